Background: an optimization exercise with open tools, aiming at small area. Do not read the settings as production practice.
Where RTL was checked, it was by simulation tests only, not by an equivalence proof against the original.
The runs stand in the order in which they began. Some may have run side by side, so a run need not build on the results above it, and the first need not be the original design.
Some runs may be left out. An edit can pass the tests and still lose a function that they never use.
The RTL of runs 7, 8 and 14 to 16 was laid out without a check of its function.

File: run.sh
#!/bin/bash
# synth_recipe.tcl (not shown) runs the flow's synth.tcl, then flattens the netlist and writes it again
# the make line also repeats each setting of config.mk as NAME=value (left out here)
make -C /OpenROAD-flow-scripts/flow DESIGN_CONFIG=/design/flow/config.mk WORK_HOME=/design/flow/orfs CLKGATE_MAP_FILE= SYNTH_SCRIPT=/design/flow/synth_recipe.tcl finish
File: config.mk
export PLATFORM = sky130hd
export DESIGN_NAME = top_fan
export DESIGN_NICKNAME = top_fan
export VERILOG_FILES = /design/flow/design.v
export SDC_FILE = /design/flow/constraint.sdc
export NUM_CORES = 4
export LEC_CHECK = 0
export CAP_MARGIN = 20
export CORE_MARGIN = 2
export CORE_UTILIZATION = 40
export SLEW_MARGIN = 20
File: constraint.sdc
create_clock -name core_clock -period 10.0 [get_ports {clk}]
set_input_delay 2.0000 -clock core_clock [delete_from_list [all_inputs] [get_ports {clk}]]
set_output_delay 2.0000 -clock core_clock [all_outputs]
set_load 0.01 [all_outputs]
File: design.v
`timescale 1ns / 1ps
module edge_detector_p(
    input clk, reset_p, cp,
    output pedge
    );
    reg ff_slave, ff_master;
    always @(posedge clk, posedge reset_p)
    begin
        if(reset_p) begin
            ff_master <= 0;
            ff_slave <= 0;
        end
        else begin
            ff_master <= cp;
            ff_slave <= ff_master;
        end
    end
    assign pedge = ({ff_master, ff_slave} == 2'b10)? 1:0;
endmodule
module edge_detector_n(
    input clk, reset_p, cp,
    output nedge
    );
    reg ff_slave, ff_master;
    always @(negedge clk, posedge reset_p)
    begin
        if(reset_p) begin
            ff_master <= 0;
            ff_slave <= 0;
        end
        else begin
            ff_master <= cp;
            ff_slave <= ff_master;
        end
    end
    assign nedge = ({ff_master, ff_slave} == 2'b01)? 1:0;
endmodule
`timescale 1ns / 1ps
module clock_div #(parameter N = 100)(
    input clk, reset_p,
    output reg div_edge
    );
    integer count;
    always @(posedge clk, posedge reset_p) begin
        if(reset_p) begin
            count <= 0; div_edge <= 0;
        end
        else if(count < (N-1)) begin
            count <= count + 1;
            div_edge <= 0;
        end
        else begin
            count <= 0; div_edge <= 1;
        end
    end
endmodule
module frequency_divider #(parameter N = 15)(
    input clk, reset_p,
    output clk_div
);
    reg [N-1:0] count;
    always @(posedge clk, posedge reset_p) begin
        if(reset_p)
            count <= 0;
        else begin
            count <= count + 1;
        end
    end
    edge_detector_p ed(
        .clk(clk), .reset_p(reset_p), .cp(count[N-1]),
        .pedge(clk_div)
    );
endmodule
`timescale 1ns / 1ps
module flipflop_t_p(
    input t, clk, reset_p,
    output reg q
    );
    always @(posedge clk, posedge reset_p) begin
        if(reset_p) q <= 0;
        else if(t) q <= ~q;
    end
endmodule
`timescale 1ns / 1ps
module pwm_Nbit #(
    parameter N = 10,
    parameter target_freq = 100,
    parameter clk_freq = 100_000_000,
    parameter resolution = 1024,
    parameter divide = clk_freq / target_freq / resolution)
    (
    input clk, reset_p, input [N-1:0] duty,
    output reg pwm
    );
    wire div_edge;
    clock_div #(divide) cd(
        clk, reset_p, div_edge
    );
    reg [N-1:0] count;
    wire [N-1:0] count_next = count + 1'b1;
    always @(posedge clk, posedge reset_p) begin
        if(reset_p) begin
            count <= 0;
            pwm <= 0;
        end
        else if(div_edge) begin
            count <= count_next;
            if(count_next < duty)
                pwm <= 1;
            else
                pwm <= 0;
        end
    end
endmodule
`timescale 1ns / 1ps
module adc(
    input clk, reset_p,
    input adc_eoc,               
    input [6:0] adc_do,          
    output reg [6:0] adc_value
);
    wire read;
    edge_detector_p eoc_edge(
        .clk(clk), .reset_p(reset_p),
        .cp(adc_eoc), .pedge(read)
    );
    always @(posedge clk or posedge reset_p) begin
        if (reset_p) begin
            adc_value <= 0;
        end
        else if(read) begin
            adc_value <= adc_do;
        end
    end
endmodule
`timescale 1ns / 1ps
module btn_cntr_long(
    input clk, reset_p, btn,
    output btn_pedge,        
    output reg held_pedge    
    );
    wire clk_ms;
    clock_div #(100) debouncing(
        .clk(clk), .reset_p(reset_p),
        .div_edge(clk_ms)
    );
    reg btn_sampled;
    integer wait_count;
    integer count;
    always @(posedge clk or posedge reset_p) begin
        if(reset_p) begin
            btn_sampled <= 0;
            wait_count <= 0;
            count <= 0;
            held_pedge <= 0;
        end
        else if(clk_ms) begin
            btn_sampled <= btn;
            if(btn) begin
                if(wait_count < 69)
                    wait_count <= wait_count + 1;
                else begin
                    if(count < 9)
                        count <= count + 1;
                    else begin
                        count <= 0;
                        held_pedge <= 1;
                    end
                end
            end
            else begin
                wait_count <= 0;
                count <= 0;
            end
        end
        else held_pedge <= 0;
    end
    edge_detector_p ed0(
        .clk(clk), .reset_p(reset_p), .cp(btn_sampled),
        .pedge(btn_pedge)
    );
endmodule
module btn_cntr_n(
    input clk, reset_p, btn,
    output btn_nedge
    );
    wire clk_ms;
    clock_div #(100) debouncing(
        .clk(clk), .reset_p(reset_p),
        .div_edge(clk_ms)
    );
    reg btn_sampled;
    always @(posedge clk or posedge reset_p) begin
        if(reset_p) begin
            btn_sampled <= 0;
        end
        else if(clk_ms) begin
            btn_sampled <= btn;
        end
    end
    edge_detector_n ed0(
        .clk(clk), .reset_p(reset_p), .cp(btn_sampled),
        .nedge(btn_nedge)
    );
endmodule
module btn_cntr_long_short (
    input  clk,
    input  reset_p,
    input  button,
    output reg short_press,
    output reg long_press
);
    parameter LONG_PRESS_COUNT = 27'd5_000;
    reg button_prev;
    reg [27:0] counter;
    wire btn_pedge;
    button_cntr_long long( .btn(button), .clk(clk), .reset_p(reset_p), .btn_long(btn_pedge));
    always @(posedge clk or posedge reset_p) begin
        if (reset_p) begin
            counter <= 0;
            short_press <= 0;
            long_press <= 0;
            button_prev <= 0;
        end
        else begin
            button_prev <= btn_pedge;
            if (btn_pedge == 1 && button_prev == 0) begin
                counter <= 0;
            end
            else if (btn_pedge && button_prev) begin
                counter <= counter + 1;
            end
            else if (btn_pedge == 0 && button_prev == 1) begin
                if (counter > LONG_PRESS_COUNT) begin
                    counter <= 0;
                    short_press <= 0;
                    long_press <= 1;
                end
                else begin
                    counter <=0;
                    short_press <= 1;
                    long_press <= 0;
                end
            end
            else begin
                short_press <= 0;
                long_press <= 0;
            end
        end
    end
endmodule
module button_cntr_long(
    input btn, clk, reset_p,
    output btn_long
);
    wire  btn_clk;
    reg [6:0] clk_div;
    reg debounced_btn;
    always @(posedge clk or posedge reset_p) begin
        if(reset_p) clk_div <= 0;
        else clk_div <= clk_div + 1;
    end
    edge_detector_p  ed1 (.clk(clk), .reset_p(reset_p), .cp(clk_div[6]), .pedge(btn_clk));
    always @(posedge clk, posedge reset_p) begin
        if(reset_p) debounced_btn <= 0;
        else if (btn_clk) debounced_btn <= btn;
    end
    assign btn_long = debounced_btn;
endmodule
`timescale 1ns / 1ps
module counter_ring_fnd(
    input clk, reset_p,
    output reg [1:0] shift
);
    wire clk_div;
    frequency_divider #(7) fd(
        .clk(clk), .reset_p(reset_p), .clk_div(clk_div)
    );
    always @(posedge clk, posedge reset_p) begin
        if(reset_p) shift <= 0;
        else if(clk_div) begin
            if(shift == 2'b01)
                shift <= 2'b10;
            else shift <= 2'b01;
        end
    end
endmodule
module seven_segment(
    input [3:0] value,
    output reg [6:0] seg
    );
    always @(*) begin
        case(value)
            4'b0000 : seg = 7'b100_0000;  
            4'b0001 : seg = 7'b111_1001;  
            4'b0010 : seg = 7'b010_0100;  
            4'b0011 : seg = 7'b011_0000;  
            4'b0100 : seg = 7'b001_1001;  
            4'b0101 : seg = 7'b001_0010;  
            4'b0110 : seg = 7'b000_0010;  
            4'b0111 : seg = 7'b111_1000;  
            4'b1000 : seg = 7'b000_0000;  
            4'b1001 : seg = 7'b001_0000;  
            default : seg = 7'b111_1111;  
        endcase
    end
endmodule
module fnd_4digit_cntr(
    input clk, reset_p,
    input [7:0] value,
    output [3:0] an, output [6:0] seg
);
    assign an[3:2] = 2'b11;
    counter_ring_fnd rc(
        .clk(clk), .reset_p(reset_p),
        .shift(an[1:0])
    );
    reg [3:0] temp;
    always @(posedge clk, posedge reset_p) begin
        if(reset_p) begin
            temp <= 0;
        end
        else begin
            case(an)
                4'b1110 : temp <= value[3:0];
                4'b1101 : temp <= value[7:4];
            endcase
        end
    end
    seven_segment fnd(.value(temp), .seg(seg));
endmodule
module bin_to_dec(
    input [7:0] bin,
    output reg [7:0] bcd
);
    integer i;
    always @(*) begin
        bcd = 0;
        for (i = 0; i < 8; i = i + 1) begin
            bcd = {bcd[6:0], bin[7 - i]};
            if (i < 7 && bcd[3:0] > 4) bcd[3:0] = bcd[3:0] + 3;
            if (i < 7 && bcd[7:4] > 4) bcd[7:4] = bcd[7:4] + 3;
        end
    end
endmodule
`timescale 1ns / 1ps
module local_default(
    input clk, reset_p,
    input [1:0] btn,
    input enable,
    output pwm,
    output reg [7:0] duty
    );
    parameter MAX = 255;
    parameter MIN = 80;
    always @(posedge clk, posedge reset_p) begin
        if(reset_p) begin
            duty <= 0;
        end
        else if(btn[0]) begin
            if(!duty)
                duty <= MIN;
            else
                duty <= 0;
        end
        else if(enable) begin
            if(btn[1]) begin
                if(duty) begin
                    if(duty != MAX)
                        duty <= duty + 25;
                    else
                        duty <= MIN;
                end
            end
        end
        else if(duty)
            duty <= MIN;
    end
    pwm_Nbit #(.N(8), .resolution(256), .target_freq(100), .divide(4)) DC_motor(
        clk, reset_p, duty, pwm
    );
endmodule
`timescale 1ns / 1ps
module local_natural(
    input clk, reset_p,
    input btn,
    input enable,
    output pwm,
    output reg [7:0] duty
    );
    reg state, next_state;
    parameter INC = 1'b0;
    parameter DEC = 1'b1;
    wire clk_1s;
    clock_div #(2_000) fd(
        .clk(clk), .reset_p(reset_p),
        .div_edge(clk_1s)
    );
    parameter MAX = 255;
    parameter MIN = 80;
    always @(negedge clk, posedge reset_p) begin
        if(reset_p)
            state <= INC;
        else
            state <= next_state;
    end
    always @(posedge clk, posedge reset_p) begin
        if(reset_p) begin
            duty <= 0;
            next_state <= INC;
        end
        else if(btn) begin
            if(!duty)
                duty <= MIN;
            else
                duty <= 0;
        end
        else if(enable) begin
            if(clk_1s && (duty != 0)) begin
                case(state)
                    INC: begin
                        if(duty != MAX)
                            duty <= duty + 25;
                        else begin
                            duty <= duty - 25;
                            next_state <= DEC;
                        end
                    end
                    DEC: begin
                        if(duty != MIN)
                            duty <= duty - 25;
                        else begin
                            duty <= duty + 25;
                            next_state <= INC;
                        end
                    end
                endcase
            end
        end
        else if(duty)
            duty <= MIN;
    end
    pwm_Nbit #(.N(8), .resolution(256), .target_freq(100), .divide(4)) DC_motor(
        clk, reset_p, duty, pwm
    );
endmodule
`timescale 1ns / 1ps
module local_auto(
	input clk, reset_p, enable,
	input btn,
	input dht11_in,                  
	output dht11_drive,              
	output motor_pwm,
	output [3:0] an, output [6:0] seg,
	output reg [7:0] duty_value
);
	wire [7:0] temp;
	dht11_cntr dht11(
	   .clk(clk), .reset_p(reset_p), .dht11_in(dht11_in), .dht11_drive(dht11_drive),
	   .temperature(temp)
	);
	wire [7:0] bcd_temp;
	bin_to_dec	b2d_temp(.bin(temp), .bcd(bcd_temp));
	fnd_4digit_cntr fnd(
	   .clk(clk), .reset_p(reset_p),
	   .value(bcd_temp),
	   .seg(seg), .an(an)
	);
	wire power;
	flipflop_t_p power_ff(
	   .clk(clk), .reset_p(reset_p),
	   .t(btn), .q(power)
	);
    always @(*) begin
        if (enable && power) begin
            if (temp <= 20) begin
                duty_value = 1;
            end else if (temp <= 22) begin
                duty_value = 80;
            end else if (temp <= 24) begin
                duty_value = 105;
            end else if (temp <= 26) begin
                duty_value = 130;
            end else if (temp <= 27) begin
                duty_value = 155;
            end else if (temp <= 28) begin
                duty_value = 180;
            end else if (temp <= 29) begin
                duty_value = 205;
            end else if (temp <= 30) begin
                duty_value = 230;
            end else begin
                duty_value = 255;
            end
        end
        else begin
            duty_value = 0;
        end
    end
	pwm_Nbit #(.N(8), .resolution(256), .target_freq(100), .divide(4)) DC_motor(
        .clk(clk), .reset_p(reset_p), .duty(duty_value), .pwm(motor_pwm)
    );
endmodule
module dht11_cntr(
    input clk, reset_p,
    input dht11_in,
    output dht11_drive,
    output reg [7:0] temperature
);
    parameter S_IDLE        = 6'b00_0001;
    parameter S_LOW_18MS    = 6'b00_0010;
    parameter S_HIGH_20US   = 6'b00_0100;
    parameter S_LOW_80US    = 6'b00_1000;
    parameter S_HIGH_80US   = 6'b01_0000;
    parameter S_READ_DATA   = 6'b10_0000;
    parameter S_WAIT_PEDGE  = 2'b01;
    parameter S_WAIT_NEDGE  = 2'b10;
    reg [21:0] count_usec;
    wire clk_usec;
    reg count_enable;
    clock_div #(4) us_clk(
        .clk(clk), .reset_p(reset_p), .div_edge(clk_usec)
    );
    always @(negedge clk or posedge reset_p) begin
        if (reset_p)
            count_usec <= 0;
        else if (clk_usec && count_enable)
            count_usec <= count_usec + 1;
        else if (count_enable == 0)
            count_usec <= 0;
    end
    wire dht_nedge, dht_pedge;
    edge_detector_p ed0(
        .clk(clk), .reset_p(reset_p), .cp(dht11_in),
        .pedge(dht_pedge)
    );
    edge_detector_n ed1(
        .clk(clk), .reset_p(reset_p), .cp(dht11_in),
        .nedge(dht_nedge)
    );
    reg [5:0] state, next_state;
    reg [1:0] read_state;
    always @(negedge clk or posedge reset_p) begin
        if (reset_p)
            state <= S_IDLE;
        else
            state <= next_state;
    end
    reg [39:0] temp_data;
    reg [5:0] data_count;
    reg drive_low;
    assign dht11_drive = drive_low;
    always @(posedge clk or posedge reset_p) begin
        if (reset_p) begin
            count_enable <= 0;
            next_state <= S_IDLE;
            read_state <= S_WAIT_PEDGE;
            data_count <= 0;
            drive_low <= 0;
            temp_data <= 0;
            temperature <= 0;
        end else begin
            case (state)
                S_IDLE: begin
                    if (count_usec < 22'd3_000) begin
                        count_enable <= 1;
                        drive_low <= 0;
                    end else begin
                        next_state <= S_LOW_18MS;
                        count_enable <= 0;
                    end
                end
                S_LOW_18MS: begin
                    if (count_usec < 22'd180) begin
                        drive_low <= 1;
                        count_enable <= 1;
                    end else begin
                        next_state <= S_HIGH_20US;
                        count_enable <= 0;
                        drive_low <= 0;
                    end
                end
                S_HIGH_20US: begin
                    count_enable <= 1;
                    if (count_usec > 22'd100) begin
                        next_state <= S_IDLE;
                        count_enable <= 0;
                    end
                    if (dht_nedge) begin
                        next_state <= S_LOW_80US;
                        count_enable <= 0;
                    end
                end
                S_LOW_80US: begin
                    count_enable <= 1;
                    if (count_usec > 22'd100) begin
                        next_state <= S_IDLE;
                        count_enable <= 0;
                    end
                    if (dht_pedge) begin
                        next_state <= S_HIGH_80US;
                    end
                end
                S_HIGH_80US: begin
                    if (dht_nedge) begin
                        next_state <= S_READ_DATA;
                    end
                end
                S_READ_DATA: begin
                    case (read_state)
                        S_WAIT_PEDGE: begin
                            if (dht_pedge)
                                read_state <= S_WAIT_NEDGE;
                            count_enable <= 0;
                        end
                        S_WAIT_NEDGE: begin
                            if (dht_nedge) begin
                                if (count_usec < 45) begin
                                    temp_data <= {temp_data[38:0], 1'b0};
                                end else begin
                                    temp_data <= {temp_data[38:0], 1'b1};
                                end
                                data_count <= data_count + 1;
                                read_state <= S_WAIT_PEDGE;
                            end else
                                count_enable <= 1;
                            if (count_usec > 22'd700) begin
                                next_state <= S_IDLE;
                                count_enable <= 0;
                                data_count <= 0;
                                read_state <= S_WAIT_PEDGE;
                            end
                        end
                    endcase
                    if (data_count >= 40) begin
                        data_count <= 0;
                        next_state <= S_IDLE;
                        if ((temp_data[39:32] + temp_data[31:24] + temp_data[23:16] + temp_data[15:8]) == temp_data[7:0]) begin
                            temperature <= temp_data[23:16];
                        end
                    end
                end
                default: next_state <= S_IDLE;
            endcase
        end
    end
endmodule
`timescale 1ns / 1ps
module auto_pause(
    input clk, reset_p, sw,
    input [7:0] duty,
    input pwm,
    output pwm_onoff,
    input echo, output trig
    );
    wire [11:0] distance;
    ultrasonic_sensing uls(
        .clk(clk), .reset_p(reset_p),
        .distance(distance),
        .echo(echo), .trig(trig)
    );
    wire fan_off;
    assign fan_off = (sw && duty && (distance > 500))? 1 : 0;
    assign pwm_onoff = fan_off? 0: pwm;
endmodule
module ultrasonic_sensing(
    input clk, reset_p,
    input echo,
    output reg trig,
    output reg [11:0] distance
);
    parameter IDLE = 3'b001,
              TRIGGER = 3'b010,
              CALC_DISTANCE = 3'b100;
    reg [2:0] state, next_state;
    always @(negedge clk, posedge reset_p) begin
        if(reset_p)
            state <= IDLE;
        else
            state <= next_state;
    end
    wire div_580;
    clock_div #(8) clock_divider(
        .clk(clk), .reset_p(reset_p),
        .div_edge(div_580)
    );
    wire echo_nedge;
    edge_detector_n echo_edge_detection(
        .clk(clk), .reset_p(reset_p),
        .cp(echo),
        .nedge(echo_nedge)
    );
    integer counter, distance_counter;
    always @(posedge clk, posedge reset_p) begin
        if(reset_p) begin
            trig <= 0;
            distance <= 0;
            next_state <= IDLE;
            counter <= 0;
            distance_counter <= 0;
        end
        else begin
            case(state)
                IDLE: begin
                    if(counter < 30_000) begin
                        counter <= counter + 1;
                    end
                    else begin
                        counter <= 0;
                        distance_counter <= 0;
                        next_state <= TRIGGER;
                    end
                end
                TRIGGER: begin
                    if(counter < 100) begin
                        trig <= 1;
                        counter <= counter + 1;
                    end
                    else begin
                        counter <= 0;
                        trig <= 0;
                        next_state <= CALC_DISTANCE;
                    end
                end
                CALC_DISTANCE: begin
                    if(echo) begin
                        if(div_580)
                            distance_counter <= distance_counter + 1;
                    end
                    else if(echo_nedge) begin
                        distance <= distance_counter;
                        next_state <= IDLE;
                    end
                end
                default: next_state <= IDLE;
            endcase
        end
    end
endmodule
`timescale 1ns / 1ps
module beep(
    input clk, reset_p,
    input [6:0] btn, input [1:0] sw,
    input [7:0] duty,
    input [6:0] adc_value,
    output buzz_passive
    );
    wire [3:0] sw_edge;
    edge_detector_p sw_sound_1(
        .clk(clk), .reset_p(reset_p), .cp(sw[0]), .pedge(sw_edge[0])
    );
    edge_detector_n sw_sound_2(
        .clk(clk), .reset_p(reset_p), .cp(sw[0]), .nedge(sw_edge[1])
    );
    edge_detector_p sw_sound_3(
        .clk(clk), .reset_p(reset_p), .cp(sw[1]), .pedge(sw_edge[2])
    );
    edge_detector_n sw_sound_4(
        .clk(clk), .reset_p(reset_p), .cp(sw[1]), .nedge(sw_edge[3])
    );
    reg buzz; integer count;
    always @(posedge clk or posedge reset_p) begin
        if(reset_p) begin
            buzz <= 0; count <= 0;
        end
        else if(adc_value < 40) begin
            buzz <= 0; count <= 0;
        end
        else if(btn[0])
            buzz <= 1;
        else if(btn[4] && !sw[1])
            buzz <= 1;
        else if((btn[1] || btn[2] || btn[3] || btn[5] || btn[6] || sw_edge) && duty)
            buzz <= 1;
        else if(buzz) begin
            if(count < 1_999)
                count <= count + 1;
            else begin
                buzz <= 0; count <= 0;
            end
        end
    end
    wire clk_div;
    frequency_divider #(5) freq_sound(
        clk, reset_p, clk_div
    );
    assign buzz_passive = buzz? clk_div : 0;
endmodule
`timescale 1ns / 1ps
module led_lighting(
    input clk, reset_p,
    input btn, sw,
    output led_pwm
);
    parameter IDLE = 4'b0001;
    parameter LED_1 = 4'b0010;
    parameter LED_2 = 4'b0100;
    parameter LED_3 = 4'b1000;
    reg [3:0] state, next_state;
    reg [6:0] duty_cycle;
    pwm_Nbit #(.N(7), .resolution(128), .target_freq(10_000), .divide(1)) LED(
        .clk(clk), .reset_p(reset_p), .duty(duty_cycle), .pwm(led_pwm)
    );
    reg sw_sampled;
    wire clk_div;
    frequency_divider #(6) switch_sampling(
        .clk(clk), .reset_p(reset_p),
        .clk_div(clk_div)
    );
    always @(posedge clk, posedge reset_p) begin
        if(reset_p)
            sw_sampled <= 0;
        else if(clk_div)
            sw_sampled <= sw;
    end
    always @(negedge clk or posedge reset_p) begin
        if (reset_p)
            state <= IDLE;
        else
            state <= next_state;
    end
    always @(posedge clk or posedge reset_p) begin
        if (reset_p) begin
            next_state <= IDLE;
            duty_cycle <= 0;
        end
        else if(sw_sampled) begin
            next_state <= IDLE;
            duty_cycle <= 0;
        end
        else begin
            case(state)
                IDLE : begin
                    if (btn) begin
                        next_state <= LED_1;
                    end else begin
                        duty_cycle <= 0;
                    end
                end
                LED_1 : begin
                    if (btn) begin
                        next_state <= LED_2;
                    end else begin
                        duty_cycle <= 42;
                    end
                end
                LED_2 : begin
                    if (btn) begin
                        next_state <= LED_3;
                    end else begin
                        duty_cycle <= 84;
                    end
                end
                LED_3 : begin
                    if (btn) begin
                        next_state <= IDLE;
                    end else begin
                        duty_cycle <= 127;
                    end
                end
            endcase
        end
    end
endmodule
module led_lighting_auto(
    input clk, reset_p,
    input sw,
    input [6:0] adc_value,
    output led_pwm
);
    reg sw_sampled;
    wire clk_div;
    frequency_divider #(6) switch_sampling(
        .clk(clk), .reset_p(reset_p),
        .clk_div(clk_div)
    );
    always @(posedge clk, posedge reset_p) begin
        if(reset_p)
            sw_sampled <= 0;
        else if(clk_div)
            sw_sampled <= sw;
    end
    reg [6:0] intensity;
    always @(posedge clk, posedge reset_p) begin
        if(reset_p)
            intensity <= 0;
        else if(sw_sampled) begin
            if(adc_value[6:0] < 15)
                intensity <= 127;
            else if(adc_value[6:0] < 40)
                intensity <= 84;
            else if(adc_value[6:0] < 60)
                intensity <= 42;
            else
                intensity <= 0;
        end
    end
    pwm_Nbit #(.N(7), .resolution(128), .target_freq(10_000), .divide(1)) LED(
        .clk(clk), .reset_p(reset_p), .duty(intensity), .pwm(led_pwm)
    );
endmodule
`timescale 1ns / 1ps
module Spin(
    input clk, reset_p,
    input btn,
    input [7:0] duty,
    output servo_pwm
    );
    reg mode;
    always @(posedge clk, posedge reset_p) begin
        if(reset_p)
            mode <= 0;
        else if(!duty)
            mode <= 0;
        else if(btn)
            mode <= ~mode;
    end
    reg [11:0] duty_servo;
    pwm_Nbit #(.target_freq(50), .N(12), .resolution(4096), .divide(1)) servo_control(
        .clk(clk), .reset_p(reset_p),
        .duty(duty_servo), .pwm(servo_pwm)
    );
    reg [1:0] state;
    parameter LEFT = 1'b0;
    parameter RIGHT = 1'b1;
    wire clk_div;
    clock_div #(100) cd_duty_level(
        .clk(clk), .reset_p(reset_p),
        .div_edge(clk_div)
    );
    integer count;
    always @(posedge clk, posedge reset_p) begin
        if(reset_p) begin
            duty_servo <= 288;
            state <= RIGHT;
            count <= 0;
        end
        else if(mode && duty && clk_div) begin
            case(state)
                RIGHT: begin
                    if(duty_servo < 400)
                        duty_servo <= duty_servo + 1;
                    else begin
                        if(count < 29)
                            count <= count + 1;
                        else begin
                            count <= 0;
                            state <= LEFT;
                        end
                    end
                end
                LEFT: begin
                    if(duty_servo > 176)
                        duty_servo <= duty_servo - 1;
                    else begin
                        if(count < 29)
                            count <= count + 1;
                        else begin
                            count <= 0;
                            state <= RIGHT;
                        end
                    end
                end
            endcase
        end
    end
endmodule
`timescale 1ns / 1ps
module fan_timer(
    input clk, reset_p,
    input btn,
    input [7:0] duty,
    output [2:0] led,
    output reg timeout
    );
    wire clk_div;
    clock_div #(100) second(
        .clk(clk), .reset_p(reset_p),
        .div_edge(clk_div)
    );
    integer count, timer;
    always @(posedge clk, posedge reset_p) begin
        if(reset_p) begin
            count <= 0;
            timer <= 0;
            timeout <= 0;
        end
        else if(!duty) begin
            count <= 0;
            timer <= 0;
        end
        else if(btn && duty) begin
            case(timer)
                0: timer <= 100;
                100: begin
                    timer <= 300;
                    count <= 0;
                end
                300: begin
                    timer <= 500;
                    count <= 0;
                end
                500: begin
                    timer <= 0;
                    count <= 0;
                end
            endcase
        end
        else if(timer) begin
            if(clk_div) begin
                if(count < timer - 1)
                    count <= count + 1;
                else begin
                    count <= 0;
                    timeout <= 1;
                end
            end
        end
        else timeout <= 0;
    end
    assign led = (timer == 500)? 3'b111 :
                 (timer == 300)? 3'b011 :
                 (timer == 100)? 3'b001 : 3'b000;
endmodule
`timescale 1ns / 1ps
module top_fan(
    input clk, reset_p,
    input [5:0] btn, input [1:0] sw,
    input adc_eoc, input [6:0] adc_do,
    input dht11_in, output dht11_drive,
    input echo, output trig,
    output motor_pwm, output led_pwm, output servo_pwm,
    output [13:0] led,
    output buzz,
    output [3:0] an, output [6:0] seg
    );
    wire [8:0] btn_edge;
    btn_cntr_n btn_power(
        .clk(clk), .reset_p(reset_p), .btn(btn[0]), .btn_nedge(btn_edge[0])
    );
    btn_cntr_long_short local_mode_change(
        .clk(clk), .reset_p(reset_p), .button(btn[1]),
        .short_press(btn_edge[1]), .long_press(btn_edge[2])
    );
    btn_cntr_n btn_timer(
        .clk(clk), .reset_p(reset_p), .btn(btn[2]), .btn_nedge(btn_edge[3])
    );
    btn_cntr_n btn_led_manual(
        .clk(clk), .reset_p(reset_p), .btn(btn[3]), .btn_nedge(btn_edge[4])
    );
    btn_cntr_n btn_servo_spin(
        .clk(clk), .reset_p(reset_p), .btn(btn[4]), .btn_nedge(btn_edge[5])
    );
    btn_cntr_long btn_fan_speed(
        .clk(clk), .reset_p(reset_p), .btn(btn[5]), .btn_pedge(btn_edge[6]), .held_pedge(btn_edge[7])
    );
    assign btn_edge[8] = btn_edge[6] || btn_edge[7];
    reg [2:0] mode;
    wire [7:0] duty;
    parameter DEFAULT   = 3'b001;
    parameter AUTO      = 3'b010;
    parameter NATURAL   = 3'b100;
    always @(posedge clk, posedge reset_p) begin
        if(reset_p) begin
            mode <= DEFAULT;
        end
        else if(!duty) begin
            mode <= DEFAULT;
        end
        else if(mode == DEFAULT) begin
            if(btn_edge[1])
                mode <= AUTO;
            else if(btn_edge[2])
                mode <= NATURAL;
        end
        else if(btn_edge[1])
            mode <= DEFAULT;
    end
    wire pwm, pwm_d, pwm_a, pwm_n;
    wire [7:0] duty_d, duty_a, duty_n;
    assign pwm = (mode == DEFAULT)? pwm_d : (mode == AUTO)? pwm_a : pwm_n;
    assign duty = (mode == DEFAULT)? duty_d : (mode == AUTO)? duty_a : duty_n;
    wire timeout, turn_off;
    assign turn_off = btn_edge[0] || timeout;
    local_default normal_mode(
        .clk(clk), .reset_p(reset_p), .btn({btn_edge[8], turn_off}),
        .enable(mode[0]),
        .pwm(pwm_d), .duty(duty_d)
    );
    local_natural natural_wind_mode(
        .clk(clk), .reset_p(reset_p), .btn(turn_off),
        .enable(mode[2]),
        .pwm(pwm_n), .duty(duty_n)
    );
    local_auto auto_mode(
        .clk(clk), .reset_p(reset_p), .btn(turn_off),
        .enable(mode[1]),
        .dht11_in(dht11_in), .dht11_drive(dht11_drive),
        .motor_pwm(pwm_a), .duty_value(duty_a),
        .seg(seg), .an(an)
    );
    auto_pause UltraSonic(
        .clk(clk), .reset_p(reset_p), .sw(sw[0]),
        .trig(trig), .echo(echo),
        .duty(duty), .pwm(pwm), .pwm_onoff(motor_pwm)
    );
    fan_timer shut_off(
        .clk(clk), .reset_p(reset_p),
        .btn(btn_edge[3]), .timeout(timeout),
        .duty(duty),
        .led(led[10:8])
    );
    wire led_pwm_a, led_pwm_p;
    assign led_pwm = sw[1]? led_pwm_p : led_pwm_a;
    led_lighting lamp(
        .clk(clk), .reset_p(reset_p), .sw(sw[1]),
        .btn(btn_edge[4]), .led_pwm(led_pwm_a)
    );
    wire [6:0] adc_value;
    adc XADC(
        .clk(clk), .reset_p(reset_p),
        .adc_eoc(adc_eoc), .adc_do(adc_do),
        .adc_value(adc_value)
    );
    led_lighting_auto automatic_lamp(
        .clk(clk), .reset_p(reset_p), .sw(sw[1]),
        .adc_value(adc_value),
        .led_pwm(led_pwm_p)
    );
    Spin servo_motor(
        .clk(clk), .reset_p(reset_p), .btn(btn_edge[5]),
        .duty(duty), .servo_pwm(servo_pwm)
    );
    beep buzzer_output(
        .clk(clk), .reset_p(reset_p), .btn(btn_edge[6:0]), .sw(sw),
        .adc_value(adc_value), .duty(duty), .buzz_passive(buzz)
    );
    assign led[0] = (duty >= 80)? 1 : 0; assign led[1] = (duty >= 105)? 1 : 0;
    assign led[2] = (duty >= 130)? 1 : 0; assign led[3] = (duty >= 155)? 1 : 0;
    assign led[4] = (duty >= 180)? 1 : 0; assign led[5] = (duty >= 205)? 1 : 0;
    assign led[6] = (duty >= 230)? 1 : 0; assign led[7] = (duty == 255)? 1 : 0;
    assign led[13:11] = ((mode == DEFAULT) && duty)? 3'b001 :
                        (mode == AUTO)? 3'b010 :
                        (mode == NATURAL)? 3'b100 : 3'b000;
endmodule
==> flow_summary.ini, run 1 <==
[timing]
worstMarginPinSlew_ns = 1.080
finalHoldViolCount = 0
report.final.slew_viol_count = 0
rsz0062_at_grt = no
slew_headroom = 0.2801
setup_viol_count_final = 0
finalSetupTns_ns = 0
setup_ws_ns = 2.083
finClkSkew_ns = 0.06922

[critical_path]
critPathMaxFanout = 38
r2r_start = btn_timer.ed0.ff_slave$_DFF_NP0_
worstSetupPathType = flop to flop
start_kind = flop
end_kind = flop
r2r_slack_ns = 2.08
reg2reg_to = shut_off.count[13]$_DFFE_PP0P_
crit_slowest_cell = a31oi_4
critPathBufInv = 1
cpPeakStageDelay_ns = 0.91
crit_family = compound AO/OA/AOI/OAI gates
arrival_ns = 8.51
critPathRequiredTime_ns = 10.60
rr_worst_depth = 6
critical_path.cell_chain = nor2b_1, a21oi_1, a31oi_4, buf_4, o21ai_0, a22o_1

[clock_tree]
clk_latency_ns = 0.72
cts_tree = yes
post_cts_resized = 0
root_buffer = clkbuf_16
ctsHtreeMaxLevel = 3
cts_buffers = 117
postCtsSetupRepairBufs = 0
cts.reportedPaths.clkPinSlew_ns = 0.06
cts_num_sinks = 1076
hold_buffers = 0
clock_path_buffers = 3

[global_route]
overflow = 0
antenna_found_initial = 1
grt_pass1_wl_mm = 191.7
groute.usage.overall = 0.1592
grt_start_max_net_pins = 151
grt_pass1_vias = 39090

[detailed_routing]
dr.first_iter.drc_count = 2455
met3_wirelength_mm = 3.655
drtPass1Iterations = 5
wl_mm = 110.6
m1WireLength_mm = 54.83
dr_wl_met2_mm = 49.71
vias = 40320
wl_per_cell_um = 14.40
antenna_left = 0
top_layer = met4
drcViolationCount = 0
vias_per_cell = 5.247

[logic_synthesis]
yosys_warnings = 34
syn_inst = 5741
synth-seq-area-share = 0.4931
synthArstFlopShare = 1.000
synth_commonest_cells = dfrtp_1, nor2_1, nand2_1, xor2_1, nand3_1
ys.flop_type = dfrtp_1
syn-cell-area_um2 = 54630
synthTopCellsByArea = dfrtp_1, xor2_1, nor2_1
synth.distinct_cells = 91
synth-seq-cells = 1076
synth_area_per_cell_um2 = 9.516
yosysMostFrequentCell = dfrtp_1
synth_edf_count = 0
synth_top_area_frac = 0.4654
synth_top_area_cell = dfrtp_1

[cells_and_area]
fin_cells = 7685
fin_util = 0.4533
syn2layout_area_growth_pct = 12.40
fillers = 12860
largest_reg_flops = 40
drive_above_1_share = 0.06047
fin_nets = 6003
largest_register = auto_mode.dht11.temp_data
antennaDiodeCount = 0

[place]
dpl.cell_count = 7465
io_buffers = 48
place_ws_ns = 1.619
dp.final_hpwl_mm = 74.90
gp_congestion = 0.8210

[die]
initial_core_util = 0.4033
io_pins = 51
die_h_um = 373.6
rows = 135
die_w_um = 373.6
fp.coreArea_um2 = 135500
die_area_um2 = 139600

[run]
maxCapViolCount = 0

[status]
status = finished clean

[worst_hold_path]
hold_path_class = flop to flop
hold_path_depth = 0
hold_end = btn_servo_spin.ed0.ff_slave$_DFF_NP0_
holdCritStartpoint = btn_servo_spin.ed0.ff_master$_DFF_NP0_
## cells in the final DEF, fill, tap and decap left out, types with 15 or more instances in the layout
| cell | Yosys | layout |
|---|---|---|
| a21o_1 | 36 | 36 |
| nor3b_1 | 16 | 16 |
| ha_1 | 162 | 162 |
| clkdlybuf4s50_1 | 0 | 48 |
| a21boi_0 | 18 | 18 |
| a22o_1 | 18 | 18 |
| clkbuf_1 | 145 | 21 |
| o22ai_1 | 31 | 31 |
| nand3_1 | 326 | 326 |
| or3_1 | 101 | 101 |
| nand4_1 | 166 | 166 |
| clkbuf_8 | 0 | 22 |
| and4_1 | 45 | 45 |
| nor4_1 | 128 | 127 |
| inv_1 | 175 | 180 |
| buf_4 | 3 | 55 |
| clkbuf_16 | 0 | 128 |
| o21a_1 | 17 | 17 |
| nor3_1 | 90 | 90 |
| xnor2_1 | 262 | 262 |
| fa_1 | 15 | 15 |
| and3_1 | 175 | 175 |
| or4_1 | 18 | 18 |
| nor2b_1 | 59 | 59 |
| dfrtn_1 | 49 | 49 |
| nand2_1 | 592 | 592 |
| nand2b_1 | 42 | 42 |
| o21ai_0 | 296 | 296 |
| a21oi_1 | 205 | 200 |
| dfrtp_1 | 1016 | 1016 |
| o31ai_1 | 23 | 23 |
| a31oi_1 | 41 | 41 |
| and2_1 | 45 | 45 |
| nor2_1 | 765 | 760 |
| xor2_1 | 414 | 414 |
| mux2_2 | 43 | 43 |
## worst register-to-register path: stages (launching register included)
cell and delay [ns]:
dfrtn_1 0.39, nor2b_1 0.72, a21oi_1 0.27, a31oi_4 0.91, buf_4 0.28, o21ai_0 0.08, a22o_1 0.19
## routing by layer
| metal | vias to the layer above | track usage |
|---|---|---|
| met2 | 476 | 0.2530 |
| li1 | 20070 | - |
| met3 | 148 | 0.02196 |
| met1 | 19620 | 0.2255 |
| met5 | - | 0 |
| met4 | 0 | 0.04843 |
## through the flow
stage | area [um^2] | hold WS (ns)
floorplan | 54640 | 0.3058
global placement | 57260 | 0.3111
CTS | 61380 | 0.3179
detailed placement | 57260 | 0.3177
finish | 61410 | 0.3163
global route | 61410 | 0.3277
## worst max path at each step
stage / start / end / cells past startpoint
floorplan: reset_p / UltraSonic.uls.echo_edge_detection.ff_master$_DFF_NP0_ / 1
global placement: reset_p / lamp.state[0]$_DFF_NP1_ / 3
detailed placement: reset_p / auto_mode.dht11.count_usec[5]$_DFFE_NP0P_ / 4
CTS: btn_timer.ed0.ff_slave$_DFF_NP0_ / shut_off.count[13]$_DFFE_PP0P_ / 6
global route: btn_timer.ed0.ff_slave$_DFF_NP0_ / shut_off.count[30]$_DFFE_PP0P_ / 6
finish: btn_timer.ed0.ff_slave$_DFF_NP0_ / shut_off.count[13]$_DFFE_PP0P_ / 6
## cells by family (layout without fill, tap and decap cells)
family | count (synthesis) | count (layout) | synth area share
AO/OA/AOI/OAI | 811 | 811 | 0.08950
flip-flops | 1076 | 1076 | 0.4931
XOR/XNOR | 676 | 676 | 0.1084
buffers and inverters | 342 | 504 | 0.02444
multiplexers | 57 | 57 | 0.01143
adder cells (fa/ha/maj) | 177 | 177 | 0.04260
other | 1 | 2 | 0.00006864
AND/OR/NAND/NOR | 2601 | 2601 | 0.2305
## area by class of cell
cell class | instances | area, um^2 | area share
tap | 1781 | 2228 | 0.03629
timing repair buffer | 108 | 979.7 | 0.01595
clock buffer | 171 | 3585 | 0.05838
sequential | 1076 | 26940 | 0.4387
multi-input combinational | 4324 | 26470 | 0.4310
clock inverter | 49 | 543.0 | 0.008843
inverter | 176 | 664.4 | 0.01082
Power of run 1 is not shown: the default activity estimate is doubtful for this run.
==> inputs of run 2 (changes only) <==
==> design.v (replaced) <==
`timescale 1ns / 1ps
module top_fan(
    input clk, reset_p,
    input [5:0] btn, input [1:0] sw,
    input adc_eoc, input [6:0] adc_do,
    input dht11_in, output dht11_drive,
    input echo, output trig,
    output motor_pwm, output led_pwm, output servo_pwm,
    output [13:0] led,
    output buzz,
    output [3:0] an, output [6:0] seg
    );
    reg [11:0] t;        
    reg [6:0]  v;        
    reg        s66;      
    always @(posedge clk, posedge reset_p) begin
        if(reset_p) begin
            t <= 0; v <= 0; s66 <= 0;
        end
        else begin
            t <= t + 1'b1;
            v <= (v == 7'd124) ? 7'd0 : v + 1'b1;
            if(t[6:0] == 7'd65) s66 <= 1'b1;
        end
    end
    wire started = s66 | (|t[6:0]);                       
    wire v25 = (v == 7'd0) | (v == 7'd25) | (v == 7'd50) | (v == 7'd75) | (v == 7'd100);
    wire tick100  = started & (t[1:0] == 2'd0) & v25;      
    wire tick2000 = (t[3:0] == 4'd0) & (v == 7'd0);        
    wire tick4    = (t[1:0] == 2'd0);
    wire tick8    = (t[2:0] == 3'd0);
    wire mode_clk = (t[6:0] == 7'd65);                     
    wire mode_ph  = (t[6:0] == 7'd66);                     
    wire sw_clk   = (t[5:0] == 6'd33);                     
    reg [3:0] bs;        
    reg [3:0] bn;        
    always @(posedge clk, posedge reset_p) begin
        if(reset_p) begin
            bs <= 0; bn <= 0;
        end
        else if(tick100) begin
            bs <= {btn[4], btn[3], btn[2], btn[0]};
            bn <= bs & ~{btn[4], btn[3], btn[2], btn[0]};
        end
        else bn <= 0;
    end
    wire pwr_n   = bn[0];
    wire timer_n = bn[1];
    wire lamp_n  = bn[2];
    wire servo_n = bn[3];
    reg sp_s, sp_m, sp_d, sp_held;
    reg [6:0] sp_cnt;    
    always @(posedge clk, posedge reset_p) begin
        if(reset_p) begin
            sp_s <= 0; sp_m <= 0; sp_d <= 0; sp_held <= 0; sp_cnt <= 0;
        end
        else begin
            sp_m <= sp_s;
            sp_d <= sp_m;
            if(tick100) begin
                sp_s <= btn[5];
                if(btn[5]) begin
                    if(sp_cnt == 7'd78) begin
                        sp_cnt <= 7'd69;
                        sp_held <= 1'b1;
                    end
                    else sp_cnt <= sp_cnt + 1'b1;
                end
                else sp_cnt <= 0;
            end
            else sp_held <= 0;
        end
    end
    wire sp_pedge = sp_m & ~sp_d;
    wire speed = sp_pedge | sp_held;
    reg md_deb, md_prev, short_p, long_p;
    reg [20:0] md_h;     
    always @(posedge clk, posedge reset_p) begin
        if(reset_p) begin
            md_deb <= 0; md_prev <= 0; short_p <= 0; long_p <= 0; md_h <= 0;
        end
        else begin
            if(mode_clk) md_deb <= btn[1];
            md_prev <= md_deb;
            if(md_deb & md_prev) begin
                if(mode_ph) md_h <= md_h + 1'b1;
            end
            else md_h <= 0;
            if(~md_deb & md_prev) begin
                if(md_h >= 21'd39) begin
                    short_p <= 0; long_p <= 1;
                end
                else begin
                    short_p <= 1; long_p <= 0;
                end
            end
            else if(~md_deb & ~md_prev) begin
                short_p <= 0; long_p <= 0;
            end
        end
    end
    reg p;               
    reg [1:0] mode;      
    reg timeout;
    wire turn_off = pwr_n | timeout;
    wire is_d = (mode == 2'd0);
    wire is_a = (mode == 2'd1);
    wire is_n = (mode == 2'd2);
    always @(posedge clk, posedge reset_p) begin
        if(reset_p) begin
            mode <= 0;
        end
        else if(!p) mode <= 0;
        else if(is_d) begin
            if(short_p) mode <= 2'd1;
            else if(long_p) mode <= 2'd2;
        end
        else if(short_p) mode <= 0;
    end
    reg [2:0] lv_d, lv_n;
    reg dir_n;           
    always @(posedge clk, posedge reset_p) begin
        if(reset_p) begin
            p <= 0; lv_d <= 0; lv_n <= 0; dir_n <= 0;
        end
        else begin
            if(turn_off) p <= ~p;
            if(turn_off | ~is_d) lv_d <= 0;
            else if(speed) lv_d <= lv_d + 1'b1;
            if(turn_off | ~is_n) lv_n <= 0;
            else if(tick2000) begin
                if(~dir_n) begin
                    if(lv_n != 3'd7) lv_n <= lv_n + 1'b1;
                    else begin
                        lv_n <= lv_n - 1'b1;
                        if(p) dir_n <= 1'b1;
                    end
                end
                else begin
                    if(lv_n != 3'd0) lv_n <= lv_n - 1'b1;
                    else begin
                        lv_n <= lv_n + 1'b1;
                        if(p) dir_n <= 1'b0;
                    end
                end
            end
        end
    end
    localparam S_IDLE = 3'd0, S_LOW = 3'd1, S_H20 = 3'd2, S_L80 = 3'd3, S_H80 = 3'd4, S_READ = 3'd5;
    reg [21:0] cu;       
    reg ce;
    reg [2:0] ds;
    reg rs;              
    reg dp_m, dp_s, dn_m, dn_s;
    reg [5:0] dcnt;
    reg [7:0] acc;       
    reg [7:0] tcap;      
    reg ok;              
    reg [7:0] temperature;
    always @(negedge clk, posedge reset_p) begin
        if(reset_p) begin
            cu <= 0; dn_m <= 0; dn_s <= 0;
        end
        else begin
            dn_m <= dht11_in;
            dn_s <= dn_m;
            if(!ce) cu <= 0;
            else if(tick4) cu <= cu + 1'b1;
        end
    end
    wire d_pedge = dp_m & ~dp_s;
    wire d_nedge = ~dn_m & dn_s;
    assign dht11_drive = (ds == S_LOW) & ce;
    wire dbit = (cu >= 22'd45);
    wire [2:0] bpos = ~dcnt[2:0];
    wire [7:0] onehot = {7'd0, dbit} << bpos;
    always @(posedge clk, posedge reset_p) begin
        if(reset_p) begin
            ce <= 0; ds <= S_IDLE; rs <= 0; dp_m <= 0; dp_s <= 0;
            dcnt <= 0; acc <= 0; tcap <= 0; ok <= 0; temperature <= 0;
        end
        else begin
            dp_m <= dht11_in;
            dp_s <= dp_m;
            case(ds)
                S_IDLE: begin
                    if(cu < 22'd3000) ce <= 1;
                    else begin
                        ds <= S_LOW; ce <= 0;
                    end
                end
                S_LOW: begin
                    if(cu < 22'd180) ce <= 1;
                    else begin
                        ds <= S_H20; ce <= 0;
                    end
                end
                S_H20: begin
                    ce <= 1;
                    if(cu > 22'd100) begin
                        ds <= S_IDLE; ce <= 0;
                    end
                    if(d_nedge) begin
                        ds <= S_L80; ce <= 0;
                    end
                end
                S_L80: begin
                    ce <= 1;
                    if(cu > 22'd100) begin
                        ds <= S_IDLE; ce <= 0;
                    end
                    if(d_pedge) ds <= S_H80;
                end
                S_H80: begin
                    if(d_nedge) ds <= S_READ;
                end
                S_READ: begin
                    if(!rs) begin
                        if(d_pedge) rs <= 1;
                        ce <= 0;
                    end
                    else begin
                        if(d_nedge) begin
                            if(dcnt[5] == 1'b0) begin
                                if(dcnt == 6'd0) acc <= onehot;
                                else acc <= acc + onehot;
                            end
                            else begin
                                if(dcnt[2:0] == 3'd0) ok <= (dbit == acc[7]);
                                else ok <= ok & (dbit == acc[bpos]);
                            end
                            if(dcnt[5:3] == 3'd2) tcap <= {tcap[6:0], dbit};
                            dcnt <= dcnt + 1'b1;
                            rs <= 0;
                        end
                        else ce <= 1;
                        if(cu > 22'd700) begin
                            ds <= S_IDLE; ce <= 0; dcnt <= 0; rs <= 0;
                        end
                    end
                    if(dcnt[5] & dcnt[3]) begin
                        dcnt <= 0;
                        ds <= S_IDLE;
                        if(ok) temperature <= tcap;
                    end
                end
                default: ds <= S_IDLE;
            endcase
        end
    end
    wire a_low = (temperature <= 8'd20);      
    reg [2:0] lv_a;
    always @(*) begin
        if(temperature <= 8'd22) lv_a = 3'd0;
        else if(temperature <= 8'd24) lv_a = 3'd1;
        else if(temperature <= 8'd26) lv_a = 3'd2;
        else if(temperature <= 8'd27) lv_a = 3'd3;
        else if(temperature <= 8'd28) lv_a = 3'd4;
        else if(temperature <= 8'd29) lv_a = 3'd5;
        else if(temperature <= 8'd30) lv_a = 3'd6;
        else lv_a = 3'd7;
    end
    reg [7:0] bcd;
    integer i;
    always @(*) begin
        bcd = 0;
        for (i = 0; i < 8; i = i + 1) begin
            bcd = {bcd[6:0], temperature[7 - i]};
            if (i < 7 && bcd[3:0] > 4) bcd[3:0] = bcd[3:0] + 3;
            if (i < 7 && bcd[7:4] > 4) bcd[7:4] = bcd[7:4] + 3;
        end
    end
    wire sh01 = s66 & (t[7:0] >= 8'd66) & (t[7:0] <= 8'd193);
    wire sh10 = s66 & ~sh01;
    assign an = {2'b11, sh10, sh01};
    reg [3:0] digit;
    always @(posedge clk, posedge reset_p) begin
        if(reset_p) digit <= 0;
        else if(sh10) digit <= bcd[3:0];
        else if(sh01) digit <= bcd[7:4];
    end
    reg [6:0] seg_r;
    always @(*) begin
        case(digit)
            4'd0 : seg_r = 7'b100_0000;
            4'd1 : seg_r = 7'b111_1001;
            4'd2 : seg_r = 7'b010_0100;
            4'd3 : seg_r = 7'b011_0000;
            4'd4 : seg_r = 7'b001_1001;
            4'd5 : seg_r = 7'b001_0010;
            4'd6 : seg_r = 7'b000_0010;
            4'd7 : seg_r = 7'b111_1000;
            4'd8 : seg_r = 7'b000_0000;
            4'd9 : seg_r = 7'b001_0000;
            default : seg_r = 7'b111_1111;
        endcase
    end
    assign seg = seg_r;
    wire [2:0] lv = is_d ? lv_d : is_a ? lv_a : lv_n;
    wire on80 = p & ~(is_a & a_low);         
    function [7:0] lvl_duty(input [2:0] l);
        lvl_duty = 8'd80 + {l, 4'd0} + {l, 3'd0} + {5'd0, l};
    endfunction
    wire [7:0] pc = t[9:2];
    reg pwm_d, pwm_a, pwm_n;
    always @(posedge clk, posedge reset_p) begin
        if(reset_p) begin
            pwm_d <= 0; pwm_a <= 0; pwm_n <= 0;
        end
        else if(tick4) begin
            pwm_d <= p & (pc < lvl_duty(lv_d));
            pwm_n <= p & (pc < lvl_duty(lv_n));
            pwm_a <= p & is_a & (a_low ? (pc == 8'd0) : (pc < lvl_duty(lv_a)));
        end
    end
    wire pwm = is_d ? pwm_d : is_a ? pwm_a : pwm_n;
    reg [14:0] us_c;
    reg us_calc, far;
    reg en_m, en_s;
    always @(negedge clk, posedge reset_p) begin
        if(reset_p) begin
            en_m <= 0; en_s <= 0;
        end
        else begin
            en_m <= echo;
            en_s <= en_m;
        end
    end
    wire echo_nedge = ~en_m & en_s;
    always @(posedge clk, posedge reset_p) begin
        if(reset_p) begin
            us_c <= 0; us_calc <= 0; far <= 0;
        end
        else if(!us_calc) begin
            if(us_c == 15'd30101) begin
                us_c <= 0; us_calc <= 1;
            end
            else us_c <= us_c + 1'b1;
        end
        else begin
            if(echo) begin
                if(tick8) us_c[11:0] <= us_c[11:0] + 1'b1;
            end
            else if(echo_nedge) begin
                far <= (us_c[11:0] > 12'd500);
                us_c <= 0; us_calc <= 0;
            end
        end
    end
    assign trig = ~us_calc & (us_c >= 15'd30002) & (us_c <= 15'd30101);
    assign motor_pwm = (sw[0] & p & far) ? 1'b0 : pwm;
    reg [1:0] tmr;       
    reg [8:0] tcnt;
    wire [8:0] tlim = (tmr == 2'd1) ? 9'd99 : (tmr == 2'd2) ? 9'd299 : 9'd499;
    always @(posedge clk, posedge reset_p) begin
        if(reset_p) begin
            tmr <= 0; tcnt <= 0; timeout <= 0;
        end
        else if(!p) begin
            tmr <= 0; tcnt <= 0;
        end
        else if(timer_n) begin
            tmr <= tmr + 1'b1;
            tcnt <= 0;
        end
        else if(tmr != 2'd0) begin
            if(tick100) begin
                if(tcnt < tlim) tcnt <= tcnt + 1'b1;
                else begin
                    tcnt <= 0; timeout <= 1;
                end
            end
        end
        else timeout <= 0;
    end
    reg sw_s;
    reg [1:0] lst, ldc, lint;
    reg adc_m, adc_s;
    reg [1:0] acls;      
    reg pwm_la, pwm_lp;
    always @(posedge clk, posedge reset_p) begin
        if(reset_p) begin
            sw_s <= 0; lst <= 0; ldc <= 0; lint <= 0;
            adc_m <= 0; adc_s <= 0; acls <= 2'd3;
            pwm_la <= 0; pwm_lp <= 0;
        end
        else begin
            if(sw_clk) sw_s <= sw[1];
            if(sw_s) begin
                lst <= 0; ldc <= 0;
                lint <= acls;
            end
            else if(lamp_n) lst <= lst + 1'b1;
            else ldc <= lst;
            adc_m <= adc_eoc;
            adc_s <= adc_m;
            if(adc_m & ~adc_s)
                acls <= (adc_do < 7'd15) ? 2'd3 : (adc_do < 7'd40) ? 2'd2 : (adc_do < 7'd60) ? 2'd1 : 2'd0;
            pwm_la <= (t[6:0] < lamp_duty(ldc));
            pwm_lp <= (t[6:0] < lamp_duty(lint));
        end
    end
    function [6:0] lamp_duty(input [1:0] c);
        case(c)
            2'd0: lamp_duty = 7'd0;
            2'd1: lamp_duty = 7'd42;
            2'd2: lamp_duty = 7'd84;
            default: lamp_duty = 7'd127;
        endcase
    endfunction
    assign led_pwm = sw[1] ? pwm_lp : pwm_la;
    reg sv_on, sv_dir;   
    reg [8:0] sv_duty;
    reg [4:0] sv_cnt;
    reg sv_pwm;
    always @(posedge clk, posedge reset_p) begin
        if(reset_p) begin
            sv_on <= 0; sv_dir <= 1; sv_duty <= 9'd288; sv_cnt <= 0; sv_pwm <= 0;
        end
        else begin
            if(!p) sv_on <= 0;
            else if(servo_n) sv_on <= ~sv_on;
            if(sv_on & p & tick100) begin
                if(sv_dir) begin
                    if(sv_duty < 9'd400) sv_duty <= sv_duty + 1'b1;
                    else if(sv_cnt < 5'd29) sv_cnt <= sv_cnt + 1'b1;
                    else begin
                        sv_cnt <= 0; sv_dir <= 0;
                    end
                end
                else begin
                    if(sv_duty > 9'd176) sv_duty <= sv_duty - 1'b1;
                    else if(sv_cnt < 5'd29) sv_cnt <= sv_cnt + 1'b1;
                    else begin
                        sv_cnt <= 0; sv_dir <= 1;
                    end
                end
            end
            sv_pwm <= started & (t < {3'd0, sv_duty});
        end
    end
    assign servo_pwm = sv_pwm;
    reg s0p_m, s0p_s, s1p_m, s1p_s;
    reg s0n_m, s0n_s, s1n_m, s1n_s;
    always @(negedge clk, posedge reset_p) begin
        if(reset_p) begin
            s0n_m <= 0; s0n_s <= 0; s1n_m <= 0; s1n_s <= 0;
        end
        else begin
            s0n_m <= sw[0]; s0n_s <= s0n_m;
            s1n_m <= sw[1]; s1n_s <= s1n_m;
        end
    end
    wire sw_edge = (s0p_m & ~s0p_s) | (~s0n_m & s0n_s) | (s1p_m & ~s1p_s) | (~s1n_m & s1n_s);
    reg bz;
    reg [10:0] bz_cnt;
    always @(posedge clk, posedge reset_p) begin
        if(reset_p) begin
            s0p_m <= 0; s0p_s <= 0; s1p_m <= 0; s1p_s <= 0;
            bz <= 0; bz_cnt <= 0;
        end
        else begin
            s0p_m <= sw[0]; s0p_s <= s0p_m;
            s1p_m <= sw[1]; s1p_s <= s1p_m;
            if(acls[1]) begin
                bz <= 0; bz_cnt <= 0;
            end
            else if(pwr_n) bz <= 1;
            else if(lamp_n & ~sw[1]) bz <= 1;
            else if((short_p | long_p | timer_n | servo_n | sp_pedge | sw_edge) & p) bz <= 1;
            else if(bz) begin
                if(bz_cnt < 11'd1999) bz_cnt <= bz_cnt + 1'b1;
                else begin
                    bz <= 0; bz_cnt <= 0;
                end
            end
        end
    end
    assign buzz = bz & (t[4:0] == 5'd17);
    assign led[0] = on80;
    assign led[1] = on80 & (lv >= 3'd1);
    assign led[2] = on80 & (lv >= 3'd2);
    assign led[3] = on80 & (lv >= 3'd3);
    assign led[4] = on80 & (lv >= 3'd4);
    assign led[5] = on80 & (lv >= 3'd5);
    assign led[6] = on80 & (lv >= 3'd6);
    assign led[7] = on80 & (lv == 3'd7);
    assign led[10:8] = (tmr == 2'd3) ? 3'b111 : (tmr == 2'd2) ? 3'b011 : (tmr == 2'd1) ? 3'b001 : 3'b000;
    assign led[13:11] = {is_n, is_a, is_d & p};
endmodule
==> run 2 against run 1 <==
Flip-flop and latch count shrank 852. Cell count is 73% lower. First-iteration DRC count down 79%. Core utilization up 0.30 points. Register-to-register slack got worse by 1.1 ns.
==> flow_summary.ini, run 2 <==
[clock_tree]
cts_buffers = 27
hold_buffers = 0
ctsHtreeMaxLevel = 1
cts_num_sinks = 224
root_buffer = clkbuf_16
cts_tree = yes
clock_path_buffers = 3
cts.reportedPaths.clkPinSlew_ns = 0.06
postCtsSetupRepairBufs = 0
clk_latency_ns = 0.54
post_cts_resized = 0

[timing]
worstMarginPinSlew_ns = 0.9932
finalHoldViolCount = 0
slew_headroom = 0.3318
report.final.slew_viol_count = 0
finalSetupTns_ns = 0
setup_viol_count_final = 0
rsz0062_at_grt = no
finClkSkew_ns = 0.02275

[logic_synthesis]
syn-cell-area_um2 = 13860
ys.flop_type = dfrtp_1
synth-seq-cells = 224
synth_top_area_frac = 0.3411
synth_commonest_cells = dfrtp_1, nand2_1, nor2_1, ha_1, o21ai_0
synth.distinct_cells = 77
yosys_warnings = 1
syn_inst = 1561
synth-seq-area-share = 0.4047
yosysMostFrequentCell = dfrtp_1
synthArstFlopShare = 1.000
synth_edf_count = 0
synth_top_area_cell = dfrtp_1
synth_area_per_cell_um2 = 8.882
synthTopCellsByArea = dfrtp_1, ha_1, dfrtn_1

[detailed_routing]
vias_per_cell = 5.240
dr.first_iter.drc_count = 508
top_layer = met4
antenna_left = 0
drcViolationCount = 0
m1WireLength_mm = 14.39
vias = 10820
met3_wirelength_mm = 1.030
drtPass1Iterations = 5
dr_wl_met2_mm = 13.30
wl_per_cell_um = 14.12
wl_mm = 29.15

[cells_and_area]
fillers = 3277
reg_top3 = cu (22), md_h (21), us_c (15)
syn2layout_area_growth_pct = 13.12
largest_register = cu
largest_reg_flops = 22
antennaDiodeCount = 0
mostFrequentLayoutCell = dfrtp_1
fin_cells = 2065
drive_above_1_share = 0.05528
final_cell_mix = dfrtp_1, nand2_1, nor2_1
fin_nets = 1732
multi_input_area_um2 = 7645
regArea_um2 = 5612

[global_route]
overflow = 0
antenna_found_initial = 0
grt_start_max_net_pins = 62
grt_pass1_vias = 10400
groute.usage.overall = 0.1649
grt_pass1_wl_mm = 50.46

[critical_path]
arrival_ns = 9.47
critPathMaxFanout = 7
critPathRequiredTime_ns = 10.46
reg2reg_to = acc[7]$_DFFE_PP0P_
start_kind = flop
rr_worst_depth = 16
r2r_start = cu[12]$_DFFE_NP0P_
r2r_slack_ns = 0.99
worstSetupPathType = flop to flop
crit_path_start = cu[12]$_DFFE_NP0P_
crit_end = acc[7]$_DFFE_PP0P_
end_kind = flop

[run]
maxCapViolCount = 0

[die]
rows = 68
die_h_um = 190.2
io_pins = 51
fp.coreArea_um2 = 34370
die_w_um = 190.2
initial_core_util = 0.4034
die_area_um2 = 36170

[place]
dpl.cell_count = 2015
dp.final_hpwl_mm = 21.08
io_buffers = 48
gp_congestion = 0.8243

[worst_hold_path]
hold_path_class = flop to flop

[status]
status = finished clean
-- run 2: cell types whose count changed after synthesis, moves of 145 or more --
cell     change
o21ai_0    -176
nor2_1     -598
xnor2_1    -213
nand3_1    -280
nand4_1    -145
dfrtp_1    -827
and3_1     -160
nand2_1    -424
xor2_1     -368
-- run 2: kinds of logic after synthesis --
kind of cell	after synthesis	share of synthesized area
flip-flops	224	0.4047
AO/OA/AOI/OAI	339	0.1492
multiplexers	28	0.02364
AND/OR/NAND/NOR	594	0.2043
XOR/XNOR	96	0.06119
other	1	0.0002705
adder cells (fa/ha/maj)	123	0.1121
buffers and inverters	156	0.04458
-- run 2: cell type report --
cell class	count	share of cell area
Tap cell	455	0.03630
Sequential cell	224	0.3578
Clock inverter	15	0.01189
Inverter	97	0.02345
Multi-Input combinational cell	1182	0.4874
Timing Repair Buffer	57	0.03494
Clock buffer	35	0.04819
-- run 2: metrics by stage --
stage / hold WS, ns / area [um^2] / setup WS, ns / utilization
6_report: 0.3184 / 15680 / 0.9933 / 0.4563
5_1_grt: 0.3301 / 15680 / 0.6534 / 0.4563
4_1_cts: 0.3191 / 15680 / 0.9850 / 0.4563
3_5_place_dp: 0.3165 / 14740 / 0.9866 / 0.4289
3_3_place_gp: 0.3165 / 14740 / 1.131 / 0.4289
2_1_floorplan: 0.3058 / 13870 / 0.2139 / -
-- run 2: worst max-delay path: stages, from the launching register on --
cell	delay, ns
dfrtn_1	0.39
nor4_1	0.37
nand4_1	0.24
nor4_1	0.43
and2_1	0.39
nor2_1	0.09
nand3_1	0.15
inv_1	0.06
ha_1	0.26
a21o_1	0.18
a21oi_1	0.22
o21bai_1	0.09
a21oi_1	0.26
o21ai_0	0.22
mux2_2	0.30
a21oi_1	0.14
o22a_1	0.14
-- run 2: worst min-delay path by stage --
stage                    start               to  slack, ns  cells past startpoint
2_1_floorplan   en_m$_DFF_NP0_   en_s$_DFF_NP0_       0.31                      0
3_3_place_gp   s0n_m$_DFF_NP0_  s0n_s$_DFF_NP0_       0.32                      0
3_5_place_dp    en_m$_DFF_NP0_   en_s$_DFF_NP0_       0.32                      0
4_1_cts         en_m$_DFF_NP0_   en_s$_DFF_NP0_       0.32                      0
5_1_grt         en_m$_DFF_NP0_   en_s$_DFF_NP0_       0.33                      0
6_report       s1n_m$_DFF_NP0_  s1n_s$_DFF_NP0_       0.32                      0
-- run 2: metal layers --
layer | vias up | GRT usage
met5 | - | 0
met4 | 0 | 0.03518
met3 | 38 | 0.02103
met2 | 139 | 0.2744
met1 | 5160 | 0.2302
li1 | 5483 | -
Power of run 2 is not shown: the default activity estimate is doubtful for this run.
==> inputs of run 3 (changes only) <==
--- a/design.v
+++ b/design.v
@@ -77,15 +77,11 @@
     reg [20:0] md_h;     
     always @(posedge clk, posedge reset_p) begin
         if(reset_p) begin
-            md_deb <= 0; md_prev <= 0; short_p <= 0; long_p <= 0; md_h <= 0;
+            md_deb <= 0; md_prev <= 0; short_p <= 0; long_p <= 0;
         end
         else begin
             if(mode_clk) md_deb <= btn[1];
             md_prev <= md_deb;
-            if(md_deb & md_prev) begin
-                if(mode_ph) md_h <= md_h + 1'b1;
-            end
-            else md_h <= 0;
             if(~md_deb & md_prev) begin
                 if(md_h >= 21'd39) begin
                     short_p <= 0; long_p <= 1;
@@ -99,6 +95,12 @@
             end
         end
     end
+    always @(posedge clk) begin
+        if(md_deb & md_prev) begin
+            if(mode_ph) md_h <= md_h + 1'b1;
+        end
+        else md_h <= 0;
+    end
     reg p;               
     reg [1:0] mode;      
     reg timeout;
@@ -121,28 +123,28 @@
     reg dir_n;           
     always @(posedge clk, posedge reset_p) begin
         if(reset_p) begin
-            p <= 0; lv_d <= 0; lv_n <= 0; dir_n <= 0;
+            p <= 0; dir_n <= 0;
         end
         else begin
             if(turn_off) p <= ~p;
-            if(turn_off | ~is_d) lv_d <= 0;
-            else if(speed) lv_d <= lv_d + 1'b1;
-            if(turn_off | ~is_n) lv_n <= 0;
-            else if(tick2000) begin
-                if(~dir_n) begin
-                    if(lv_n != 3'd7) lv_n <= lv_n + 1'b1;
-                    else begin
-                        lv_n <= lv_n - 1'b1;
-                        if(p) dir_n <= 1'b1;
-                    end
-                end
-                else begin
-                    if(lv_n != 3'd0) lv_n <= lv_n - 1'b1;
-                    else begin
-                        lv_n <= lv_n + 1'b1;
-                        if(p) dir_n <= 1'b0;
-                    end
-                end
+            if(~turn_off & is_n & tick2000 & p) begin
+                if(~dir_n & (lv_n == 3'd7)) dir_n <= 1'b1;
+                if(dir_n & (lv_n == 3'd0)) dir_n <= 1'b0;
+            end
+        end
+    end
+    always @(posedge clk) begin
+        if(turn_off | ~is_d) lv_d <= 0;
+        else if(speed) lv_d <= lv_d + 1'b1;
+        if(turn_off | ~is_n) lv_n <= 0;
+        else if(tick2000) begin
+            if(~dir_n) begin
+                if(lv_n != 3'd7) lv_n <= lv_n + 1'b1;
+                else lv_n <= lv_n - 1'b1;
+            end
+            else begin
+                if(lv_n != 3'd0) lv_n <= lv_n - 1'b1;
+                else lv_n <= lv_n + 1'b1;
             end
         end
     end
@@ -155,8 +157,10 @@
     reg [5:0] dcnt;
     reg [7:0] acc;       
     reg [7:0] tcap;      
+    reg tcap_h;          
     reg ok;              
-    reg [7:0] temperature;
+    reg [7:0] temperature;   
+    reg temp_h;              
     always @(negedge clk, posedge reset_p) begin
         if(reset_p) begin
             cu <= 0; dn_m <= 0; dn_s <= 0;
@@ -172,12 +176,10 @@
     wire d_nedge = ~dn_m & dn_s;
     assign dht11_drive = (ds == S_LOW) & ce;
     wire dbit = (cu >= 22'd45);
-    wire [2:0] bpos = ~dcnt[2:0];
-    wire [7:0] onehot = {7'd0, dbit} << bpos;
     always @(posedge clk, posedge reset_p) begin
         if(reset_p) begin
             ce <= 0; ds <= S_IDLE; rs <= 0; dp_m <= 0; dp_s <= 0;
-            dcnt <= 0; acc <= 0; tcap <= 0; ok <= 0; temperature <= 0;
+            dcnt <= 0; temperature <= 0; temp_h <= 0;
         end
         else begin
             dp_m <= dht11_in;
@@ -221,15 +223,6 @@
                     end
                     else begin
                         if(d_nedge) begin
-                            if(dcnt[5] == 1'b0) begin
-                                if(dcnt == 6'd0) acc <= onehot;
-                                else acc <= acc + onehot;
-                            end
-                            else begin
-                                if(dcnt[2:0] == 3'd0) ok <= (dbit == acc[7]);
-                                else ok <= ok & (dbit == acc[bpos]);
-                            end
-                            if(dcnt[5:3] == 3'd2) tcap <= {tcap[6:0], dbit};
                             dcnt <= dcnt + 1'b1;
                             rs <= 0;
                         end
@@ -241,35 +234,62 @@
                     if(dcnt[5] & dcnt[3]) begin
                         dcnt <= 0;
                         ds <= S_IDLE;
-                        if(ok) temperature <= tcap;
+                        if(ok) begin
+                            temperature <= tcap;
+                            temp_h <= tcap_h;
+                        end
                     end
                 end
                 default: ds <= S_IDLE;
             endcase
         end
     end
-    wire a_low = (temperature <= 8'd20);      
-    reg [2:0] lv_a;
-    always @(*) begin
-        if(temperature <= 8'd22) lv_a = 3'd0;
-        else if(temperature <= 8'd24) lv_a = 3'd1;
-        else if(temperature <= 8'd26) lv_a = 3'd2;
-        else if(temperature <= 8'd27) lv_a = 3'd3;
-        else if(temperature <= 8'd28) lv_a = 3'd4;
-        else if(temperature <= 8'd29) lv_a = 3'd5;
-        else if(temperature <= 8'd30) lv_a = 3'd6;
-        else lv_a = 3'd7;
+    wire [3:0] tlo = tcap[3:0], thi = tcap[7:4];
+    wire [7:0] tadj = {(thi > 4'd4) ? thi + 4'd3 : thi, (tlo > 4'd4) ? tlo + 4'd3 : tlo};
+    wire [7:0] acc0 = (dcnt == 6'd0) ? 8'd0 : acc;
+    wire [2:0] q = dcnt[2:0];
+    wire [6:0] g;
+    assign g[0] = acc0[7] & dbit & (q > 3'd0);
+    genvar gi;
+    generate for (gi = 1; gi < 7; gi = gi + 1) begin : cchain
+        assign g[gi] = g[gi-1] & acc0[gi-1] & (q > gi);
+    end endgenerate
+    wire [7:0] acc_add = {acc0[7] ^ dbit, acc0[6:0] ^ g};
+    wire bit_in = (ds == S_READ) & rs & d_nedge;
+    always @(posedge clk) begin
+        if(bit_in) begin
+            if(dcnt[5] == 1'b0) acc <= {acc_add[6:0], acc_add[7]};
+            else begin
+                acc <= {acc[6:0], acc[7]};
+                if(dcnt[2:0] == 3'd0) ok <= (dbit == acc[7]);
+                else ok <= ok & (dbit == acc[7]);
+            end
+            if(dcnt[5:3] == 3'd2) begin
+                if(dcnt[2:0] == 3'd0) begin
+                    tcap <= {7'd0, dbit};
+                    tcap_h <= 0;
+                end
+                else begin
+                    tcap <= {tadj[6:0], dbit};
+                    tcap_h <= tcap_h | tadj[7];
+                end
+            end
+        end
     end
-    reg [7:0] bcd;
-    integer i;
+    wire [3:0] tens = temperature[7:4], ones = temperature[3:0];
+    wire t_le20 = ~temp_h & ((tens < 4'd2) | ((tens == 4'd2) & (ones == 4'd0)));
+    wire a_low = t_le20;      
+    reg [2:0] lv_a;
     always @(*) begin
-        bcd = 0;
-        for (i = 0; i < 8; i = i + 1) begin
-            bcd = {bcd[6:0], temperature[7 - i]};
-            if (i < 7 && bcd[3:0] > 4) bcd[3:0] = bcd[3:0] + 3;
-            if (i < 7 && bcd[7:4] > 4) bcd[7:4] = bcd[7:4] + 3;
-        end
+        if(temp_h | (tens > 4'd3)) lv_a = 3'd7;
+        else if(tens == 4'd3) lv_a = (ones == 4'd0) ? 3'd6 : 3'd7;
+        else if(tens < 4'd2) lv_a = 3'd0;
+        else if(ones <= 4'd2) lv_a = 3'd0;
+        else if(ones <= 4'd4) lv_a = 3'd1;
+        else if(ones <= 4'd6) lv_a = 3'd2;
+        else lv_a = ones[2:0] - 3'd4;    
     end
+    wire [7:0] bcd = temperature;
     wire sh01 = s66 & (t[7:0] >= 8'd66) & (t[7:0] <= 8'd193);
     wire sh10 = s66 & ~sh01;
     assign an = {2'b11, sh10, sh01};
@@ -329,13 +349,11 @@
     wire echo_nedge = ~en_m & en_s;
     always @(posedge clk, posedge reset_p) begin
         if(reset_p) begin
-            us_c <= 0; us_calc <= 0; far <= 0;
+            us_c <= 15'd2666; us_calc <= 0; far <= 0;
         end
         else if(!us_calc) begin
-            if(us_c == 15'd30101) begin
-                us_c <= 0; us_calc <= 1;
-            end
-            else us_c <= us_c + 1'b1;
+            us_c <= us_c + 1'b1;
+            if(&us_c) us_calc <= 1;
         end
         else begin
             if(echo) begin
@@ -343,36 +361,33 @@
             end
             else if(echo_nedge) begin
                 far <= (us_c[11:0] > 12'd500);
-                us_c <= 0; us_calc <= 0;
+                us_c <= 15'd2666; us_calc <= 0;
             end
         end
     end
-    assign trig = ~us_calc & (us_c >= 15'd30002) & (us_c <= 15'd30101);
+    assign trig = ~us_calc & (us_c >= 15'd32668);
     assign motor_pwm = (sw[0] & p & far) ? 1'b0 : pwm;
     reg [1:0] tmr;       
     reg [8:0] tcnt;
     wire [8:0] tlim = (tmr == 2'd1) ? 9'd99 : (tmr == 2'd2) ? 9'd299 : 9'd499;
     always @(posedge clk, posedge reset_p) begin
         if(reset_p) begin
-            tmr <= 0; tcnt <= 0; timeout <= 0;
-        end
-        else if(!p) begin
-            tmr <= 0; tcnt <= 0;
-        end
-        else if(timer_n) begin
-            tmr <= tmr + 1'b1;
-            tcnt <= 0;
+            tmr <= 0; timeout <= 0;
         end
+        else if(!p) tmr <= 0;
+        else if(timer_n) tmr <= tmr + 1'b1;
         else if(tmr != 2'd0) begin
-            if(tick100) begin
-                if(tcnt < tlim) tcnt <= tcnt + 1'b1;
-                else begin
-                    tcnt <= 0; timeout <= 1;
-                end
-            end
+            if(tick100 & (tcnt >= tlim)) timeout <= 1;
         end
         else timeout <= 0;
     end
+    always @(posedge clk) begin
+        if(!p | timer_n) tcnt <= 0;
+        else if(tick100) begin
+            if(tcnt < tlim) tcnt <= tcnt + 1'b1;
+            else tcnt <= 0;
+        end
+    end
     reg sw_s;
     reg [1:0] lst, ldc, lint;
     reg adc_m, adc_s;
@@ -410,33 +425,30 @@
     endfunction
     assign led_pwm = sw[1] ? pwm_lp : pwm_la;
     reg sv_on, sv_dir;   
-    reg [8:0] sv_duty;
-    reg [4:0] sv_cnt;
+    reg [8:0] sv_x;
     reg sv_pwm;
     always @(posedge clk, posedge reset_p) begin
         if(reset_p) begin
-            sv_on <= 0; sv_dir <= 1; sv_duty <= 9'd288; sv_cnt <= 0; sv_pwm <= 0;
+            sv_on <= 0; sv_dir <= 1; sv_x <= 9'd288; sv_pwm <= 0;
         end
         else begin
             if(!p) sv_on <= 0;
             else if(servo_n) sv_on <= ~sv_on;
             if(sv_on & p & tick100) begin
                 if(sv_dir) begin
-                    if(sv_duty < 9'd400) sv_duty <= sv_duty + 1'b1;
-                    else if(sv_cnt < 5'd29) sv_cnt <= sv_cnt + 1'b1;
-                    else begin
-                        sv_cnt <= 0; sv_dir <= 0;
+                    if(sv_x == 9'd429) begin
+                        sv_x <= 9'd400; sv_dir <= 0;
                     end
+                    else sv_x <= sv_x + 1'b1;
                 end
                 else begin
-                    if(sv_duty > 9'd176) sv_duty <= sv_duty - 1'b1;
-                    else if(sv_cnt < 5'd29) sv_cnt <= sv_cnt + 1'b1;
-                    else begin
-                        sv_cnt <= 0; sv_dir <= 1;
+                    if(sv_x == 9'd147) begin
+                        sv_x <= 9'd176; sv_dir <= 1;
                     end
+                    else sv_x <= sv_x - 1'b1;
                 end
             end
-            sv_pwm <= started & (t < {3'd0, sv_duty});
+            sv_pwm <= started & ((t < 12'd176) | ((t < {3'd0, sv_x}) & (t < 12'd400)));
         end
     end
     assign servo_pwm = sv_pwm;
@@ -457,21 +469,21 @@
     always @(posedge clk, posedge reset_p) begin
         if(reset_p) begin
             s0p_m <= 0; s0p_s <= 0; s1p_m <= 0; s1p_s <= 0;
-            bz <= 0; bz_cnt <= 0;
+            bz <= 0; bz_cnt <= 11'd48;
         end
         else begin
             s0p_m <= sw[0]; s0p_s <= s0p_m;
             s1p_m <= sw[1]; s1p_s <= s1p_m;
             if(acls[1]) begin
-                bz <= 0; bz_cnt <= 0;
+                bz <= 0; bz_cnt <= 11'd48;
             end
             else if(pwr_n) bz <= 1;
             else if(lamp_n & ~sw[1]) bz <= 1;
             else if((short_p | long_p | timer_n | servo_n | sp_pedge | sw_edge) & p) bz <= 1;
             else if(bz) begin
-                if(bz_cnt < 11'd1999) bz_cnt <= bz_cnt + 1'b1;
+                if(~&bz_cnt) bz_cnt <= bz_cnt + 1'b1;
                 else begin
-                    bz <= 0; bz_cnt <= 0;
+                    bz <= 0; bz_cnt <= 11'd48;
                 end
             end
         end
==> run 3 against run 2 <==
Global-route usage rose by 0.19 points. Critical path depth increased by 3. Core utilization up 0.50 points. Clock-buffer cell count is 1 lower. Worst setup slack worse by 0.16 ns. Clock skew fell by 0.015 ns. Hold slack improved by 0.011 ns.
==> flow_summary.ini, run 3 <==
[clock_tree]
root_buffer = clkbuf_16
post_cts_resized = 0
hold_buffers = 0
cts.reportedPaths.clkPinSlew_ns = 0.06
ctsHtreeMaxLevel = 1
cts_tree = yes
cts_num_sinks = 221
cts_buffers = 26
postCtsSetupRepairBufs = 0
clk_latency_ns = 0.53
clock_path_buffers = 3

[critical_path]
start_kind = flop
crit_slowest_cell = dfrtn_1
critPathBufInv = 1
critical_path.cell_chain = inv_1, ha_1, nand2b_1, a31o_2, a211o_1, ha_1, nor2b_1, ha_1, o21a_1, ha_1, and2_1, ha_1, nor3b_1, ha_1, nor3b_1, ha_1, nor4b_1, ha_1, mux2_2
arrival_ns = 9.45
critPathMaxFanout = 4
end_kind = flop
r2r_slack_ns = 0.83
crit_top_cell = ha_1
crit_family = adder cells
worstSetupPathType = flop to flop
critPathRequiredTime_ns = 10.28
cpPeakStageDelay_ns = 0.44

[logic_synthesis]
synth.distinct_cells = 80
synth-seq-cells = 221
yosysMostFrequentCell = nor2_1
ys.flop_type = dfrtp_1
synthTopCellsByArea = dfrtp_1, ha_1, dfrtn_1
synth_edf_count = 18
yosys_warnings = 1
syn-cell-area_um2 = 12910
syn_inst = 1384
synth_commonest_cells = nor2_1, dfrtp_1, nand2_1, ha_1, o21ai_0
synth_top_area_frac = 0.2404
synthArstFlopShare = 0.7557
synth_top_area_cell = dfrtp_1
synth-seq-area-share = 0.4228
synth_area_per_cell_um2 = 9.325

[cells_and_area]
reg_top3 = cu (22), md_h (21), us_c (15)
largest_register = cu
drive_above_1_share = 0.07118
mostFrequentLayoutCell = nor2_1
syn2layout_area_growth_pct = 13.08
regArea_um2 = 5456
largest_reg_flops = 22
fillers = 3019
antennaDiodeCount = 0
final_cell_mix = nor2_1, dfrtp_1, nand2_1
fin_nets = 1543
multi_input_area_um2 = 6878

[die]
die_w_um = 183.6
rows = 65
io_pins = 51
fp.coreArea_um2 = 31640
initial_core_util = 0.4079
die_area_um2 = 33720
die_h_um = 183.6

[place]
io_buffers = 48
dp.final_hpwl_mm = 19.08
gp_congestion = 0.8289
place_ws_ns = 0.8448

[detailed_routing]
antenna_left = 0
wl_per_cell_um = 14.95
dr.first_iter.drc_count = 595
wl_mm = 27.44
vias = 9828
drtPass1Iterations = 5
vias_per_cell = 5.356
drcViolationCount = 0

[global_route]
grt_pass1_vias = 9616
grt_start_max_net_pins = 61
grt_pass1_wl_mm = 47.24
groute.usage.overall = 0.1668
antenna_found_initial = 0
overflow = 0

[timing]
worstMarginPinSlew_ns = 1.055
slew_headroom = 0.2951
report.final.slew_viol_count = 0
finalSetupTns_ns = 0
finClkSkew_ns = 0.007502
finalHoldViolCount = 0
rsz0062_at_grt = no
setup_viol_count_final = 0
setup_ws_ns = 0.8315

[status]
status = finished clean

[worst_hold_path]
hold_path_class = flop to flop

[run]
maxCapViolCount = 0
## run 3: cell types whose count changed in the layout (fill, tap and decap cells not counted), moves of 14 or more
cell,change
nand2b_1,-21
edfxtp_1,+18
nand2_1,-54
dfrtp_1,-65
o21ai_0,-27
xnor2_1,-14
nand4_1,+14
a21oi_1,-22
nor2_1,-31
dfxtp_1,+36
## run 3: metal layers
metal / routed length (um) / up-vias / track usage
met4: 683 / 0 / 0.04352
met2: 12610 / 131 / 0.2702
met3: 881 / 49 / 0.02377
met1: 13270 / 4690 / 0.2341
li1: - / 4958 / -
met5: 0 / - / 0
## run 3: final cells by class
| type | count | share of cell area |
|---|---|---|
| multi-input cells | 1025 | 0.4713 |
| clock inverters | 14 | 0.009859 |
| well taps | 402 | 0.03446 |
| clock buffers | 34 | 0.05153 |
| flip-flops and latches | 221 | 0.3739 |
| inverters | 85 | 0.02212 |
| repair buffers | 54 | 0.03687 |
## run 3: path summary, 6_finish.rpt
path / startpoint / endpoint / depth (start not counted)
max in group asynchronous: reset_p / cu[12]$_DFFE_NP0P_ / 3
setup / recovery: cu[1]$_DFFE_NP0P_ / acc[6]$_DFFE_PP_ / 19
hold / removal: s0n_m$_DFF_NP0_ / s0n_s$_DFF_NP0_ / 0
min in group asynchronous: reset_p / us_c[2]$_DFFE_PP0P_ / 2
hold reg to reg: s0n_m$_DFF_NP0_ / s0n_s$_DFF_NP0_ / 0
setup reg to reg: cu[1]$_DFFE_NP0P_ / acc[6]$_DFFE_PP_ / 19
## run 3: kinds of logic after synthesis
kind of cell | count (synthesis) | synth area share
AOI/OAI and AO/OA | 270 | 0.1311
xor gates and xnor gates | 82 | 0.05565
adders and majority gates | 110 | 0.1066
buffers and inverters | 139 | 0.04556
DFF | 221 | 0.4228
muxes | 28 | 0.02356
other | 1 | 0.0002906
and+or+nand+nor | 533 | 0.2144
## run 3: per-stage QoR
stage               utilization  hold WS, ns  instance area (um^2)  std cells
floorplan                     -       0.3141                 12910       1385
global placement         0.4330       0.3281                 13700       1787
detailed placement       0.4330       0.3311                 13700       1787
CTS                      0.4613       0.3376                 14590       1835
global route             0.4613       0.3506                 14590       1835
finish                   0.4613       0.3295                 14590       1835
Power of run 3 is not shown: the default activity estimate is doubtful for this run.
==> inputs of run 4 (changes only) <==
--- a/design.v
+++ b/design.v
@@ -179,7 +179,7 @@
     always @(posedge clk, posedge reset_p) begin
         if(reset_p) begin
             ce <= 0; ds <= S_IDLE; rs <= 0; dp_m <= 0; dp_s <= 0;
-            dcnt <= 0; temperature <= 0; temp_h <= 0;
+            temperature <= 0; temp_h <= 0;
         end
         else begin
             dp_m <= dht11_in;
@@ -223,16 +223,14 @@
                     end
                     else begin
                         if(d_nedge) begin
-                            dcnt <= dcnt + 1'b1;
                             rs <= 0;
                         end
                         else ce <= 1;
                         if(cu > 22'd700) begin
-                            ds <= S_IDLE; ce <= 0; dcnt <= 0; rs <= 0;
+                            ds <= S_IDLE; ce <= 0; rs <= 0;
                         end
                     end
                     if(dcnt[5] & dcnt[3]) begin
-                        dcnt <= 0;
                         ds <= S_IDLE;
                         if(ok) begin
                             temperature <= tcap;
@@ -246,6 +244,10 @@
     end
     wire [3:0] tlo = tcap[3:0], thi = tcap[7:4];
     wire [7:0] tadj = {(thi > 4'd4) ? thi + 4'd3 : thi, (tlo > 4'd4) ? tlo + 4'd3 : tlo};
+    always @(posedge clk) begin
+        if(ds != S_READ) dcnt <= 0;
+        else if(bit_in) dcnt <= dcnt + 1'b1;
+    end
     wire [7:0] acc0 = (dcnt == 6'd0) ? 8'd0 : acc;
     wire [2:0] q = dcnt[2:0];
     wire [6:0] g;
@@ -318,9 +320,8 @@
     assign seg = seg_r;
     wire [2:0] lv = is_d ? lv_d : is_a ? lv_a : lv_n;
     wire on80 = p & ~(is_a & a_low);         
-    function [7:0] lvl_duty(input [2:0] l);
-        lvl_duty = 8'd80 + {l, 4'd0} + {l, 3'd0} + {5'd0, l};
-    endfunction
+    wire [7:0] below = {pc != 8'd255, pc < 8'd230, pc < 8'd205, pc < 8'd180,
+                        pc < 8'd155, pc < 8'd130, pc < 8'd105, pc < 8'd80};
     wire [7:0] pc = t[9:2];
     reg pwm_d, pwm_a, pwm_n;
     always @(posedge clk, posedge reset_p) begin
@@ -328,9 +329,9 @@
             pwm_d <= 0; pwm_a <= 0; pwm_n <= 0;
         end
         else if(tick4) begin
-            pwm_d <= p & (pc < lvl_duty(lv_d));
-            pwm_n <= p & (pc < lvl_duty(lv_n));
-            pwm_a <= p & is_a & (a_low ? (pc == 8'd0) : (pc < lvl_duty(lv_a)));
+            pwm_d <= p & below[lv_d];
+            pwm_n <= p & below[lv_n];
+            pwm_a <= p & is_a & (a_low ? (pc == 8'd0) : below[lv_a]);
         end
     end
     wire pwm = is_d ? pwm_d : is_a ? pwm_a : pwm_n;
@@ -411,10 +412,11 @@
             adc_s <= adc_m;
             if(adc_m & ~adc_s)
                 acls <= (adc_do < 7'd15) ? 2'd3 : (adc_do < 7'd40) ? 2'd2 : (adc_do < 7'd60) ? 2'd1 : 2'd0;
-            pwm_la <= (t[6:0] < lamp_duty(ldc));
-            pwm_lp <= (t[6:0] < lamp_duty(lint));
+            pwm_la <= lbelow[ldc];
+            pwm_lp <= lbelow[lint];
         end
     end
+    wire [3:0] lbelow = {t[6:0] != 7'd127, t[6:0] < 7'd84, t[6:0] < 7'd42, 1'b0};
     function [6:0] lamp_duty(input [1:0] c);
         case(c)
             2'd0: lamp_duty = 7'd0;
@@ -469,23 +471,22 @@
     always @(posedge clk, posedge reset_p) begin
         if(reset_p) begin
             s0p_m <= 0; s0p_s <= 0; s1p_m <= 0; s1p_s <= 0;
-            bz <= 0; bz_cnt <= 11'd48;
+            bz <= 0;
         end
         else begin
             s0p_m <= sw[0]; s0p_s <= s0p_m;
             s1p_m <= sw[1]; s1p_s <= s1p_m;
-            if(acls[1]) begin
-                bz <= 0; bz_cnt <= 11'd48;
-            end
-            else if(pwr_n) bz <= 1;
-            else if(lamp_n & ~sw[1]) bz <= 1;
-            else if((short_p | long_p | timer_n | servo_n | sp_pedge | sw_edge) & p) bz <= 1;
-            else if(bz) begin
-                if(~&bz_cnt) bz_cnt <= bz_cnt + 1'b1;
-                else begin
-                    bz <= 0; bz_cnt <= 11'd48;
-                end
-            end
+            if(acls[1]) bz <= 0;
+            else if(bz_set) bz <= 1;
+            else if(bz & (&bz_cnt)) bz <= 0;
+        end
+    end
+    wire bz_set = pwr_n | (lamp_n & ~sw[1]) | ((short_p | long_p | timer_n | servo_n | sp_pedge | sw_edge) & p);
+    always @(posedge clk) begin
+        if(~bz | acls[1]) bz_cnt <= 11'd48;
+        else if(~bz_set) begin
+            if(~&bz_cnt) bz_cnt <= bz_cnt + 1'b1;
+            else bz_cnt <= 11'd48;
         end
     end
     assign buzz = bz & (t[4:0] == 5'd17);
==> run 4 against run 3 <==
Clock-buffer cell count is 3 higher. Via count is 4.6% lower. Critical path depth is 1 lower. Critical path type unchanged. Highest routed layer unchanged.
==> flow_summary.ini, run 4 <==
[critical_path]
worstSetupPathType = flop to flop
crit_path_start = cu[15]$_DFFE_NP0P_
end_kind = flop
critical_path.cell_chain = nor4_1, nand4_1, or3b_2, ha_1, nor2b_1, ha_1, o21a_1, ha_1, and2_1, ha_1, nor3b_1, ha_1, inv_1, nor2_1, ha_1, nor3b_1, ha_1, mux2_2
cpPeakStageDelay_ns = 0.54
critPathMaxFanout = 5
crit_slowest_cell = or3b_2
critPathRequiredTime_ns = 10.28
arrival_ns = 9.58
r2r_start = cu[15]$_DFFE_NP0P_
rr_worst_depth = 18
crit_top_cell = ha_1
start_kind = flop

[timing]
setup_viol_count_final = 0
rsz0062_at_grt = no
finClkSkew_ns = 0.008821
worstMarginPinSlew_ns = 0.9460
finalSetupTns_ns = 0
report.final.slew_viol_count = 0
timing.hold.ws_ns = 0.3257
slew_headroom = 0.3624
finalHoldViolCount = 0

[place]
placed_area_um2 = 13010
dp.final_hpwl_mm = 18.23
gp_congestion = 0.8368
io_buffers = 48

[clock_tree]
post_cts_resized = 0
root_buffer = clkbuf_16
hold_buffers = 0
cts_num_sinks = 221
postCtsSetupRepairBufs = 0
clock_path_buffers = 3
cts_buffers = 26
cts_tree = yes
clk_latency_ns = 0.53
cts.reportedPaths.clkPinSlew_ns = 0.06
ctsHtreeMaxLevel = 1

[global_route]
antenna_found_initial = 0
groute.usage.overall = 0.1666
grt_pass1_vias = 8974
grt_start_max_net_pins = 47
grt_pass1_wl_mm = 44.26
overflow = 0

[logic_synthesis]
synth_area_per_cell_um2 = 9.270
synth_top_area_frac = 0.2229
yosysMostFrequentCell = nor2_1
synthArstFlopShare = 0.6787
syn-cell-area_um2 = 12240
synthTopCellsByArea = dfrtp_1, dfxtp_1, ha_1
yosys_warnings = 1
synthAdderAreaFrac = 0.06646
synth_commonest_cells = nor2_1, nand2_1, dfrtp_1, o21ai_0
synth-seq-area-share = 0.4388
ys.flop_type = dfrtp_1
synth_top_area_cell = dfrtp_1
synth_compound_area_frac = 0.1276
synth_edf_count = 18
synth-seq-cells = 221
synth.distinct_cells = 79
synthMuxAreaShare = 0.03425
synth_top_family_by_area = simple AND/OR/NAND/NOR gates
yosys.area_share.simple = 0.2301
synth_xor_area_frac = 0.06513
syn_inst = 1320

[die]
die_area_um2 = 32010
die_w_um = 178.9
initial_core_util = 0.4032
rows = 64
io_pins = 51
die_h_um = 178.9
fp.coreArea_um2 = 30350

[cells_and_area]
largest_reg_flops = 22
antennaDiodeCount = 0
final_cell_mix = nor2_1, nand2_1, dfrtp_1
mostFrequentLayoutCell = nor2_1
fillers = 2916
reg_top3 = cu (22), md_h (21), us_c (15)
largest_register = cu
final_area_um2 = 13940
syn2layout_area_growth_pct = 13.93
fin_nets = 1429
drive_above_1_share = 0.07551
fin_util = 0.4594

[worst_hold_path]
holdCritStartpoint = s0n_m$_DFF_NP0_
hold_path_depth = 0
hold_path_class = flop to flop

[run]
maxCapViolCount = 0

[detailed_routing]
vias_per_cell = 5.324
dr.first_iter.drc_count = 532
antenna_left = 0
drtPass1Iterations = 5
drcViolationCount = 0
vias = 9371
wl_per_cell_um = 14.68
wl_mm = 25.84

[status]
status = finished clean
-- run 4: changes by cell type in the layout (fill, tap and decap cells not counted), sizes merged, moves of 10 or more --
cell / previous run / this run
dfrtp: 124 / 109
inv: 84 / 54
ha: 110 / 65
dfxtp: 36 / 53
xor2: 47 / 57
o21ai: 93 / 80
and2: 15 / 35
-- run 4: cell type report --
cell class / instances / area (um^2) / share of cell area
clock buffers: 37 / 794.5 / 0.05699
clock inverters: 11 / 128.9 / 0.009244
inverters: 54 / 206.4 / 0.01481
multi-input cells: 988 / 6429 / 0.4611
flip-flops and latches: 221 / 5369 / 0.3851
well taps: 396 / 495.5 / 0.03554
repair buffers: 53 / 518.0 / 0.03716
-- run 4: critical path, delay by kind of cell, from the launching register on --
kind	cells	cell delay, ns
flip-flops	1	0.39
buffers and inverters	1	0.05
AND/OR/NAND/NOR	8	1.81
multiplexers	1	0.25
AO/OA/AOI/OAI	1	0.10
adder cells (fa/ha/maj)	7	1.45
-- run 4: stage by stage --
step	worst slack, ns	std cells
finish	0.6939	1760
global placement	0.7644	1712
detailed placement	0.6965	1712
global route	0.4402	1760
CTS	0.6934	1760
floorplan	1.095	1321
-- run 4: layer usage --
metal / global-route usage / vias up / share of wire
met4: 0.04201 / 0 / 0.021
met1: 0.2292 / 4487 / 0.48
met3: 0.02226 / 39 / 0.034
li1: - / 4703 / -
met5: 0 / - / 0
met2: 0.2768 / 142 / 0.47
-- run 4: kinds of logic (layout without fill, tap and decap cells) --
logic type | Yosys count | count (layout)
mux | 39 | 39
compound gates | 251 | 251
fa+ha+maj | 65 | 65
simple gates | 540 | 540
other cells | 1 | 2
flops | 221 | 221
buf+inv | 112 | 155
xor+xnor | 91 | 91
-- run 4: worst paths after layout --
kind / endpoint / slack [ns]
worst max register to register: acc[6]$_DFFE_PP_ / 0.69
worst min register to register: s0n_s$_DFF_NP0_ / 0.33
worst max-delay path: acc[6]$_DFFE_PP_ / 0.69
max in group asynchronous: dn_m$_DFF_NP0_ / 2.43
worst min-delay path: s0n_s$_DFF_NP0_ / 0.33
min in group asynchronous: s0p_s$_DFF_PP0_ / 2.03
Power of run 4 is not shown: the default activity estimate is doubtful for this run.
==> inputs of run 5 (changes only) <==
==> flow/run.sh (new file) <==
#!/bin/bash
# Layout flow: the standard flow (standard.sh), with an area-oriented ABC
# mapping script in synthesis and flow settings passed to make below.
# Synthesis is the standard flow's own script (synth_recipe.tcl) with only the ABC script
# swapped, so the registers are the same as the standard synthesis.
set -euo pipefail
here=$(pwd)
{
  cat <<'EOT'
proc abc {args} {
  set i [lsearch -exact $args -script]
  if {$i >= 0} { lset args [expr {$i+1}] $::env(AREA_ABC_SCRIPT) }
  yosys abc {*}$args
}
EOT
  cat "$here/synth_recipe.tcl"
} > "$here/area_synth.tcl"
export AREA_ABC_SCRIPT="$here/flow/abc_area.script"
bash standard.sh SYNTH_SCRIPT="$here/area_synth.tcl"  finish > "$here/flow_make.log" 2>&1
==> flow/abc_area.script (new file) <==
strash
dc2
dch -f
amap
strash
dc2
dch -f
amap
topo
==> standard.sh (new file) <==
#!/bin/bash
# synth_recipe.tcl (not shown) runs the flow's synth.tcl, then flattens the netlist and writes it again
# the make line also repeats each setting of config.mk as NAME=value (left out here)
make -C /OpenROAD-flow-scripts/flow DESIGN_CONFIG=/design/flow/config.mk WORK_HOME=/design/flow/orfs CLKGATE_MAP_FILE= SYNTH_SCRIPT=/design/flow/synth_recipe.tcl "${@:-finish}"
removed: run.sh
==> run 5 against run 4 <==
Die area down 6.0%. Critical path depth up 6. Hold slack worse by 0.0031 ns. Flip-flop and latch count unchanged. Worst setup slack worse by 0.36 ns. Area after synthesis down 6.2%. Core utilization up 0.96 points. Synthesized cell count up 1.5%. Design area down 4.2%. Clock-buffer cell count up 4. Sequential share of layout area up 1.7 points. Clock skew up 0.0014 ns. Largest cell class is now sequential cells.
==> flow_summary.ini, run 5 <==
[status]
status = finished clean

[detailed_routing]
drcViolationCount = 0
wl_mm = 25.37
vias_per_cell = 5.240
antenna_left = 0
wl_per_cell_um = 13.93
vias = 9542
drtPass1Iterations = 5
dr.first_iter.drc_count = 578

[place]
io_buffers = 48
gp_congestion = 0.8333
placed_area_um2 = 12440
place_ws_ns = 0.1228
dpl.cell_count = 1771
dp.final_hpwl_mm = 18.48

[clock_tree]
cts_num_sinks = 221
hold_buffers = 0
ctsHtreeMaxLevel = 1
root_buffer = clkbuf_16
cts.reportedPaths.clkPinSlew_ns = 0.06
cts_buffers = 26
clk_latency_ns = 0.52
cts_tree = yes
clock_path_buffers = 3

[cells_and_area]
reg_top3 = cu (22), md_h (21), us_c (15)
final_area_um2 = 13350
final_cell_mix = nor2_1, clkinv_1, dfrtp_1
fin_nets = 1502
drive_above_1_share = 0.04454
syn2layout_area_growth_pct = 16.29
fin_cells = 1821
antennaDiodeCount = 0
fillers = 2728
mostFrequentLayoutCell = nor2_1
fin_util = 0.4690
largest_register = cu
largest_reg_flops = 22

[logic_synthesis]
synth_commonest_cells = nor2_1, clkinv_1, dfrtp_1, nand2_1, o21ai_0
synth_top_area_cell = dfrtp_1
synthTopCellsByArea = dfrtp_1, dfxtp_1, nor2_1
synth.distinct_cells = 55
syn_inst = 1340
synth_edf_count = 18
synth_top_area_frac = 0.2376
ys.flop_type = dfrtp_1
syn-cell-area_um2 = 11480
synthArstFlopShare = 0.6787
yosysMostFrequentCell = nor2_1
synth-seq-area-share = 0.4676
yosys_warnings = 1
synth_area_per_cell_um2 = 8.568
synth-seq-cells = 221

[critical_path]
r2r_start = cu[15]$_DFFE_NP0P_
rr_worst_depth = 24
critPathRequiredTime_ns = 10.25
critPathMaxFanout = 4
start_kind = flop
crit_path_start = cu[15]$_DFFE_NP0P_
worstSetupPathType = flop to flop
end_kind = flop
arrival_ns = 9.92

[global_route]
overflow = 0
antenna_found_initial = 0
grt_pass1_vias = 8984
grt_start_max_net_pins = 86
groute.usage.overall = 0.1682
grt_pass1_wl_mm = 43.02

[timing]
slew_headroom = 0.2637
report.final.slew_viol_count = 0
setup_viol_count_final = 0
finClkSkew_ns = 0.01024
worstMarginPinSlew_ns = 1.093
setup_ws_ns = 0.3338
finalHoldViolCount = 0

[die]
die_w_um = 173.4
die_h_um = 173.4
die_area_um2 = 30070
fp.coreArea_um2 = 28470
rows = 62
initial_core_util = 0.4033
io_pins = 51

[worst_hold_path]
holdCritStartpoint = en_m$_DFF_NP0_
hold_path_class = flop to flop
hold_path_depth = 0

[run]
maxCapViolCount = 0
## run 5: cell count changes in the layout (fill, tap and decap cells not counted), sizes merged, moves of 23 or more
cell,change
nor2,+93
and2,-31
xnor2,-34
nor3,+45
o22ai,+24
mux2,-23
nand4,-26
clkinv,+191
xor2,-56
inv,-52
a211oi,+37
## run 5: cell families after synthesis
group,synth area share
compound gates,0.1968
buf+inv,0.06866
xor+xnor,0.0007630
flops,0.4676
fa+ha+maj,0.07084
simple gates,0.1950
other cells,0.0003266
## run 5: per-layer routing
metal  part of all wire  vias up  GRT usage
li1                   -     4928          -
met1               0.49     4408     0.2330
met2               0.45      167     0.2718
met3              0.042       39    0.03092
met4              0.023        0    0.04379
met5                  0        -          0
## run 5: worst max-delay path: stages (launching register included)
cell	delay, ns
dfrtn_1	0.36
clkinv_1	0.09
nand4_1	0.12
nor3_2	0.12
nand4_1	0.12
or3_1	0.41
or4_4	0.44
a311oi_2	0.34
inv_2	0.08
ha_1	0.19
nor2b_1	0.13
ha_1	0.20
o21a_1	0.10
ha_1	0.19
o21a_1	0.10
ha_1	0.18
nor3b_1	0.14
ha_1	0.19
nand2_1	0.06
nor2_1	0.04
ha_1	0.18
and3_1	0.17
ha_1	0.26
nand2_1	0.06
o21ai_0	0.11
## run 5: final timing paths
kind	slack [ns]	to
max in group asynchronous	2.54	cu[3]$_DFFE_NP0P_
min in group asynchronous	1.99	sp_cnt[5]$_DFFE_PP0P_
setup reg to reg	0.33	acc[6]$_DFFE_PP_
setup / recovery	0.33	acc[6]$_DFFE_PP_
hold / removal	0.32	en_s$_DFF_NP0_
hold reg to reg	0.32	en_s$_DFF_NP0_
## run 5: what timing repair did
action / CTS / global route
endpoints found under the setup margin: 0 / 2
resized for setup: 0 / 4
hold endpoints to repair: 0 / 0
setup buffers: 0 / 2
## run 5: area by class of cell
class | count | area (um^2) | share of cell area
multi-input combinational | 917 | 5343 | 0.4001
inverter | 196 | 740.7 | 0.05548
sequential | 221 | 5369 | 0.4021
timing repair buffer | 55 | 533.0 | 0.03992
tap | 384 | 480.5 | 0.03599
clock buffer | 41 | 798.3 | 0.05979
clock inverter | 7 | 87.58 | 0.006560
## run 5: stage by stage
step	TNS, ns	hold WS (ns)
4_1_cts	0	0.3248
6_report	0	0.3226
5_1_grt	-0.03376	0.3304
3_5_place_dp	0	0.3249
3_3_place_gp	0	0.3213
2_1_floorplan	0	0.3141
Power of run 5 is not shown: the default activity estimate is doubtful for this run.
==> inputs of run 6 (changes only) <==
--- a/flow/run.sh
+++ b/flow/run.sh
@@ -16,4 +16,4 @@
   cat "$here/synth_recipe.tcl"
 } > "$here/area_synth.tcl"
 export AREA_ABC_SCRIPT="$here/flow/abc_area.script"
-bash standard.sh SYNTH_SCRIPT="$here/area_synth.tcl"  finish > "$here/flow_make.log" 2>&1
+bash standard.sh SYNTH_SCRIPT="$here/area_synth.tcl" BUFFER_PORTS_ARGS='-buffer_cell sky130_fd_sc_hd__buf_1' CTS_ARGS='-sink_clustering_enable -repair_clock_nets -dont_use_dummy_load' finish > "$here/flow_make.log" 2>&1
==> run 6 against run 5 <==
Still clean on timing, DRC and antenna. Design area fell by 4.2%. Wire length fell by 1.2%. Largest cell class unchanged. First-iteration DRC count fell by 0.35%. Critical endpoint is now acc[7]$_DFFE_PP_.
==> flow_summary.ini, run 6 <==
[status]
status = finished clean

[critical_path]
crit_slowest_cell = or4_4
worstSetupPathType = flop to flop
r2r_start = cu[15]$_DFFE_NP0P_
reg2reg_to = acc[7]$_DFFE_PP_
cpPeakStageDelay_ns = 0.45
rr_worst_depth = 26
start_kind = flop
path_depth = 26
r2r_slack_ns = 0.30
crit_top_cell = ha_1
critPathRequiredTime_ns = 10.29
critPathBufInv = 2
crit_family = simple AND/OR/NAND/NOR gates
arrival_ns = 9.99
critPathMaxFanout = 4
end_kind = flop

[detailed_routing]
wl_mm = 25.06
antenna_left = 0
vias_per_cell = 5.321
vias = 9556
dr.first_iter.drc_count = 576
drtPass1Iterations = 5
wl_per_cell_um = 13.95
drcViolationCount = 0

[die]
io_pins = 51
rows = 62
fp.coreArea_um2 = 28470
die_area_um2 = 30070
die_w_um = 173.4
die_h_um = 173.4
initial_core_util = 0.4033

[global_route]
groute.usage.overall = 0.1690
antenna_found_initial = 0
grt_start_max_net_pins = 101
grt_pass1_wl_mm = 43.51
grt_pass1_vias = 9202
overflow = 0

[clock_tree]
cts.reportedPaths.clkPinSlew_ns = 0.05
cts_tree = yes
clk_latency_ns = 0.54
root_buffer = clkbuf_16
clock_path_buffers = 3
hold_buffers = 0
cts_num_sinks = 221
cts_buffers = 26
ctsHtreeMaxLevel = 1

[timing]
timing.hold.ws_ns = 0.3267
finClkSkew_ns = 0.07433
slew_headroom = 0.2789
finalHoldViolCount = 0
setup_viol_count_final = 0
report.final.slew_viol_count = 0
worstMarginPinSlew_ns = 1.070
finalSetupTns_ns = 0
rsz0062_at_grt = no

[logic_synthesis]
synth_compound_area_frac = 0.1968
yosysMostFrequentCell = nor2_1
syn-cell-area_um2 = 11480
synthTopCellsByArea = dfrtp_1, dfxtp_1, nor2_1
synth_top_family_by_area = compound AO/OA/AOI/OAI gates
synth_area_per_cell_um2 = 8.568
synth_commonest_cells = nor2_1, clkinv_1, dfrtp_1, nand2_1, o21ai_0
synth_xor_area_frac = 0.0007629
synth.distinct_cells = 55
synthAdderAreaFrac = 0.07084
synth-seq-area-share = 0.4676
synth_edf_count = 18
ys.flop_type = dfrtp_1
yosys.area_share.simple = 0.1950
synthMuxAreaShare = 0
synth_top_area_cell = dfrtp_1
synthArstFlopShare = 0.6787
synth_top_area_frac = 0.2376
synth-seq-cells = 221
syn_inst = 1340
yosys_warnings = 1

[cells_and_area]
largest_register = cu
drive_above_1_share = 0.03187
syn2layout_area_growth_pct = 11.39
antennaDiodeCount = 0
multi_input_area_um2 = 5338
fin_nets = 1499
mostFrequentLayoutCell = nor2_1
fin_cells = 1796
largest_reg_flops = 22
final_cell_mix = nor2_1, clkinv_1, dfrtp_1
regArea_um2 = 5369
reg_top3 = cu (22), md_h (21), us_c (15)
fillers = 2793

[place]
dp.final_hpwl_mm = 18.46
gp_congestion = 0.8337
io_buffers = 48
dpl.cell_count = 1770

[worst_hold_path]
hold_end = s0n_s$_DFF_NP0_
hold_path_class = flop to flop
hold_path_depth = 0
holdCritStartpoint = s0n_m$_DFF_NP0_

[run]
maxCapViolCount = 0
-- run 6: cell count changes in the layout (fill, tap and decap cells not counted), moves of 2 or more --
cell and delta:
buf_1 +48, buf_4 -3, bufinv_16 -2, clkbuf_1 -7, clkbuf_8 -7, clkdlybuf4s50_1 -48
clkinv_2 -4
-- run 6: through the flow --
stage	utilization	instance area (um^2)	setup slack, ns
2_1_floorplan	-	11480	0.4841
3_3_place_gp	0.4260	12130	0.1658
3_5_place_dp	0.4260	12130	0.1569
4_1_cts	0.4488	12780	0.1549
5_1_grt	0.4492	12790	0.02304
6_report	0.4492	12790	0.2964
-- run 6: worst max path at each step --
stage | slack [ns] | to | startpoint
floorplan | 0.48 | cu[0]$_DFFE_NP0P_ | reset_p
global placement | 0.17 | acc[7]$_DFFE_PP_ | cu[15]$_DFFE_NP0P_
detailed placement | 0.16 | acc[7]$_DFFE_PP_ | cu[15]$_DFFE_NP0P_
CTS | 0.15 | acc[7]$_DFFE_PP_ | cu[15]$_DFFE_NP0P_
global route | 0.02 | acc[7]$_DFFE_PP_ | cu[15]$_DFFE_NP0P_
finish | 0.30 | acc[7]$_DFFE_PP_ | cu[15]$_DFFE_NP0P_
-- run 6: layout make-up --
cell class	instances	area share
tap	384	0.03757
sequential	221	0.4198
inverter	196	0.05792
timing repair buffer	52	0.01644
clock buffer	26	0.05088
multi-input combinational	917	0.4174
-- run 6: per-layer routing --
layer | part of all wire | GRT usage
met5 | 0 | 0
met4 | 0.022 | 0.04273
met3 | 0.041 | 0.02785
met2 | 0.46 | 0.2760
met1 | 0.48 | 0.2343
-- run 6: repair_timing --
action                     4_1_cts  5_1_grt
setup endpoints to repair        0        2
resized for setup                0        3
setup buffers                    0        0
-- run 6: cells by family (layout without fill, tap and decap cells) --
| family | after synthesis | count (layout) |
|---|---|---|
| compound gates | 343 | 343 |
| simple gates | 506 | 506 |
| other cells | 1 | 2 |
| flops | 221 | 221 |
| xor+xnor | 1 | 1 |
| fa+ha+maj | 65 | 65 |
| buf+inv | 203 | 274 |
Power of run 6 is not shown: the default activity estimate is doubtful for this run.
==> inputs of run 7 (changes only) <==
--- a/design.v
+++ b/design.v
@@ -378,14 +378,14 @@
         else if(!p) tmr <= 0;
         else if(timer_n) tmr <= tmr + 1'b1;
         else if(tmr != 2'd0) begin
-            if(tick100 & (tcnt >= tlim)) timeout <= 1;
+            if(tick100 & (tcnt == tlim)) timeout <= 1;
         end
         else timeout <= 0;
     end
     always @(posedge clk) begin
         if(!p | timer_n) tcnt <= 0;
         else if(tick100) begin
-            if(tcnt < tlim) tcnt <= tcnt + 1'b1;
+            if(tcnt != tlim) tcnt <= tcnt + 1'b1;
             else tcnt <= 0;
         end
     end
--- a/flow/run.sh
+++ b/flow/run.sh
@@ -16,4 +16,4 @@
   cat "$here/synth_recipe.tcl"
 } > "$here/area_synth.tcl"
 export AREA_ABC_SCRIPT="$here/flow/abc_area.script"
-bash standard.sh SYNTH_SCRIPT="$here/area_synth.tcl" BUFFER_PORTS_ARGS='-buffer_cell sky130_fd_sc_hd__buf_1' CTS_ARGS='-sink_clustering_enable -repair_clock_nets -dont_use_dummy_load' finish > "$here/flow_make.log" 2>&1
+bash standard.sh SYNTH_SCRIPT="$here/area_synth.tcl" CORE_UTILIZATION=65 BUFFER_PORTS_ARGS='-buffer_cell sky130_fd_sc_hd__buf_1' CTS_ARGS='-sink_clustering_enable -repair_clock_nets -dont_use_dummy_load -buf_list sky130_fd_sc_hd__clkbuf_8 -sink_clustering_size 14 -sink_clustering_max_diameter 60' finish > "$here/flow_make.log" 2>&1
==> flow/abc_area.script (replaced) <==
strash
ifraig
dc2
dch -f
amap -F 4 -A 8
strash
dc2
dch -f
amap -F 4 -A 8
topo
==> run 7 against run 6 <==
Non-clock buffer count is the same. Clock skew shrank 0.0063 ns. Largest cell class unchanged. Highest routed layer unchanged. Cell count down 13%. Flip-flop and latch count stayed put. Still clean on timing, DRC and antenna. Sequential share of layout area grew 2.8 points. Synthesized cell count down 4.6%. Critical endpoint unchanged.
==> flow_summary.ini, run 7 <==
[critical_path]
crit_slowest_cell = or4_1
r2r_start = cu[12]$_DFFE_NP0P_
crit_end = acc[7]$_DFFE_PP_
path_depth = 23
end_kind = flop
crit_top_cell = ha_1
cpPeakStageDelay_ns = 0.54
worstSetupPathType = flop to flop
reg2reg_to = acc[7]$_DFFE_PP_
critical_path.cell_chain = or4_1, nor4_2, nand3_1, or3_1, nor2_2, o2111ai_2, ha_1, nor2b_1, ha_1, o21a_1, ha_1, o21a_1, ha_1, nor3b_1, ha_1, nand2_1, a21oi_1, ha_1, and3_1, ha_1, nor3b_1, nor2_1, a21oi_1
critPathRequiredTime_ns = 10.29
critPathBufInv = 0
crit_path_start = cu[12]$_DFFE_NP0P_
rr_worst_depth = 23
arrival_ns = 9.94
critPathMaxFanout = 5
crit_family = simple AND/OR/NAND/NOR gates
r2r_slack_ns = 0.35
start_kind = flop

[logic_synthesis]
yosysMostFrequentCell = clkinv_1
synth.distinct_cells = 54
yosys_warnings = 1
synth_edf_count = 18
synthArstFlopShare = 0.6787
synth-seq-cells = 221
synth_top_area_cell = dfrtp_1
syn-cell-area_um2 = 11240
ys.flop_type = dfrtp_1
synth_top_area_frac = 0.2427
synthTopCellsByArea = dfrtp_1, dfxtp_1, dfrtn_1
synth_area_per_cell_um2 = 8.793
synth-seq-area-share = 0.4778
synth_commonest_cells = clkinv_1, nor2_1, dfrtp_1, a21oi_1, o21ai_0
syn_inst = 1278

[global_route]
groute.usage.overall = 0.2515
grt_use_met1 = 0.3440
overflow = 0
grtUsageMet2 = 0.4191
grt_pass1_wl_mm = 38.31
grt_start_max_net_pins = 115
top_usage_layer = met2
grt_pass1_vias = 8322
antenna_found_initial = 0
grt_util_met3 = 0.03629

[timing]
slew_headroom = 0.4947
finalSetupTns_ns = 0
rsz0062_at_grt = no
finalHoldViolCount = 0
report.final.slew_viol_count = 0
timing.hold.ws_ns = 0.3243
worstMarginPinSlew_ns = 0.7552
setup_viol_count_final = 0
finClkSkew_ns = 0.06799

[die]
die_area_um2 = 18350
die_w_um = 135.5
initial_core_util = 0.6565
io_pins = 51
die_h_um = 135.5
rows = 48
fp.coreArea_um2 = 17120

[cells_and_area]
final_area_um2 = 11980
multi_input_area_um2 = 5095
regArea_um2 = 5369
drive_above_1_share = 0.02902
final_cell_mix = clkinv_1, nor2_1, dfrtp_1
fin_util = 0.6998
reg_top3 = cu (22), md_h (21), us_c (15)
syn2layout_area_growth_pct = 6.591
fin_nets = 1426
fillers = 1394
mostFrequentLayoutCell = clkinv_1
largest_reg_flops = 22
largest_register = cu
antennaDiodeCount = 0

[worst_hold_path]
hold_path_class = flop to flop
hold_path_depth = 0

[detailed_routing]
antenna_left = 0
wl_per_cell_um = 14.60
drcViolationCount = 0
wl_mm = 22.90
drtPass1Iterations = 5
vias = 9222
vias_per_cell = 5.878
dr.first_iter.drc_count = 587

[clock_tree]
clock_path_buffers = 3
clk_latency_ns = 0.55
cts_tree = yes
cts_buffers = 20
hold_buffers = 0
root_buffer = clkbuf_8
cts_num_sinks = 221
ctsHtreeMaxLevel = 1
cts.reportedPaths.clkPinSlew_ns = 0.08

[status]
status = finished clean

[place]
placed_area_um2 = 11690
dp.final_hpwl_mm = 16.90
io_buffers = 48
gp_congestion = 0.9204

[run]
maxCapViolCount = 0
[run 7: cell families (layout without fill, tap and decap cells)]
kind of cell,Yosys count,count (layout),synth area share
simple gates,412,412,0.1704
flops,221,221,0.4778
other cells,1,2,0.0003337
fa+ha+maj,60,60,0.06681
xor+xnor,1,1,0.0007796
compound gates,379,379,0.2135
buf+inv,204,269,0.07048
[run 7: worst min path at each step]
stage	startpoint	endpoint	slack, ns
finish	dn_m$_DFF_NP0_	dn_s$_DFF_NP0_	0.32
global route	dn_m$_DFF_NP0_	dn_s$_DFF_NP0_	0.33
CTS	dn_m$_DFF_NP0_	dn_s$_DFF_NP0_	0.33
detailed placement	dn_m$_DFF_NP0_	dn_s$_DFF_NP0_	0.33
global placement	en_m$_DFF_NP0_	en_s$_DFF_NP0_	0.32
floorplan	dn_m$_DFF_NP0_	dn_s$_DFF_NP0_	0.31
[run 7: what timing repair did]
action,in CTS,in global routing
resized for setup,0,3
setup endpoints to repair,0,2
setup buffers,0,0
[run 7: worst reg2reg max path, stage by stage (launching register included)]
cell	delay, ns
dfrtn_1	0.38
or4_1	0.54
nor4_2	0.27
nand3_1	0.15
or3_1	0.41
nor2_2	0.13
o2111ai_2	0.15
ha_1	0.21
nor2b_1	0.12
ha_1	0.21
o21a_1	0.10
ha_1	0.19
o21a_1	0.10
ha_1	0.19
nor3b_1	0.14
ha_1	0.19
nand2_1	0.06
a21oi_1	0.04
ha_1	0.19
and3_1	0.17
ha_1	0.17
nor3b_1	0.14
nor2_1	0.13
a21oi_1	0.04
[run 7: metrics by stage]
stage               instances  setup slack (ns)
global route             1569           0.03190
finish                   1569            0.3491
floorplan                1279            0.4841
CTS                      1569            0.1720
global placement         1549            0.2172
detailed placement       1549            0.1494
[run 7: per-layer routing]
metal  wire (um)  vias to the layer above
met1       10610                     4266
met4         639                        0
met2       10630                      183
met5           0                        -
met3        1021                       51
li1            -                     4722
[run 7: cell type report]
type | instances | share of cell area
clock buffer | 20 | 0.02298
inverter | 197 | 0.06236
multi-input combinational | 854 | 0.4254
sequential | 221 | 0.4482
tap | 225 | 0.02350
timing repair buffer | 52 | 0.01755
Power of run 7 is not shown: the default activity estimate is doubtful for this run.
==> inputs of run 8 (changes only) <==
--- a/flow/run.sh
+++ b/flow/run.sh
@@ -16,4 +16,4 @@
   cat "$here/synth_recipe.tcl"
 } > "$here/area_synth.tcl"
 export AREA_ABC_SCRIPT="$here/flow/abc_area.script"
-bash standard.sh SYNTH_SCRIPT="$here/area_synth.tcl" CORE_UTILIZATION=65 BUFFER_PORTS_ARGS='-buffer_cell sky130_fd_sc_hd__buf_1' CTS_ARGS='-sink_clustering_enable -repair_clock_nets -dont_use_dummy_load -buf_list sky130_fd_sc_hd__clkbuf_8 -sink_clustering_size 14 -sink_clustering_max_diameter 60' finish > "$here/flow_make.log" 2>&1
+bash standard.sh SYNTH_SCRIPT="$here/area_synth.tcl" CORE_UTILIZATION=65 BUFFER_PORTS_ARGS='-buffer_cell sky130_fd_sc_hd__buf_1' CTS_ARGS='-sink_clustering_enable -repair_clock_nets -dont_use_dummy_load -buf_list sky130_fd_sc_hd__clkbuf_16 -sink_clustering_size 25 -sink_clustering_max_diameter 80' finish > "$here/flow_make.log" 2>&1
==> run 8 against run 7 <==
First-iteration DRC count fell by 0.17%. Via count rose by 0.26%. Clock-buffer cell count fell by 7. Design area rose by 0.56%. Non-clock buffer count did not move. Register-to-register slack got worse by 0.04 ns. Sequential share of layout area fell by 0.25 points. Synthesized cell count did not move.
==> flow_summary.ini, run 8 <==
[cells_and_area]
fillers = 1356
fin_nets = 1419
antennaDiodeCount = 0
regArea_um2 = 5369
final_cell_mix = clkinv_1, nor2_1, dfrtp_1
largest_reg_flops = 22
mostFrequentLayoutCell = clkinv_1
syn2layout_area_growth_pct = 7.193
largest_register = cu
drive_above_1_share = 0.02543
multi_input_area_um2 = 5112
reg_top3 = cu (22), md_h (21), us_c (15)

[place]
io_buffers = 48
dp.final_hpwl_mm = 16.90
gp_congestion = 0.9204
place_ws_ns = 0.1494

[run]
maxCapViolCount = 0

[logic_synthesis]
yosysMostFrequentCell = clkinv_1
syn_inst = 1278
synth_edf_count = 18
synth_top_area_cell = dfrtp_1
ys.flop_type = dfrtp_1
synthArstFlopShare = 0.6787
synth-seq-area-share = 0.4778
yosys_warnings = 1
synth_area_per_cell_um2 = 8.793
syn-cell-area_um2 = 11240
synth.distinct_cells = 54
synth-seq-cells = 221
synth_top_area_frac = 0.2427
synthTopCellsByArea = dfrtp_1, dfxtp_1, dfrtn_1
synth_commonest_cells = clkinv_1, nor2_1, dfrtp_1, a21oi_1, o21ai_0

[timing]
report.final.slew_viol_count = 0
timing.hold.ws_ns = 0.3269
finalSetupTns_ns = 0
finClkSkew_ns = 0.03789
setup_ws_ns = 0.3134
finalHoldViolCount = 0
worstMarginPinSlew_ns = 0.7499
rsz0062_at_grt = no
setup_viol_count_final = 0
slew_headroom = 0.4982

[global_route]
grt_start_max_net_pins = 115
grt_pass1_wl_mm = 38.12
antenna_found_initial = 0
overflow = 0
groute.usage.overall = 0.2497
grt_pass1_vias = 8283

[detailed_routing]
antenna_left = 0
drcViolationCount = 0
dr.first_iter.drc_count = 586
wl_per_cell_um = 14.63
vias_per_cell = 5.919
wl_mm = 22.85
vias = 9246
drtPass1Iterations = 5

[die]
initial_core_util = 0.6565
io_pins = 51
rows = 48
die_w_um = 135.5
die_area_um2 = 18350
fp.coreArea_um2 = 17120
die_h_um = 135.5

[critical_path]
path_depth = 23
reg2reg_to = acc[7]$_DFFE_PP_
cpPeakStageDelay_ns = 0.54
critPathMaxFanout = 4
r2r_slack_ns = 0.31
critPathBufInv = 0
crit_end = acc[7]$_DFFE_PP_
crit_top_cell = ha_1
start_kind = flop
worstSetupPathType = flop to flop
critPathRequiredTime_ns = 10.20
crit_slowest_cell = or4_4
crit_family = simple AND/OR/NAND/NOR gates
rr_worst_depth = 23
critical_path.cell_chain = or4_4, nor4_4, nand3_2, or3_1, nor2_2, o2111ai_2, ha_1, nor2b_1, ha_1, o21a_1, ha_1, o21a_1, ha_1, nor3b_1, ha_1, nand2_1, a21oi_1, ha_1, and3_1, ha_1, nor3b_1, nor2_1, a21oi_1
end_kind = flop
r2r_start = cu[20]$_DFFE_NP0P_
crit_path_start = cu[20]$_DFFE_NP0P_
arrival_ns = 9.89

[clock_tree]
hold_buffers = 0
root_buffer = clkbuf_16
cts_num_sinks = 221
cts_buffers = 13
clock_path_buffers = 3
postCtsSetupRepairBufs = 0
post_cts_resized = 0
clk_latency_ns = 0.49
ctsHtreeMaxLevel = 1
cts.reportedPaths.clkPinSlew_ns = 0.07
cts_tree = yes

[worst_hold_path]
hold_path_class = flop to flop

[status]
status = finished clean
[run 8: cell counts after synthesis]
Identical to the previous run, type by type.
[run 8: logic make-up after synthesis]
group / count (synthesis) / synth area share
simple gates: 412 / 0.1704
other cells: 1 / 0.0003337
fa+ha+maj: 60 / 0.06681
compound gates: 379 / 0.2135
buf+inv: 204 / 0.07048
flops: 221 / 0.4778
xor+xnor: 1 / 0.0007796
[run 8: worst register-to-register path: stages, from the launching register on]
cell and delay [ns]:
dfrtn_1 0.38, or4_4 0.54, nor4_4 0.27, nand3_2 0.13
or3_1 0.40, nor2_2 0.13, o2111ai_2 0.15, ha_1 0.21
nor2b_1 0.12, ha_1 0.21, o21a_1 0.10, ha_1 0.19
o21a_1 0.10, ha_1 0.18, nor3b_1 0.14, ha_1 0.19
nand2_1 0.06, a21oi_1 0.04, ha_1 0.19, and3_1 0.17
ha_1 0.17, nor3b_1 0.14, nor2_1 0.13, a21oi_1 0.04
[run 8: layout make-up]
type,count,share of cell area
timing repair buffer,52,0.01745
sequential,221,0.4457
tap,225,0.02337
inverter,197,0.06201
clock buffer,13,0.02701
multi-input combinational,854,0.4244
[run 8: worst min path at each step]
stage                               from        endpoint  slack (ns)  depth (start not counted)
after global placement    en_m$_DFF_NP0_  en_s$_DFF_NP0_        0.32                          0
after global routing      dn_m$_DFF_NP0_  dn_s$_DFF_NP0_        0.33                          0
after detailed placement  dn_m$_DFF_NP0_  dn_s$_DFF_NP0_        0.33                          0
after CTS                 dn_m$_DFF_NP0_  dn_s$_DFF_NP0_        0.33                          0
final                     dn_m$_DFF_NP0_  dn_s$_DFF_NP0_        0.33                          0
after floorplan           dn_m$_DFF_NP0_  dn_s$_DFF_NP0_        0.31                          0
[run 8: per-stage QoR]
stage               utilization  instances  instance area (um^2)
floorplan                     -       1279                 11240
detailed placement       0.6827       1549                 11690
CTS                      0.7017       1562                 12010
global route             0.7037       1562                 12050
finish                   0.7037       1562                 12050
global placement         0.6827       1549                 11690
[run 8: layer usage]
layer | vias to the layer above | track usage | share of wire
li1 | 4710 | - | -
met1 | 4311 | 0.3431 | 0.46
met2 | 185 | 0.4202 | 0.47
met3 | 40 | 0.03330 | 0.038
met4 | 0 | 0.06829 | 0.026
met5 | - | 0 | 0
Power of run 8 is not shown: the default activity estimate is doubtful for this run.
==> inputs of run 9 (changes only) <==
--- a/design.v
+++ b/design.v
@@ -52,36 +52,37 @@
     reg [6:0] sp_cnt;    
     always @(posedge clk, posedge reset_p) begin
         if(reset_p) begin
-            sp_s <= 0; sp_m <= 0; sp_d <= 0; sp_held <= 0; sp_cnt <= 0;
+            sp_s <= 0; sp_cnt <= 0;
         end
-        else begin
-            sp_m <= sp_s;
-            sp_d <= sp_m;
-            if(tick100) begin
-                sp_s <= btn[5];
-                if(btn[5]) begin
-                    if(sp_cnt == 7'd78) begin
-                        sp_cnt <= 7'd69;
-                        sp_held <= 1'b1;
-                    end
-                    else sp_cnt <= sp_cnt + 1'b1;
-                end
-                else sp_cnt <= 0;
+        else if(tick100) begin
+            sp_s <= btn[5];
+            if(btn[5]) begin
+                if(sp_cnt == 7'd78) sp_cnt <= 7'd69;
+                else sp_cnt <= sp_cnt + 1'b1;
             end
-            else sp_held <= 0;
+            else sp_cnt <= 0;
         end
     end
+    always @(posedge clk) begin
+        sp_m <= sp_s;
+        sp_d <= sp_m;
+        sp_held <= tick100 & btn[5] & (sp_cnt == 7'd78);
+    end
     wire sp_pedge = sp_m & ~sp_d;
     wire speed = sp_pedge | sp_held;
     reg md_deb, md_prev, short_p, long_p;
     reg [20:0] md_h;     
     always @(posedge clk, posedge reset_p) begin
         if(reset_p) begin
-            md_deb <= 0; md_prev <= 0; short_p <= 0; long_p <= 0;
+            md_deb <= 0; md_prev <= 0;
         end
         else begin
             if(mode_clk) md_deb <= btn[1];
             md_prev <= md_deb;
+        end
+    end
+    always @(posedge clk) begin
+        begin
             if(~md_deb & md_prev) begin
                 if(md_h >= 21'd39) begin
                     short_p <= 0; long_p <= 1;
@@ -163,27 +164,31 @@
     reg temp_h;              
     always @(negedge clk, posedge reset_p) begin
         if(reset_p) begin
-            cu <= 0; dn_m <= 0; dn_s <= 0;
+            cu <= 0;
         end
         else begin
-            dn_m <= dht11_in;
-            dn_s <= dn_m;
             if(!ce) cu <= 0;
             else if(tick4) cu <= cu + 1'b1;
         end
     end
+    always @(negedge clk) begin
+        dn_m <= dht11_in;
+        dn_s <= dn_m;
+    end
+    always @(posedge clk) begin
+        dp_m <= dht11_in;
+        dp_s <= dp_m;
+    end
     wire d_pedge = dp_m & ~dp_s;
     wire d_nedge = ~dn_m & dn_s;
     assign dht11_drive = (ds == S_LOW) & ce;
     wire dbit = (cu >= 22'd45);
     always @(posedge clk, posedge reset_p) begin
         if(reset_p) begin
-            ce <= 0; ds <= S_IDLE; rs <= 0; dp_m <= 0; dp_s <= 0;
+            ce <= 0; ds <= S_IDLE; rs <= 0;
             temperature <= 0; temp_h <= 0;
         end
         else begin
-            dp_m <= dht11_in;
-            dp_s <= dp_m;
             case(ds)
                 S_IDLE: begin
                     if(cu < 22'd3000) ce <= 1;
@@ -338,14 +343,9 @@
     reg [14:0] us_c;
     reg us_calc, far;
     reg en_m, en_s;
-    always @(negedge clk, posedge reset_p) begin
-        if(reset_p) begin
-            en_m <= 0; en_s <= 0;
-        end
-        else begin
-            en_m <= echo;
-            en_s <= en_m;
-        end
+    always @(negedge clk) begin
+        en_m <= echo;
+        en_s <= en_m;
     end
     wire echo_nedge = ~en_m & en_s;
     always @(posedge clk, posedge reset_p) begin
@@ -456,26 +456,22 @@
     assign servo_pwm = sv_pwm;
     reg s0p_m, s0p_s, s1p_m, s1p_s;
     reg s0n_m, s0n_s, s1n_m, s1n_s;
-    always @(negedge clk, posedge reset_p) begin
-        if(reset_p) begin
-            s0n_m <= 0; s0n_s <= 0; s1n_m <= 0; s1n_s <= 0;
-        end
-        else begin
-            s0n_m <= sw[0]; s0n_s <= s0n_m;
-            s1n_m <= sw[1]; s1n_s <= s1n_m;
-        end
+    always @(negedge clk) begin
+        s0n_m <= sw[0]; s0n_s <= s0n_m;
+        s1n_m <= sw[1]; s1n_s <= s1n_m;
+    end
+    always @(posedge clk) begin
+        s0p_m <= sw[0]; s0p_s <= s0p_m;
+        s1p_m <= sw[1]; s1p_s <= s1p_m;
     end
     wire sw_edge = (s0p_m & ~s0p_s) | (~s0n_m & s0n_s) | (s1p_m & ~s1p_s) | (~s1n_m & s1n_s);
     reg bz;
     reg [10:0] bz_cnt;
     always @(posedge clk, posedge reset_p) begin
         if(reset_p) begin
-            s0p_m <= 0; s0p_s <= 0; s1p_m <= 0; s1p_s <= 0;
             bz <= 0;
         end
         else begin
-            s0p_m <= sw[0]; s0p_s <= s0p_m;
-            s1p_m <= sw[1]; s1p_s <= s1p_m;
             if(acls[1]) bz <= 0;
             else if(bz_set) bz <= 1;
             else if(bz & (&bz_cnt)) bz <= 0;
--- a/flow/run.sh
+++ b/flow/run.sh
@@ -16,4 +16,4 @@
   cat "$here/synth_recipe.tcl"
 } > "$here/area_synth.tcl"
 export AREA_ABC_SCRIPT="$here/flow/abc_area.script"
-bash standard.sh SYNTH_SCRIPT="$here/area_synth.tcl" CORE_UTILIZATION=65 BUFFER_PORTS_ARGS='-buffer_cell sky130_fd_sc_hd__buf_1' CTS_ARGS='-sink_clustering_enable -repair_clock_nets -dont_use_dummy_load -buf_list sky130_fd_sc_hd__clkbuf_16 -sink_clustering_size 25 -sink_clustering_max_diameter 80' finish > "$here/flow_make.log" 2>&1
+bash standard.sh SYNTH_SCRIPT="$here/area_synth.tcl" CORE_UTILIZATION=75 BUFFER_PORTS_ARGS='-buffer_cell sky130_fd_sc_hd__buf_1' CTS_ARGS='-sink_clustering_enable -repair_clock_nets -dont_use_dummy_load -buf_list sky130_fd_sc_hd__clkbuf_8 -sink_clustering_size 18 -sink_clustering_max_diameter 50' finish > "$here/flow_make.log" 2>&1
==> run 9 against run 8 <==
Still clean on timing, DRC and antenna. Via count is 3.6% higher. Flip-flop and latch count stayed put. Global-route usage is 5.0 points higher.
==> flow_summary.ini, run 9 <==
[global_route]
top_usage_layer = met2
overflow = 0
grt_util_met3 = 0.04588
grt_use_met1 = 0.3940
grt_pass1_wl_mm = 40.29
grt_pass1_vias = 9156
groute.usage.overall = 0.2996
antenna_found_initial = 0
grtUsageMet2 = 0.5174
grt_start_max_net_pins = 72

[die]
rows = 44
die_w_um = 126.2
io_pins = 51
initial_core_util = 0.7703
die_h_um = 126.2
die_area_um2 = 15920
fp.coreArea_um2 = 14530

[detailed_routing]
wl_mm = 23.55
dr.first_iter.drc_count = 772
vias = 9578
drcViolationCount = 0
wl_per_cell_um = 15.22
antenna_left = 0
drtPass1Iterations = 5
vias_per_cell = 6.191

[critical_path]
rr_worst_depth = 20
worstSetupPathType = flop to flop
r2r_slack_ns = 0.22
r2r_start = cu[14]$_DFFE_NP0P_
critPathRequiredTime_ns = 10.27
start_kind = flop
end_kind = flop
critPathMaxFanout = 4
arrival_ns = 10.05
reg2reg_to = acc[6]$_DFFE_PP_

[logic_synthesis]
synth_edf_count = 20
synth.distinct_cells = 57
synth_area_per_cell_um2 = 8.719
synth_commonest_cells = clkinv_1, nor2_1, o21ai_0, dfrtp_1, a21oi_1
syn_inst = 1284
synth_top_area_frac = 0.2190
synth-seq-cells = 221
synth-seq-area-share = 0.4728
synthTopCellsByArea = dfrtp_1, dfxtp_1, clkinv_1
synth_top_area_cell = dfrtp_1
yosys_warnings = 1
syn-cell-area_um2 = 11200
yosysMostFrequentCell = clkinv_1
synthArstFlopShare = 0.5928
ys.flop_type = dfrtp_1

[cells_and_area]
mostFrequentLayoutCell = clkinv_1
fin_util = 0.8240
drive_above_1_share = 0.03448
syn2layout_area_growth_pct = 6.974
largest_register = cu
final_area_um2 = 11980
largest_reg_flops = 22
reg_top3 = cu (22), md_h (21), us_c (15)
final_cell_mix = clkinv_1, nor2_1, o21ai_0
fin_nets = 1445
antennaDiodeCount = 0
fin_cells = 1547

[worst_hold_path]
hold_path_depth = 0
holdCritStartpoint = s1p_m$_DFF_P_
hold_path_class = flop to flop
hold_end = s1p_s$_DFF_P_

[timing]
setup_viol_count_final = 0
report.final.slew_viol_count = 0
setup_ws_ns = 0.2184
finClkSkew_ns = 0.07674
worstMarginPinSlew_ns = 0.8812
slew_headroom = 0.4126
finalHoldViolCount = 0

[place]
dp.final_hpwl_mm = 17.33
placed_area_um2 = 11600
dpl.cell_count = 1515
gp_congestion = 0.9543
place_ws_ns = -0.02545
io_buffers = 48

[clock_tree]
hold_buffers = 0
root_buffer = clkbuf_8
cts_tree = yes
ctsHtreeMaxLevel = 1
cts_buffers = 21
clk_latency_ns = 0.55
clock_path_buffers = 3
cts.reportedPaths.clkPinSlew_ns = 0.11
cts_num_sinks = 221

[status]
status = finished clean

[run]
maxCapViolCount = 0
run 9: per-layer routing:
metal | part of all wire | wire [um]
met1 | 0.43 | 10140
met2 | 0.49 | 11600
met3 | 0.051 | 1200
met4 | 0.026 | 616
met5 | 0 | 0
run 9: stage by stage:
step                      hold slack, ns   TNS, ns
after global routing              0.3067  -0.02652
after detailed placement          0.3402  -0.02545
after CTS                         0.3090         0
after global placement            0.3308         0
after floorplan                   0.3235         0
final                             0.3069         0
run 9: cell type report:
class | instances | area [um^2]
fill | 952 | 2557
tap | 184 | 230.2
clock buffer | 21 | 289.0
multi-input combinational | 843 | 5081
sequential | 221 | 5294
inverter | 213 | 804.5
clock inverter | 8 | 30.03
timing repair buffer | 57 | 247.7
run 9: cells by family after synthesis:
| family | Yosys count | synth area share |
|---|---|---|
| and+or+nand+nor | 393 | 0.1625 |
| DFF | 221 | 0.4728 |
| AOI/OAI and AO/OA | 388 | 0.2208 |
| buffers and inverters | 221 | 0.07644 |
| other | 1 | 0.0003349 |
| adders and majority gates | 60 | 0.06705 |
run 9: how the worst max path moves through the flow:
stage                       end  cells after the start                from
3_3_place_gp   acc[6]$_DFFE_PP_                     20  cu[20]$_DFFE_NP0P_
2_1_floorplan  acc[6]$_DFFE_PP_                     20  cu[20]$_DFFE_NP0P_
4_1_cts        acc[6]$_DFFE_PP_                     20  cu[20]$_DFFE_NP0P_
3_5_place_dp   acc[6]$_DFFE_PP_                     20  cu[20]$_DFFE_NP0P_
5_1_grt        acc[7]$_DFFE_PP_                     23  cu[14]$_DFFE_NP0P_
6_report       acc[6]$_DFFE_PP_                     20  cu[14]$_DFFE_NP0P_
run 9: repair_timing:
item	4_1_cts	5_1_grt
pin swaps	0	2
buffers inserted	0	4
gates resized for setup	1	5
endpoints found under the setup margin	2	2
run 9: critical path, cell delays in order, from the launching register on:
cell,delay [ns]
dfrtn_1,0.36
or4_4,0.55
nor4_4,0.27
nand3_2,0.13
or3_1,0.38
or4_4,0.47
ha_1,0.20
nor2b_1,0.13
ha_1,0.20
o21a_1,0.10
ha_1,0.20
o21a_1,0.11
ha_1,0.18
nor3b_1,0.13
ha_1,0.19
nand2_1,0.07
a21oi_1,0.04
ha_1,0.19
and3_1,0.18
ha_1,0.26
o22a_1,0.20
Power of run 9 is not shown: the default activity estimate is doubtful for this run.
==> inputs of run 10 (changes only) <==
--- a/flow/run.sh
+++ b/flow/run.sh
@@ -16,4 +16,4 @@
   cat "$here/synth_recipe.tcl"
 } > "$here/area_synth.tcl"
 export AREA_ABC_SCRIPT="$here/flow/abc_area.script"
-bash standard.sh SYNTH_SCRIPT="$here/area_synth.tcl" CORE_UTILIZATION=75 BUFFER_PORTS_ARGS='-buffer_cell sky130_fd_sc_hd__buf_1' CTS_ARGS='-sink_clustering_enable -repair_clock_nets -dont_use_dummy_load -buf_list sky130_fd_sc_hd__clkbuf_8 -sink_clustering_size 18 -sink_clustering_max_diameter 50' finish > "$here/flow_make.log" 2>&1
+bash standard.sh SYNTH_SCRIPT="$here/area_synth.tcl" CORE_UTILIZATION=75 BUFFER_PORTS_ARGS='-buffer_cell sky130_fd_sc_hd__buf_1' CTS_ARGS='-sink_clustering_enable -repair_clock_nets -dont_use_dummy_load -buf_list sky130_fd_sc_hd__clkbuf_16 -sink_clustering_size 40 -sink_clustering_max_diameter 80' finish > "$here/flow_make.log" 2>&1
==> run 10 against run 9 <==
Synthesized cell count stayed put. Cell count is 0.58% lower. Clock-buffer cell count is 10 lower. Register-to-register slack worse by 0.05 ns. Wire length is 0.53% lower. Area after synthesis stayed put. Sequential share of layout area is 0.060 points lower. Critical path depth stayed put. Flip-flop and latch count stayed put. Non-clock buffer count is 1 higher.
==> flow_summary.ini, run 10 <==
[clock_tree]
cts_buffers = 11
cts.reportedPaths.clkPinSlew_ns = 0.12
clk_latency_ns = 0.54
cts_tree = yes
hold_buffers = 0
ctsHtreeMaxLevel = 1
root_buffer = clkbuf_16
cts_num_sinks = 221
clock_path_buffers = 3

[logic_synthesis]
syn_inst = 1284
synth_commonest_cells = clkinv_1, nor2_1, o21ai_0, dfrtp_1, a21oi_1
ys.flop_type = dfrtp_1
synth-seq-cells = 221
synthTopCellsByArea = dfrtp_1, dfxtp_1, clkinv_1
synth.distinct_cells = 57
syn-cell-area_um2 = 11200
synth-seq-area-share = 0.4728
yosysMostFrequentCell = clkinv_1
synthArstFlopShare = 0.5928
synth_area_per_cell_um2 = 8.719
synth_edf_count = 20
synth_top_area_cell = dfrtp_1
yosys_warnings = 1
synth_top_area_frac = 0.2190

[critical_path]
r2r_start = cu[14]$_DFFE_NP0P_
crit_top_cell = ha_1
r2r_slack_ns = 0.17
critPathRequiredTime_ns = 10.24
end_kind = flop
critical_path.cell_chain = or4_4, nor4_4, nand3_2, or3_4, or4_4, ha_4, nor2b_1, ha_1, o21a_1, ha_2, o21a_1, ha_1, nor3b_1, ha_1, nand2_1, a21oi_1, ha_2, and3_1, ha_1, o22a_1
crit_family = simple AND/OR/NAND/NOR gates
start_kind = flop
rr_worst_depth = 20
crit_slowest_cell = or4_4
critPathBufInv = 0
reg2reg_to = acc[6]$_DFFE_PP_
arrival_ns = 10.08
cpPeakStageDelay_ns = 0.60
critPathMaxFanout = 4
worstSetupPathType = flop to flop

[cells_and_area]
final_cell_mix = clkinv_1, nor2_1, o21ai_0
fin_cells = 1538
antennaDiodeCount = 0
fillers = 938
largest_reg_flops = 22
syn2layout_area_growth_pct = 7.119
reg_top3 = cu (22), md_h (21), us_c (15)
drive_above_1_share = 0.03102
regArea_um2 = 5294
largest_register = cu
fin_nets = 1436
mostFrequentLayoutCell = clkinv_1
fin_util = 0.8252
multi_input_area_um2 = 5104

[place]
io_buffers = 48
dpl.cell_count = 1515
dp.final_hpwl_mm = 17.33
gp_congestion = 0.9543

[run]
maxCapViolCount = 0

[die]
die_h_um = 126.2
initial_core_util = 0.7703
die_w_um = 126.2
fp.coreArea_um2 = 14530
die_area_um2 = 15920
io_pins = 51
rows = 44

[detailed_routing]
drtPass1Iterations = 8
vias_per_cell = 6.191
wl_per_cell_um = 15.23
vias = 9522
wl_mm = 23.43
dr.first_iter.drc_count = 765
antenna_left = 0
drcViolationCount = 0

[worst_hold_path]
hold_end = en_s$_DFF_N_
hold_path_depth = 0
hold_path_class = flop to flop
holdCritStartpoint = en_m$_DFF_N_

[timing]
setup_viol_count_final = 0
worstMarginPinSlew_ns = 0.8963
finalHoldViolCount = 0
finalSetupTns_ns = 0
report.final.slew_viol_count = 0
slew_headroom = 0.4025
finClkSkew_ns = 0.08567

[global_route]
grt_start_max_net_pins = 72
groute.usage.overall = 0.2954
grt_pass1_vias = 9061
grt_pass1_wl_mm = 39.87
antenna_found_initial = 0
overflow = 0

[status]
status = finished clean
## run 10: worst register-to-register path: stages, from the launching register on
cell and delay, ns:
dfrtn_1 0.36, or4_4 0.55, nor4_4 0.27, nand3_2 0.13, or3_4 0.35, or4_4 0.60
ha_4 0.19, nor2b_1 0.12, ha_1 0.20, o21a_1 0.11, ha_2 0.18, o21a_1 0.10
ha_1 0.18, nor3b_1 0.13, ha_1 0.19, nand2_1 0.07, a21oi_1 0.05, ha_2 0.17
and3_1 0.17, ha_1 0.27, o22a_1 0.20
## run 10: cell type report
type / count / share of cell area
inverters: 213 / 0.06708
flip-flops and latches: 221 / 0.4414
clock buffers: 11 / 0.02295
well taps: 184 / 0.01920
repair buffers: 58 / 0.02128
multi-input cells: 843 / 0.4256
clock inverters: 8 / 0.002504
## run 10: cell families after synthesis
logic type / count (synthesis) / share of synthesized area
DFF: 221 / 0.4728
adders and majority gates: 60 / 0.06705
buffers and inverters: 221 / 0.07644
other: 1 / 0.0003349
AOI/OAI and AO/OA: 388 / 0.2208
and+or+nand+nor: 393 / 0.1625
## run 10: per-layer routing
layer	track usage	wire, um	vias to the layer above
met5	0	0	-
met4	0.1028	703	0
met3	0.03144	1104	57
met2	0.5092	11380	265
met1	0.3928	10240	4437
li1	-	-	4763
## run 10: worst max-delay path by stage
stage                            start                to  slack (ns)  cells after the start
global route        cu[14]$_DFFE_NP0P_  acc[7]$_DFFE_PP_       -0.04                     23
detailed placement  cu[20]$_DFFE_NP0P_  acc[6]$_DFFE_PP_       -0.03                     20
CTS                 cu[20]$_DFFE_NP0P_  acc[6]$_DFFE_PP_        0.01                     20
floorplan           cu[20]$_DFFE_NP0P_  acc[6]$_DFFE_PP_        0.43                     20
global placement    cu[20]$_DFFE_NP0P_  acc[6]$_DFFE_PP_        0.15                     20
finish              cu[14]$_DFFE_NP0P_  acc[6]$_DFFE_PP_        0.17                     20
## run 10: per-stage QoR
step                area (um^2)  hold WS (ns)  setup slack, ns
finish                    11990        0.3447           0.1652
global route              11990        0.3582         -0.04480
CTS                       11910        0.3485          0.01320
detailed placement        11600        0.3402         -0.02545
global placement          11600        0.3308           0.1517
floorplan                 11200        0.3235           0.4297
## run 10: what timing repair did
item	in CTS	in global routing
resized for setup	1	10
setup endpoints to repair	2	2
pin swaps	0	5
setup buffers	0	5
Power of run 10 is not shown: the default activity estimate is doubtful for this run.
==> inputs of run 11 (changes only) <==
--- a/flow/run.sh
+++ b/flow/run.sh
@@ -16,4 +16,4 @@
   cat "$here/synth_recipe.tcl"
 } > "$here/area_synth.tcl"
 export AREA_ABC_SCRIPT="$here/flow/abc_area.script"
-bash standard.sh SYNTH_SCRIPT="$here/area_synth.tcl" CORE_UTILIZATION=75 BUFFER_PORTS_ARGS='-buffer_cell sky130_fd_sc_hd__buf_1' CTS_ARGS='-sink_clustering_enable -repair_clock_nets -dont_use_dummy_load -buf_list sky130_fd_sc_hd__clkbuf_16 -sink_clustering_size 40 -sink_clustering_max_diameter 80' finish > "$here/flow_make.log" 2>&1
+bash standard.sh SYNTH_SCRIPT="$here/area_synth.tcl" CORE_UTILIZATION=60 BUFFER_PORTS_ARGS='-buffer_cell sky130_fd_sc_hd__buf_1' CTS_ARGS='-sink_clustering_enable -repair_clock_nets -dont_use_dummy_load -buf_list sky130_fd_sc_hd__clkbuf_8 -sink_clustering_size 16 -sink_clustering_max_diameter 60' finish > "$here/flow_make.log" 2>&1
==> run 11 against run 10 <==
Hold slack got worse by 0.0029 ns. Critical path type unchanged. Global-route usage decreased by 5.9 points. Core utilization decreased by 17 points. Non-clock buffer count decreased by 5. Area after synthesis unchanged. Sequential share of layout area increased by 0.11 points. Critical endpoint unchanged. Clock-buffer cell count increased by 7. Still clean. First-iteration DRC count decreased by 43%. Worst setup slack improved by 0.065 ns. Cell count increased by 3.1%. Largest cell class unchanged. Flip-flop and latch count unchanged. Design area decreased by 0.25%.
==> flow_summary.ini, run 11 <==
[status]
status = finished clean

[detailed_routing]
wl_per_cell_um = 14.58
drtPass1Iterations = 5
vias_per_cell = 5.823
drcViolationCount = 0
vias = 9229
dr.first_iter.drc_count = 435
wl_mm = 23.11
antenna_left = 0

[logic_synthesis]
synth.distinct_cells = 57
synthTopCellsByArea = dfrtp_1, dfxtp_1, clkinv_1
yosysMostFrequentCell = clkinv_1
synthArstFlopShare = 0.5928
synth_commonest_cells = clkinv_1, nor2_1, o21ai_0, dfrtp_1, a21oi_1
synth_top_area_frac = 0.2190
syn-cell-area_um2 = 11200
syn_inst = 1284
ys.flop_type = dfrtp_1
yosys_warnings = 1
synth-seq-area-share = 0.4728
synth_area_per_cell_um2 = 8.719
synth_top_area_cell = dfrtp_1
synth_edf_count = 20
synth-seq-cells = 221

[critical_path]
arrival_ns = 10.04
critical_path.cell_chain = or4_4, nor4_4, nand3_2, or3_4, or4_4, ha_1, nor2b_1, ha_1, o21a_1, ha_1, o21a_1, ha_1, nor3b_1, ha_1, nand2_1, a21oi_1, ha_1, and3_1, ha_1, o22a_1
critPathBufInv = 0
crit_family = simple AND/OR/NAND/NOR gates
end_kind = flop
crit_slowest_cell = or4_4
critPathRequiredTime_ns = 10.27
crit_top_cell = ha_1
cpPeakStageDelay_ns = 0.55
start_kind = flop
critPathMaxFanout = 6
worstSetupPathType = flop to flop

[worst_hold_path]
hold_path_class = flop to flop

[global_route]
antenna_found_initial = 0
grt_start_max_net_pins = 68
groute.usage.overall = 0.2360
overflow = 0
grt_pass1_vias = 8711
grt_pass1_wl_mm = 39.66

[clock_tree]
ctsHtreeMaxLevel = 1
cts_buffers = 18
clk_latency_ns = 0.54
hold_buffers = 0
root_buffer = clkbuf_8
cts_tree = yes
cts_num_sinks = 221
cts.reportedPaths.clkPinSlew_ns = 0.10
clock_path_buffers = 3

[cells_and_area]
largest_reg_flops = 22
regArea_um2 = 5294
antennaDiodeCount = 0
fin_nets = 1438
fin_util = 0.6592
fillers = 1565
final_cell_mix = clkinv_1, nor2_1, o21ai_0
reg_top3 = cu (22), md_h (21), us_c (15)
syn2layout_area_growth_pct = 6.850
multi_input_area_um2 = 5082
largest_register = cu
fin_cells = 1585
mostFrequentLayoutCell = clkinv_1
drive_above_1_share = 0.02950

[die]
die_area_um2 = 19770
die_w_um = 140.6
die_h_um = 140.6
rows = 49
io_pins = 51
initial_core_util = 0.6169
fp.coreArea_um2 = 18150

[place]
io_buffers = 48
dpl.cell_count = 1559
dp.final_hpwl_mm = 17.27
place_ws_ns = 0.05617
gp_congestion = 0.8916

[timing]
setup_viol_count_final = 0
finalHoldViolCount = 0
worstMarginPinSlew_ns = 0.9596
slew_headroom = 0.3579
report.final.slew_viol_count = 0
setup_ws_ns = 0.2297
finalSetupTns_ns = 0
finClkSkew_ns = 0.04162

[run]
maxCapViolCount = 0
[run 11: layout make-up]
cell class | instances | area share
clock buffers | 18 | 0.02071
clock inverters | 8 | 0.002510
inverters | 213 | 0.06725
multi-input cells | 843 | 0.4249
flip-flops and latches | 221 | 0.4425
well taps | 229 | 0.02395
repair buffers | 53 | 0.01820
[run 11: logic make-up after synthesis]
logic type,after synthesis,synth area share
flip-flops,221,0.4728
AO/OA/AOI/OAI,388,0.2208
adder cells (fa/ha/maj),60,0.06705
AND/OR/NAND/NOR,393,0.1625
buffers and inverters,221,0.07644
other,1,0.0003349
[run 11: repair_timing]
item	in CTS	in global routing
setup endpoints to repair	0	2
setup buffers	0	1
resized for setup	0	6
[run 11: per-layer routing]
| layer | up-vias | wire length (um) | global-route usage |
|---|---|---|---|
| met5 | - | 0 | 0 |
| met4 | 0 | 531 | 0.06579 |
| met3 | 37 | 817 | 0.02989 |
| met2 | 160 | 10680 | 0.3923 |
| met1 | 4279 | 11080 | 0.3294 |
| li1 | 4753 | - | - |
[run 11: worst paths after layout]
kind | from | to | slack (ns) | cells past startpoint
min reg2reg | en_m$_DFF_N_ | en_s$_DFF_N_ | 0.34 | 0
min | en_m$_DFF_N_ | en_s$_DFF_N_ | 0.34 | 0
min in group asynchronous | reset_p | digit[1]$_DFFE_PP0P_ | 1.57 | 2
max in group asynchronous | reset_p | cu[18]$_DFFE_NP0P_ | 3.06 | 2
max | cu[12]$_DFFE_NP0P_ | acc[6]$_DFFE_PP_ | 0.23 | 20
max reg2reg | cu[12]$_DFFE_NP0P_ | acc[6]$_DFFE_PP_ | 0.23 | 20
[run 11: per-stage QoR]
step           hold WS [ns]  cell area, um^2
2_1_floorplan        0.3235            11200
3_3_place_gp         0.3303            11650
3_5_place_dp         0.3334            11650
4_1_cts              0.3467            11920
5_1_grt              0.3584            11960
6_report             0.3418            11960
Power of run 11 is not shown: the default activity estimate is doubtful for this run.
==> inputs of run 12 (changes only) <==
--- a/flow/run.sh
+++ b/flow/run.sh
@@ -16,4 +16,4 @@
   cat "$here/synth_recipe.tcl"
 } > "$here/area_synth.tcl"
 export AREA_ABC_SCRIPT="$here/flow/abc_area.script"
-bash standard.sh SYNTH_SCRIPT="$here/area_synth.tcl" CORE_UTILIZATION=60 BUFFER_PORTS_ARGS='-buffer_cell sky130_fd_sc_hd__buf_1' CTS_ARGS='-sink_clustering_enable -repair_clock_nets -dont_use_dummy_load -buf_list sky130_fd_sc_hd__clkbuf_8 -sink_clustering_size 16 -sink_clustering_max_diameter 60' finish > "$here/flow_make.log" 2>&1
+bash standard.sh SYNTH_SCRIPT="$here/area_synth.tcl" CORE_UTILIZATION=65 BUFFER_PORTS_ARGS='-buffer_cell sky130_fd_sc_hd__buf_1' CTS_ARGS='-sink_clustering_enable -repair_clock_nets -dont_use_dummy_load -buf_list sky130_fd_sc_hd__clkbuf_4 -sink_clustering_size 9 -sink_clustering_max_diameter 40' finish > "$here/flow_make.log" 2>&1
==> run 12 against run 11 <==
Still clean on timing, DRC and antenna. Die area fell by 7.5%. Non-clock buffer count down 1. Critical path depth unchanged. Register-to-register slack is essentially flat. Via count grew 2.9%. Global-route usage grew 3.2 points. Critical path type unchanged. Critical endpoint unchanged. Largest cell class unchanged.
==> flow_summary.ini, run 12 <==
[detailed_routing]
vias = 9499
dr.first_iter.drc_count = 410
wl_mm = 23.48
drcViolationCount = 0
wl_per_cell_um = 14.74
drtPass1Iterations = 5
vias_per_cell = 5.963
antenna_left = 0

[critical_path]
critPathMaxFanout = 4
r2r_slack_ns = 0.22
arrival_ns = 10.14
r2r_start = cu[20]$_DFFE_NP0P_
end_kind = flop
critPathRequiredTime_ns = 10.36
worstSetupPathType = flop to flop
start_kind = flop
rr_worst_depth = 20
reg2reg_to = acc[6]$_DFFE_PP_

[clock_tree]
cts_buffers = 35
ctsHtreeMaxLevel = 2
postCtsSetupRepairBufs = 0
root_buffer = clkbuf_4
cts_tree = yes
clock_path_buffers = 3
cts.reportedPaths.clkPinSlew_ns = 0.10
clk_latency_ns = 0.64
cts_num_sinks = 221

[timing]
worstMarginPinSlew_ns = 0.9804
finalHoldViolCount = 0
finalSetupTns_ns = 0
finClkSkew_ns = 0.08076
report.final.slew_viol_count = 0
setup_viol_count_final = 0
timing.hold.ws_ns = 0.3532
slew_headroom = 0.3440

[logic_synthesis]
yosysMostFrequentCell = clkinv_1
synth_commonest_cells = clkinv_1, nor2_1, o21ai_0, dfrtp_1, a21oi_1
yosys_warnings = 1
synth_top_area_frac = 0.2190
synthArstFlopShare = 0.5928
synth_top_area_cell = dfrtp_1
synthTopCellsByArea = dfrtp_1, dfxtp_1, clkinv_1
ys.flop_type = dfrtp_1
syn-cell-area_um2 = 11200
synth-seq-area-share = 0.4728
synth_area_per_cell_um2 = 8.719
synth-seq-cells = 221
synth_edf_count = 20
syn_inst = 1284
synth.distinct_cells = 57

[global_route]
overflow = 0
grt_pass1_wl_mm = 40.70
antenna_found_initial = 1
grt_pass1_vias = 9082
grt_start_max_net_pins = 70
groute.usage.overall = 0.2685

[run]
maxCapViolCount = 0

[cells_and_area]
syn2layout_area_growth_pct = 6.717
drive_above_1_share = 0.03863
reg_top3 = cu (22), md_h (21), us_c (15)
largest_reg_flops = 22
largest_register = cu
fin_nets = 1454
fin_cells = 1593
fillers = 1358
final_cell_mix = clkinv_1, nor2_1, o21ai_0
fin_util = 0.7154
mostFrequentLayoutCell = clkinv_1

[place]
dp.final_hpwl_mm = 17.31
dpl.cell_count = 1550
io_buffers = 48
gp_congestion = 0.9044

[die]
initial_core_util = 0.6704
fp.coreArea_um2 = 16700
die_w_um = 135.2
die_h_um = 135.2
die_area_um2 = 18290
io_pins = 51
rows = 47

[worst_hold_path]
hold_end = s1p_s$_DFF_P_
hold_path_class = flop to flop
hold_path_depth = 0
holdCritStartpoint = s1p_m$_DFF_P_

[status]
status = finished clean
run 12: timing repair:
action	CTS	global route
endpoints found under the setup margin	0	2
hold buffers	0	0
gates resized for setup	0	3
endpoints found under the hold margin	0	0
run 12: worst max-delay path by stage:
stage / startpoint / endpoint / slack, ns / cells after the start
floorplan: cu[20]$_DFFE_NP0P_ / acc[6]$_DFFE_PP_ / 0.43 / 20
global placement: cu[20]$_DFFE_NP0P_ / acc[6]$_DFFE_PP_ / 0.16 / 20
detailed placement: cu[20]$_DFFE_NP0P_ / acc[6]$_DFFE_PP_ / 0.1 / 20
CTS: cu[20]$_DFFE_NP0P_ / acc[6]$_DFFE_PP_ / 0.14 / 20
global route: cu[20]$_DFFE_NP0P_ / acc[7]$_DFFE_PP_ / -0.006 / 23
finish: cu[20]$_DFFE_NP0P_ / acc[6]$_DFFE_PP_ / 0.22 / 20
run 12: kinds of logic after synthesis:
logic type      share of synthesized area
fa+ha+maj                         0.06705
simple gates                       0.1625
other cells                     0.0003349
compound gates                     0.2208
flops                              0.4728
buf+inv                           0.07644
run 12: cell type report:
type | instances | area [um^2] | area share
flip-flops and latches | 221 | 5294 | 0.4431
multi-input cells | 843 | 5069 | 0.4242
inverters | 213 | 804.5 | 0.06734
well taps | 220 | 275.3 | 0.02304
clock buffers | 35 | 262.8 | 0.02199
repair buffers | 52 | 210.2 | 0.01759
clock inverters | 8 | 30.03 | 0.002513
diodes | 1 | 2.502 | 0.0002094
run 12: worst max-delay path, cell delays in order (launching register included):
cell	delay, ns
dfrtn_1	0.38
or4_1	0.58
nor4_4	0.26
nand3_1	0.16
or3_1	0.39
or4_4	0.46
ha_1	0.19
nor2b_1	0.13
ha_1	0.20
o21a_1	0.10
ha_1	0.19
o21a_1	0.10
ha_1	0.19
nor3b_1	0.13
ha_1	0.19
nand2_1	0.06
a21oi_1	0.04
ha_1	0.19
and3_1	0.18
ha_1	0.26
o22a_1	0.20
run 12: routing by layer:
| metal | up-vias | track usage | wire, um |
|---|---|---|---|
| li1 | 4814 | - | - |
| met1 | 4438 | 0.3562 | 10920 |
| met2 | 214 | 0.4529 | 11120 |
| met3 | 33 | 0.04489 | 1010 |
| met4 | 0 | 0.08681 | 426 |
| met5 | - | 0 | 0 |
run 12: through the flow:
step / setup WS (ns) / instance area, um^2
floorplan: 0.4297 / 11200
global placement: 0.1640 / 11640
detailed placement: 0.09621 / 11640
CTS: 0.1398 / 11930
global route: -0.006286 / 11950
finish: 0.2175 / 11950
Power of run 12 is not shown: the default activity estimate is doubtful for this run.
==> inputs of run 13 (changes only) <==
==> flow/run.sh (replaced) <==
#!/bin/bash
# Layout flow: the standard flow (standard.sh) with these changes:
#  - synthesis: the standard flow's own script (synth_recipe.tcl) with the ABC mapping
#    script swapped for an area-oriented one (flow/abc_area.script) and no
#    separate adder mapping, so ABC maps the adders with the rest of the logic;
#    the registers are the standard synthesis's;
#  - port buffers: sky130_fd_sc_hd__buf_1 on every input and output port;
#  - clock tree: smaller clock buffers, no dummy loads;
#  - higher core utilization.
# Each tool's output is in orfs/logs/ (ORFS) and flow_make.log.
set -euo pipefail
here=$(pwd)
{
  cat <<'EOT'
proc abc {args} {
  set i [lsearch -exact $args -script]
  if {$i >= 0} { lset args [expr {$i+1}] $::env(AREA_ABC_SCRIPT) }
  yosys abc {*}$args
}
EOT
  cat "$here/synth_recipe.tcl"
} > "$here/area_synth.tcl"
export AREA_ABC_SCRIPT="$here/flow/abc_area.script"
bash standard.sh \
  SYNTH_SCRIPT="$here/area_synth.tcl" \
  ADDER_MAP_FILE= \
  CORE_UTILIZATION=65 BUFFER_PORTS_ARGS='-buffer_cell sky130_fd_sc_hd__buf_1' CTS_ARGS='-sink_clustering_enable -repair_clock_nets -dont_use_dummy_load -buf_list sky130_fd_sc_hd__clkbuf_4 -sink_clustering_size 9 -sink_clustering_max_diameter 40' \
  finish > "$here/flow_make.log" 2>&1
==> flow/abc_area.script (replaced) <==
strash
ifraig
dc2
dch -f
amap -m -F 10 -A 20
strash
dc2
dch -f
amap -m -F 10 -A 20
strash
dc2
dch -f
amap -m -F 10 -A 20
topo
==> run 13 against run 12 <==
Non-clock buffer count fell by 1. Critical path type unchanged. Flip-flop and latch count is the same. Die area is 8.9% lower. Critical endpoint is now cu[21]$_DFFE_NP0P_. Wire length fell by 10%.
==> flow_summary.ini, run 13 <==
[critical_path]
start_kind = flop
critPathMaxFanout = 7
worstSetupPathType = flop to flop
arrival_ns = 4.59
end_kind = flop
critPathRequiredTime_ns = 5.45

[cells_and_area]
largest_reg_flops = 22
fin_nets = 1293
multi_input_area_um2 = 4126
drive_above_1_share = 0.03698
syn2layout_area_growth_pct = 6.666
mostFrequentLayoutCell = clkinv_1
regArea_um2 = 5294
reg_top3 = cu (22), md_h (21), us_c (15)
fillers = 1220
largest_register = cu
final_cell_mix = clkinv_1, nor2_1, o21ai_0

[detailed_routing]
vias_per_cell = 5.809
wl_per_cell_um = 14.21
drtPass1Iterations = 6
antenna_left = 0
vias = 8615
wl_mm = 21.07
drcViolationCount = 0
dr.first_iter.drc_count = 612

[status]
status = finished clean

[logic_synthesis]
synth_xor_area_frac = 0.0008609
synth_commonest_cells = nor2_1, clkinv_1, o21ai_0, dfrtp_1, nand2_1
synth_edf_count = 20
syn_inst = 1190
yosys_warnings = 1
synthMuxAreaShare = 0.001107
yosysMostFrequentCell = nor2_1
synthTopCellsByArea = dfrtp_1, dfxtp_1, nor2_1
yosys.area_share.simple = 0.1848
synth-seq-cells = 221
ys.flop_type = dfrtp_1
synth_top_family_by_area = compound AO/OA/AOI/OAI gates
synthArstFlopShare = 0.5928
synth_area_per_cell_um2 = 8.549
synthAdderAreaFrac = 0
synth-seq-area-share = 0.5204
synth_compound_area_frac = 0.2176
synth.distinct_cells = 54
syn-cell-area_um2 = 10170
synth_top_area_frac = 0.2411
synth_top_area_cell = dfrtp_1

[clock_tree]
cts_num_sinks = 221
cts.reportedPaths.clkPinSlew_ns = 0.09
ctsHtreeMaxLevel = 1
clk_latency_ns = 0.68
clock_path_buffers = 3
cts_buffers = 30
cts_tree = yes
root_buffer = clkbuf_4

[worst_hold_path]
hold_path_class = flop to flop

[die]
io_pins = 51
die_area_um2 = 16670
die_h_um = 129.1
die_w_um = 129.1
rows = 45
fp.coreArea_um2 = 15260
initial_core_util = 0.6667

[timing]
setup_viol_count_final = 0
finClkSkew_ns = 0.07947
rsz0062_at_grt = no
finalSetupTns_ns = 0
worstMarginPinSlew_ns = 0.8676
finalHoldViolCount = 0
report.final.slew_viol_count = 0
slew_headroom = 0.4163

[global_route]
antenna_found_initial = 1
overflow = 0
groute.usage.overall = 0.2618
grt_pass1_wl_mm = 36.15
grt_pass1_vias = 7925
grt_start_max_net_pins = 68

[place]
io_buffers = 48
dp.final_hpwl_mm = 15.73
gp_congestion = 0.9234

[run]
maxCapViolCount = 0
## run 13: cell count changes in the layout (fill, tap and decap cells not counted), sizes merged, moves of 10 or more
cell    previous run  this run
ha                60         0
nor2             141       192
a21oi             92        66
clkinv           220       194
nand3             30        17
and2               4        14
## run 13: cell families after synthesis
logic type / after synthesis
buf+inv: 196
flops: 221
simple gates: 423
other cells: 1
xor+xnor: 1
mux: 1
compound gates: 347
## run 13: worst max-delay path: stages, from the launching register on
cell and delay, ns:
dfrtp_1 0.46, nor2_2 0.27, and3_1 0.25, nand2_1 0.08
nor2_1 0.18, nand2_1 0.10, nor2_1 0.20, nand2_1 0.11
nor2_1 0.21, nand2_1 0.10, nor2_1 0.19, nand2_1 0.10
nor2_1 0.19, nand2_1 0.11, nor2_1 0.20, nand2_1 0.10
nor2_1 0.20, nand2_1 0.10, nor2_1 0.20, nand2_1 0.10
nor2_1 0.18, and2_0 0.21, a21oi_1 0.09
## run 13: metrics by stage
step	utilization	hold slack [ns]	setup WS, ns	instance area, um^2	instances
final	0.7112	0.3499	0.8585	10850	1483
after global routing	0.7112	0.3554	0.09856	10850	1483
after CTS	0.7107	0.3541	0.8223	10840	1482
after detailed placement	0.6942	0.3314	0.9294	10590	1445
after global placement	0.6942	0.3280	1.186	10590	1445
after floorplan	-	0.3235	0.8410	10180	1191
## run 13: what timing repair did
action,in CTS,in global routing
hold buffers,0,0
buffers inserted,0,0
resized for setup,0,1
endpoints found under the setup margin,0,2
## run 13: path summary, 6_finish.rpt
path	start	slack, ns	cells after the start	to
worst min register to register	sp_m$_DFF_P_	0.35	0	sp_d$_DFF_P_
worst max-delay path	t[0]$_DFF_PP0_	0.86	22	cu[21]$_DFFE_NP0P_
worst min-delay path	sp_m$_DFF_P_	0.35	0	sp_d$_DFF_P_
worst max register to register	t[0]$_DFF_PP0_	0.86	22	cu[21]$_DFFE_NP0P_
max in group asynchronous	reset_p	3.22	2	cu[6]$_DFFE_NP0P_
min in group asynchronous	reset_p	1.40	2	adc_s$_DFF_PP0_
## run 13: area by class of cell
type / instances / area share
Timing Repair Buffer: 51 / 0.01868
Multi-Input combinational cell: 774 / 0.3803
Clock inverter: 8 / 0.002767
Clock buffer: 30 / 0.02075
Inverter: 187 / 0.06514
Tap cell: 211 / 0.02433
Sequential cell: 221 / 0.4878
Antenna cell: 1 / 0.0002306
## run 13: layer usage
metal / wire, um / up-vias / GRT usage / part of all wire
li1: - / 4380 / - / -
met1: 10040 / 3993 / 0.3780 / 0.48
met2: 9373 / 202 / 0.4186 / 0.44
met3: 1222 / 40 / 0.04500 / 0.058
met4: 435 / 0 / 0.06074 / 0.021
met5: 0 / - / 0 / 0
Power of run 13 is not shown: the default activity estimate is doubtful for this run.
==> inputs of run 14 (changes only) <==
--- a/design.v
+++ b/design.v
@@ -325,6 +325,9 @@
     assign seg = seg_r;
     wire [2:0] lv = is_d ? lv_d : is_a ? lv_a : lv_n;
     wire on80 = p & ~(is_a & a_low);         
+    wire [3:0] pm = (pc < 8'd80) ? 4'd0 : (pc < 8'd105) ? 4'd1 : (pc < 8'd130) ? 4'd2 :
+                    (pc < 8'd155) ? 4'd3 : (pc < 8'd180) ? 4'd4 : (pc < 8'd205) ? 4'd5 :
+                    (pc < 8'd230) ? 4'd6 : (pc < 8'd255) ? 4'd7 : 4'd8;
     wire [7:0] below = {pc != 8'd255, pc < 8'd230, pc < 8'd205, pc < 8'd180,
                         pc < 8'd155, pc < 8'd130, pc < 8'd105, pc < 8'd80};
     wire [7:0] pc = t[9:2];
@@ -334,9 +337,9 @@
             pwm_d <= 0; pwm_a <= 0; pwm_n <= 0;
         end
         else if(tick4) begin
-            pwm_d <= p & below[lv_d];
-            pwm_n <= p & below[lv_n];
-            pwm_a <= p & is_a & (a_low ? (pc == 8'd0) : below[lv_a]);
+            pwm_d <= p & ({1'b0, lv_d} >= pm);
+            pwm_n <= p & ({1'b0, lv_n} >= pm);
+            pwm_a <= p & is_a & (a_low ? (pc == 8'd0) : ({1'b0, lv_a} >= pm));
         end
     end
     wire pwm = is_d ? pwm_d : is_a ? pwm_a : pwm_n;
--- a/flow/run.sh
+++ b/flow/run.sh
@@ -24,5 +24,5 @@
 bash standard.sh \
   SYNTH_SCRIPT="$here/area_synth.tcl" \
   ADDER_MAP_FILE= \
-  CORE_UTILIZATION=65 BUFFER_PORTS_ARGS='-buffer_cell sky130_fd_sc_hd__buf_1' CTS_ARGS='-sink_clustering_enable -repair_clock_nets -dont_use_dummy_load -buf_list sky130_fd_sc_hd__clkbuf_4 -sink_clustering_size 9 -sink_clustering_max_diameter 40' \
+  CORE_UTILIZATION=65 BUFFER_PORTS_ARGS='-buffer_cell sky130_fd_sc_hd__buf_1' CTS_ARGS='-sink_clustering_enable -repair_clock_nets -dont_use_dummy_load -buf_list sky130_fd_sc_hd__clkbuf_2 -sink_clustering_size 5 -sink_clustering_max_diameter 30' \
   finish > "$here/flow_make.log" 2>&1
==> run 14 against run 13 <==
Critical path depth decreased by 9. Sequential share of layout area down 0.18 points. Non-clock buffer count is the same. Design area increased by 0.37%. Register-to-register slack better by 0.48 ns. Core utilization grew 0.26 points. Area after synthesis about the same. First-iteration DRC count down 5.7%.
==> flow_summary.ini, run 14 <==
[die]
die_w_um = 129.1
fp.coreArea_um2 = 15260
io_pins = 51
die_area_um2 = 16660
rows = 45
die_h_um = 129.1
initial_core_util = 0.6666

[place]
dp.final_hpwl_mm = 15.48
io_buffers = 48
placed_area_um2 = 10590
dpl.cell_count = 1457
gp_congestion = 0.9222

[logic_synthesis]
synthTopCellsByArea = dfrtp_1, dfxtp_1, clkinv_1
syn_inst = 1202
syn-cell-area_um2 = 10170
synth_edf_count = 20
synth-seq-area-share = 0.5205
synthArstFlopShare = 0.5928
synth_commonest_cells = clkinv_1, nor2_1, o21ai_0, dfrtp_1, nand2_1
synth.distinct_cells = 53
synth_area_per_cell_um2 = 8.462
ys.flop_type = dfrtp_1
synth_top_area_frac = 0.2411
synth-seq-cells = 221
yosysMostFrequentCell = clkinv_1
yosys_warnings = 1
synth_top_area_cell = dfrtp_1

[clock_tree]
clock_path_buffers = 3
clk_latency_ns = 0.81
cts_num_sinks = 221
ctsHtreeMaxLevel = 2
post_cts_resized = 0
cts.reportedPaths.clkPinSlew_ns = 0.09
cts_buffers = 54
postCtsSetupRepairBufs = 0
hold_buffers = 0
root_buffer = clkbuf_2
cts_tree = yes

[critical_path]
start_kind = flop
arrival_ns = 4.24
critPathRequiredTime_ns = 5.57
end_kind = flop
worstSetupPathType = flop to flop
critPathMaxFanout = 8

[cells_and_area]
reg_top3 = cu (22), md_h (21), us_c (15)
final_cell_mix = clkinv_1, nor2_1, o21ai_0
fin_cells = 1519
fillers = 1276
syn2layout_area_growth_pct = 7.086
largest_reg_flops = 22
fin_nets = 1329
final_area_um2 = 10890
largest_register = cu
mostFrequentLayoutCell = clkinv_1
drive_above_1_share = 0.05356

[global_route]
grt_start_max_net_pins = 78
antenna_found_initial = 1
groute.usage.overall = 0.2678
grt_pass1_vias = 8229
overflow = 0
grt_pass1_wl_mm = 36.76

[timing]
report.final.slew_viol_count = 0
finalSetupTns_ns = 0
setup_viol_count_final = 0
timing.hold.ws_ns = 0.3366
slew_headroom = 0.2988
finClkSkew_ns = 0.1857
finalHoldViolCount = 0
rsz0062_at_grt = no
worstMarginPinSlew_ns = 1.044

[detailed_routing]
antenna_left = 0
drcViolationCount = 0
wl_per_cell_um = 14.06
vias_per_cell = 5.761
dr.first_iter.drc_count = 577
drtPass1Iterations = 5
wl_mm = 21.36
vias = 8751

[run]
maxCapViolCount = 0

[worst_hold_path]
hold_path_class = flop to flop

[status]
status = finished clean
==> run 14: cell count changes after synthesis, sizes merged, moves of 3 or more <==
cell | before | now
o32a | 3 | 0
nor3 | 52 | 62
nand3 | 17 | 24
o21a | 18 | 11
o211a | 5 | 2
o21ai | 106 | 111
a31oi | 21 | 13
clkinv | 188 | 195
a221oi | 5 | 8
nand4 | 8 | 14
==> run 14: area by class of cell <==
cell class | instances | area [um^2] | area share
Antenna cell | 1 | 2.502 | 0.0002298
Clock buffer | 54 | 270.3 | 0.02481
Clock inverter | 8 | 30.03 | 0.002757
Inverter | 194 | 733.2 | 0.06732
Multi-Input combinational cell | 779 | 4095 | 0.3760
Sequential cell | 221 | 5294 | 0.4860
Tap cell | 211 | 264.0 | 0.02424
Timing Repair Buffer | 51 | 202.7 | 0.01861
==> run 14: cell families after synthesis <==
logic type,count (synthesis),synth area share
AO/OA/AOI/OAI,326,0.1997
XOR/XNOR,1,0.0008613
buffers and inverters,203,0.07750
flip-flops,221,0.5205
multiplexers,1,0.001107
other,1,0.0003687
AND/OR/NAND/NOR,449,0.2000
==> run 14: path summary, 6_finish.rpt <==
kind | startpoint | to | slack (ns) | depth (start not counted)
max | t[1]$_DFF_PP0_ | cu[19]$_DFFE_NP0P_ | 1.34 | 13
min | dn_m$_DFF_N_ | dn_s$_DFF_N_ | 0.34 | 0
max reg2reg | t[1]$_DFF_PP0_ | cu[19]$_DFFE_NP0P_ | 1.34 | 13
min reg2reg | dn_m$_DFF_N_ | dn_s$_DFF_N_ | 0.34 | 0
max in group asynchronous | reset_p | cu[5]$_DFFE_NP0P_ | 3.12 | 2
min in group asynchronous | reset_p | timeout$_DFFE_PP0P_ | 1.30 | 2
==> run 14: per-layer routing <==
metal | track usage | up-vias | part of all wire
met1 | 0.3735 | 4022 | 0.47
met2 | 0.4261 | 228 | 0.45
li1 | - | 4467 | -
met4 | 0.08887 | 0 | 0.017
met3 | 0.05367 | 34 | 0.058
met5 | 0 | - | 0
==> run 14: worst max-delay path, stage by stage, from the launching register on <==
cell	delay [ns]
dfrtp_1	0.46
nor2_1	0.40
clkinv_1	0.30
nor4_1	0.42
nand2_1	0.17
clkinv_1	0.10
nand3_1	0.10
nor3_1	0.33
nand2_1	0.15
nor3_1	0.30
clkinv_1	0.16
nor3_1	0.23
clkinv_1	0.13
and3_1	0.19
==> run 14: per-stage QoR <==
stage	setup slack [ns]	utilization
6_report	1.336	0.7138
5_1_grt	0.8673	0.7138
4_1_cts	1.352	0.7135
3_5_place_dp	1.481	0.6941
3_3_place_gp	1.667	0.6941
2_1_floorplan	0.8410	-
Power of run 14 is not shown: the default activity estimate is doubtful for this run.
==> inputs of run 15 (changes only) <==
--- a/flow/run.sh
+++ b/flow/run.sh
@@ -24,5 +24,5 @@
 bash standard.sh \
   SYNTH_SCRIPT="$here/area_synth.tcl" \
   ADDER_MAP_FILE= \
-  CORE_UTILIZATION=65 BUFFER_PORTS_ARGS='-buffer_cell sky130_fd_sc_hd__buf_1' CTS_ARGS='-sink_clustering_enable -repair_clock_nets -dont_use_dummy_load -buf_list sky130_fd_sc_hd__clkbuf_2 -sink_clustering_size 5 -sink_clustering_max_diameter 30' \
+  CORE_UTILIZATION=70 BUFFER_PORTS_ARGS='-buffer_cell sky130_fd_sc_hd__buf_1' CTS_ARGS='-sink_clustering_enable -repair_clock_nets -dont_use_dummy_load -buf_list sky130_fd_sc_hd__clkbuf_4 -sink_clustering_size 10 -sink_clustering_max_diameter 40' \
   finish > "$here/flow_make.log" 2>&1
==> run 15 against run 14 <==
Hold slack got worse by 0.035 ns. Worst setup slack improved by 0.025 ns. First-iteration DRC count rose by 1.7%. Critical path depth did not move. Die area fell by 6.9%. Wire length fell by 2.0%. Area after synthesis unchanged. Sequential share of layout area increased by 0.22 points. Clock-buffer cell count shrank 20. Critical path type unchanged. Critical endpoint unchanged. Largest cell class unchanged.
==> flow_summary.ini, run 15 <==
[logic_synthesis]
synthTopCellsByArea = dfrtp_1, dfxtp_1, clkinv_1
syn_inst = 1202
yosysMostFrequentCell = clkinv_1
ys.flop_type = dfrtp_1
synth_edf_count = 20
synth_commonest_cells = clkinv_1, nor2_1, o21ai_0, dfrtp_1, nand2_1
yosys_warnings = 1
synth_top_area_cell = dfrtp_1
synth_top_area_frac = 0.2411
synth.distinct_cells = 53
synth-seq-area-share = 0.5205
syn-cell-area_um2 = 10170
synthArstFlopShare = 0.5928
synth_area_per_cell_um2 = 8.462
synth-seq-cells = 221

[cells_and_area]
drive_above_1_share = 0.03885
final_cell_mix = clkinv_1, nor2_1, o21ai_0
fin_nets = 1309
syn2layout_area_growth_pct = 6.606
reg_top3 = cu (22), md_h (21), us_c (15)
largest_register = cu
final_area_um2 = 10840
fillers = 1074
fin_cells = 1472
mostFrequentLayoutCell = clkinv_1
largest_reg_flops = 22

[worst_hold_path]
hold_path_depth = 0
hold_path_class = flop to flop

[die]
die_area_um2 = 15510
io_pins = 51
fp.coreArea_um2 = 14370
die_w_um = 124.5
die_h_um = 124.5
rows = 44
initial_core_util = 0.7079

[detailed_routing]
drcViolationCount = 0
vias = 8660
antenna_left = 0
drtPass1Iterations = 5
vias_per_cell = 5.883
wl_per_cell_um = 14.21
dr.first_iter.drc_count = 587
wl_mm = 20.92

[critical_path]
end_kind = flop
crit_slowest_cell = dfrtp_1
r2r_slack_ns = 1.36
critPathRequiredTime_ns = 5.41
critPathBufInv = 4
crit_top_cell = clkinv_1
arrival_ns = 4.05
start_kind = flop
path_depth = 13
crit_family = simple AND/OR/NAND/NOR gates
critPathMaxFanout = 8
cpPeakStageDelay_ns = 0.47
rr_worst_depth = 13
critical_path.cell_chain = nor2_1, clkinv_1, nor4_1, nand2_1, clkinv_1, nand3_1, nor3_1, nand2_1, nor3_1, clkinv_1, nor3_1, clkinv_1, and3_1
worstSetupPathType = flop to flop

[place]
dpl.cell_count = 1430
placed_area_um2 = 10560
gp_congestion = 0.9419
io_buffers = 48
dp.final_hpwl_mm = 15.35

[clock_tree]
clock_path_buffers = 3
root_buffer = clkbuf_4
cts.reportedPaths.clkPinSlew_ns = 0.10
clk_latency_ns = 0.62
cts_num_sinks = 221
post_cts_resized = 0
cts_buffers = 34
postCtsSetupRepairBufs = 0
hold_buffers = 0
cts_tree = yes
ctsHtreeMaxLevel = 2

[timing]
rsz0062_at_grt = no
report.final.slew_viol_count = 0
slew_headroom = 0.3032
finalHoldViolCount = 0
finalSetupTns_ns = 0
worstMarginPinSlew_ns = 1.037
setup_viol_count_final = 0
finClkSkew_ns = 0.09595

[global_route]
overflow = 0
groute.usage.overall = 0.2773
grt_pass1_vias = 8096
antenna_found_initial = 1
grt_start_max_net_pins = 92
grt_pass1_wl_mm = 36.45

[status]
status = finished clean

[run]
maxCapViolCount = 0
## run 15: cell counts after synthesis
Identical to the previous run, type by type.
## run 15: logic make-up after synthesis
group                  count (synthesis)  synth area share
other                                  1         0.0003687
AO/OA/AOI/OAI                        326            0.1997
XOR/XNOR                               1         0.0008613
AND/OR/NAND/NOR                      449            0.2000
buffers and inverters                203           0.07750
flip-flops                           221            0.5205
multiplexers                           1          0.001107
## run 15: final timing paths
path / end / startpoint
worst max-delay path: cu[19]$_DFFE_NP0P_ / t[1]$_DFF_PP0_
worst min-delay path: dn_s$_DFF_N_ / dn_m$_DFF_N_
worst max register to register: cu[19]$_DFFE_NP0P_ / t[1]$_DFF_PP0_
worst min register to register: dn_s$_DFF_N_ / dn_m$_DFF_N_
max in group asynchronous: cu[5]$_DFFE_NP0P_ / reset_p
min in group asynchronous: bn[2]$_DFF_PP0_ / reset_p
## run 15: layer usage
metal / share of wire / GRT usage / wire (um)
met1: 0.47 / 0.3964 / 9774
met2: 0.46 / 0.4391 / 9548
met3: 0.057 / 0.04811 / 1196
met4: 0.019 / 0.08460 / 404
met5: 0 / 0 / 0
## run 15: layout make-up
class	instances	area, um^2	share of cell area
diodes	1	2.502	0.0002308
repair buffers	51	202.7	0.01869
well taps	184	230.2	0.02123
clock inverters	8	30.03	0.002769
inverters	194	733.2	0.06762
multi-input cells	779	4095	0.3777
flip-flops and latches	221	5294	0.4882
clock buffers	34	255.2	0.02354
## run 15: stage by stage
stage | worst slack (ns) | util | hold WS [ns]
after detailed placement | 1.479 | 0.7347 | 0.3306
final | 1.362 | 0.7546 | 0.3011
after floorplan | 0.8410 | - | 0.3226
after CTS | 1.379 | 0.7543 | 0.3049
after global placement | 1.668 | 0.7347 | 0.3256
after global routing | 0.8960 | 0.7546 | 0.3263
## run 15: worst reg2reg max path, cell delays in order, from the launching register on
cell      delay (ns)
dfrtp_1         0.47
nor2_1          0.39
clkinv_1        0.30
nor4_1          0.43
nand2_1         0.17
clkinv_1        0.10
nand3_1         0.10
nor3_1          0.32
nand2_1         0.15
nor3_1          0.29
clkinv_1        0.16
nor3_1          0.23
clkinv_1        0.12
and3_1          0.19
Power of run 15 is not shown: the default activity estimate is doubtful for this run.
==> inputs of run 16 (changes only) <==
--- a/flow/run.sh
+++ b/flow/run.sh
@@ -24,5 +24,5 @@
 bash standard.sh \
   SYNTH_SCRIPT="$here/area_synth.tcl" \
   ADDER_MAP_FILE= \
-  CORE_UTILIZATION=70 BUFFER_PORTS_ARGS='-buffer_cell sky130_fd_sc_hd__buf_1' CTS_ARGS='-sink_clustering_enable -repair_clock_nets -dont_use_dummy_load -buf_list sky130_fd_sc_hd__clkbuf_4 -sink_clustering_size 10 -sink_clustering_max_diameter 40' \
+  CORE_UTILIZATION=65 BUFFER_PORTS_ARGS='-buffer_cell sky130_fd_sc_hd__buf_1' CTS_ARGS='-sink_clustering_enable -repair_clock_nets -dont_use_dummy_load -buf_list sky130_fd_sc_hd__clkbuf_4 -sink_clustering_size 10 -sink_clustering_max_diameter 45' \
   finish > "$here/flow_make.log" 2>&1
==> run 16 against run 15 <==
Area after synthesis is the same. Flip-flop and latch count is the same. Critical path depth unchanged. Die area grew 7.4%. Design area up 0.10%. Via count shrank 0.12%. Hold slack improved by 0.038 ns. Non-clock buffer count unchanged. Global-route usage decreased by 1.4 points. Synthesized cell count is the same. Worst setup slack worse by 0.0025 ns.
==> flow_summary.ini, run 16 <==
[die]
fp.coreArea_um2 = 15260
die_w_um = 129.1
die_area_um2 = 16660
rows = 45
initial_core_util = 0.6666
io_pins = 51
die_h_um = 129.1

[logic_synthesis]
synthTopCellsByArea = dfrtp_1, dfxtp_1, clkinv_1
yosysMostFrequentCell = clkinv_1
ys.flop_type = dfrtp_1
yosys_warnings = 1
synth_top_area_cell = dfrtp_1
synth-seq-cells = 221
synth-seq-area-share = 0.5205
synth_commonest_cells = clkinv_1, nor2_1, o21ai_0, dfrtp_1, nand2_1
synth_edf_count = 20
synth_top_area_frac = 0.2411
synth.distinct_cells = 53
synth_area_per_cell_um2 = 8.462
syn_inst = 1202
synthArstFlopShare = 0.5928
syn-cell-area_um2 = 10170

[place]
gp_congestion = 0.9222
io_buffers = 48
dp.final_hpwl_mm = 15.48

[critical_path]
arrival_ns = 4.10
critical_path.cell_chain = nor2_1, clkinv_1, nor4_1, nand2_1, clkinv_1, nand3_1, nor3_1, nand2_1, nor3_1, clkinv_1, nor3_1, clkinv_1, and3_1
r2r_slack_ns = 1.36
critPathMaxFanout = 8
critPathRequiredTime_ns = 5.46
cpPeakStageDelay_ns = 0.45
crit_top_cell = clkinv_1
crit_family = simple AND/OR/NAND/NOR gates
crit_slowest_cell = dfrtp_1
start_kind = flop
worstSetupPathType = flop to flop
end_kind = flop
critPathBufInv = 4

[cells_and_area]
final_cell_mix = clkinv_1, nor2_1, o21ai_0
fillers = 1262
drive_above_1_share = 0.03660
fin_nets = 1306
syn2layout_area_growth_pct = 6.717
regArea_um2 = 5294
largest_reg_flops = 22
largest_register = cu
reg_top3 = cu (22), md_h (21), us_c (15)
fin_util = 0.7114
mostFrequentLayoutCell = clkinv_1
multi_input_area_um2 = 4095

[clock_tree]
post_cts_resized = 0
root_buffer = clkbuf_4
cts_buffers = 31
cts_tree = yes
cts_num_sinks = 221
cts.reportedPaths.clkPinSlew_ns = 0.07
clock_path_buffers = 3
postCtsSetupRepairBufs = 0
hold_buffers = 0
ctsHtreeMaxLevel = 1
clk_latency_ns = 0.66

[global_route]
grt_pass1_wl_mm = 36.47
overflow = 0
grt_pass1_vias = 7986
antenna_found_initial = 1
groute.usage.overall = 0.2632
grt_start_max_net_pins = 78

[timing]
setup_viol_count_final = 0
rsz0062_at_grt = no
slew_headroom = 0.3180
finalSetupTns_ns = 0
worstMarginPinSlew_ns = 1.015
report.final.slew_viol_count = 0
timing.hold.ws_ns = 0.3387
finalHoldViolCount = 0
finClkSkew_ns = 0.09190

[detailed_routing]
wl_mm = 21.12
antenna_left = 0
vias = 8650
drtPass1Iterations = 6
dr.first_iter.drc_count = 666
vias_per_cell = 5.782
drcViolationCount = 0
wl_per_cell_um = 14.12

[worst_hold_path]
hold_path_class = flop to flop

[run]
maxCapViolCount = 0

[status]
status = finished clean
-- run 16: worst reg2reg max path, cell delays in order, from the launching register on --
cell and delay (ns):
dfrtp_1 0.45, nor2_1 0.41, clkinv_1 0.31, nor4_1 0.43, nand2_1 0.17, clkinv_1 0.10
nand3_1 0.10, nor3_1 0.33, nand2_1 0.15, nor3_1 0.29, clkinv_1 0.16, nor3_1 0.22
clkinv_1 0.13, and3_1 0.19
-- run 16: per-layer routing --
layer  GRT usage  part of all wire  wire, um
met1      0.3771              0.48     10070
met2      0.4261              0.45      9439
met3     0.04418             0.059      1256
met4     0.06202             0.017       351
met5           0                 0         0
-- run 16: path summary, 6_finish.rpt --
check | startpoint | to | depth (start not counted)
worst max-delay path | t[1]$_DFF_PP0_ | cu[19]$_DFFE_NP0P_ | 13
worst min-delay path | dn_m$_DFF_N_ | dn_s$_DFF_N_ | 0
worst max register to register | t[1]$_DFF_PP0_ | cu[19]$_DFFE_NP0P_ | 13
worst min register to register | dn_m$_DFF_N_ | dn_s$_DFF_N_ | 0
max in group asynchronous | reset_p | cu[0]$_DFFE_NP0P_ | 2
min in group asynchronous | reset_p | v[1]$_DFF_PP0_ | 2
-- run 16: kinds of logic after synthesis --
| logic type | synth area share |
|---|---|
| AOI/OAI and AO/OA | 0.1997 |
| muxes | 0.001107 |
| buffers and inverters | 0.07750 |
| other | 0.0003687 |
| xor gates and xnor gates | 0.0008613 |
| DFF | 0.5205 |
| and+or+nand+nor | 0.2000 |
-- run 16: layout make-up --
cell class,instances,share of cell area
diodes,1,0.0002305
clock buffers,31,0.02144
clock inverters,8,0.002767
inverters,194,0.06755
multi-input cells,779,0.3773
flip-flops and latches,221,0.4877
well taps,211,0.02432
repair buffers,51,0.01867
-- run 16: stage by stage --
stage / setup WS (ns) / instances / area, um^2
after CTS: 1.408 / 1495 / 10850
after floorplan: 0.8410 / 1203 / 10170
final: 1.359 / 1496 / 10850
after detailed placement: 1.481 / 1457 / 10590
after global placement: 1.667 / 1457 / 10590
after global routing: 0.9200 / 1496 / 10850
Power of run 16 is not shown: the default activity estimate is doubtful for this run.
==> inputs of run 17 (changes only) <==
--- a/design.v
+++ b/design.v
@@ -11,22 +11,24 @@
     output [3:0] an, output [6:0] seg
     );
     reg [11:0] t;        
-    reg [6:0]  v;        
+    reg [4:0]  v;        
+    reg [2:0]  w;        
     reg        s66;      
     always @(posedge clk, posedge reset_p) begin
         if(reset_p) begin
-            t <= 0; v <= 0; s66 <= 0;
+            t <= 0; v <= 0; w <= 0; s66 <= 0;
         end
         else begin
             t <= t + 1'b1;
-            v <= (v == 7'd124) ? 7'd0 : v + 1'b1;
+            v <= (v == 5'd24) ? 5'd0 : v + 1'b1;
+            if(v == 5'd24) w <= (w == 3'd4) ? 3'd0 : w + 1'b1;
             if(t[6:0] == 7'd65) s66 <= 1'b1;
         end
     end
     wire started = s66 | (|t[6:0]);                       
-    wire v25 = (v == 7'd0) | (v == 7'd25) | (v == 7'd50) | (v == 7'd75) | (v == 7'd100);
+    wire v25 = (v == 5'd0);
     wire tick100  = started & (t[1:0] == 2'd0) & v25;      
-    wire tick2000 = (t[3:0] == 4'd0) & (v == 7'd0);        
+    wire tick2000 = (t[3:0] == 4'd0) & (v == 5'd0) & (w == 3'd0);        
     wire tick4    = (t[1:0] == 2'd0);
     wire tick8    = (t[2:0] == 3'd0);
     wire mode_clk = (t[6:0] == 7'd65);                     
--- a/flow/run.sh
+++ b/flow/run.sh
@@ -24,5 +24,5 @@
 bash standard.sh \
   SYNTH_SCRIPT="$here/area_synth.tcl" \
   ADDER_MAP_FILE= \
-  CORE_UTILIZATION=65 BUFFER_PORTS_ARGS='-buffer_cell sky130_fd_sc_hd__buf_1' CTS_ARGS='-sink_clustering_enable -repair_clock_nets -dont_use_dummy_load -buf_list sky130_fd_sc_hd__clkbuf_4 -sink_clustering_size 10 -sink_clustering_max_diameter 45' \
+  CORE_UTILIZATION=65 BUFFER_PORTS_ARGS='-buffer_cell sky130_fd_sc_hd__buf_1' CTS_ARGS='-sink_clustering_enable -repair_clock_nets -dont_use_dummy_load -buf_list sky130_fd_sc_hd__clkbuf_4 -sink_clustering_size 9 -sink_clustering_max_diameter 40' \
   finish > "$here/flow_make.log" 2>&1
==> run 17 against run 16 <==
Via count fell by 1.7%. Synthesized cell count fell by 2.3%. Die area fell by 1.2%. Wire length fell by 0.48%. Critical path type unchanged.
==> flow_summary.ini, run 17 <==
[status]
status = finished clean

[run]
maxCapViolCount = 0

[clock_tree]
ctsHtreeMaxLevel = 2
cts_buffers = 37
post_cts_resized = 0
clk_latency_ns = 0.62
hold_buffers = 0
cts_num_sinks = 222
cts.reportedPaths.clkPinSlew_ns = 0.07
clock_path_buffers = 3
cts_tree = yes
root_buffer = clkbuf_4
postCtsSetupRepairBufs = 0

[die]
initial_core_util = 0.6635
io_pins = 51
die_area_um2 = 16470
fp.coreArea_um2 = 15150
rows = 45
die_h_um = 128.3
die_w_um = 128.3

[timing]
finalHoldViolCount = 0
worstMarginPinSlew_ns = 1.158
report.final.slew_viol_count = 0
slew_headroom = 0.2184
finClkSkew_ns = 0.07878
setup_ws_ns = 0.7667
finalSetupTns_ns = 0
rsz0062_at_grt = no
setup_viol_count_final = 0

[critical_path]
cpPeakStageDelay_ns = 0.46
critPathMaxFanout = 8
crit_slowest_cell = dfrtp_1
crit_family = simple AND/OR/NAND/NOR gates
r2r_slack_ns = 0.77
critical_path.cell_chain = clkinv_1, and3_1, nand2_1, nor2_1, nand2_1, nor2_1, nand2_1, nor2_1, clkinv_1, nor3_1, nand2_1, nor2_1, nand2_1, nor2_1, nand2_1, nor2_1, nand2_1, nor2_1, and2_0, nand2_1, nor2_1, a211oi_1
critPathRequiredTime_ns = 5.36
end_kind = flop
critPathBufInv = 2
worstSetupPathType = flop to flop
start_kind = flop
arrival_ns = 4.60

[logic_synthesis]
synthTopCellsByArea = dfrtp_1, dfxtp_1, nor2_1
synth_edf_count = 20
synth_area_per_cell_um2 = 8.560
yosysMostFrequentCell = nor2_1
syn-cell-area_um2 = 10050
yosys_warnings = 1
synth.distinct_cells = 56
syn_inst = 1174
synth_top_area_frac = 0.2465
synth-seq-area-share = 0.5293
synth_commonest_cells = nor2_1, clkinv_1, o21ai_0, dfrtp_1, nand2_1
synthArstFlopShare = 0.5946
synth-seq-cells = 222
ys.flop_type = dfrtp_1
synth_top_area_cell = dfrtp_1

[cells_and_area]
mostFrequentLayoutCell = nor2_1
largest_reg_flops = 22
reg_top3 = cu (22), md_h (21), us_c (15)
syn2layout_area_growth_pct = 7.060
largest_register = cu
final_cell_mix = nor2_1, clkinv_1, o21ai_0
drive_above_1_share = 0.04200
fin_nets = 1284

[place]
dp.final_hpwl_mm = 15.43
place_ws_ns = 0.8093
io_buffers = 48
gp_congestion = 0.9747

[detailed_routing]
drtPass1Iterations = 5
drcViolationCount = 0
wl_per_cell_um = 14.45
dr.first_iter.drc_count = 623
vias = 8503
vias_per_cell = 5.844
wl_mm = 21.02
antenna_left = 0

[global_route]
grt_pass1_wl_mm = 35.92
grt_pass1_vias = 7788
groute.usage.overall = 0.2666
antenna_found_initial = 1
overflow = 0
grt_start_max_net_pins = 88

[worst_hold_path]
hold_path_class = flop to flop
[run 17: cell types whose count changed after synthesis, sizes merged, moves of 6 or more]
cell | before | now
a211oi | 26 | 19
clkinv | 195 | 161
nand3 | 24 | 18
nor2 | 191 | 220
nor3 | 62 | 47
o221ai | 10 | 4
o22ai | 34 | 27
[run 17: final timing paths]
check | startpoint | endpoint | cells after the start
min in group asynchronous | reset_p | t[10]$_DFF_PP0_ | 2
max in group asynchronous | reset_p | cu[20]$_DFFE_NP0P_ | 2
hold / removal | dn_m$_DFF_N_ | dn_s$_DFF_N_ | 0
hold reg to reg | dn_m$_DFF_N_ | dn_s$_DFF_N_ | 0
setup / recovery | t[1]$_DFF_PP0_ | cu[20]$_DFFE_NP0P_ | 22
setup reg to reg | t[1]$_DFF_PP0_ | cu[20]$_DFFE_NP0P_ | 22
[run 17: area by class of cell]
cell class	instances	area [um^2]
Fill cell	1251	4387
Timing Repair Buffer	51	202.7
Tap cell	188	235.2
Inverter	160	605.6
Sequential cell	222	5319
Clock buffer	37	277.8
Antenna cell	5	12.51
Clock inverter	8	30.03
Multi-Input combinational cell	784	4076
[run 17: per-layer routing]
metal	vias to the layer above	track usage	wire length (um)
met4	0	0.09308	533
met5	-	0	0
met1	3897	0.3737	9669
met2	229	0.4243	9692
met3	51	0.04699	1123
li1	4326	-	-
[run 17: cell families (layout without fill, tap and decap cells)]
kind of cell | after synthesis | count (layout) | share of synthesized area
AND/OR/NAND/NOR | 460 | 460 | 0.2032
AO/OA/AOI/OAI | 321 | 321 | 0.2003
flip-flops | 222 | 222 | 0.5293
buffers and inverters | 169 | 256 | 0.06574
other | 1 | 7 | 0.0003731
multiplexers | 1 | 1 | 0.001120
[run 17: through the flow]
stage | hold slack [ns] | util | cells | cell area [um^2]
final | 0.3335 | 0.7104 | 1455 | 10760
after global routing | 0.3401 | 0.7104 | 1455 | 10760
after CTS | 0.3366 | 0.7094 | 1450 | 10740
after detailed placement | 0.3288 | 0.6893 | 1406 | 10440
after global placement | 0.3263 | 0.6893 | 1406 | 10440
after floorplan | 0.3226 | - | 1175 | 10050
Power of run 17 is not shown: the default activity estimate is doubtful for this run.
==> inputs of run 18 (changes only) <==
--- a/design.v
+++ b/design.v
@@ -255,7 +255,7 @@
         if(ds != S_READ) dcnt <= 0;
         else if(bit_in) dcnt <= dcnt + 1'b1;
     end
-    wire [7:0] acc0 = (dcnt == 6'd0) ? 8'd0 : acc;
+    wire [7:0] acc0 = acc;
     wire [2:0] q = dcnt[2:0];
     wire [6:0] g;
     assign g[0] = acc0[7] & dbit & (q > 3'd0);
@@ -266,10 +266,13 @@
     wire [7:0] acc_add = {acc0[7] ^ dbit, acc0[6:0] ^ g};
     wire bit_in = (ds == S_READ) & rs & d_nedge;
     always @(posedge clk) begin
+        if(ds != S_READ) acc <= 0;
+        else if(bit_in & ~dcnt[5]) acc <= {acc_add[6:0], acc_add[7]};
+        else if(bit_in) acc <= {acc[6:0], acc[7]};
+    end
+    always @(posedge clk) begin
         if(bit_in) begin
-            if(dcnt[5] == 1'b0) acc <= {acc_add[6:0], acc_add[7]};
-            else begin
-                acc <= {acc[6:0], acc[7]};
+            if(dcnt[5] == 1'b1) begin
                 if(dcnt[2:0] == 3'd0) ok <= (dbit == acc[7]);
                 else ok <= ok & (dbit == acc[7]);
             end
==> run 18 against run 17 <==
Still clean. Core utilization up 0.29 points. Wire length is 2.2% lower. Critical path depth is the same. Critical path type unchanged.
==> flow_summary.ini, run 18 <==
[status]
status = finished clean

[detailed_routing]
wl_per_cell_um = 13.79
wl_mm = 20.57
vias = 8662
antenna_left = 0
drcViolationCount = 0
dr.first_iter.drc_count = 537
vias_per_cell = 5.810
drtPass1Iterations = 5

[cells_and_area]
largest_register = cu
syn2layout_area_growth_pct = 6.895
reg_top3 = cu (22), md_h (21), us_c (15)
drive_above_1_share = 0.04147
final_cell_mix = nor2_1, clkinv_1, o21ai_0
fin_nets = 1324
largest_reg_flops = 22
final_area_um2 = 10840
mostFrequentLayoutCell = nor2_1
fin_util = 0.7133

[clock_tree]
cts_tree = yes
cts.reportedPaths.clkPinSlew_ns = 0.10
ctsHtreeMaxLevel = 2
cts_num_sinks = 222
root_buffer = clkbuf_4
clk_latency_ns = 0.61
hold_buffers = 0
clock_path_buffers = 3
cts_buffers = 34

[critical_path]
r2r_slack_ns = 0.70
crit_slowest_cell = dfrtp_1
start_kind = flop
crit_top_cell = nor2_1
critPathRequiredTime_ns = 5.41
worstSetupPathType = flop to flop
crit_end = cu[21]$_DFFE_NP0P_
arrival_ns = 4.71
critPathMaxFanout = 6
end_kind = flop
crit_path_start = t[1]$_DFF_PP0_
cpPeakStageDelay_ns = 0.45
r2r_start = t[1]$_DFF_PP0_
critical_path.cell_chain = clkinv_1, and3_1, nand2_1, nor2_1, nand2_1, nor2_1, nand2_1, nor2_1, clkinv_1, nor3_2, clkinv_1, nor4_2, clkinv_1, nor4_2, nand2_1, nor2_1, and3_1, nand2_1, nor2_1, nor2_1, a21oi_1, nor2_1
rr_worst_depth = 22
reg2reg_to = cu[21]$_DFFE_NP0P_

[global_route]
grt_start_max_net_pins = 70
grt_pass1_wl_mm = 35.09
groute.usage.overall = 0.2560
antenna_found_initial = 1
overflow = 0
grt_pass1_vias = 7864

[logic_synthesis]
synthTopCellsByArea = dfrtp_1, dfxtp_1, nor2_1
syn_inst = 1217
yosysMostFrequentCell = nor2_1
synthArstFlopShare = 0.5946
ys.flop_type = dfrtp_1
synth_top_area_frac = 0.2442
yosys_warnings = 1
synth_edf_count = 12
synth-seq-area-share = 0.5165
synth_top_area_cell = dfrtp_1
syn-cell-area_um2 = 10140
synth_area_per_cell_um2 = 8.335
synth-seq-cells = 222
synth.distinct_cells = 53
synth_commonest_cells = nor2_1, clkinv_1, o21ai_0, dfrtp_1, nand2_1

[die]
die_area_um2 = 16620
initial_core_util = 0.6672
die_w_um = 128.9
fp.coreArea_um2 = 15200
io_pins = 51
die_h_um = 128.9
rows = 45

[worst_hold_path]
hold_path_class = flop to flop

[place]
gp_congestion = 0.9170
placed_area_um2 = 10530
io_buffers = 48
place_ws_ns = 0.4133
dp.final_hpwl_mm = 14.99

[timing]
worstMarginPinSlew_ns = 0.8345
finClkSkew_ns = 0.06639
finalHoldViolCount = 0
timing.hold.ws_ns = 0.3496
report.final.slew_viol_count = 0
setup_viol_count_final = 0
slew_headroom = 0.4386
setup_ws_ns = 0.7002

[run]
maxCapViolCount = 0
[run 18: changes by cell type after synthesis, sizes merged, moves of 4 or more]
cell and delta:
nor3 +5, edfxtp -8, o32ai +4, dfxtp +8, and2 -5, nor4 +5, nand3 +4, a221oi -4
clkinv +21, a21oi +17
[run 18: layout make-up]
class	instances	area, um^2
tap	188	235.2
clock buffer	34	255.2
clock inverter	8	30.03
inverter	181	684.4
timing repair buffer	51	202.7
multi-input combinational	806	4194
fill	1201	4359
antenna	1	2.502
sequential	222	5239
[run 18: critical path, delay by kind of cell (launching register included)]
family | cells | cell delay (ns)
AOI/OAI and AO/OA | 1 | 0.12
DFF | 1 | 0.45
buffers and inverters | 4 | 0.60
and+or+nand+nor | 17 | 2.91
[run 18: repair_timing]
item | CTS | global route
setup buffers | 0 | 0
endpoints found under the setup margin | 0 | 2
gates resized for setup | 0 | 3
[run 18: logic make-up after synthesis]
kind of cell    synth area share
compound gates            0.2008
other cells            0.0003697
buf+inv                  0.07290
mux                     0.001110
flops                     0.5165
simple gates              0.2083
[run 18: metrics by stage]
step | instances | TNS (ns)
3_5_place_dp | 1449 | 0
2_1_floorplan | 1218 | 0
3_3_place_gp | 1449 | 0
5_1_grt | 1491 | -0.01340
4_1_cts | 1490 | 0
6_report | 1491 | 0
[run 18: how the worst min path moves through the flow]
stage / slack (ns) / depth (start not counted) / startpoint / end
2_1_floorplan: 0.32 / 0 / dn_m$_DFF_N_ / dn_s$_DFF_N_
3_3_place_gp: 0.33 / 0 / dp_m$_DFF_P_ / dp_s$_DFF_P_
3_5_place_dp: 0.33 / 0 / sp_m$_DFF_P_ / sp_d$_DFF_P_
4_1_cts: 0.35 / 0 / s0p_m$_DFF_P_ / s0p_s$_DFF_P_
5_1_grt: 0.35 / 0 / sp_m$_DFF_P_ / sp_d$_DFF_P_
6_report: 0.35 / 0 / sp_m$_DFF_P_ / sp_d$_DFF_P_
[run 18: per-layer routing]
layer | part of all wire | track usage
met5 | 0 | 0
met4 | 0.020 | 0.08120
met3 | 0.044 | 0.04324
met2 | 0.44 | 0.4074
met1 | 0.50 | 0.3625
Power of run 18 is not shown: the default activity estimate is doubtful for this run.
==> inputs of run 19 (changes only) <==
--- a/flow/run.sh
+++ b/flow/run.sh
@@ -24,5 +24,5 @@
 bash standard.sh \
   SYNTH_SCRIPT="$here/area_synth.tcl" \
   ADDER_MAP_FILE= \
-  CORE_UTILIZATION=65 BUFFER_PORTS_ARGS='-buffer_cell sky130_fd_sc_hd__buf_1' CTS_ARGS='-sink_clustering_enable -repair_clock_nets -dont_use_dummy_load -buf_list sky130_fd_sc_hd__clkbuf_4 -sink_clustering_size 9 -sink_clustering_max_diameter 40' \
+  CORE_UTILIZATION=65 BUFFER_PORTS_ARGS='-buffer_cell sky130_fd_sc_hd__buf_1' CTS_ARGS='-sink_clustering_enable -repair_clock_nets -dont_use_dummy_load -buf_list sky130_fd_sc_hd__clkbuf_4 -sink_clustering_size 10 -sink_clustering_max_diameter 70' \
   finish > "$here/flow_make.log" 2>&1
==> run 19 against run 18 <==
Clock-buffer cell count decreased by 8. Via count fell by 1.0%. Clock skew about the same. Sequential share of layout area rose by 0.27 points. Die area stayed put. Critical endpoint unchanged.
==> flow_summary.ini, run 19 <==
[die]
rows = 45
fp.coreArea_um2 = 15200
io_pins = 51
die_h_um = 128.9
die_w_um = 128.9
initial_core_util = 0.6672
die_area_um2 = 16620

[cells_and_area]
multi_input_area_um2 = 4194
mostFrequentLayoutCell = nor2_1
regArea_um2 = 5239
drive_above_1_share = 0.03555
syn2layout_area_growth_pct = 6.303
fillers = 1201
largest_register = cu
reg_top3 = cu (22), md_h (21), us_c (15)
largest_reg_flops = 22
fin_util = 0.7093
final_cell_mix = nor2_1, clkinv_1, o21ai_0
fin_nets = 1316

[logic_synthesis]
synthTopCellsByArea = dfrtp_1, dfxtp_1, nor2_1
synthAdderAreaFrac = 0
synth.distinct_cells = 53
synth-seq-area-share = 0.5165
ys.flop_type = dfrtp_1
yosys_warnings = 1
yosysMostFrequentCell = nor2_1
synth_area_per_cell_um2 = 8.335
synthArstFlopShare = 0.5946
synth_compound_area_frac = 0.2008
synthMuxAreaShare = 0.001110
synth_top_area_frac = 0.2442
syn-cell-area_um2 = 10140
yosys.area_share.simple = 0.2083
syn_inst = 1217
synth_top_family_by_area = simple AND/OR/NAND/NOR gates
synth_xor_area_frac = 0
synth_commonest_cells = nor2_1, clkinv_1, o21ai_0, dfrtp_1, nand2_1
synth-seq-cells = 222
synth_edf_count = 12
synth_top_area_cell = dfrtp_1

[critical_path]
crit_slowest_cell = dfrtp_1
critical_path.cell_chain = clkinv_1, and3_1, nand2_1, nor2_1, nand2_1, nor2_1, nand2_1, nor2_1, clkinv_1, nor3_2, clkinv_1, nor4_2, clkinv_1, nor4_2, nand2_1, nor2_1, and3_1, nand2_1, nor2_1, nor2_1, a21oi_1, nor2_1
critPathBufInv = 4
arrival_ns = 4.72
worstSetupPathType = flop to flop
crit_family = simple AND/OR/NAND/NOR gates
cpPeakStageDelay_ns = 0.47
end_kind = flop
critPathMaxFanout = 7
critPathRequiredTime_ns = 5.42
crit_top_cell = nor2_1
start_kind = flop

[clock_tree]
clock_path_buffers = 3
clk_latency_ns = 0.64
hold_buffers = 0
ctsHtreeMaxLevel = 1
cts_tree = yes
root_buffer = clkbuf_4
cts_buffers = 26
cts.reportedPaths.clkPinSlew_ns = 0.11
cts_num_sinks = 222

[detailed_routing]
vias = 8574
dr.first_iter.drc_count = 561
antenna_left = 0
wl_mm = 20.48
wl_per_cell_um = 13.81
drtPass1Iterations = 5
vias_per_cell = 5.782
drcViolationCount = 0

[global_route]
overflow = 0
antenna_found_initial = 1
grt_start_max_net_pins = 70
grt_pass1_vias = 7737
grt_pass1_wl_mm = 34.80
groute.usage.overall = 0.2506

[timing]
setup_viol_count_final = 0
timing.hold.ws_ns = 0.3530
finalHoldViolCount = 0
finClkSkew_ns = 0.06678
setup_ws_ns = 0.6970
slew_headroom = 0.4316
report.final.slew_viol_count = 0
worstMarginPinSlew_ns = 0.8449

[status]
status = finished clean

[place]
io_buffers = 48
dp.final_hpwl_mm = 14.99
gp_congestion = 0.9170
place_ws_ns = 0.4133

[run]
maxCapViolCount = 0

[worst_hold_path]
hold_path_class = flop to flop
run 19: cell counts after synthesis:
No cell type changed its count.
run 19: metal layers:
layer  up-vias  track usage  routed length (um)
met5         -            0                   0
met4         0      0.05115                 303
met3        28      0.03784                 850
li1       4442            -                   -
met1      3930       0.3622               10190
met2       174       0.4077                9132
run 19: path summary, 6_finish.rpt:
check                               startpoint                  end  slack [ns]  depth (start not counted)
worst max register to register  t[0]$_DFF_PP0_   cu[21]$_DFFE_NP0P_        0.70                         22
worst max-delay path            t[0]$_DFF_PP0_   cu[21]$_DFFE_NP0P_        0.70                         22
min in group asynchronous              reset_p  us_c[4]$_DFFE_PP0P_        1.46                          2
worst min register to register    sp_m$_DFF_P_         sp_d$_DFF_P_        0.35                          0
max in group asynchronous              reset_p    cu[7]$_DFFE_NP0P_        3.17                          2
worst min-delay path              sp_m$_DFF_P_         sp_d$_DFF_P_        0.35                          0
run 19: area by class of cell:
class	count	area share
diodes	1	0.0002321
clock buffers	26	0.01810
clock inverters	8	0.002785
inverters	181	0.06347
multi-input cells	806	0.3890
flip-flops and latches	222	0.4858
well taps	188	0.02181
repair buffers	51	0.01880
run 19: through the flow:
stage | TNS (ns) | cell area, um^2 | std cells
2_1_floorplan | 0 | 10150 | 1218
3_3_place_gp | 0 | 10530 | 1449
3_5_place_dp | 0 | 10530 | 1449
4_1_cts | 0 | 10760 | 1482
5_1_grt | -0.02515 | 10780 | 1483
6_report | 0 | 10780 | 1483
run 19: cell families (layout without fill, tap and decap cells):
kind of cell | count (synthesis) | count (layout)
AND/OR/NAND/NOR | 474 | 474
AO/OA/AOI/OAI | 329 | 329
flip-flops | 222 | 222
buffers and inverters | 190 | 266
other | 1 | 3
multiplexers | 1 | 1
run 19: repair_timing:
action	CTS	global route
setup buffers	0	0
gates resized for setup	0	3
setup endpoints to repair	0	2
Power of run 19 is not shown: the default activity estimate is doubtful for this run.
==> inputs of run 20 (changes only) <==
--- a/flow/run.sh
+++ b/flow/run.sh
@@ -24,5 +24,5 @@
 bash standard.sh \
   SYNTH_SCRIPT="$here/area_synth.tcl" \
   ADDER_MAP_FILE= \
-  CORE_UTILIZATION=65 BUFFER_PORTS_ARGS='-buffer_cell sky130_fd_sc_hd__buf_1' CTS_ARGS='-sink_clustering_enable -repair_clock_nets -dont_use_dummy_load -buf_list sky130_fd_sc_hd__clkbuf_4 -sink_clustering_size 10 -sink_clustering_max_diameter 70' \
+  CORE_UTILIZATION=65 BUFFER_PORTS_ARGS='-buffer_cell sky130_fd_sc_hd__buf_1' CTS_ARGS='-sink_clustering_enable -repair_clock_nets -dont_use_dummy_load -buf_list sky130_fd_sc_hd__clkbuf_8 -sink_clustering_size 16 -sink_clustering_max_diameter 100' \
   finish > "$here/flow_make.log" 2>&1
==> run 20 against run 19 <==
Still clean on timing, DRC and antenna. Worst setup slack improved by 0.014 ns. Core utilization increased by 0.24 points. Cell count fell by 0.67%. Critical path type unchanged.
==> flow_summary.ini, run 20 <==
[run]
maxCapViolCount = 0

[detailed_routing]
dr.first_iter.drc_count = 675
antenna_left = 0
vias = 8591
wl_per_cell_um = 13.76
wl_mm = 20.28
drtPass1Iterations = 5
drcViolationCount = 0
vias_per_cell = 5.832

[cells_and_area]
drive_above_1_share = 0.02879
syn2layout_area_growth_pct = 6.661
fillers = 1202
final_cell_mix = nor2_1, clkinv_1, o21ai_0
fin_nets = 1307
reg_top3 = cu (22), md_h (21), us_c (15)
mostFrequentLayoutCell = nor2_1
antennaDiodeCount = 0
largest_reg_flops = 22
largest_register = cu

[die]
die_area_um2 = 16620
io_pins = 51
die_w_um = 128.9
die_h_um = 128.9
rows = 45
fp.coreArea_um2 = 15200
initial_core_util = 0.6672

[critical_path]
end_kind = flop
rr_worst_depth = 22
r2r_start = t[1]$_DFF_PP0_
critPathRequiredTime_ns = 5.32
arrival_ns = 4.61
r2r_slack_ns = 0.71
reg2reg_to = cu[21]$_DFFE_NP0P_
worstSetupPathType = flop to flop
critPathMaxFanout = 6
start_kind = flop

[global_route]
groute.usage.overall = 0.2496
antenna_found_initial = 0
overflow = 0
grt_start_max_net_pins = 70
grtUsageMet2 = 0.4037
grt_pass1_vias = 7674
grt_util_met3 = 0.02911
top_usage_layer = met2
grt_use_met1 = 0.3666
grt_pass1_wl_mm = 34.58

[logic_synthesis]
synth_commonest_cells = nor2_1, clkinv_1, o21ai_0, dfrtp_1, nand2_1
synth-seq-cells = 222
syn-cell-area_um2 = 10140
synthAdderAreaFrac = 0
syn_inst = 1217
synth_top_family_by_area = simple AND/OR/NAND/NOR gates
synthMuxAreaShare = 0.001110
yosysMostFrequentCell = nor2_1
synth_xor_area_frac = 0
synth_top_area_frac = 0.2442
synthArstFlopShare = 0.5946
synth_compound_area_frac = 0.2008
synth_top_area_cell = dfrtp_1
synth.distinct_cells = 53
synth_edf_count = 12
ys.flop_type = dfrtp_1
yosys_warnings = 1
synth_area_per_cell_um2 = 8.335
yosys.area_share.simple = 0.2083
synth-seq-area-share = 0.5165
synthTopCellsByArea = dfrtp_1, dfxtp_1, nor2_1

[place]
gp_congestion = 0.9170
dp.final_hpwl_mm = 14.99
io_buffers = 48

[clock_tree]
post_cts_resized = 0
ctsHtreeMaxLevel = 1
hold_buffers = 0
cts_num_sinks = 222
clock_path_buffers = 3
clk_latency_ns = 0.54
root_buffer = clkbuf_8
cts_buffers = 17
cts.reportedPaths.clkPinSlew_ns = 0.10
postCtsSetupRepairBufs = 0
cts_tree = yes

[timing]
worstMarginPinSlew_ns = 0.8503
finalHoldViolCount = 0
report.final.slew_viol_count = 0
finalSetupTns_ns = 0
slew_headroom = 0.4279
setup_viol_count_final = 0
rsz0062_at_grt = no
finClkSkew_ns = 0.06285

[worst_hold_path]
hold_path_depth = 0
hold_path_class = flop to flop
holdCritStartpoint = sp_m$_DFF_P_
hold_end = sp_d$_DFF_P_

[status]
status = finished clean
run 20: cell types whose count changed in the layout (fill, tap and decap cells not counted), sizes merged:
cell,previous run,this run
clkbuf,26,17
diode,1,0
run 20: worst max-delay path by stage:
stage	slack, ns	startpoint	depth (start not counted)	end
6_report	0.71	t[1]$_DFF_PP0_	22	cu[21]$_DFFE_NP0P_
5_1_grt	0.02	t[1]$_DFF_PP0_	22	cu[21]$_DFFE_NP0P_
4_1_cts	0.39	t[1]$_DFF_PP0_	22	cu[21]$_DFFE_NP0P_
3_5_place_dp	0.41	t[0]$_DFF_PP0_	22	cu[21]$_DFFE_NP0P_
3_3_place_gp	0.66	t[0]$_DFF_PP0_	22	cu[21]$_DFFE_NP0P_
2_1_floorplan	0.82	reset_p	1	cu[0]$_DFFE_NP0P_
run 20: cell families after synthesis:
group | after synthesis
muxes | 1
and+or+nand+nor | 474
DFF | 222
buffers and inverters | 190
AOI/OAI and AO/OA | 329
other | 1
run 20: stage by stage:
step	cells	hold WS, ns	util	cell area [um^2]	setup slack, ns
after floorplan	1218	0.3226	-	10150	0.8222
after global placement	1449	0.3279	0.6929	10530	0.6557
after detailed placement	1449	0.3307	0.6929	10530	0.4133
after CTS	1473	0.3525	0.7100	10790	0.3879
after global routing	1473	0.3559	0.7117	10820	0.02351
final	1473	0.3520	0.7117	10820	0.7108
run 20: routing by layer:
| layer | vias to the layer above | share of wire |
|---|---|---|
| li1 | 4397 | - |
| met2 | 211 | 0.45 |
| met4 | 0 | 0.013 |
| met5 | - | 0 |
| met1 | 3958 | 0.49 |
| met3 | 25 | 0.047 |
run 20: layout make-up:
type | count | area (um^2) | area share
inverters | 181 | 684.4 | 0.06326
flip-flops and latches | 222 | 5239 | 0.4842
clock inverters | 8 | 30.03 | 0.002776
multi-input cells | 806 | 4194 | 0.3876
clock buffers | 17 | 234.0 | 0.02163
repair buffers | 51 | 202.7 | 0.01873
well taps | 188 | 235.2 | 0.02174
run 20: worst max-delay path, stage by stage, from the launching register on:
cell and delay [ns]:
dfrtp_1 0.45, clkinv_1 0.14, and3_1 0.22, nand2_1 0.09, nor2_1 0.19, nand2_1 0.12, nor2_1 0.22, nand2_1 0.11
nor2_1 0.15, clkinv_1 0.11, nor3_2 0.29, clkinv_1 0.15, nor4_2 0.34, clkinv_1 0.18, nor4_2 0.29, nand2_1 0.12
nor2_1 0.19, and3_1 0.24, nand2_1 0.09, nor2_1 0.16, nor2_1 0.06, a21oi_1 0.11, nor2_1 0.05
Power of run 20 is not shown: the default activity estimate is doubtful for this run.
==> inputs of run 21 (changes only) <==
--- a/flow/run.sh
+++ b/flow/run.sh
@@ -24,5 +24,5 @@
 bash standard.sh \
   SYNTH_SCRIPT="$here/area_synth.tcl" \
   ADDER_MAP_FILE= \
-  CORE_UTILIZATION=65 BUFFER_PORTS_ARGS='-buffer_cell sky130_fd_sc_hd__buf_1' CTS_ARGS='-sink_clustering_enable -repair_clock_nets -dont_use_dummy_load -buf_list sky130_fd_sc_hd__clkbuf_8 -sink_clustering_size 16 -sink_clustering_max_diameter 100' \
+  CORE_UTILIZATION=65 BUFFER_PORTS_ARGS='-buffer_cell sky130_fd_sc_hd__buf_1' CTS_ARGS='-sink_clustering_enable -repair_clock_nets -dont_use_dummy_load -buf_list sky130_fd_sc_hd__clkbuf_4 -sink_clustering_size 9 -sink_clustering_max_diameter 70' \
   finish > "$here/flow_make.log" 2>&1
==> run 21 against run 20 <==
Core utilization shrank 0.14 points. Clock skew shrank 0.0029 ns. Die area unchanged. Clock-buffer cell count rose by 11. Global-route usage grew 0.18 points. Flip-flop and latch count is the same. Worst setup slack worse by 0.037 ns. Cell count up 0.81%. Critical path type unchanged. Design area is 0.20% lower. Register-to-register slack worse by 0.04 ns. Hold slack got worse by 0.0022 ns.
==> flow_summary.ini, run 21 <==
[logic_synthesis]
syn_inst = 1217
synthTopCellsByArea = dfrtp_1, dfxtp_1, nor2_1
synth_top_area_frac = 0.2442
synth_edf_count = 12
synth_area_per_cell_um2 = 8.335
ys.flop_type = dfrtp_1
yosysMostFrequentCell = nor2_1
synth_top_area_cell = dfrtp_1
synth_commonest_cells = nor2_1, clkinv_1, o21ai_0, dfrtp_1, nand2_1
syn-cell-area_um2 = 10140
synthArstFlopShare = 0.5946
synth-seq-cells = 222
synth.distinct_cells = 53
yosys_warnings = 1
synth-seq-area-share = 0.5165

[critical_path]
critical_path.cell_chain = clkinv_1, and3_1, nand2_1, nor2_1, nand2_1, nor2_1, nand2_1, nor2_1, clkinv_1, nor3_2, clkinv_1, nor4_2, clkinv_1, nor4_2, nand2_1, nor2_1, and3_1, nand2_1, nor2_1, nor2_1, a21oi_1, nor2_1
r2r_slack_ns = 0.67
arrival_ns = 4.76
crit_top_cell = nor2_1
crit_family = simple AND/OR/NAND/NOR gates
critPathRequiredTime_ns = 5.44
end_kind = flop
cpPeakStageDelay_ns = 0.45
crit_slowest_cell = dfrtp_1
critPathMaxFanout = 6
critPathBufInv = 4
worstSetupPathType = flop to flop
start_kind = flop

[global_route]
groute.usage.overall = 0.2513
grt_util_met3 = 0.04075
grt_use_met1 = 0.3624
grtUsageMet2 = 0.4037
grt_pass1_wl_mm = 34.90
grt_start_max_net_pins = 70
overflow = 0
top_usage_layer = met2
antenna_found_initial = 1
grt_pass1_vias = 7798

[cells_and_area]
final_cell_mix = nor2_1, clkinv_1, o21ai_0
largest_register = cu
largest_reg_flops = 22
syn2layout_area_growth_pct = 6.452
reg_top3 = cu (22), md_h (21), us_c (15)
fin_nets = 1318
fillers = 1211
drive_above_1_share = 0.03704
mostFrequentLayoutCell = nor2_1

[clock_tree]
clock_path_buffers = 3
ctsHtreeMaxLevel = 1
cts_tree = yes
cts_buffers = 28
cts.reportedPaths.clkPinSlew_ns = 0.10
cts_num_sinks = 222
root_buffer = clkbuf_4
clk_latency_ns = 0.65
hold_buffers = 0

[timing]
setup_viol_count_final = 0
worstMarginPinSlew_ns = 0.8596
slew_headroom = 0.4216
finalHoldViolCount = 0
timing.hold.ws_ns = 0.3498
finClkSkew_ns = 0.05990
report.final.slew_viol_count = 0
finalSetupTns_ns = 0

[run]
maxCapViolCount = 0

[die]
die_h_um = 128.9
die_w_um = 128.9
rows = 45
fp.coreArea_um2 = 15200
io_pins = 51
initial_core_util = 0.6672
die_area_um2 = 16620

[detailed_routing]
wl_mm = 20.46
drcViolationCount = 0
vias = 8610
vias_per_cell = 5.798
drtPass1Iterations = 6
antenna_left = 0
dr.first_iter.drc_count = 554
wl_per_cell_um = 13.78

[place]
gp_congestion = 0.9170
io_buffers = 48
dp.final_hpwl_mm = 14.99

[status]
status = finished clean

[worst_hold_path]
hold_path_class = flop to flop
-- run 21: changes by cell type in the layout (fill, tap and decap cells not counted), sizes merged --
| cell | previous run | this run |
|---|---|---|
| clkbuf | 17 | 28 |
| diode | 0 | 1 |
-- run 21: cells by family (layout without fill, tap and decap cells) --
| logic type | after synthesis | in the layout | share of synthesized area |
|---|---|---|---|
| compound gates | 329 | 329 | 0.2008 |
| buf+inv | 190 | 268 | 0.07290 |
| flops | 222 | 222 | 0.5165 |
| other cells | 1 | 3 | 0.0003697 |
| mux | 1 | 1 | 0.001110 |
| simple gates | 474 | 474 | 0.2083 |
-- run 21: final cells by class --
| cell class | count | area (um^2) | area share |
|---|---|---|---|
| clock buffer | 28 | 210.2 | 0.01947 |
| inverter | 181 | 684.4 | 0.06338 |
| clock inverter | 8 | 30.03 | 0.002781 |
| multi-input combinational | 806 | 4194 | 0.3884 |
| timing repair buffer | 51 | 202.7 | 0.01877 |
| tap | 188 | 235.2 | 0.02178 |
| sequential | 222 | 5239 | 0.4852 |
| antenna | 1 | 2.502 | 0.0002317 |
-- run 21: per-stage QoR --
step	util	cells	setup WS (ns)	area, um^2
after floorplan	-	1218	0.8222	10150
after global placement	0.6929	1449	0.6557	10530
after detailed placement	0.6929	1449	0.4133	10530
after CTS	0.7085	1484	0.3110	10770
after global routing	0.7103	1485	-0.02905	10800
final	0.7103	1485	0.6742	10800
-- run 21: routing by layer --
layer | wire length (um) | up-vias
met5 | 0 | -
met4 | 304 | 0
met3 | 955 | 26
met2 | 9129 | 189
met1 | 10070 | 3953
li1 | - | 4442
-- run 21: final timing paths --
kind | from | endpoint | depth (start not counted)
worst max-delay path | t[1]$_DFF_PP0_ | cu[21]$_DFFE_NP0P_ | 22
worst min-delay path | sp_m$_DFF_P_ | sp_d$_DFF_P_ | 0
worst max register to register | t[1]$_DFF_PP0_ | cu[21]$_DFFE_NP0P_ | 22
worst min register to register | sp_m$_DFF_P_ | sp_d$_DFF_P_ | 0
max in group asynchronous | reset_p | cu[7]$_DFFE_NP0P_ | 2
min in group asynchronous | reset_p | us_c[14]$_DFFE_PP0P_ | 2
-- run 21: what timing repair did --
item                                    in CTS  in global routing
endpoints found under the setup margin       0                  2
gates resized for setup                      0                  3
setup buffers                                0                  0
Power of run 21 is not shown: the default activity estimate is doubtful for this run.
==> inputs of run 22 (changes only) <==
--- a/design.v
+++ b/design.v
@@ -122,34 +122,22 @@
         end
         else if(short_p) mode <= 0;
     end
-    reg [2:0] lv_d, lv_n;
-    reg dir_n;           
+    reg [2:0] lv_d;
+    reg [3:0] ph_n;
+    wire [2:0] lv_n = ph_n[3] ? 3'd6 - ph_n[2:0] : ph_n[2:0];
     always @(posedge clk, posedge reset_p) begin
         if(reset_p) begin
-            p <= 0; dir_n <= 0;
+            p <= 0;
         end
         else begin
             if(turn_off) p <= ~p;
-            if(~turn_off & is_n & tick2000 & p) begin
-                if(~dir_n & (lv_n == 3'd7)) dir_n <= 1'b1;
-                if(dir_n & (lv_n == 3'd0)) dir_n <= 1'b0;
-            end
         end
     end
     always @(posedge clk) begin
         if(turn_off | ~is_d) lv_d <= 0;
         else if(speed) lv_d <= lv_d + 1'b1;
-        if(turn_off | ~is_n) lv_n <= 0;
-        else if(tick2000) begin
-            if(~dir_n) begin
-                if(lv_n != 3'd7) lv_n <= lv_n + 1'b1;
-                else lv_n <= lv_n - 1'b1;
-            end
-            else begin
-                if(lv_n != 3'd0) lv_n <= lv_n - 1'b1;
-                else lv_n <= lv_n + 1'b1;
-            end
-        end
+        if(turn_off | ~is_n) ph_n <= 0;
+        else if(tick2000) ph_n <= (ph_n == 4'd13) ? 4'd0 : ph_n + 1'b1;
     end
     localparam S_IDLE = 3'd0, S_LOW = 3'd1, S_H20 = 3'd2, S_L80 = 3'd3, S_H80 = 3'd4, S_READ = 3'd5;
     reg [21:0] cu;       
@@ -410,12 +398,12 @@
         end
         else begin
             if(sw_clk) sw_s <= sw[1];
+            ldc <= sw_s ? 2'd0 : lst;
             if(sw_s) begin
-                lst <= 0; ldc <= 0;
+                lst <= 0;
                 lint <= acls;
             end
             else if(lamp_n) lst <= lst + 1'b1;
-            else ldc <= lst;
             adc_m <= adc_eoc;
             adc_s <= adc_m;
             if(adc_m & ~adc_s)
==> run 22 against run 21 <==
Still clean. Clock skew rose by 0.028 ns. Wire length is 1.3% lower. Via count is 0.77% lower. Critical path depth is 2 lower. Design area is 1.0% lower. Area after synthesis decreased by 0.93%. Core utilization is 0.47 points lower. Flip-flop and latch count stayed put. Worst setup slack improved by 0.34 ns. Cell count fell by 1.8%.
==> flow_summary.ini, run 22 <==
[die]
initial_core_util = 0.6635
fp.coreArea_um2 = 15150
rows = 45
die_w_um = 128.3
io_pins = 51
die_h_um = 128.3
die_area_um2 = 16470

[place]
placed_area_um2 = 10450
gp_congestion = 0.9205
io_buffers = 48
dp.final_hpwl_mm = 14.96

[timing]
finalHoldViolCount = 0
rsz0062_at_grt = no
finClkSkew_ns = 0.08792
slew_headroom = 0.3073
finalSetupTns_ns = 0
report.final.slew_viol_count = 0
worstMarginPinSlew_ns = 1.035
setup_viol_count_final = 0

[logic_synthesis]
ys.flop_type = dfrtp_1
synth-seq-cells = 222
synth_edf_count = 12
yosysMostFrequentCell = nor2_1
syn-cell-area_um2 = 10050
yosys_warnings = 1
synth_top_area_frac = 0.2440
synth-seq-area-share = 0.5208
synth_top_area_cell = dfrtp_1
synth_area_per_cell_um2 = 8.452
synthArstFlopShare = 0.5901
syn_inst = 1189
synth_commonest_cells = nor2_1, clkinv_1, o21ai_0, dfrtp_1, nand2_1
synthTopCellsByArea = dfrtp_1, dfxtp_1, nor2_1
synth.distinct_cells = 53

[cells_and_area]
fin_nets = 1291
drive_above_1_share = 0.03467
final_cell_mix = nor2_1, clkinv_1, o21ai_0
largest_register = cu
reg_top3 = cu (22), md_h (21), us_c (15)
syn2layout_area_growth_pct = 6.337
largest_reg_flops = 22
final_area_um2 = 10690
mostFrequentLayoutCell = nor2_1

[detailed_routing]
drcViolationCount = 0
vias_per_cell = 5.860
wl_per_cell_um = 13.84
dr.first_iter.drc_count = 425
drtPass1Iterations = 5
vias = 8544
wl_mm = 20.19
antenna_left = 0

[critical_path]
arrival_ns = 4.42
start_kind = flop
end_kind = flop
worstSetupPathType = flop to flop
r2r_start = t[1]$_DFF_PP0_
critPathMaxFanout = 10
rr_worst_depth = 20
crit_path_start = t[1]$_DFF_PP0_
critPathRequiredTime_ns = 5.44
reg2reg_to = cu[21]$_DFFE_NP0P_
r2r_slack_ns = 1.02

[global_route]
antenna_found_initial = 1
grt_pass1_vias = 7714
grt_pass1_wl_mm = 34.53
overflow = 0
groute.usage.overall = 0.2516
grt_start_max_net_pins = 95

[status]
status = finished clean

[worst_hold_path]
hold_end = en_s$_DFF_N_
hold_path_depth = 0
holdCritStartpoint = en_m$_DFF_N_
hold_path_class = flop to flop

[clock_tree]
hold_buffers = 0
cts.reportedPaths.clkPinSlew_ns = 0.10
cts_buffers = 28
clock_path_buffers = 3
root_buffer = clkbuf_4
postCtsSetupRepairBufs = 0
cts_tree = yes
post_cts_resized = 0
cts_num_sinks = 222
clk_latency_ns = 0.68
ctsHtreeMaxLevel = 1

[run]
maxCapViolCount = 0
-- run 22: cell count changes after synthesis, moves of 4 or more --
cell,previous run,this run
a21oi_1,83,74
and3_1,18,22
clkinv_1,182,177
nand3_1,22,16
nor2_1,222,201
nor4_1,24,20
-- run 22: cell type report --
type / count / area [um^2]
antenna: 1 / 2.502
clock buffer: 28 / 210.2
clock inverter: 8 / 30.03
fill: 1258 / 4459
inverter: 176 / 665.6
multi-input combinational: 783 / 4099
sequential: 222 / 5234
tap: 188 / 235.2
timing repair buffer: 52 / 210.2
-- run 22: worst max-delay path, stage by stage, from the launching register on --
cell and delay [ns]:
dfrtp_1 0.43, clkinv_1 0.17, and3_1 0.25, nand2_1 0.09, nor2_1 0.20, nand2_1 0.13
nor2_1 0.18, nand2_1 0.12, nor3_1 0.34, nand2_1 0.12, nor2_1 0.19, nand2_1 0.10
nor2_1 0.19, nand2_1 0.12, nor2_1 0.20, nand2_1 0.10, nor2_1 0.20, and3_1 0.26
nand2_1 0.09, nor2_1 0.18, a211oi_1 0.10
-- run 22: cell families after synthesis --
family / count (synthesis) / share of synthesized area
and+or+nand+nor: 453 / 0.2043
AOI/OAI and AO/OA: 327 / 0.2017
DFF: 222 / 0.5208
buffers and inverters: 185 / 0.07171
muxes: 1 / 0.001120
other: 1 / 0.0003731
-- run 22: through the flow --
stage / hold WS, ns / std cells / util / setup slack (ns)
floorplan: 0.3235 / 1190 / - / 0.8410
global placement: 0.3275 / 1422 / 0.6898 / 1.328
detailed placement: 0.3302 / 1422 / 0.6898 / 1.122
CTS: 0.3395 / 1457 / 0.7054 / 1.024
global route: 0.3428 / 1458 / 0.7056 / 0.4416
finish: 0.3400 / 1458 / 0.7056 / 1.015
-- run 22: how the worst max path moves through the flow --
stage / end / slack [ns]
finish: cu[21]$_DFFE_NP0P_ / 1.02
global route: cu[21]$_DFFE_NP0P_ / 0.44
CTS: cu[21]$_DFFE_NP0P_ / 1.02
detailed placement: cu[21]$_DFFE_NP0P_ / 1.12
global placement: cu[21]$_DFFE_NP0P_ / 1.33
floorplan: cu[0]$_DFFE_NP0P_ / 0.84
-- run 22: metal layers --
metal	wire, um	track usage	part of all wire
met3	902	0.03784	0.045
met5	0	0	0
met1	9495	0.3522	0.47
met4	559	0.08274	0.028
met2	9227	0.4080	0.46
Power of run 22 is not shown: the default activity estimate is doubtful for this run.
==> inputs of run 23 (changes only) <==
--- a/design.v
+++ b/design.v
@@ -181,20 +181,20 @@
         else begin
             case(ds)
                 S_IDLE: begin
-                    if(cu < 22'd3000) ce <= 1;
+                    if(~(cu[11] & cu[9] & cu[8] & cu[7] & cu[5] & cu[4] & cu[3])) ce <= 1;
                     else begin
                         ds <= S_LOW; ce <= 0;
                     end
                 end
                 S_LOW: begin
-                    if(cu < 22'd180) ce <= 1;
+                    if(~(cu[7] & cu[5] & cu[4] & cu[2])) ce <= 1;
                     else begin
                         ds <= S_H20; ce <= 0;
                     end
                 end
                 S_H20: begin
                     ce <= 1;
-                    if(cu > 22'd100) begin
+                    if(cu[6] & cu[5] & cu[2] & cu[0]) begin
                         ds <= S_IDLE; ce <= 0;
                     end
                     if(d_nedge) begin
@@ -203,7 +203,7 @@
                 end
                 S_L80: begin
                     ce <= 1;
-                    if(cu > 22'd100) begin
+                    if(cu[6] & cu[5] & cu[2] & cu[0]) begin
                         ds <= S_IDLE; ce <= 0;
                     end
                     if(d_pedge) ds <= S_H80;
--- a/flow/abc_area.script
+++ b/flow/abc_area.script
@@ -11,4 +11,16 @@
 dc2
 dch -f
 amap -m -F 10 -A 20
+strash
+dc2
+dch -f
+amap -m -F 10 -A 20
+strash
+dc2
+dch -f
+amap -m -F 10 -A 20
+strash
+dc2
+dch -f
+amap -m -F 10 -A 20
 topo
==> run 23 against run 22 <==
Still clean on timing, DRC and antenna. Non-clock buffer count decreased by 1. Wire length decreased by 1.5%. Critical path depth increased by 2. Clock-buffer cell count unchanged. Via count decreased by 3.0%. Clock skew decreased by 0.0069 ns. First-iteration DRC count increased by 30%. Register-to-register slack got worse by 0.41 ns. Area after synthesis decreased by 1.2%. Cell count decreased by 1.3%. Design area decreased by 1.1%. Hold slack improved by 0.00076 ns. Critical path type unchanged.
==> flow_summary.ini, run 23 <==
[status]
status = finished clean

[global_route]
grt_pass1_wl_mm = 34.47
groute.usage.overall = 0.2531
antenna_found_initial = 1
overflow = 0
grt_start_max_net_pins = 69
grt_pass1_vias = 7620

[die]
die_w_um = 127.6
io_pins = 51
initial_core_util = 0.6582
die_h_um = 127.6
fp.coreArea_um2 = 15090
rows = 45
die_area_um2 = 16280

[logic_synthesis]
synthTopCellsByArea = dfrtp_1, dfxtp_1, nor2_1
synth-seq-area-share = 0.5270
synth_top_family_by_area = simple AND/OR/NAND/NOR gates
synth_edf_count = 12
ys.flop_type = dfrtp_1
synth_top_area_cell = dfrtp_1
synthAdderAreaFrac = 0
synth_area_per_cell_um2 = 8.482
synth_commonest_cells = nor2_1, clkinv_1, o21ai_0, dfrtp_1
syn-cell-area_um2 = 9932
synthArstFlopShare = 0.5901
yosys.area_share.simple = 0.2128
yosysMostFrequentCell = nor2_1
syn_inst = 1171
synth-seq-cells = 222
synthMuxAreaShare = 0.001134
synth_xor_area_frac = 0
yosys_warnings = 1
synth.distinct_cells = 52
synth_top_area_frac = 0.2469
synth_compound_area_frac = 0.1919

[timing]
rsz0062_at_grt = no
finalSetupTns_ns = 0
slew_headroom = 0.2345
setup_viol_count_final = 0
finClkSkew_ns = 0.08099
report.final.slew_viol_count = 0
worstMarginPinSlew_ns = 1.138
finalHoldViolCount = 0

[clock_tree]
clock_path_buffers = 3
root_buffer = clkbuf_4
postCtsSetupRepairBufs = 0
hold_buffers = 0
ctsHtreeMaxLevel = 1
cts_buffers = 28
cts_tree = yes
clk_latency_ns = 0.66
post_cts_resized = 0
cts_num_sinks = 222
cts.reportedPaths.clkPinSlew_ns = 0.10

[cells_and_area]
reg_top3 = cu (22), md_h (21), us_c (15)
largest_reg_flops = 22
fin_nets = 1272
largest_register = cu
mostFrequentLayoutCell = nor2_1
drive_above_1_share = 0.03680
syn2layout_area_growth_pct = 6.412
final_cell_mix = nor2_1, clkinv_1, o21ai_0

[critical_path]
rr_worst_depth = 22
end_kind = flop
critPathRequiredTime_ns = 5.42
start_kind = flop
critPathMaxFanout = 9
arrival_ns = 4.81
worstSetupPathType = flop to flop

[place]
io_buffers = 48
dp.final_hpwl_mm = 14.62
gp_congestion = 0.8547

[detailed_routing]
antenna_left = 0
drcViolationCount = 0
vias = 8291
drtPass1Iterations = 5
wl_mm = 19.89
dr.first_iter.drc_count = 551
wl_per_cell_um = 13.82
vias_per_cell = 5.762

[worst_hold_path]
hold_path_class = flop to flop
hold_path_depth = 0

[run]
maxCapViolCount = 0
[run 23: cell types whose count changed in the layout (fill, tap and decap cells not counted), sizes merged, moves of 5 or more]
cell / delta
clkinv: -16
and2: +7
a21oi: -8
nor3: +5
nor2: +15
nand2: -5
[run 23: final timing paths]
path	start	to	slack, ns
setup / recovery	t[1]$_DFF_PP0_	cu[21]$_DFFE_NP0P_	0.61
hold / removal	en_m$_DFF_N_	en_s$_DFF_N_	0.34
setup reg to reg	t[1]$_DFF_PP0_	cu[21]$_DFFE_NP0P_	0.61
hold reg to reg	en_m$_DFF_N_	en_s$_DFF_N_	0.34
max in group asynchronous	reset_p	cu[1]$_DFFE_NP0P_	3.21
min in group asynchronous	reset_p	sp_cnt[0]$_DFFE_PP0P_	1.42
[run 23: cell type report]
cell class / count / area, um^2
fill: 1274 / 4521
multi-input combinational: 780 / 4045
tap: 188 / 235.2
sequential: 222 / 5234
inverter: 161 / 609.3
clock inverter: 8 / 30.03
antenna: 1 / 2.502
timing repair buffer: 51 / 202.7
clock buffer: 28 / 210.2
[run 23: kinds of logic (layout without fill, tap and decap cells)]
family / Yosys count / count (layout)
buffers and inverters: 170 / 248
DFF: 222 / 222
AOI/OAI and AO/OA: 308 / 308
muxes: 1 / 1
other: 1 / 3
and+or+nand+nor: 469 / 469
[run 23: layer usage]
layer / track usage / vias to the layer above / part of all wire
li1: - / 4262 / -
met1: 0.3628 / 3813 / 0.48
met2: 0.4089 / 190 / 0.45
met3: 0.03392 / 26 / 0.047
met4: 0.07046 / 0 / 0.016
met5: 0 / - / 0
[run 23: per-stage QoR]
step	util	hold slack [ns]	instances	instance area, um^2	setup WS [ns]
3_5_place_dp	0.6841	0.3456	1403	10320	0.4312
4_1_cts	0.6998	0.3424	1438	10560	0.3586
2_1_floorplan	-	0.3235	1172	9936	0.8410
6_report	0.7004	0.3407	1439	10570	0.6074
3_3_place_gp	0.6841	0.3281	1403	10320	0.7596
5_1_grt	0.7004	0.3430	1439	10570	0.06330
[run 23: worst max-delay path, cell delays in order (launching register included)]
cell,delay (ns)
dfrtp_1,0.46
nor2_1,0.28
inv_2,0.14
nor2_1,0.21
nand2_1,0.10
nor2_1,0.20
nand2_1,0.10
nor2_1,0.20
nand2_1,0.10
nor2_1,0.22
nand2_1,0.15
nor3_2,0.25
nand2_1,0.11
nor2_1,0.17
and2_0,0.24
nand2_1,0.10
nor2_1,0.16
and2_0,0.22
nand2_1,0.09
nor2_1,0.15
and2_0,0.21
and3_1,0.21
a211oi_1,0.08
Power of run 23 is not shown: the default activity estimate is doubtful for this run.
==> inputs of run 24 (changes only) <==
--- a/flow/abc_area.script
+++ b/flow/abc_area.script
@@ -23,4 +23,5 @@
 dc2
 dch -f
 amap -m -F 10 -A 20
+mfs3 -a
 topo
==> run 24 against run 23 <==
Still clean. Hold slack better by 0.00086 ns. Non-clock buffer count unchanged. Register-to-register slack better by 0.09 ns. First-iteration DRC count shrank 4.7%. Worst setup slack gained 0.086 ns. Flip-flop and latch count is the same. Design area is 0.51% lower.
==> flow_summary.ini, run 24 <==
[detailed_routing]
antenna_left = 0
drtPass1Iterations = 5
drcViolationCount = 0
dr.first_iter.drc_count = 525
vias_per_cell = 5.763
vias = 8137
wl_mm = 19.66
wl_per_cell_um = 13.92

[timing]
worstMarginPinSlew_ns = 1.057
finalSetupTns_ns = 0
slew_headroom = 0.2885
setup_viol_count_final = 0
finalHoldViolCount = 0
rsz0062_at_grt = no
finClkSkew_ns = 0.09179
report.final.slew_viol_count = 0

[logic_synthesis]
synth_top_area_frac = 0.2483
yosysMostFrequentCell = nor2_1
synth-seq-cells = 222
yosys_warnings = 1
synthArstFlopShare = 0.5901
synthTopCellsByArea = dfrtp_1, dfxtp_1, nor2_1
synth_top_area_cell = dfrtp_1
ys.flop_type = dfrtp_1
synth_area_per_cell_um2 = 8.635
synth.distinct_cells = 56
synth_edf_count = 12
synth-seq-area-share = 0.5298
syn_inst = 1144
syn-cell-area_um2 = 9878
synth_commonest_cells = nor2_1, clkinv_1, o21ai_0, dfrtp_1, dfxtp_1

[critical_path]
critPathMaxFanout = 9
worstSetupPathType = flop to flop
end_kind = flop
start_kind = flop
critPathRequiredTime_ns = 5.44
arrival_ns = 4.75

[die]
io_pins = 51
rows = 45
die_h_um = 127.3
fp.coreArea_um2 = 15030
die_w_um = 127.3
die_area_um2 = 16200
initial_core_util = 0.6571

[clock_tree]
cts_tree = yes
post_cts_resized = 0
clk_latency_ns = 0.67
ctsHtreeMaxLevel = 1
hold_buffers = 0
clock_path_buffers = 3
cts.reportedPaths.clkPinSlew_ns = 0.10
root_buffer = clkbuf_4
cts_buffers = 28
cts_num_sinks = 222
postCtsSetupRepairBufs = 0

[global_route]
antenna_found_initial = 1
groute.usage.overall = 0.2505
grt_start_max_net_pins = 88
grt_pass1_vias = 7451
overflow = 0
grt_pass1_wl_mm = 34.07

[cells_and_area]
fillers = 1244
mostFrequentLayoutCell = nor2_1
syn2layout_area_growth_pct = 6.447
largest_reg_flops = 22
final_cell_mix = nor2_1, clkinv_1, o21ai_0
fin_nets = 1245
reg_top3 = cu (22), md_h (21), us_c (15)
drive_above_1_share = 0.03761
largest_register = cu
fin_cells = 1412

[place]
io_buffers = 48
dp.final_hpwl_mm = 14.33
gp_congestion = 0.8820
dpl.cell_count = 1376

[status]
status = finished clean

[run]
maxCapViolCount = 0

[worst_hold_path]
hold_path_class = flop to flop
## run 24: worst max-delay path, stage by stage, from the launching register on
cell	delay [ns]
dfrtp_1	0.46
nor2_1	0.24
inv_2	0.13
nor2_2	0.16
nand2_1	0.09
nor2_1	0.19
nand2_1	0.10
nor2_1	0.19
nand2_1	0.10
nor2_1	0.20
nand2_1	0.14
nor3_2	0.26
nand2_1	0.11
nor2_1	0.17
and2_0	0.23
nand2_1	0.09
nor2_1	0.16
and2_0	0.24
nand2_1	0.09
nor2_1	0.16
and2_0	0.24
and3_1	0.24
a211oi_1	0.08
## run 24: cells by family (layout without fill, tap and decap cells)
logic type	after synthesis	in the layout	synth area share
AND/OR/NAND/NOR	460	460	0.2137
AO/OA/AOI/OAI	305	305	0.1924
flip-flops	222	222	0.5298
buffers and inverters	153	231	0.06080
XOR/XNOR	2	2	0.001774
other	1	3	0.0003796
multiplexers	1	1	0.001140
## run 24: layout make-up
class                           instances  area, um^2  share of cell area
Tap cell                              188       235.2             0.02237
Sequential cell                       222        5234              0.4977
Clock buffer                           28       210.2             0.01999
Clock inverter                          8       30.03            0.002856
Timing Repair Buffer                   51       202.7             0.01928
Antenna cell                            1       2.502           0.0002380
Multi-Input combinational cell        770        4055              0.3856
Inverter                              144       545.5             0.05188
## run 24: metal layers
layer  routed length, um  up-vias  share of wire  track usage
met5                   0        -              0            0
met3                 771       38          0.039      0.03853
met2                8683      156           0.44       0.3935
met4                 540        0          0.027      0.07498
li1                    -     4182              -            -
met1                9661     3761           0.49       0.3641
## run 24: metrics by stage
| step | hold slack (ns) | cell area (um^2) | worst slack, ns | utilization |
|---|---|---|---|---|
| final | 0.3416 | 10520 | 0.6938 | 0.6995 |
| after global placement | 0.3305 | 10270 | 0.7505 | 0.6831 |
| after detailed placement | 0.3347 | 10270 | 0.5384 | 0.6831 |
| after floorplan | 0.3235 | 9882 | 0.8410 | - |
| after CTS | 0.3435 | 10510 | 0.4146 | 0.6988 |
| after global routing | 0.3523 | 10520 | 0.01263 | 0.6995 |
## run 24: worst paths after layout
| path | from | end | slack (ns) | cells past startpoint |
|---|---|---|---|---|
| setup / recovery | t[1]$_DFF_PP0_ | cu[21]$_DFFE_NP0P_ | 0.69 | 22 |
| hold / removal | en_m$_DFF_N_ | en_s$_DFF_N_ | 0.34 | 0 |
| setup reg to reg | t[1]$_DFF_PP0_ | cu[21]$_DFFE_NP0P_ | 0.69 | 22 |
| hold reg to reg | en_m$_DFF_N_ | en_s$_DFF_N_ | 0.34 | 0 |
| max in group asynchronous | reset_p | cu[6]$_DFFE_NP0P_ | 3.00 | 2 |
| min in group asynchronous | reset_p | us_c[0]$_DFFE_PP0P_ | 1.50 | 2 |
Power of run 24 is not shown: the default activity estimate is doubtful for this run.
